What follows belongs to an exercise in optimizing a design on an open flow for small area and a short achievable clock period; a production flow would make more cautious choices.
Where RTL was checked, it was by simulation tests only, not by an equivalence proof against the original.
The runs stand in the order in which they began. Some may have run side by side, so a run need not build on the results above it, and the first need not be the original design.
Not every run is shown, and edits may drop behaviour that the tests do not exercise.
The RTL of runs 4, 14, 16 and 17 was laid out without a check of its function.

$ cat design.v
`timescale 1 ns / 1 ns
module div_signed(clock, clken, numer, denom, quotient, remain);
   parameter stages = 32;  
   localparam width = stages;
   parameter z_width = 2*width;  
   parameter width_n = width;  
   parameter width_d = width;  
   input clock;                
   input clken;                
   input [width_n -1:0] numer;  
   input [width_d -1:0] denom;  
   output [width_n -1:0] quotient;  
   output [width_d -1:0] remain;  
   reg [width_n-1:0] 	 quotient;
   reg [width_d-1:0] 	 remain;
   function [z_width:0] gen_s;
      input [z_width:0]  si;
      input [z_width:0]  di;
      begin
	 if(si[z_width])
	   gen_s = {si[z_width-1:0], 1'b0} + di;
	 else
	   gen_s = {si[z_width-1:0], 1'b0} - di;
      end
   endfunction
   function [width-1:0] gen_q;
      input [width-1:0] qi;
      input [z_width:0]   si;
      begin
	 gen_q = {qi[width-2:0], ~si[z_width]};
      end
   endfunction
   function [width-1:0] assign_s;
      input [z_width:0] si;
      input [z_width:0] di;
      reg [z_width:0] 	tmp;
      begin
	 if(si[z_width])
	   tmp = si + di;
	 else
	   tmp = si;
	 assign_s = tmp[z_width-1:z_width-width];
      end
   endfunction
   reg [width-1:0] q_pipe  [width-1:0];
   reg [z_width:0]   s_pipe  [width:0];
   reg [z_width:0]   d_pipe  [width:0];
   reg [width-1:0]     spipe1;
   reg [width-1:0] 	 spipe2;
   reg [width-1:0] 	 inumer;
   reg [width-1:0] 	 idenom;
   integer 	     n0, n1, n2;
   always @(numer)
     if (numer[width_n-1])
       inumer = ~numer + 1'b1;
     else
       inumer = numer;
   always @(denom)
     if (denom[width_d-1])
       idenom = ~denom + 1'b1;
     else
       idenom = denom;
   always @(idenom)
     begin
	d_pipe[0] 	<= {1'b0, idenom, {(z_width-width){1'b0}} };
     end
   always @(posedge clock)
     if(clken)
       for(n0=1; n0 <= width; n0=n0+1)
	 d_pipe[n0] <= d_pipe[n0-1];
   always @(inumer)
     begin
	s_pipe[0] <= {{(width){1'b0}}, inumer};
     end
   always @(posedge clock)
     if(clken)
       for(n1=1; n1 <= width; n1=n1+1)
	 s_pipe[n1] <= gen_s(s_pipe[n1-1], d_pipe[n1-1]);
   always @(posedge clock)
     q_pipe[0] <= 0;
   always @(posedge clock)
     if(clken)
       for(n2=1; n2 < width; n2=n2+1)
	 q_pipe[n2] <= gen_q(q_pipe[n2-1], s_pipe[n2]);
   integer n,m;
   always @(posedge clock)
     if(clken)
       begin
	  spipe1[0] <= numer[width-1];
	  for(n=1; n < width; n=n+1)
	    spipe1[n] <= spipe1[n-1];
	  spipe2[0] <= numer[width-1] ^ denom[width-1];
	  for(m=1; m < width; m=m+1)
	    spipe2[m] <= spipe2[m-1];
       end
   always @(posedge clock)
     if(clken)  
       remain <= spipe1[width-1] ? ~assign_s(s_pipe[width], d_pipe[width]) + 1'b1 : assign_s(s_pipe[width], d_pipe[width]);
   always @(posedge clock)
     if(clken)  
       quotient <= spipe2[width-1] ? ~gen_q(q_pipe[width-1], s_pipe[width]) + 1'b1 : gen_q(q_pipe[width-1], s_pipe[width]);
endmodule
$ cat constraint.sdc
create_clock -name core_clock -period 5.5 [get_ports {clock}]
set_input_delay 1.1000 -clock core_clock [delete_from_list [all_inputs] [get_ports {clock}]]
set_output_delay 1.1000 -clock core_clock [all_outputs]
set_load 0.01 [all_outputs]
$ cat run.sh
#!/bin/bash
# synth_recipe.tcl (not shown) runs the flow's synth.tcl, then flattens the netlist and writes it again
# the make line also repeats each setting of config.mk as NAME=value (left out here)
make -C /OpenROAD-flow-scripts/flow DESIGN_CONFIG=/design/flow/config.mk WORK_HOME=/design/flow/orfs CLKGATE_MAP_FILE= SYNTH_SCRIPT=/design/flow/synth_recipe.tcl finish
$ cat config.mk
export PLATFORM = sky130hd
export DESIGN_NAME = div_signed
export DESIGN_NICKNAME = div_signed
export VERILOG_FILES = /design/flow/design.v
export SDC_FILE = /design/flow/constraint.sdc
export NUM_CORES = 4
export LEC_CHECK = 0
export CAP_MARGIN = 20
export CORE_MARGIN = 2
export CORE_UTILIZATION = 40
export SLEW_MARGIN = 20
==> summary.txt, run 1 <==
Run status
  • Outcome: no timing/DRC/antenna violations

Synthesis
  • Yosys warning count: 4
  • Post-Synthesis Cells: 13,369
  • Post-synth EDFFs: 3,200
  • Ranking of synthesized cells by instance count: edfxtp_1 (3,200), a21oi_1 (1,303), nor2_1 (1,080)
  • Post-Synthesis Cell Area: 0.166 mm²
  • Synth Register Bits: 3,200
  • Most common cell in the netlist: edfxtp_1
  • Ranking of synthesized cells by area: edfxtp_1 (58%), ha_1 (8.0%), xnor2_1 (5.5%), xor2_1 (5.2%), a21oi_1 (3.9%)
  • Area fraction of the dominant cell type after synthesis: 57.9%
  • Syn Nets: 14,527
  • Synth area leader: edfxtp_1
  • Post-synthesis sequential area ratio: 57.9%
  • Synth unique cells: 89
  • Synthesized area per cell: 12.4 µm²
  • Synth async-reset ratio: 0%
  • Post-synth top flop: edfxtp_1

Worst setup path
  • CP arrival: 5960 ps
  • Crit-path max FO: 4
  • Crit-path slowest cell: or4_4
  • Crit path cell chain: clkdlybuf4s50_1, or4_4, or3_4, or4_4, or3_4, or4_4, or4_4, nand4bb_4, ha_4, inv_1, ha_2, nand4_1, nor2_2, nand4b_1, nor2_4, nand2_2, or3_1
  • Crit path launch type: input pin
  • CP Class: input pin to register
  • Crit. End Element: register
  • CP required: 6170 ps
  • Most common cell on crit path: or4_4
  • Crit-path max cell delay: 490 ps

Drt
  • DR iter-0 viols: 6,460
  • Via count: 103,141
  • Drt wl/cell: 17.1 µm
  • Vias/cell: 5.17
  • Drt total wl: 341,000 µm
  • Drt drc: 0
  • First drt pass iteration count: 6
  • ANT nets after route: 0

CTS
  • Clk buf depth: 4
  • Root Buffer: clkbuf_16
  • Worst-skew pair later-pin latency: 930 ps
  • TritonCTS Buffers: 358
  • H-tree levels: 5
  • CTS sink count: 3,200
  • TritonCTS clock tree: done
  • Clock transition at path regs: 60 ps

Timing
  • Unrepaired setup endpoints after global routing: false
  • Max_slew headroom: 17.6%
  • Layout Skew: 70.0 ps
  • Hold Vio Cnt, Final: 0
  • Achievable Freq: 189 MHz
  • Slew Limit Fails: 0
  • Final cycle utilization of the critical path: 96.2%
  • Actual slew at the worst max-slew pin: 1200 ps
  • Final min period: 5290 ps
  • Final hold slack: 351 ps
  • Final setup fails: 0

Global routing
  • Global-route wire length before repair: 544,000 µm
  • Largest net degree at the start of global routing: 173
  • Global route overflow: 0
  • Vias in the first global route: 102,584
  • GRT Overall Usage: 15.9%
  • Antenna violations before repair: 14

Placed design
  • RePlAce Congestion: 0.837
  • Cell Area, Placed: 0.178 mm²
  • DP Wirelength: 255,000 µm
  • # port buffers: 129

Cells and area
  • Nets: 15,342
  • Area growth from synthesis to layout: 14.1%
  • Fill cells: 37,194
  • Share of cells above drive strength 1: 7.98%
  • Final instance area: 0.190 mm²

Die
  • Boundary pin count: 130
  • Width of the die: 648 µm
  • Total die area: 0.420 mm²
  • Die Y: 648 µm
  • # rows: 236
  • Initial Util: 40.2%
  • Area of the core: 0.413 mm²

Flow run
  • Total of max-cap violations: 0

Worst hold path
  • Hold Crit Class: register to register
final cells by class:
| cell class | instances | area [µm²] | area share (%) |
|---|---|---|---|
| multi-input combinational | 9495 | 67600 | 35.7 |
| inverter | 505 | 1900 | 1.00 |
| tap | 5474 | 6850 | 3.61 |
| clock buffer | 437 | 9400 | 4.96 |
| sequential | 3200 | 96100 | 50.7 |
| timing repair buffer | 624 | 5400 | 2.85 |
| clock inverter | 220 | 2270 | 1.20 |
| antenna | 5 | 12.5 | 0.00660 |
critical path, delay by kind of cell:
kind / cells / cell delay (ps)
buffers and inverters: 2 / 480
and+or+nand+nor: 13 / 3980
adders and majority gates: 2 / 390
through the flow:
stage,cells,setup TNS [ps],setup slack (ps),util (%)
global placement,19295,-49200,-1870,43.0
global route,19958,0,10.3,45.8
detailed placement,19295,-45360,-1740,43.0
floorplan,13369,-181,-78.1,-
CTS,19954,0,8.05,45.8
finish,19960,0,209,45.8
per-layer routing:
layer	vias up	GRT usage (%)	share of wire, %
li1	51597	-	-
met4	0	5.30	3.4
met2	1679	28.2	49
met5	-	0	0
met1	49257	20.0	44
met3	608	2.03	3.9
cell usage in the layout, fill, tap and decap left out, types with 78 or more instances in the layout:
cell type	netlist	routed
nor4_1	144	142
nand4_1	78	78
and2_1	87	87
edfxtp_1	3200	3200
nor2_1	1080	1074
o21ai_0	476	476
inv_1	504	504
and3_1	88	88
xor2_1	987	987
xnor2_1	1052	1051
nor3_1	345	342
nand2b_1	165	165
ha_1	1060	1058
clkinv_1	1	84
or3_1	83	83
a21o_1	486	486
nand2_1	517	515
nand3_1	171	170
clkbuf_16	0	365
o21a_1	139	139
a31oi_1	166	166
o21bai_1	168	168
buf_4	0	465
clkdlybuf4s50_1	0	124
nor2b_1	115	115
a21oi_1	1303	1303
final timing paths:
kind                   from              to  slack, ps  cells after the start
min reg2reg  s_pipe[15][19]  s_pipe[16][20]        350                      0
max reg2reg  d_pipe[29][38]  s_pipe[30][64]        360                     18
min          s_pipe[15][19]  s_pipe[16][20]        350                      0
max               numer[11]   s_pipe[1][64]        210                     17
repair_timing:
item / 4_1_cts / 5_1_grt
resized for setup: 17 / 7
setup endpoints to repair: 27 / 18
pin swaps: 7 / 6
buffers inserted: 3 / 1
hold buffers: 0 / 0
state kept, by name, indices dropped and copies added (netlist names):
signal	flops
remain	32
spipe2	32
s_pipe	1552
quotient	32
q_pipe	496
d_pipe	1024
spipe1	32
cells by family (layout without fill, tap and decap cells):
| group | Yosys count | after routing | share of synthesized area, % |
|---|---|---|---|
| fa+ha+maj | 1092 | 1092 | 8.37 |
| xor+xnor | 2039 | 2039 | 10.8 |
| mux | 55 | 55 | 0.358 |
| other cells | 0 | 5 | 0 |
| flops | 3200 | 3200 | 57.9 |
| buf+inv | 674 | 1786 | 1.53 |
| compound gates | 3194 | 3194 | 11.9 |
| simple gates | 3115 | 3115 | 9.20 |
Power of run 1 is not shown: the default activity estimate is doubtful for this run.
==> run 2: changes to the inputs <==
==> design.v (replaced) <==
`timescale 1 ns / 1 ns
module div_signed(clock, clken, numer, denom, quotient, remain);
   input clock;
   input clken;
   input [31:0] numer;
   input [31:0] denom;
   output [31:0] quotient;
   output [31:0] remain;
   reg [31:0] quotient;
   reg [31:0] remain;
   reg [31:0] n0;
   reg [31:0] d0;
   always @(posedge clock)
     if (clken) begin
        n0 <= numer;
        d0 <= denom;
     end
   wire [31:0] an = n0[31] ? (~n0 + 32'd1) : n0;
   wire [31:0] ad = d0[31] ? (~d0 + 32'd1) : d0;
   wire        g1 = ~|ad[31:1] & (an[31] | ~ad[0]);
   reg [31:0]  d1;
   reg [0:0]   r1;
   reg [31:0]  nq1;    
   reg         sn1;    
   reg         sq1;    
   always @(posedge clock)
     if (clken) begin
        d1  <= ad;
        r1  <= g1 ? (an[31] ^ ad[0]) : an[31];
        nq1 <= {an[30:0], g1};
        sn1 <= n0[31];
        sq1 <= n0[31] ^ d0[31];
     end
   genvar j;
   generate
      for (j = 2; j <= 31; j = j + 1) begin : st
         wire [31:0]  dp;
         wire [j-2:0] rp;
         wire [31:0]  nqp;
         wire         snp, sqp;
         if (j == 2) begin : from1
            assign dp = d1;
            assign rp = r1;
            assign nqp = nq1;
            assign snp = sn1;
            assign sqp = sq1;
         end else begin : fromj
            assign dp = st[j-1].d;
            assign rp = st[j-1].r;
            assign nqp = st[j-1].nq;
            assign snp = st[j-1].sn;
            assign sqp = st[j-1].sq;
         end
         wire [j-1:0] rr = {rp, nqp[31]};
         wire [j:0]   df = {1'b0, rr} - {1'b0, dp[j-1:0]};
         wire         g  = ~|dp[31:j] & ~df[j];
         reg [31:0]  d;
         reg [j-1:0] r;
         reg [31:0]  nq;
         reg         sn, sq;
         always @(posedge clock)
           if (clken) begin
              d  <= dp;
              r  <= g ? df[j-1:0] : rr;
              nq <= {nqp[30:0], g};
              sn <= snp;
              sq <= sqp;
           end
      end
   endgenerate
   wire [31:0] dl  = st[31].d;
   wire [31:0] rl  = {st[31].r, st[31].nq[31]};
   wire [30:0] ql  = st[31].nq[30:0];
   wire [32:0] dfl = {1'b0, rl} - {1'b0, dl};
   wire        gl  = ~dfl[32];
   wire [31:0] ndf = dl - rl;           
   wire [31:0] nrl = ~rl + 32'd1;       
   wire [30:0] nql = ~ql + 31'd1;       
   always @(posedge clock)
     if (clken) begin
        remain <= st[31].sn ? (gl ? ndf : nrl) : (gl ? dfl[31:0] : rl);
        quotient <= st[31].sq ? (gl ? {~ql, 1'b1} : {nql, 1'b0}) : {ql, gl};
     end
endmodule
==> summary.txt, run 2 <==
Run status
  • Outcome: no timing/DRC/antenna violations

Worst setup path
  • Crit path launch type: register
  • Crit-path slowest cell: or4_1
  • Crit. End Element: register
  • Crit-path max FO: 4 (unchanged)
  • CP endpoint: r1
  • CP arrival: 5250 ps (-710 ps)
  • Worst Reg-to-Reg Cells: 14 (-4)
  • Crit-path max cell delay: 530 ps (+40 ps)
  • CP required: 6180 ps (about the same)
  • Reg2Reg Launch Point: n0[6]
  • R2R setup slack: 920 ps (+560 ps)
  • Worst setup startpoint: n0[6]
  • Crit path cell chain: nor4_1, nand4_1, or3_1, or2_2, nor2_1, nand3_1, nand4bb_1, ha_1, or4_1, nor3_1, and3_1, nand4_1, nor4_2, mux2i_1
  • FF-to-FF End: r1
  • Most common cell on crit path: nand4_1
  • CP Class: register to register

Die
  • Boundary pin count: 130 (unchanged)
  • Width of the die: 542 µm (-16%)
  • Total die area: 0.294 mm² (-30%)
  • Area of the core: 0.288 mm² (-30%)
  • # rows: 197 (-17%)
  • Die Y: 542 µm (-16%)
  • Initial Util: 40.2% (+0.049 points)

Placed design
  • Pre-CTS WS: 872 ps (+2610 ps)
  • # port buffers: 129 (unchanged)
  • DP Wirelength: 142,000 µm (-44%)
  • RePlAce Congestion: 0.890 (+6.3%)

CTS
  • H-tree levels: 5 (unchanged)
  • Post-cts resize count: 0 (-17)
  • Worst-skew pair later-pin latency: 820 ps (-110 ps)
  • Postcts setup bufs: 0 (-3)
  • TritonCTS Buffers: 285 (-20%)
  • TritonCTS clock tree: done
  • Clock transition at path regs: 60 ps (about the same)
  • CTS sink count: 2,670 (-17%)
  • Root Buffer: clkbuf_16
  • Clk buf depth: 4 (unchanged)
  • Cts hold-fix bufs: 0 (unchanged)

Synthesis
  • Synthesized area per cell: 14.5 µm² (+16%)
  • Adder-cell share of the synthesized area: 6.62% (-1.8 points)
  • Post-Synth Simple-Gate Area: 6.56% (-2.6 points)
  • Most common cell in the netlist: edfxtp_1
  • Synth area leader: edfxtp_1
  • Post-synth top flop: edfxtp_1
  • Area fraction of the dominant cell type after synthesis: 69.2% (+11 points)
  • Post-synthesis sequential area ratio: 69.2% (+11 points)
  • Ranking of synthesized cells by area: edfxtp_1 (69%), ha_1 (6.1%), xnor2_1 (2.7%), inv_1 (2.3%), mux2_2 (2.3%)
  • Post-Synthesis Cell Area: 0.116 mm² (-30%)
  • Synth async-reset ratio: 0% (unchanged)
  • Post-synth EDFFs: 2,670 (-17%)
  • Synth Register Bits: 2,670 (-17%)
  • Post-synthesis compound-gate area fraction: 8.55% (-3.4 points)
  • Syn Nets: 8,674 (-40%)
  • Mux contribution to synthesized area: 2.65% (+2.3 points)
  • Largest family of logic cells by synthesized area: compound AO/OA/AOI/OAI gates
  • Synth Area in XOR/XNOR: 3.72% (-7.0 points)
  • Post-Synthesis Cells: 8,014 (-40%)
  • Yosys warning count: 1 (-3)
  • Synth unique cells: 83 (-6.7%)
  • Ranking of synthesized cells by instance count: edfxtp_1 (2,670), inv_1 (712), ha_1 (562)

Timing
  • Layout Skew: 41.0 ps (-29.0 ps)
  • Actual slew at the worst max-slew pin: 994 ps (-211 ps)
  • Final setup fails: 0 (unchanged)
  • Final min period: 4580 ps (-714 ps)
  • Final hold slack: 377 ps (+26.0 ps)
  • Final worst-path setup slack: 923 ps (+714 ps)
  • Slew Limit Fails: 0 (unchanged)
  • Final cycle utilization of the critical path: 83.2% (-13 points)
  • Unrepaired setup endpoints after global routing: false
  • Hold Vio Cnt, Final: 0 (unchanged)
  • Max_slew headroom: 33.8% (+16 points)
  • Setup TNS Final: 0 ps (unchanged)
  • Achievable Freq: 218 MHz (+16%)

Drt
  • DR iter-0 viols: 3,055 (-53%)
  • Drt drc: 0 (unchanged)
  • ANT nets after route: 0 (unchanged)
  • Drt wl/cell: 16.1 µm (-5.5%)
  • Drt total wl: 200,000 µm (-41%)
  • First drt pass iteration count: 5 (-1)
  • Vias/cell: 5.04 (-2.5%)
  • Via count: 62,431 (-39%)

Cells and area
  • Regs by FF count: st.d: 960 flops, st.nq: 960 flops, st.r: 495 flops
  • Nets: 9,059 (-41%)
  • Most frequent cells in the layout: edfxtp_1 (2,670), inv_1 (712), ha_1 (562), nand2_1 (499), o21ai_0 (469)
  • Most common cell after layout, fill and taps aside: edfxtp_1
  • Antenna fix cells: 0 (-5)
  • Area growth from synthesis to layout: 13.3%
  • Share of cells above drive strength 1: 8.75% (+0.77 points)
  • Fill cells: 24,781 (-33%)

Global routing
  • Global route overflow: 0 (unchanged)
  • Vias in the first global route: 65,761 (-36%)
  • Largest net degree at the start of global routing: 165 (-4.6%)
  • Global-route wire length before repair: 326,000 µm (-40%)
  • GRT Overall Usage: 13.5% (-2.4 points)
  • Antenna violations before repair: 0 (-14)

Worst hold path
  • Hold Crit Class: register to register

Flow run
  • Total of max-cap violations: 0 (unchanged)
## run 2: changes by cell type after synthesis, sizes merged, moves of 85 or more
cell    before   now
a21o       486   171
a21oi     1303   363
a31oi      166    45
edfxtp    3200  2670
ha        1060   562
inv        504   713
mux2        35   233
nand2b     165    80
nor2      1080   347
nor3       345   111
o21bai     168    36
xnor2     1052   356
xor2       987   136
## run 2: routing by layer
| metal | GRT usage (%) | wire length, µm | part of all wire [%] | up-vias |
|---|---|---|---|---|
| met5 | 0 | 0 | 0 | - |
| met1 | 13.4 | 72100 | 36 | 30216 |
| met2 | 27.2 | 114000 | 57 | 952 |
| met4 | 5.87 | 7980 | 4.0 | 0 |
| met3 | 1.84 | 5690 | 2.8 | 459 |
| li1 | - | - | - | 30804 |
## run 2: area by class of cell
cell class | instances | area, µm² | area share [%]
flip-flops and latches | 2670 | 80200 | 61.0
multi-input cells | 4505 | 32600 | 24.8
clock buffers | 351 | 7510 | 5.72
well taps | 3781 | 4730 | 3.60
inverters | 713 | 2680 | 2.04
repair buffers | 224 | 2370 | 1.81
clock inverters | 143 | 1270 | 0.966
## run 2: worst min-delay path by stage
stage	start	depth (start not counted)	slack, ps	to
5_1_grt	st[4].nq[5]	0	390	st[5].nq[6]
3_5_place_dp	st[9].nq[19]	0	400	st[10].nq[20]
2_1_floorplan	st[9].nq[9]	0	400	st[10].nq[10]
6_report	st[9].nq[8]	0	380	st[10].nq[9]
4_1_cts	st[8].nq[17]	0	390	st[9].nq[18]
3_3_place_gp	st[9].nq[12]	0	400	st[10].nq[13]
## run 2: worst max-delay path: cells and delay by family (launching register included)
family / cells / cell delay (ps)
muxes: 1 / 250
and+or+nand+nor: 12 / 3490
adders and majority gates: 1 / 280
DFF: 1 / 440
## run 2: cell families after synthesis
group           after synthesis
flops                      2670
simple gates               1576
compound gates             1567
buf+inv                     839
fa+ha+maj                   594
xor+xnor                    492
mux                         276
## run 2: per-stage QoR
| step | utilization [%] | instance area (µm²) | instances |
|---|---|---|---|
| after floorplan | - | 116000 | 8014 |
| after global placement | 42.5 | 123000 | 11893 |
| after detailed placement | 42.5 | 123000 | 11893 |
| after CTS | 45.6 | 131000 | 12387 |
| after global routing | 45.6 | 131000 | 12387 |
| final | 45.6 | 131000 | 12387 |
Power of run 2 is not shown: the default activity estimate is doubtful for this run.
==> run 3: changes to the inputs <==
--- a/config.mk
+++ b/config.mk
@@ -8,4 +8,5 @@
 export CAP_MARGIN = 20
 export CORE_MARGIN = 2
 export CORE_UTILIZATION = 40
+export SETUP_SLACK_MARGIN = 3.0
 export SLEW_MARGIN = 20
==> summary.txt, run 3 <==
Synthesis
  • Synth async-reset ratio: 0% (unchanged)
  • Ranking of synthesized cells by area: edfxtp_1 (69%), ha_1 (6.1%), xnor2_1 (2.7%), inv_1 (2.3%), mux2_2 (2.3%)
  • Area fraction of the dominant cell type after synthesis: 69.2% (unchanged)
  • Post-synthesis sequential area ratio: 69.2% (unchanged)
  • Synth area leader: edfxtp_1
  • Post-Synthesis Cell Area: 0.116 mm² (unchanged)
  • Yosys warning count: 1 (unchanged)
  • Post-synth EDFFs: 2,670 (unchanged)
  • Most common cell in the netlist: edfxtp_1
  • Post-Synthesis Cells: 8,014 (unchanged)
  • Ranking of synthesized cells by instance count: edfxtp_1 (2,670), inv_1 (712), ha_1 (562)
  • Synth Register Bits: 2,670 (unchanged)
  • Syn Nets: 8,674 (unchanged)
  • Synthesized area per cell: 14.5 µm² (unchanged)
  • Post-synth top flop: edfxtp_1
  • Synth unique cells: 83 (unchanged)

Die
  • Total die area: 0.294 mm² (unchanged)
  • Die Y: 542 µm (unchanged)
  • # rows: 197 (unchanged)
  • Width of the die: 542 µm (unchanged)
  • Initial Util: 40.2% (unchanged)
  • Boundary pin count: 130 (unchanged)
  • Area of the core: 0.288 mm² (unchanged)

Cells and area
  • Fill cells: 23,758 (-4.1%)
  • Area growth from synthesis to layout: 25.2%
  • Most common cell after layout, fill and taps aside: edfxtp_1
  • Nets: 9,652 (+6.5%)
  • Share of cells above drive strength 1: 25.8% (+17 points)
  • Regs by FF count: st.d: 960 flops, st.nq: 960 flops, st.r: 495 flops
  • Most frequent cells in the layout: edfxtp_1 (2,670), inv_1 (673), ha_1 (480), buf_4 (404), xnor2_1 (353)

Global routing
  • Antenna violations before repair: 1 (+1)
  • Gr busiest metal: met2
  • Vias in the first global route: 69,286 (+5.4%)
  • Largest net degree at the start of global routing: 145 (-12%)
  • M3 GR Usage: 1.94% (+0.10 points)
  • Met1 usage in global routing: 18.0% (+4.5 points)
  • GRT Overall Usage: 16.5% (+3.0 points)
  • Global route overflow: 0 (unchanged)
  • Met2 GRT Util: 31.9% (+4.7 points)
  • Global-route wire length before repair: 382,000 µm (+17%)

CTS
  • Clock transition at path regs: 60 ps (about the same)
  • Cts hold-fix bufs: 0 (unchanged)
  • H-tree levels: 5 (unchanged)
  • Root Buffer: clkbuf_16
  • Worst-skew pair later-pin latency: 900 ps (+80 ps)
  • TritonCTS Buffers: 291 (+2.1%)
  • Clk buf depth: 4 (unchanged)
  • TritonCTS clock tree: done
  • CTS sink count: 2,670 (unchanged)

Worst setup path
  • R2R setup slack: 1800 ps (+880 ps)
  • CP required: 6120 ps (-60 ps)
  • Crit. End Element: register
  • Crit path launch type: register
  • Crit-path max FO: 3 (-1)
  • Worst setup startpoint: n0[5]
  • CP Class: register to register
  • CP arrival: 4320 ps (-930 ps)
  • Reg2Reg Launch Point: n0[5]

Timing
  • Actual slew at the worst max-slew pin: 1040 ps (+43.4 ps)
  • Hold Vio Cnt, Final: 0 (unchanged)
  • Slew Limit Fails: 0 (unchanged)
  • Max_slew headroom: 30.1% (-3.6 points)
  • Final min period: 3700 ps (-878 ps)
  • Setup TNS Final: 0 ps (unchanged)
  • Unrepaired setup endpoints after global routing: true
  • Final setup fails: 0 (unchanged)
  • Layout Skew: 67.0 ps (+26.0 ps)
  • Final cycle utilization of the critical path: 67.2% (-16 points)
  • Achievable Freq: 270 MHz (+24%)

Drt
  • ANT nets after route: 0 (unchanged)
  • Vias/cell: 5.15 (+2.3%)
  • Drt drc: 0 (unchanged)
  • Drt total wl: 253,000 µm (+26%)
  • DR iter-0 viols: 4,175 (+37%)
  • First drt pass iteration count: 5 (unchanged)
  • Via count: 67,039 (+7.4%)
  • Drt wl/cell: 19.4 µm (+20%)

Placed design
  • DP Wirelength: 157,000 µm (+11%)
  • # port buffers: 129 (unchanged)
  • RePlAce Congestion: 0.864 (-3.0%)

Run status
  • Outcome: no timing/DRC/antenna violations

Worst hold path
  • Hold Startpoint: st[26].nq[2]
  • Hold Crit Class: register to register

Flow run
  • Total of max-cap violations: 0 (unchanged)
[run 3: cell counts after synthesis]
No cell type changed its count.
[run 3: cells by family (layout without fill, tap and decap cells)]
kind of cell	after synthesis	in the layout	share of synthesized area [%]
xor gates and xnor gates	492	492	3.72
and+or+nand+nor	1576	1580	6.56
adders and majority gates	594	594	6.62
buffers and inverters	839	2023	2.73
DFF	2670	2670	69.2
AOI/OAI and AO/OA	1567	1587	8.55
other	0	3	0
muxes	276	276	2.65
[run 3: what timing repair did]
item | 4_1_cts | 5_1_grt
hold endpoints to repair | 0 | 0
setup buffers | 376 | 145
cloned | 63 | 13
setup endpoints to repair | 650 | 658
gates resized for setup | 1175 | 571
pin swaps | 374 | 276
[run 3: metrics by stage]
| stage | setup WS (ps) | utilization, % | instances | instance area, µm² | hold slack (ps) |
|---|---|---|---|---|---|
| after global routing | 1620 | 50.4 | 13003 | 145000 | 382 |
| after floorplan | 1870 | - | 8014 | 118000 | 400 |
| after detailed placement | 1360 | 43.0 | 11883 | 124000 | 405 |
| final | 1800 | 50.4 | 13006 | 145000 | 363 |
| after CTS | 1790 | 49.1 | 12845 | 141000 | 374 |
| after global placement | 1310 | 43.0 | 11883 | 124000 | 400 |
[run 3: final cells by class]
class / count / area [µm²] / area share, %
multi-input cells: 4529 / 39700 / 27.4
repair inverters: 3 / 52.6 / 0.0362
clock buffers: 359 / 7730 / 5.33
well taps: 3781 / 4730 / 3.26
flip-flops and latches: 2670 / 80200 / 55.3
clock inverters: 164 / 1680 / 1.15
inverters: 713 / 2720 / 1.87
diodes: 3 / 7.51 / 0.00517
repair buffers: 784 / 8270 / 5.70
[run 3: per-layer routing]
metal | part of all wire, % | vias to the layer above
met4 | 4.2 | 0
li1 | - | 32109
met3 | 3.3 | 577
met5 | 0 | -
met2 | 55 | 1275
met1 | 37 | 33078
[run 3: worst paths after layout]
kind                            depth (start not counted)            to
worst max register to register                         14            r1
worst min-delay path                                    0  st[27].nq[3]
worst min register to register                          0  st[27].nq[3]
worst max-delay path                                   14            r1
[run 3: critical path, cell delays in order, from the launching register on]
cell	delay [ps]
edfxtp_1	430
nor4_4	320
nand4_1	170
or3_4	410
or2_4	250
nor2_4	100
nand3_2	110
nand4bb_4	280
ha_4	200
or4_4	410
nor3_2	120
and3_1	180
nand4_1	140
nor4_4	230
mux2i_1	110
Power of run 3 is not shown: the default activity estimate is doubtful for this run.
==> run 4: changes to the inputs <==
--- a/design.v
+++ b/design.v
@@ -17,7 +17,10 @@
      end
    wire [31:0] an = n0[31] ? (~n0 + 32'd1) : n0;
    wire [31:0] ad = d0[31] ? (~d0 + 32'd1) : d0;
-   wire        g1 = ~|ad[31:1] & (an[31] | ~ad[0]);
+   wire        nmin = n0 == 32'h80000000;
+   wire        dz   = d0 == 32'd0;
+   wire        d1s  = (d0 == 32'd1) | (d0 == 32'hffffffff);
+   wire        g1   = dz | (d1s & nmin);
    reg [31:0]  d1;
    reg [0:0]   r1;
    reg [31:0]  nq1;    
@@ -26,7 +29,7 @@
    always @(posedge clock)
      if (clken) begin
         d1  <= ad;
-        r1  <= g1 ? (an[31] ^ ad[0]) : an[31];
+        r1  <= nmin & ~d1s;
         nq1 <= {an[30:0], g1};
         sn1 <= n0[31];
         sq1 <= n0[31] ^ d0[31];
==> summary.txt, run 4 <==
Placed design
  • DP Wirelength: 150,000 µm (-4.4%)
  • Pre-CTS WS: 784 ps (-575 ps)
  • RePlAce Congestion: 0.876 (+1.5%)
  • # port buffers: 129 (unchanged)
  • Cell Area, Placed: 0.124 mm² (-0.40%)

Drt
  • Via count: 65,588 (-2.2%)
  • DR iter-0 viols: 3,431 (-18%)
  • ANT nets after route: 0 (unchanged)
  • Drt drc: 0 (unchanged)
  • First drt pass iteration count: 5 (unchanged)
  • Drt total wl: 245,000 µm (-3.2%)
  • Drt wl/cell: 18.9 µm (-2.8%)
  • Vias/cell: 5.06 (-1.8%)

Worst setup path
  • FF-to-FF End: quotient[31]
  • CP required: 6020 ps (-100 ps)
  • CP endpoint: quotient[31]
  • CP Class: register to register
  • Worst setup startpoint: st[31].nq[11]
  • Crit path launch type: register
  • Reg2Reg Launch Point: st[31].nq[11]
  • Crit. End Element: register
  • Worst Reg-to-Reg Cells: 10 (-4)
  • CP arrival: 4540 ps (+220 ps)
  • R2R setup slack: 1480 ps (-320 ps)
  • Crit-path max FO: 3 (unchanged)

Synthesis
  • Area fraction of the dominant cell type after synthesis: 69.5% (+0.37 points)
  • Synth area leader: edfxtp_1
  • Yosys warning count: 1 (unchanged)
  • Synth Area in XOR/XNOR: 4.00% (+0.28 points)
  • Post-Synthesis Cell Area: 0.115 mm² (-0.53%)
  • Post-Synth Simple-Gate Area: 6.25% (-0.32 points)
  • Post-synthesis compound-gate area fraction: 8.40% (-0.15 points)
  • Most common cell in the netlist: edfxtp_1
  • Ranking of synthesized cells by area: edfxtp_1 (70%), ha_1 (6.1%), xnor2_1 (2.8%), inv_1 (2.3%), o21ai_0 (2.2%)
  • Largest family of logic cells by synthesized area: compound AO/OA/AOI/OAI gates
  • Synth async-reset ratio: 0% (unchanged)
  • Mux contribution to synthesized area: 2.38% (-0.26 points)
  • Post-Synthesis Cells: 7,908 (-1.3%)
  • Post-synth top flop: edfxtp_1
  • Synth Register Bits: 2,670 (unchanged)
  • Synth unique cells: 79 (-4.8%)
  • Adder-cell share of the synthesized area: 6.67% (+0.046 points)
  • Post-synth EDFFs: 2,670 (unchanged)
  • Syn Nets: 8,569 (-1.2%)
  • Post-synthesis sequential area ratio: 69.5% (+0.37 points)
  • Ranking of synthesized cells by instance count: edfxtp_1 (2,670), inv_1 (717), ha_1 (563)
  • Synthesized area per cell: 14.6 µm² (+0.80%)

Die
  • Initial Util: 40.1% (-0.11 points)
  • Total die area: 0.293 mm² (-0.53%)
  • Boundary pin count: 130 (unchanged)
  • # rows: 197 (unchanged)
  • Die Y: 541 µm (-0.26%)
  • Width of the die: 541 µm (-0.26%)
  • Area of the core: 0.287 mm² (-0.26%)

Timing
  • Slew Limit Fails: 0 (unchanged)
  • Hold Vio Cnt, Final: 0 (unchanged)
  • Final cycle utilization of the critical path: 73.1% (+5.8 points)
  • Final worst-path setup slack: 1480 ps (-321 ps)
  • Unrepaired setup endpoints after global routing: true
  • Achievable Freq: 249 MHz (-8.0%)
  • Actual slew at the worst max-slew pin: 1050 ps (+15.3 ps)
  • Setup TNS Final: 0 ps (unchanged)
  • Final min period: 4020 ps (+321 ps)
  • Max_slew headroom: 28.0% (-2.1 points)
  • Layout Skew: 67.6 ps (+0.617 ps)
  • Final hold slack: 402 ps (+38.6 ps)
  • Final setup fails: 0 (unchanged)

Global routing
  • Antenna violations before repair: 8 (+7)
  • Global route overflow: 0 (unchanged)
  • GRT Overall Usage: 16.2% (-0.28 points)
  • Global-route wire length before repair: 373,000 µm (-2.2%)
  • Largest net degree at the start of global routing: 165 (+14%)
  • Vias in the first global route: 69,046 (-0.35%)

CTS
  • TritonCTS Buffers: 297 (+2.1%)
  • Root Buffer: clkbuf_16
  • TritonCTS clock tree: done
  • H-tree levels: 5 (unchanged)
  • Clock transition at path regs: 60 ps (about the same)
  • Clk buf depth: 4 (unchanged)
  • Worst-skew pair later-pin latency: 840 ps (-60 ps)
  • CTS sink count: 2,670 (unchanged)

Cells and area
  • Most common cell after layout, fill and taps aside: edfxtp_1
  • Fill cells: 23,607 (-0.64%)
  • Most frequent cells in the layout: edfxtp_1 (2,670), inv_1 (671), ha_1 (481), buf_4 (443), xnor2_1 (349)
  • Share of cells above drive strength 1: 26.0% (+0.14 points)
  • Multi-input gate area: 0.0390 mm² (-1.8%)
  • Regs by FF count: st.d: 960 flops, st.nq: 960 flops, st.r: 495 flops
  • Final instance area: 0.145 mm² (-0.36%)
  • FF+latch area: 0.0802 mm² (unchanged)
  • Area growth from synthesis to layout: 25.4%
  • Nets: 9,606 (-0.48%)

Run status
  • Outcome: no timing/DRC/antenna violations

Flow run
  • Total of max-cap violations: 0 (unchanged)

Worst hold path
  • Hold Startpoint: st[15].nq[15]
  • Hold Crit Class: register to register
run 4: cell types whose count changed after synthesis, sizes merged, moves of 22 or more:
cell | previous run | this run
a21o | 171 | 231
mux2 | 233 | 211
nand3 | 106 | 69
nor2 | 347 | 301
nor3 | 111 | 88
o21a | 96 | 59
o21ai | 472 | 499
xor2 | 136 | 160
run 4: routing by layer:
metal  GRT usage (%)  routed length (µm)  vias to the layer above
met5               0                   0                        -
met4            10.8               17400                        0
met3            2.02                6350                      642
met2            32.4              139000                     1107
met1            15.1               81700                    32134
li1                -                   -                    31705
run 4: worst min path at each step:
| stage | endpoint | slack (ps) | cells past startpoint |
|---|---|---|---|
| after CTS | st[16].nq[16] | 390 | 0 |
| after floorplan | st[10].nq[10] | 400 | 0 |
| final | st[16].nq[16] | 400 | 0 |
| after detailed placement | st[10].nq[11] | 400 | 0 |
| after global placement | st[24].nq[14] | 400 | 0 |
| after global routing | st[16].nq[16] | 400 | 0 |
run 4: cell type report:
type | count | share of cell area (%)
Timing Repair Buffer | 839 | 6.19
Inverter | 717 | 1.88
Antenna cell | 12 | 0.0208
Tap cell | 3781 | 3.27
Multi-Input combinational cell | 4420 | 27.0
Clock buffer | 369 | 5.39
Clock inverter | 144 | 0.820
Sequential cell | 2670 | 55.5
run 4: timing repair:
item / in CTS / in global routing
hold buffers: 0 / 0
setup endpoints to repair: 674 / 633
gates cloned: 74 / 3
endpoints found under the hold margin: 0 / 0
pin swaps: 374 / 326
resized for setup: 1166 / 524
setup buffers: 430 / 155
run 4: critical path: stages (launching register included):
cell	delay (ps)
edfxtp_1	390
or4_4	560
or4_4	470
or3_4	360
or4_4	440
or4_4	440
or2_1	240
or3_4	340
or2_4	260
o31ai_4	180
xnor2_1	90
run 4: logic make-up (layout without fill, tap and decap cells):
family | after synthesis | after routing
fa+ha+maj | 595 | 595
flops | 2670 | 2670
buf+inv | 848 | 2069
other cells | 0 | 12
xor+xnor | 526 | 526
simple gates | 1475 | 1498
mux | 247 | 247
compound gates | 1547 | 1554
run 4: stage by stage:
step	std cells	utilization, %
after global routing	12951	50.3
after global placement	11764	43.0
after CTS	12781	49.0
after floorplan	7908	-
final	12952	50.3
after detailed placement	11764	43.0
Power of run 4 is not shown: the default activity estimate is doubtful for this run.
==> run 5: changes to the inputs <==
--- a/design.v
+++ b/design.v
@@ -8,6 +8,22 @@
    output [31:0] remain;
    reg [31:0] quotient;
    reg [31:0] remain;
+   function [32:0] ks_carry;
+      input [31:0] gi;
+      input [31:0] pi;
+      reg [32:0] g, p;
+      integer i, k;
+      begin
+         g = {gi, 1'b1};
+         p = {pi, 1'b1};
+         for (k = 1; k < 33; k = k * 2)
+           for (i = 32; i >= k; i = i - 1) begin
+              g[i] = g[i] | (p[i] & g[i-k]);
+              p[i] = p[i] & p[i-k];
+           end
+         ks_carry = g;
+      end
+   endfunction
    reg [31:0] n0;
    reg [31:0] d0;
    always @(posedge clock)
@@ -55,8 +71,12 @@
             assign sqp = st[j-1].sq;
          end
          wire [j-1:0] rr = {rp, nqp[31]};
-         wire [j:0]   df = {1'b0, rr} - {1'b0, dp[j-1:0]};
-         wire         g  = ~|dp[31:j] & ~df[j];
+         wire [j:0]   df;
+         wire [j:0]   cy;
+         assign df[j-1:0] = ~(rr ^ dp[j-1:0] ^ cy[j-1:0]);
+         assign df[j] = ~cy[j];
+         assign cy = ks_carry(rr & ~dp[j-1:0], rr | ~dp[j-1:0]);
+         wire         g  = ~|dp[31:j] & cy[j];
          reg [31:0]  d;
          reg [j-1:0] r;
          reg [31:0]  nq;
==> summary.txt, run 5 <==
Timing
  • Slew Limit Fails: 0 (unchanged)
  • Hold Vio Cnt, Final: 0 (unchanged)
  • Layout Skew: 96.3 ps (+28.7 ps)
  • Achievable Freq: 269 MHz (+8.3%)
  • Unrepaired setup endpoints after global routing: true
  • Max_slew headroom: 26.5% (-1.6 points)
  • Final min period: 3710 ps (-306 ps)
  • Final cycle utilization of the critical path: 67.5% (-5.6 points)
  • Actual slew at the worst max-slew pin: 1100 ps (+50.5 ps)
  • Final setup fails: 0 (unchanged)
  • Setup TNS Final: 0 ps (unchanged)

Worst setup path
  • CP Class: register to register
  • Worst Reg-to-Reg Cells: 15 (+5)
  • Crit. End Element: register
  • Crit-path max FO: 6 (+3)
  • FF-to-FF End: quotient[18]
  • CP arrival: 4330 ps (-210 ps)
  • CP required: 6110 ps (+90 ps)
  • Reg2Reg Launch Point: st[31].nq[31]
  • R2R setup slack: 1790 ps (+310 ps)
  • Crit path launch type: register

Flow run
  • Total of max-cap violations: 0 (unchanged)

Worst hold path
  • Hold Path Sink: st[26].nq[19]
  • Hold Crit Class: register to register
  • Hold Path Depth: 0 (unchanged)
  • Hold Startpoint: st[25].nq[18]

Synthesis
  • Post-synth EDFFs: 2,670 (unchanged)
  • Yosys warning count: 1 (unchanged)
  • Synth unique cells: 94 (+19%)
  • Synth async-reset ratio: 0% (unchanged)
  • Area fraction of the dominant cell type after synthesis: 64.4% (-5.1 points)
  • Most common cell in the netlist: edfxtp_1
  • Post-synthesis sequential area ratio: 64.4% (-5.1 points)
  • Synth area leader: edfxtp_1
  • Synth Area in XOR/XNOR: 4.12% (+0.12 points)
  • Ranking of synthesized cells by instance count: edfxtp_1 (2,670), inv_1 (1,421), ha_1 (1,060)
  • Post-Synthesis Cell Area: 0.124 mm² (+8.0%)
  • Synth Register Bits: 2,670 (unchanged)
  • Post-synth top flop: edfxtp_1
  • Ranking of synthesized cells by area: edfxtp_1 (64%), ha_1 (11%), inv_1 (4.3%), mux2i_1 (2.2%), xor2_1 (2.1%)
  • Post-Synth Simple-Gate Area: 6.00% (-0.25 points)
  • Synthesized area per cell: 13.6 µm² (-7.0%)
  • Post-Synthesis Cells: 9,177 (+16%)
  • Adder-cell share of the synthesized area: 10.7% (+4.0 points)
  • Post-synthesis compound-gate area fraction: 7.67% (-0.73 points)
  • Largest family of logic cells by synthesized area: adder cells
  • Syn Nets: 10,305 (+20%)
  • Mux contribution to synthesized area: 2.45% (+0.061 points)

Die
  • Boundary pin count: 130 (unchanged)
  • # rows: 204 (+3.6%)
  • Die Y: 562 µm (+3.9%)
  • Initial Util: 40.2% (+0.13 points)
  • Width of the die: 562 µm (+3.9%)
  • Area of the core: 0.309 mm² (+7.6%)
  • Total die area: 0.316 mm² (+7.9%)

Drt
  • Drt drc: 0 (unchanged)
  • First drt pass iteration count: 5 (unchanged)
  • Drt wl/cell: 18.7 µm (-0.87%)
  • Via count: 72,948 (+11%)
  • Drt total wl: 273,000 µm (+12%)
  • DR iter-0 viols: 4,054 (+18%)
  • ANT nets after route: 0 (unchanged)
  • Vias/cell: 5.00 (-1.2%)

CTS
  • TritonCTS Buffers: 297 (unchanged)
  • H-tree levels: 5 (unchanged)
  • Clock transition at path regs: 60 ps (about the same)
  • TritonCTS clock tree: done
  • CTS sink count: 2,670 (unchanged)
  • Cts hold-fix bufs: 0 (unchanged)
  • Worst-skew pair later-pin latency: 920 ps (+80 ps)
  • Clk buf depth: 4 (unchanged)
  • Root Buffer: clkbuf_16

Cells and area
  • Fill cells: 25,757 (+9.1%)
  • Most frequent cells in the layout: edfxtp_1 (2,670), inv_1 (1,358), ha_1 (918), nor2_1 (456), buf_4 (430)
  • Nets: 11,355 (+18%)
  • Area growth from synthesis to layout: 25.1%
  • Regs by FF count: st.d: 960 flops, st.nq: 960 flops, st.r: 495 flops
  • Multi-input gate area: 0.0459 mm² (+18%)
  • Final instance area: 0.156 mm² (+7.7%)
  • Most common cell after layout, fill and taps aside: edfxtp_1
  • FF+latch area: 0.0802 mm² (unchanged)
  • Share of cells above drive strength 1: 22.5% (-3.5 points)
  • Antenna fix cells: 0 (-12)

Global routing
  • GRT Overall Usage: 16.7% (+0.51 points)
  • Global route overflow: 0 (unchanged)
  • Antenna violations before repair: 9 (+1)
  • Largest net degree at the start of global routing: 175 (+6.1%)
  • Global-route wire length before repair: 417,000 µm (+12%)
  • Vias in the first global route: 75,924 (+10%)

Placed design
  • Cell Area, Placed: 0.132 mm² (+7.2%)
  • DP Wirelength: 174,000 µm (+16%)
  • RePlAce Congestion: 0.866 (-1.2%)
  • # port buffers: 129 (unchanged)

Run status
  • Outcome: no timing/DRC/antenna violations
[run 5: cell types whose count changed in the layout (fill, tap and decap cells not counted), sizes merged, moves of 92 or more]
cell | previous run | this run
o21bai | 47 | 139
nor2 | 301 | 490
xor2 | 160 | 299
a21o | 234 | 68
mux2i | 35 | 276
nand2 | 487 | 332
o21ai | 500 | 385
ha | 563 | 1060
mux2 | 211 | 25
inv | 730 | 1436
[run 5: cell families (layout without fill, tap and decap cells)]
kind of cell | after synthesis | count (layout)
and+or+nand+nor | 1534 | 1540
DFF | 2670 | 2670
xor gates and xnor gates | 585 | 585
muxes | 301 | 301
buffers and inverters | 1541 | 2814
adders and majority gates | 1062 | 1062
AOI/OAI and AO/OA | 1484 | 1488
[run 5: timing repair]
action                                   CTS  global route
cloned                                    66             6
buffers inserted                         401           187
resized for setup                       1451           480
endpoints found under the setup margin   650           656
pin swaps                                374           269
[run 5: metrics by stage]
| step | hold slack (ps) | util [%] | setup WS, ps | instances |
|---|---|---|---|---|
| 2_1_floorplan | 400 | - | 2110 | 9177 |
| 3_3_place_gp | 400 | 42.8 | 1020 | 13387 |
| 3_5_place_dp | 405 | 42.8 | 1040 | 13388 |
| 4_1_cts | 370 | 49.1 | 1810 | 14387 |
| 5_1_grt | 378 | 50.3 | 1680 | 14580 |
| 6_report | 386 | 50.3 | 1790 | 14580 |
[run 5: area by class of cell]
class | count | share of cell area (%)
clock inverters | 172 | 1.17
inverters | 1425 | 3.48
clock buffers | 360 | 4.97
well taps | 4120 | 3.31
repair inverters | 1 | 0.0104
repair buffers | 856 | 6.06
multi-input cells | 4976 | 29.5
flip-flops and latches | 2670 | 51.5
[run 5: critical path: stages, from the launching register on]
cell and delay (ps):
edfxtp_1 410, inv_2 100, ha_4 130, fa_2 200
nor2b_2 50, o31a_1 260, o41a_1 450, o211ai_1 180
buf_4 190, a311oi_4 120, a41oi_2 230, a21o_4 230
inv_12 70, or3b_4 490, o31ai_4 240, xnor2_1 90
[run 5: metal layers]
layer | global-route usage [%] | part of all wire, % | wire length [µm] | up-vias
met5 | 0 | 0 | 0 | -
li1 | - | - | - | 35005
met3 | 1.91 | 3.1 | 8580 | 626
met4 | 6.83 | 4.0 | 10800 | 0
met1 | 18.7 | 39 | 105000 | 36029
met2 | 32.0 | 54 | 148000 | 1288
[run 5: worst max path at each step]
| stage | start | to | slack (ps) | depth (start not counted) |
|---|---|---|---|---|
| after CTS | st[30].r[3] | st[31].r[9] | 1810 | 14 |
| after detailed placement | st[31].r[1] | quotient[18] | 1040 | 12 |
| after global placement | st[31].r[1] | quotient[18] | 1020 | 12 |
| final | st[31].nq[31] | quotient[18] | 1790 | 15 |
| after global routing | st[30].r[3] | st[31].r[8] | 1680 | 16 |
| after floorplan | st[31].r[14] | quotient[14] | 2110 | 14 |
Power of run 5 is not shown: the default activity estimate is doubtful for this run.
==> run 6: changes to the inputs <==
--- a/config.mk
+++ b/config.mk
@@ -7,6 +7,6 @@
 export LEC_CHECK = 0
 export CAP_MARGIN = 20
 export CORE_MARGIN = 2
-export CORE_UTILIZATION = 40
+export CORE_UTILIZATION = 60
 export SETUP_SLACK_MARGIN = 3.0
 export SLEW_MARGIN = 20
==> summary.txt, run 6 <==
Run status
  • Outcome: no timing/DRC/antenna violations

CTS
  • Root Buffer: clkbuf_16
  • H-tree levels: 5 (unchanged)
  • TritonCTS clock tree: done
  • TritonCTS Buffers: 297 (unchanged)
  • Clk buf depth: 4 (unchanged)
  • Worst-skew pair later-pin latency: 970 ps (+50 ps)
  • CTS sink count: 2,670 (unchanged)
  • Clock transition at path regs: 50 ps (about the same)

Worst setup path
  • FF-to-FF End: st[31].r[4]
  • Crit-path max FO: 2 (-4)
  • CP Class: register to register
  • CP required: 6230 ps (+120 ps)
  • R2R setup slack: 1550 ps (-230 ps)
  • Most common cell on crit path: buf_4
  • Crit-path slowest cell: edfxtp_1
  • Crit. End Element: register
  • Crit-path max cell delay: 420 ps (-70 ps)
  • Worst Reg-to-Reg Cells: 28 (+13)
  • Crit path launch type: register
  • Reg2Reg Launch Point: st[30].r[3]
  • CP arrival: 4680 ps (+350 ps)

Drt
  • ANT nets after route: 0 (unchanged)
  • Drt total wl: 295,000 µm (+7.9%)
  • Via count: 75,319 (+3.3%)
  • Drt drc: 0 (unchanged)
  • Drt wl/cell: 22.3 µm (+19%)
  • Vias/cell: 5.71 (+14%)
  • First drt pass iteration count: 6 (+1)
  • DR iter-0 viols: 5,645 (+39%)

Timing
  • Final min period: 3950 ps (+234 ps)
  • Max_slew headroom: 23.9% (-2.6 points)
  • Final setup fails: 0 (unchanged)
  • Final cycle utilization of the critical path: 71.8% (+4.2 points)
  • Achievable Freq: 253 MHz (-5.9%)
  • Actual slew at the worst max-slew pin: 1130 ps (+29.8 ps)
  • Slew Limit Fails: 0 (unchanged)
  • Unrepaired setup endpoints after global routing: true
  • Final worst-path setup slack: 1550 ps (-234 ps)
  • Layout Skew: 86.5 ps (-9.79 ps)
  • Setup TNS Final: 0 ps (unchanged)
  • Hold Vio Cnt, Final: 0 (unchanged)

Cells and area
  • Area growth from synthesis to layout: 23.9%
  • FF+latch area: 0.0802 mm² (unchanged)
  • Fill cells: 12,535 (-51%)
  • Most common cell after layout, fill and taps aside: edfxtp_1
  • Regs by FF count: st.d: 960 flops, st.nq: 960 flops, st.r: 495 flops
  • Multi-input gate area: 0.0460 mm² (+0.18%)
  • Share of cells above drive strength 1: 22.7% (+0.23 points)
  • Final instance area: 0.154 mm² (-0.96%)
  • Most frequent cells in the layout: edfxtp_1 (2,670), inv_1 (1,362), ha_1 (932), nor2_1 (456), buf_4 (444)
  • Nets: 11,405 (+0.44%)
  • Final core occ: 74.6% (+24 points)

Synthesis
  • Post-Synthesis Cells: 9,177 (unchanged)
  • Synth unique cells: 94 (unchanged)
  • Most common cell in the netlist: edfxtp_1
  • Synth area leader: edfxtp_1
  • Ranking of synthesized cells by area: edfxtp_1 (64%), ha_1 (11%), inv_1 (4.3%), mux2i_1 (2.2%), xor2_1 (2.1%)
  • Ranking of synthesized cells by instance count: edfxtp_1 (2,670), inv_1 (1,421), ha_1 (1,060)
  • Synth Register Bits: 2,670 (unchanged)
  • Post-synthesis sequential area ratio: 64.4% (unchanged)
  • Synthesized area per cell: 13.6 µm² (unchanged)
  • Post-synth top flop: edfxtp_1
  • Post-synth EDFFs: 2,670 (unchanged)
  • Yosys warning count: 1 (unchanged)
  • Synth async-reset ratio: 0% (unchanged)
  • Post-Synthesis Cell Area: 0.124 mm² (unchanged)
  • Syn Nets: 10,305 (unchanged)
  • Area fraction of the dominant cell type after synthesis: 64.4% (unchanged)

Placed design
  • Cell Area, Placed: 0.131 mm² (-1.2%)
  • # port buffers: 129 (unchanged)
  • Pre-CTS WS: 971 ps (-71.5 ps)
  • DP Wirelength: 184,000 µm (+5.4%)
  • RePlAce Congestion: 0.890 (+2.9%)

Die
  • # rows: 167 (-18%)
  • Width of the die: 459 µm (-18%)
  • Initial Util: 60.2% (+20 points)
  • Total die area: 0.211 mm² (-33%)
  • Die Y: 459 µm (-18%)
  • Area of the core: 0.207 mm² (-33%)
  • Boundary pin count: 130 (unchanged)

Global routing
  • Largest net degree at the start of global routing: 133 (-24%)
  • Met2 GRT Util: 48.7% (+17 points)
  • Vias in the first global route: 75,932 (+0.011%)
  • Antenna violations before repair: 13 (+4)
  • M3 GR Usage: 3.72% (+1.8 points)
  • Gr busiest metal: met2
  • Met1 usage in global routing: 32.7% (+14 points)
  • GRT Overall Usage: 27.0% (+10 points)
  • Global-route wire length before repair: 436,000 µm (+4.7%)
  • Global route overflow: 0 (unchanged)

Worst hold path
  • Hold Path Depth: 0 (unchanged)
  • Hold Startpoint: st[12].nq[4]
  • Hold Crit Class: register to register
  • Hold Path Sink: st[13].nq[5]

Flow run
  • Total of max-cap violations: 0 (unchanged)
## run 6: cell counts after synthesis
Identical to the previous run, type by type.
## run 6: kinds of logic (layout without fill, tap and decap cells)
kind of cell	after synthesis	count (layout)	share of synthesized area, %
simple gates	1534	1538	6.00
flops	2670	2670	64.4
compound gates	1484	1489	7.67
fa+ha+maj	1062	1062	10.7
other cells	0	5	0
mux	301	301	2.45
xor+xnor	585	585	4.12
buf+inv	1541	2836	4.68
## run 6: cell type report
type	count	share of cell area [%]
diodes	5	0.00811
clock buffers	361	5.04
clock inverters	142	0.868
inverters	1425	3.52
multi-input cells	4975	29.8
flip-flops and latches	2670	52.0
well taps	2704	2.19
repair buffers	907	6.51
repair inverters	1	0.00730
## run 6: per-stage QoR
stage               hold slack (ps)  std cells
floorplan                       400       9177
global placement                400      11979
CTS                             372      12946
global route                    380      13187
finish                          378      13190
detailed placement              405      11979
## run 6: worst max-delay path by stage
stage | to | depth (start not counted) | slack [ps] | startpoint
4_1_cts | st[31].r[9] | 14 | 1630 | st[30].r[3]
2_1_floorplan | quotient[14] | 14 | 2110 | st[31].r[14]
3_3_place_gp | quotient[18] | 12 | 1020 | st[31].r[1]
6_report | st[31].r[4] | 28 | 1550 | st[30].r[3]
3_5_place_dp | quotient[18] | 14 | 970 | st[31].nq[31]
5_1_grt | st[31].r[4] | 28 | 1510 | st[30].r[3]
## run 6: metal layers
layer	up-vias	part of all wire, %
li1	35162	-
met1	37527	39
met2	1913	52
met3	717	4.6
met4	0	4.8
met5	-	0
## run 6: what timing repair did
item,in CTS,in global routing
hold buffers,0,0
buffers inserted,406,228
endpoints found under the hold margin,0,0
gates cloned,58,11
endpoints found under the setup margin,657,660
pin swaps,361,323
gates resized for setup,1385,592
## run 6: worst max-delay path: cells and delay by family (launching register included)
kind                   cells  cell delay (ps)
buffers and inverters     27             3240
DFF                        1              420
muxes                      1              160
Power of run 6 is not shown: the default activity estimate is doubtful for this run.
==> run 7: changes to the inputs <==
==> flow/run.sh (new file) <==
#!/bin/bash
# Own layout flow: the standard flow (standard.sh), with one change in
# synthesis: the combinational logic is mapped by ABC with a delay-driven
# script (flow/abc_map.script) instead of ORFS's default speed script, and no
# half/full adder cells are extracted before ABC, so that ABC sees the whole
# adder logic.  Registers are mapped exactly as in the standard synthesis.
set -euo pipefail
here=$(pwd)
flowdir=$(cd "$(dirname "${BASH_SOURCE[0]}")" && pwd)

# a copy of ORFS's scripts with the ABC script replaced
rm -rf "$here/scripts"
cp -r "$FLOW_HOME/scripts" "$here/scripts"
cp "$flowdir/abc_map.script" "$here/scripts/abc_speed.script"

# standard.sh with the changed scripts folder and no adder-cell map
sed -e "s|^make -C \(.*\) DESIGN_CONFIG=|make -C \1 SCRIPTS_DIR=$here/scripts ADDER_MAP_FILE= DESIGN_CONFIG=|" \
    "$here/standard.sh" > "$here/own_standard.sh"
grep -q "SCRIPTS_DIR=$here/scripts" "$here/own_standard.sh"

bash "$here/own_standard.sh" > "$here/make.log" 2>&1
==> flow/abc_map.script (new file) <==
strash
dch
map -D 1500
buffer -c
topo
stime -c
upsize -c
dnsize -c
==> standard.sh (new file) <==
#!/bin/bash
# synth_recipe.tcl (not shown) runs the flow's synth.tcl, then flattens the netlist and writes it again
# the make line also repeats each setting of config.mk as NAME=value (left out here)
make -C /OpenROAD-flow-scripts/flow DESIGN_CONFIG=/design/flow/config.mk WORK_HOME=/design/flow/orfs CLKGATE_MAP_FILE= SYNTH_SCRIPT=/design/flow/synth_recipe.tcl "${@:-finish}"
--- a/config.mk
+++ b/config.mk
@@ -7,6 +7,6 @@
 export LEC_CHECK = 0
 export CAP_MARGIN = 20
 export CORE_MARGIN = 2
-export CORE_UTILIZATION = 60
+export CORE_UTILIZATION = 40
 export SETUP_SLACK_MARGIN = 3.0
 export SLEW_MARGIN = 20
removed: run.sh
==> summary.txt, run 7 <==
Run status
  • Outcome: no timing/DRC/antenna violations

CTS
  • TritonCTS clock tree: done
  • Worst-skew pair later-pin latency: 910 ps (-60 ps)
  • Root Buffer: clkbuf_16
  • CTS sink count: 2,670 (unchanged)
  • H-tree levels: 5 (unchanged)
  • Clock transition at path regs: 60 ps (about the same)
  • TritonCTS Buffers: 294 (-1.0%)
  • Clk buf depth: 4 (unchanged)
  • Cts hold-fix bufs: 0 (unchanged)

Placed design
  • # port buffers: 129 (unchanged)
  • DP Wirelength: 202,000 µm (+10%)
  • RePlAce Congestion: 0.916 (+2.9%)

Worst setup path
  • CP required: 6110 ps (-120 ps)
  • Worst setup startpoint: st[17].r[0]
  • CP arrival: 3500 ps (-1180 ps)
  • Crit-path max FO: 8 (+6)
  • Crit path launch type: register
  • R2R setup slack: 2610 ps (+1060 ps)
  • Reg2Reg Launch Point: st[17].r[0]
  • Worst Reg-to-Reg Cells: 16 (-43%)
  • Crit. End Element: register
  • FF-to-FF End: st[18].r[14]
  • CP Class: register to register

Timing
  • Final cycle utilization of the critical path: 52.5% (-19 points)
  • Unrepaired setup endpoints after global routing: true
  • Actual slew at the worst max-slew pin: 1230 ps (+96.1 ps)
  • Max_slew headroom: 18.0% (-5.9 points)
  • Achievable Freq: 346 MHz (+37%)
  • Layout Skew: 63.7 ps (-22.8 ps)
  • Hold Vio Cnt, Final: 0 (unchanged)
  • Setup TNS Final: 0 ps (unchanged)
  • Slew Limit Fails: 0 (unchanged)
  • Final min period: 2890 ps (-1060 ps)
  • Final setup fails: 0 (unchanged)

Synthesis
  • Post-synth EDFFs: 2,670 (unchanged)
  • Synth Register Bits: 2,670 (unchanged)
  • Post-synth top flop: edfxtp_1
  • Ranking of synthesized cells by instance count: edfxtp_1 (2,670), nor2_1 (1,598), nand2_1 (1,549)
  • Area fraction of the dominant cell type after synthesis: 68.4% (+4.0 points)
  • Yosys warning count: 1 (unchanged)
  • Synth async-reset ratio: 0% (unchanged)
  • Most common cell in the netlist: edfxtp_1
  • Ranking of synthesized cells by area: edfxtp_1 (68%), nor2_1 (5.1%), nand2_1 (5.0%), inv_1 (4.6%), o21ai_0 (3.0%)
  • Synth unique cells: 95 (+1.1%)
  • Syn Nets: 10,415 (+1.1%)
  • Synthesized area per cell: 11.3 µm² (-17%)
  • Post-Synthesis Cell Area: 0.117 mm² (-5.9%)
  • Post-synthesis sequential area ratio: 68.4% (+4.0 points)
  • Synth area leader: edfxtp_1
  • Post-Synthesis Cells: 10,349 (+13%)

Die
  • Initial Util: 40.2% (-20 points)
  • Area of the core: 0.291 mm² (+41%)
  • # rows: 198 (+19%)
  • Total die area: 0.297 mm² (+41%)
  • Boundary pin count: 130 (unchanged)
  • Die Y: 545 µm (+19%)
  • Width of the die: 545 µm (+19%)

Worst hold path
  • Hold Startpoint: st[19].nq[10]
  • Hold Path Sink: st[20].nq[11]
  • Hold Crit Class: register to register
  • Hold Path Depth: 0 (unchanged)

Global routing
  • Antenna violations before repair: 13 (unchanged)
  • Largest net degree at the start of global routing: 184 (+38%)
  • Global-route wire length before repair: 470,000 µm (+7.7%)
  • GRT Overall Usage: 20.3% (-6.7 points)
  • Vias in the first global route: 79,883 (+5.2%)
  • Global route overflow: 0 (unchanged)

Drt
  • First drt pass iteration count: 6 (unchanged)
  • Drt wl/cell: 20.3 µm (-9.2%)
  • Drt drc: 0 (unchanged)
  • Vias/cell: 5.09 (-11%)
  • Via count: 80,087 (+6.3%)
  • Drt total wl: 319,000 µm (+8.3%)
  • ANT nets after route: 0 (unchanged)
  • DR iter-0 viols: 5,574 (-1.3%)

Cells and area
  • Share of cells above drive strength 1: 25.9% (+3.2 points)
  • Most common cell after layout, fill and taps aside: edfxtp_1
  • Area growth from synthesis to layout: 28.7%
  • Most frequent cells in the layout: edfxtp_1 (2,670), nor2_1 (1,376), inv_1 (1,348), nand2_1 (1,111), buf_4 (587)
  • Nets: 11,669 (+2.3%)
  • Regs by FF count: st.d: 960 flops, st.nq: 960 flops, st.r: 495 flops

Flow run
  • Total of max-cap violations: 0 (unchanged)
==> run 7: cell types whose count changed after synthesis, sizes merged, moves of 84 or more <==
cell	delta
nand2	+1238
nor2	+1147
ha	-1060
o21ai	+533
mux2i	-273
xor2	+99
nand3	+87
xnor2	-84
==> run 7: area by class of cell <==
class / instances / area [µm²]
fillers: 24562 / 140000
inverters: 1462 / 5560
multi-input cells: 6163 / 40100
clock buffers: 362 / 7720
well taps: 3900 / 4880
repair buffers: 1012 / 10600
clock inverters: 165 / 1710
flip-flops and latches: 2670 / 80200
diodes: 4 / 10.0
==> run 7: cell families after synthesis <==
group,after synthesis,synth area share [%]
AOI/OAI and AO/OA,1786,8.74
xor gates and xnor gates,600,4.49
buffers and inverters,1576,5.22
DFF,2670,68.4
muxes,3,0.0256
and+or+nand+nor,3714,13.1
==> run 7: worst max path at each step <==
stage	endpoint	slack, ps
4_1_cts	st[29].r[10]	2580
3_3_place_gp	st[25].r[8]	1720
6_report	st[18].r[14]	2610
3_5_place_dp	st[25].r[8]	1740
5_1_grt	remain[31]	2470
2_1_floorplan	remain[31]	3100
==> run 7: per-stage QoR <==
stage | cell area, µm² | hold slack (ps) | cells | setup WS [ps] | util, %
5_1_grt | 151000 | 408 | 15738 | 2470 | 51.8
3_3_place_gp | 124000 | 401 | 14343 | 1720 | 42.4
3_5_place_dp | 124000 | 405 | 14343 | 1740 | 42.4
6_report | 151000 | 390 | 15738 | 2610 | 51.8
4_1_cts | 144000 | 391 | 15437 | 2580 | 49.4
2_1_floorplan | 117000 | 400 | 10349 | 3100 | -
==> run 7: worst max-delay path, cell delays in order, from the launching register on <==
cell and delay [ps]:
edfxtp_1 390, inv_2 90, or2_1 130, nand2_2 80, nand3_2 100, nand3_4 90
a211oi_4 300, o22ai_4 130, nand2_2 110, o21ai_4 80, nand4_1 90, nand4_1 260
nor3b_4 270, buf_12 160, buf_16 170, nand2_4 60, o21ai_2 60
==> run 7: per-layer routing <==
metal  up-vias  GRT usage (%)  wire length, µm
li1      38276              -                -
met1     39128           23.3           123000
met2      1988           38.0           169000
met3       695           2.62            13400
met4         0           8.02            14200
met5         -              0                0
==> run 7: repair_timing <==
item	4_1_cts	5_1_grt
gates resized for setup	1872	1194
pin swaps	301	438
endpoints found under the hold margin	0	0
cloned	97	20
setup buffers	470	277
endpoints found under the setup margin	660	639
Power of run 7 is not shown: the default activity estimate is doubtful for this run.
==> run 8: changes to the inputs <==
--- a/config.mk
+++ b/config.mk
@@ -8,5 +8,6 @@
 export CAP_MARGIN = 20
 export CORE_MARGIN = 2
 export CORE_UTILIZATION = 40
+export CTS_BUF_LIST = sky130_fd_sc_hd__clkbuf_8
 export SETUP_SLACK_MARGIN = 3.0
 export SLEW_MARGIN = 20
==> summary.txt, run 8 <==
Run status
  • Outcome: no timing/DRC/antenna violations

Worst setup path
  • Crit-path slowest cell: edfxtp_1
  • CP required: 6310 ps (+200 ps)
  • Most common cell on crit path: a31oi_4
  • Crit-path max cell delay: 490 ps (+100 ps)
  • Crit. End Element: register
  • Crit path launch type: register
  • Crit-path max FO: 6 (-2)
  • Crit path cell chain: nand2_2, a31oi_4, o311ai_4, a31oi_4, o21ai_2, and3_4, nor2_4, nor4_2, o21bai_4, buf_6, buf_12, buf_16, a21oi_4
  • CP Class: register to register
  • CP arrival: 3770 ps (+270 ps)

Timing
  • Final cycle utilization of the critical path: 53.8% (+1.2 points)
  • Hold Vio Cnt, Final: 0 (unchanged)
  • Layout Skew: 128 ps (+63.9 ps)
  • Actual slew at the worst max-slew pin: 1120 ps (-110 ps)
  • Final setup fails: 0 (unchanged)
  • Slew Limit Fails: 0 (unchanged)
  • Final min period: 2960 ps (+66.4 ps)
  • Achievable Freq: 338 MHz (-2.2%)
  • Final hold slack: 365 ps (-25.4 ps)
  • Setup TNS Final: 0 ps (unchanged)
  • Max_slew headroom: 25.4% (+7.4 points)
  • Unrepaired setup endpoints after global routing: true

Cells and area
  • Share of cells above drive strength 1: 25.9% (about the same)
  • Most common cell after layout, fill and taps aside: edfxtp_1
  • Regs by FF count: st.d: 960 flops, st.nq: 960 flops, st.r: 495 flops
  • Most frequent cells in the layout: edfxtp_1 (2,670), inv_1 (1,505), nor2_1 (1,385), nand2_1 (1,139), buf_4 (579)
  • Area growth from synthesis to layout: 26.9%
  • Nets: 11,793 (+1.1%)

Global routing
  • GRT Overall Usage: 20.2% (-0.10 points)
  • Global-route wire length before repair: 469,000 µm (-0.21%)
  • Vias in the first global route: 81,036 (+1.4%)
  • Global route overflow: 0 (unchanged)
  • Largest net degree at the start of global routing: 184 (unchanged)
  • Antenna violations before repair: 14 (+1)

CTS
  • Root Buffer: clkbuf_8
  • Cts hold-fix bufs: 0 (unchanged)
  • Worst-skew pair later-pin latency: 1120 ps (+210 ps)
  • CTS sink count: 2,670 (unchanged)
  • TritonCTS clock tree: done
  • Clk buf depth: 4 (unchanged)
  • Clock transition at path regs: 60 ps (about the same)
  • H-tree levels: 5 (unchanged)
  • TritonCTS Buffers: 436 (+48%)

Die
  • Total die area: 0.297 mm² (unchanged)
  • Area of the core: 0.291 mm² (unchanged)
  • Die Y: 545 µm (unchanged)
  • Boundary pin count: 130 (unchanged)
  • # rows: 198 (unchanged)
  • Width of the die: 545 µm (unchanged)
  • Initial Util: 40.2% (unchanged)

Placed design
  • RePlAce Congestion: 0.916 (unchanged)
  • # port buffers: 129 (unchanged)
  • DP Wirelength: 202,000 µm (unchanged)

Synthesis
  • Post-Synthesis Cell Area: 0.117 mm² (unchanged)
  • Post-synthesis sequential area ratio: 68.4% (unchanged)
  • Post-Synth Simple-Gate Area: 13.1% (unchanged)
  • Yosys warning count: 1 (unchanged)
  • Synth area leader: edfxtp_1
  • Most common cell in the netlist: edfxtp_1
  • Synth unique cells: 95 (unchanged)
  • Synth Register Bits: 2,670 (unchanged)
  • Synthesized area per cell: 11.3 µm² (unchanged)
  • Post-Synthesis Cells: 10,349 (unchanged)
  • Mux contribution to synthesized area: 0.0256% (unchanged)
  • Post-synthesis compound-gate area fraction: 8.74% (unchanged)
  • Adder-cell share of the synthesized area: 0% (unchanged)
  • Largest family of logic cells by synthesized area: simple AND/OR/NAND/NOR gates
  • Synth Area in XOR/XNOR: 4.49% (unchanged)
  • Synth async-reset ratio: 0% (unchanged)
  • Ranking of synthesized cells by area: edfxtp_1 (68%), nor2_1 (5.1%), nand2_1 (5.0%), inv_1 (4.6%), o21ai_0 (3.0%)
  • Ranking of synthesized cells by instance count: edfxtp_1 (2,670), nor2_1 (1,598), nand2_1 (1,549)
  • Syn Nets: 10,415 (unchanged)
  • Area fraction of the dominant cell type after synthesis: 68.4% (unchanged)
  • Post-synth EDFFs: 2,670 (unchanged)
  • Post-synth top flop: edfxtp_1

Drt
  • Drt wl/cell: 19.7 µm (-2.7%)
  • Vias/cell: 5.03 (-1.1%)
  • Wire length on met3: 13,900 µm (+3.7%)
  • Drt total wl: 315,000 µm (-1.2%)
  • Drt drc: 0 (unchanged)
  • Met1 wire length: 121,000 µm (-1.2%)
  • First drt pass iteration count: 5 (-1)
  • DR iter-0 viols: 5,556 (-0.32%)
  • Top Layer Used: met4
  • Via count: 80,431 (+0.43%)
  • ANT nets after route: 0 (unchanged)
  • Met2 WL post-DR: 166,000 µm (-1.4%)

Flow run
  • Total of max-cap violations: 0 (unchanged)

Worst hold path
  • Hold Crit Class: register to register
run 8: cell types whose count changed in the layout (fill, tap and decap cells not counted), moves of 38 or more:
cell / change
clkbuf_16: -307
clkbuf_1: -63
clkbuf_8: +441
nand2_4: -38
clkinv_1: +57
inv_1: +157
run 8: final timing paths:
path	slack, ps	end	cells after the start	from
worst max-delay path	2540	st[27].r[23]	13	st[26].d[2]
worst min-delay path	360	st[2].d[0]	0	d1[0]
worst max register to register	2540	st[27].r[23]	13	st[26].d[2]
worst min register to register	360	st[2].d[0]	0	d1[0]
run 8: cell families (layout without fill, tap and decap cells):
kind of cell | count (synthesis) | in the layout
buffers and inverters | 1576 | 3252
other | 0 | 4
xor gates and xnor gates | 600 | 600
and+or+nand+nor | 3714 | 3765
muxes | 3 | 3
AOI/OAI and AO/OA | 1786 | 1793
DFF | 2670 | 2670
run 8: final cells by class:
cell class                      count  area, µm²
Clock buffer                      441       6070
Timing Repair Buffer              996      10400
Sequential cell                  2670      80200
Inverter                         1462       5540
Multi-Input combinational cell   6161      39700
Fill cell                       24955     142000
Antenna cell                        4       10.0
Tap cell                         3900       4880
Clock inverter                    353       1980
run 8: per-layer routing:
layer | GRT usage, % | up-vias
met1 | 23.0 | 39069
met3 | 2.95 | 730
li1 | - | 38553
met2 | 37.6 | 2079
met5 | 0 | -
met4 | 8.56 | 0
run 8: timing repair:
item	CTS	global route
setup buffers	455	273
gates resized for setup	1844	1091
setup endpoints to repair	659	642
gates cloned	104	12
pin swaps	306	423
run 8: critical path: cells and delay by family, from the launching register on:
family / cells / cell delay (ps)
buffers and inverters: 3 / 430
AND/OR/NAND/NOR: 4 / 550
AO/OA/AOI/OAI: 6 / 1180
flip-flops: 1 / 490
run 8: per-stage QoR:
step	instances	area, µm²	utilization (%)	setup WS, ps
floorplan	10349	117000	-	3100
global placement	14343	124000	42.4	1720
detailed placement	14343	124000	42.4	1740
CTS	15696	142000	48.9	2550
global route	15987	149000	51.1	2440
finish	15987	149000	51.1	2540
Power of run 8 is not shown: the default activity estimate is doubtful for this run.
==> run 9: changes to the inputs <==
--- a/config.mk
+++ b/config.mk
@@ -8,6 +8,5 @@
 export CAP_MARGIN = 20
 export CORE_MARGIN = 2
 export CORE_UTILIZATION = 40
-export CTS_BUF_LIST = sky130_fd_sc_hd__clkbuf_8
-export SETUP_SLACK_MARGIN = 3.0
+export SETUP_SLACK_MARGIN = 2.6
 export SLEW_MARGIN = 20
==> summary.txt, run 9 <==
Synthesis
  • Ranking of synthesized cells by area: edfxtp_1 (68%), nor2_1 (5.1%), nand2_1 (5.0%), inv_1 (4.6%), o21ai_0 (3.0%)
  • Most common cell in the netlist: edfxtp_1
  • Post-synthesis sequential area ratio: 68.4% (unchanged)
  • Post-Synthesis Cell Area: 0.117 mm² (unchanged)
  • Ranking of synthesized cells by instance count: edfxtp_1 (2,670), nor2_1 (1,598), nand2_1 (1,549)
  • Syn Nets: 10,415 (unchanged)
  • Post-synth top flop: edfxtp_1
  • Post-synth EDFFs: 2,670 (unchanged)
  • Post-Synthesis Cells: 10,349 (unchanged)
  • Area fraction of the dominant cell type after synthesis: 68.4% (unchanged)
  • Yosys warning count: 1 (unchanged)
  • Synthesized area per cell: 11.3 µm² (unchanged)
  • Synth area leader: edfxtp_1
  • Synth Register Bits: 2,670 (unchanged)
  • Synth async-reset ratio: 0% (unchanged)
  • Synth unique cells: 95 (unchanged)

Worst setup path
  • CP required: 6100 ps (-210 ps)
  • Crit. End Element: register
  • CP arrival: 3480 ps (-290 ps)
  • CP Class: register to register
  • Crit path max-delay family: compound AO/OA/AOI/OAI gates
  • Crit-path slowest cell: edfxtp_1
  • Crit path buffers/inverters: 1 (-2)
  • Crit path launch type: register
  • Crit path cell chain: inv_1, nor2_1, nor2_2, nand2_1, o21ai_0, o21bai_1, nor2_2, o21ai_1, xnor2_1, nand2_1, o211ai_1, o21ai_1
  • Crit-path max FO: 5 (-1)
  • R2R setup slack: 2610 ps (+70 ps)
  • Crit-path max cell delay: 460 ps (-30 ps)

Die
  • Area of the core: 0.291 mm² (unchanged)
  • Width of the die: 545 µm (unchanged)
  • Initial Util: 40.2% (unchanged)
  • Die Y: 545 µm (unchanged)
  • Total die area: 0.297 mm² (unchanged)
  • # rows: 198 (unchanged)
  • Boundary pin count: 130 (unchanged)

Global routing
  • Antenna violations before repair: 13 (-1)
  • Global route overflow: 0 (unchanged)
  • Vias in the first global route: 75,608 (-6.7%)
  • Global-route wire length before repair: 434,000 µm (-7.3%)
  • Largest net degree at the start of global routing: 184 (unchanged)
  • GRT Overall Usage: 18.7% (-1.6 points)

Timing
  • Achievable Freq: 346 MHz (+2.4%)
  • Max_slew headroom: 5.98% (-19 points)
  • Final cycle utilization of the critical path: 52.5% (-1.3 points)
  • Final min period: 2890 ps (-68.8 ps)
  • Final setup fails: 0 (unchanged)
  • Slew Limit Fails: 0 (unchanged)
  • Hold Vio Cnt, Final: 0 (unchanged)
  • Setup TNS Final: 0 ps (unchanged)
  • Layout Skew: 62.9 ps (-64.7 ps)
  • Unrepaired setup endpoints after global routing: true
  • Actual slew at the worst max-slew pin: 1410 ps (+286 ps)

CTS
  • Clk buf depth: 4 (unchanged)
  • Worst-skew pair later-pin latency: 910 ps (-210 ps)
  • TritonCTS Buffers: 294 (-33%)
  • H-tree levels: 5 (unchanged)
  • TritonCTS clock tree: done
  • Root Buffer: clkbuf_16
  • CTS sink count: 2,670 (unchanged)
  • Clock transition at path regs: 60 ps (about the same)

Flow run
  • Total of max-cap violations: 0 (unchanged)

Cells and area
  • Final core occ: 47.5% (-3.6 points)
  • Most common cell after layout, fill and taps aside: edfxtp_1
  • Regs by FF count: st.d: 960 flops, st.nq: 960 flops, st.r: 495 flops
  • Most frequent cells in the layout: edfxtp_1 (2,670), nor2_1 (1,510), nand2_1 (1,486), inv_1 (1,417), o21ai_0 (606)
  • Area growth from synthesis to layout: 18.0%
  • Share of cells above drive strength 1: 12.0% (-14 points)
  • Nets: 11,080 (-6.0%)

Drt
  • DR iter-0 viols: 5,617 (+1.1%)
  • ANT nets after route: 0 (unchanged)
  • Drt drc: 0 (unchanged)
  • Drt wl/cell: 19.3 µm (-2.4%)
  • Via count: 75,773 (-5.8%)
  • Vias/cell: 5.00 (-0.58%)
  • First drt pass iteration count: 8 (+3)
  • Drt total wl: 292,000 µm (-7.5%)

Placed design
  • # port buffers: 129 (unchanged)
  • RePlAce Congestion: 0.916 (unchanged)
  • DP Wirelength: 202,000 µm (unchanged)

Worst hold path
  • Hold Crit Class: register to register

Run status
  • Outcome: no timing/DRC/antenna violations
-- run 9: cell counts after synthesis --
Identical to the previous run, type by type.
-- run 9: cell families after synthesis --
kind of cell / count (synthesis) / share of synthesized area [%]
xor gates and xnor gates: 600 / 4.49
DFF: 2670 / 68.4
buffers and inverters: 1576 / 5.22
muxes: 3 / 0.0256
and+or+nand+nor: 3714 / 13.1
AOI/OAI and AO/OA: 1786 / 8.74
-- run 9: stage by stage --
stage,hold WS (ps),worst slack (ps),area (µm²),std cells
final,393,2610,138000,15149
after global routing,408,2490,138000,15149
after CTS,391,2500,136000,15006
after detailed placement,405,1740,124000,14343
after global placement,401,1720,124000,14343
after floorplan,400,3100,117000,10349
-- run 9: worst paths after layout --
path	start	to	cells past startpoint
worst max register to register	st[31].r[13]	remain[23]	12
worst min register to register	st[19].nq[10]	st[20].nq[11]	0
worst min-delay path	st[19].nq[10]	st[20].nq[11]	0
worst max-delay path	st[31].r[13]	remain[23]	12
-- run 9: repair_timing --
item,CTS,global route
gates cloned,25,24
buffers inserted,111,115
pin swaps,80,126
hold buffers,0,0
setup endpoints to repair,587,499
resized for setup,445,331
-- run 9: area by class of cell --
cell class	count	area, µm²
Clock inverter	165	1710
Sequential cell	2670	80200
Tap cell	3900	4880
Clock buffer	362	7720
Timing Repair Buffer	454	4500
Multi-Input combinational cell	6132	33700
Inverter	1462	5500
Antenna cell	4	10.0
Fill cell	25866	153000
-- run 9: routing by layer --
| metal | part of all wire, % | GRT usage [%] | routed length [µm] |
|---|---|---|---|
| met3 | 4.0 | 2.39 | 11700 |
| met2 | 53 | 34.7 | 153000 |
| met5 | 0 | 0 | 0 |
| met4 | 3.7 | 6.73 | 10700 |
| met1 | 40 | 21.8 | 116000 |
Power of run 9 is not shown: the default activity estimate is doubtful for this run.
==> run 10: changes to the inputs <==
--- a/config.mk
+++ b/config.mk
@@ -8,5 +8,6 @@
 export CAP_MARGIN = 20
 export CORE_MARGIN = 2
 export CORE_UTILIZATION = 40
+export CTS_BUF_LIST = sky130_fd_sc_hd__clkbuf_8
 export SETUP_SLACK_MARGIN = 2.6
 export SLEW_MARGIN = 20
==> summary.txt, run 10 <==
Run status
  • Outcome: no timing/DRC/antenna violations

Worst setup path
  • CP arrival: 3700 ps (+220 ps)
  • Crit path cell chain: nand2_2, a31oi_4, o311ai_4, a31oi_4, o21ai_2, and3_4, nor2_4, nor4_2, o21bai_4, buf_12, clkbuf_16, a21oi_4
  • R2R setup slack: 2610 ps (about the same)
  • Worst Reg-to-Reg Cells: 12 (unchanged)
  • FF-to-FF End: st[27].r[23]
  • CP required: 6300 ps (+200 ps)
  • Most common cell on crit path: a31oi_4
  • Crit-path max FO: 7 (+2)
  • CP endpoint: st[27].r[23]
  • Crit. End Element: register
  • Worst setup startpoint: st[26].d[2]
  • Reg2Reg Launch Point: st[26].d[2]
  • CP Class: register to register
  • Crit path launch type: register
  • Crit-path max cell delay: 480 ps (+20 ps)
  • Crit-path slowest cell: edfxtp_1

Die
  • Initial Util: 40.2% (unchanged)
  • # rows: 198 (unchanged)
  • Die Y: 545 µm (unchanged)
  • Width of the die: 545 µm (unchanged)
  • Total die area: 0.297 mm² (unchanged)
  • Boundary pin count: 130 (unchanged)
  • Area of the core: 0.291 mm² (unchanged)

Drt
  • Met2 WL post-DR: 155,000 µm (+1.1%)
  • First drt pass iteration count: 6 (-2)
  • ANT nets after route: 0 (unchanged)
  • Wire length on met3: 12,700 µm (+7.9%)
  • Vias/cell: 4.98 (-0.44%)
  • Met1 wire length: 117,000 µm (+0.61%)
  • Drt drc: 0 (unchanged)
  • DR iter-0 viols: 5,573 (-0.78%)
  • Drt total wl: 295,000 µm (+1.2%)
  • Top Layer Used: met4
  • Via count: 76,895 (+1.5%)
  • Drt wl/cell: 19.1 µm (-0.75%)

Cells and area
  • Area growth from synthesis to layout: 17.4%
  • Share of cells above drive strength 1: 14.1% (+2.1 points)
  • Fill cells: 26,157 (+1.1%)
  • Most frequent cells in the layout: edfxtp_1 (2,670), inv_1 (1,555), nor2_1 (1,505), nand2_1 (1,454), o21ai_0 (606)
  • Most common cell after layout, fill and taps aside: edfxtp_1
  • Nets: 11,248 (+1.5%)
  • Regs by FF count: st.d: 960 flops, st.nq: 960 flops, st.r: 495 flops

CTS
  • Cts hold-fix bufs: 0 (unchanged)
  • TritonCTS clock tree: done
  • Worst-skew pair later-pin latency: 1110 ps (+200 ps)
  • TritonCTS Buffers: 436 (+48%)
  • Clk buf depth: 4 (unchanged)
  • Root Buffer: clkbuf_8
  • H-tree levels: 5 (unchanged)
  • Clock transition at path regs: 60 ps (about the same)
  • CTS sink count: 2,670 (unchanged)

Global routing
  • Largest net degree at the start of global routing: 184 (unchanged)
  • GRT Overall Usage: 18.8% (+0.13 points)
  • Vias in the first global route: 76,955 (+1.8%)
  • Global-route wire length before repair: 438,000 µm (+0.79%)
  • Antenna violations before repair: 14 (+1)
  • Global route overflow: 0 (unchanged)

Synthesis
  • Area fraction of the dominant cell type after synthesis: 68.4% (unchanged)
  • Most common cell in the netlist: edfxtp_1
  • Post-synth top flop: edfxtp_1
  • Post-Synthesis Cell Area: 0.117 mm² (unchanged)
  • Post-synthesis sequential area ratio: 68.4% (unchanged)
  • Yosys warning count: 1 (unchanged)
  • Syn Nets: 10,415 (unchanged)
  • Synth Register Bits: 2,670 (unchanged)
  • Ranking of synthesized cells by instance count: edfxtp_1 (2,670), nor2_1 (1,598), nand2_1 (1,549)
  • Ranking of synthesized cells by area: edfxtp_1 (68%), nor2_1 (5.1%), nand2_1 (5.0%), inv_1 (4.6%), o21ai_0 (3.0%)
  • Post-synth EDFFs: 2,670 (unchanged)
  • Synth async-reset ratio: 0% (unchanged)
  • Post-Synthesis Cells: 10,349 (unchanged)
  • Synth unique cells: 95 (unchanged)
  • Synth area leader: edfxtp_1
  • Synthesized area per cell: 11.3 µm² (unchanged)

Timing
  • Final min period: 2890 ps (+4.66 ps)
  • Layout Skew: 121 ps (+58.5 ps)
  • Achievable Freq: 346 MHz (-0.16%)
  • Unrepaired setup endpoints after global routing: true
  • Actual slew at the worst max-slew pin: 1130 ps (-275 ps)
  • Slew Limit Fails: 0 (unchanged)
  • Setup TNS Final: 0 ps (unchanged)
  • Final cycle utilization of the critical path: 52.6% (+0.085 points)
  • Max_slew headroom: 24.7% (+19 points)
  • Final setup fails: 0 (unchanged)
  • Hold Vio Cnt, Final: 0 (unchanged)

Flow run
  • Total of max-cap violations: 0 (unchanged)

Worst hold path
  • Hold Crit Class: register to register

Placed design
  • DP Wirelength: 202,000 µm (unchanged)
  • # port buffers: 129 (unchanged)
  • RePlAce Congestion: 0.916 (unchanged)
==> run 10: cell families after synthesis <==
family | count (synthesis) | synth area share, %
and+or+nand+nor | 3714 | 13.1
DFF | 2670 | 68.4
AOI/OAI and AO/OA | 1786 | 8.74
buffers and inverters | 1576 | 5.22
xor gates and xnor gates | 600 | 4.49
muxes | 3 | 0.0256
==> run 10: worst max-delay path, delay by kind of cell, from the launching register on <==
family	cells	cell delay, ps
DFF	1	480
AOI/OAI and AO/OA	6	1130
and+or+nand+nor	4	550
buffers and inverters	2	410
==> run 10: repair_timing <==
| item | CTS | global route |
|---|---|---|
| pin swaps | 74 | 141 |
| resized for setup | 633 | 450 |
| setup endpoints to repair | 597 | 511 |
| gates cloned | 34 | 28 |
| buffers inserted | 111 | 128 |
==> run 10: worst min-delay path by stage <==
stage	start	to	cells after the start
5_1_grt	d1[0]	st[2].d[0]	0
2_1_floorplan	st[9].nq[9]	st[10].nq[10]	0
3_3_place_gp	st[9].nq[2]	st[10].nq[3]	0
3_5_place_dp	st[10].nq[25]	st[11].nq[26]	0
4_1_cts	d1[0]	st[2].d[0]	0
6_report	d1[0]	st[2].d[0]	0
==> run 10: layout make-up <==
cell class / instances / area, µm² / area share, %
flip-flops and latches: 2670 / 80200 / 58.3
multi-input cells: 6137 / 34200 / 24.9
inverters: 1462 / 5500 / 4.00
well taps: 3900 / 4880 / 3.55
repair buffers: 475 / 4720 / 3.43
diodes: 4 / 10.0 / 0.00728
clock buffers: 441 / 6070 / 4.41
clock inverters: 353 / 1980 / 1.44
==> run 10: through the flow <==
step	util (%)	std cells	setup WS [ps]	hold WS (ps)	instance area, µm²
5_1_grt	47.2	15442	2410	381	138000
6_report	47.2	15442	2610	367	138000
3_3_place_gp	42.4	14343	1720	401	124000
4_1_cts	46.2	15282	2430	361	134000
2_1_floorplan	-	10349	3100	400	117000
3_5_place_dp	42.4	14343	1740	405	124000
==> run 10: routing by layer <==
layer,up-vias,track usage [%]
met4,0,6.79
met3,574,2.63
li1,37348,-
met5,-,0
met1,37133,21.8
met2,1840,35.0
Power of run 10 is not shown: the default activity estimate is doubtful for this run.
==> run 11: changes to the inputs <==
--- a/design.v
+++ b/design.v
@@ -17,10 +17,11 @@
          g = {gi, 1'b1};
          p = {pi, 1'b1};
          for (k = 1; k < 33; k = k * 2)
-           for (i = 32; i >= k; i = i - 1) begin
-              g[i] = g[i] | (p[i] & g[i-k]);
-              p[i] = p[i] & p[i-k];
-           end
+           for (i = 32; i >= 0; i = i - 1)
+             if ((i / k) % 2 == 1) begin
+                g[i] = g[i] | (p[i] & g[(i / k) * k - 1]);
+                p[i] = p[i] & p[(i / k) * k - 1];
+             end
          ks_carry = g;
       end
    endfunction
==> flow/abc_map.script (replaced) <==
strash
dch
map -D 1200
buffer -c
topo
stime -c
upsize -c
dnsize -c
--- a/config.mk
+++ b/config.mk
@@ -9,5 +9,6 @@
 export CORE_MARGIN = 2
 export CORE_UTILIZATION = 40
 export CTS_BUF_LIST = sky130_fd_sc_hd__clkbuf_8
+export CTS_CLUSTER_SIZE = 30
 export SETUP_SLACK_MARGIN = 2.6
 export SLEW_MARGIN = 20
==> summary.txt, run 11 <==
Cells and area
  • Most common cell after layout, fill and taps aside: edfxtp_1
  • Share of cells above drive strength 1: 10.5% (-3.6 points)
  • Regs by FF count: st.d: 960 flops, st.nq: 960 flops, st.r: 495 flops
  • Area growth from synthesis to layout: 14.2%
  • Nets: 10,518 (-6.5%)
  • Most frequent cells in the layout: edfxtp_1 (2,670), nand2_1 (1,799), inv_1 (1,352), nor2_1 (976), o21ai_0 (785)

Run status
  • Outcome: no timing/DRC/antenna violations

CTS
  • Clock transition at path regs: 60 ps (about the same)
  • TritonCTS Buffers: 435 (-0.23%)
  • TritonCTS clock tree: done
  • Worst-skew pair later-pin latency: 1060 ps (-50 ps)
  • Clk buf depth: 4 (unchanged)
  • H-tree levels: 5 (unchanged)
  • CTS sink count: 2,670 (unchanged)
  • Root Buffer: clkbuf_8

Drt
  • ANT nets after route: 0 (unchanged)
  • Drt wl/cell: 16.8 µm (-12%)
  • DR iter-0 viols: 4,738 (-15%)
  • Drt drc: 0 (unchanged)
  • Via count: 72,560 (-5.6%)
  • Drt total wl: 244,000 µm (-17%)
  • Vias/cell: 4.98 (about the same)
  • First drt pass iteration count: 7 (+1)

Synthesis
  • Post-synth top flop: edfxtp_1
  • Post-synth EDFFs: 2,670 (unchanged)
  • Synth Register Bits: 2,670 (unchanged)
  • Yosys warning count: 1 (unchanged)
  • Area fraction of the dominant cell type after synthesis: 70.0% (+1.6 points)
  • Synth unique cells: 82 (-14%)
  • Synth area leader: edfxtp_1
  • Synth async-reset ratio: 0% (unchanged)
  • Post-Synthesis Cells: 9,826 (-5.1%)
  • Post-Synthesis Cell Area: 0.114 mm² (-2.3%)
  • Post-synthesis sequential area ratio: 70.0% (+1.6 points)
  • Synthesized area per cell: 11.7 µm² (+3.0%)
  • Ranking of synthesized cells by instance count: edfxtp_1 (2,670), nand2_1 (1,815), inv_1 (1,215)
  • Most common cell in the netlist: edfxtp_1
  • Ranking of synthesized cells by area: edfxtp_1 (70%), nand2_1 (6.0%), inv_1 (4.0%), o21ai_0 (3.6%), nor2_1 (3.4%)
  • Syn Nets: 9,892 (-5.0%)

Die
  • # rows: 196 (-1.0%)
  • Width of the die: 539 µm (-1.1%)
  • Area of the core: 0.285 mm² (-2.1%)
  • Die Y: 539 µm (-1.1%)
  • Total die area: 0.291 mm² (-2.2%)
  • Boundary pin count: 130 (unchanged)
  • Initial Util: 40.2% (-0.060 points)

Worst setup path
  • Crit-path max FO: 1 (-6)
  • Crit. End Element: output port
  • Crit path cell chain: buf_2
  • Crit path buffers/inverters: 1 (-1)
  • CP arrival: 1790 ps (-1910 ps)
  • Crit-path slowest cell: edfxtp_1
  • CP required: 4400 ps (-1900 ps)
  • Crit path max-delay family: flip-flops
  • Crit path launch type: register
  • CP Class: register to output port
  • Crit-path max cell delay: 520 ps (+40 ps)

Global routing
  • Vias in the first global route: 72,691 (-5.5%)
  • Antenna violations before repair: 3 (-11)
  • GRT Overall Usage: 16.4% (-2.4 points)
  • Global-route wire length before repair: 383,000 µm (-13%)
  • Largest net degree at the start of global routing: 174 (-5.4%)
  • Global route overflow: 0 (unchanged)

Timing
  • Slew Limit Fails: 0 (unchanged)
  • Final setup fails: 0 (unchanged)
  • Achievable Freq: 346 MHz (about the same)
  • Layout Skew: 82.5 ps (-38.9 ps)
  • Hold Vio Cnt, Final: 0 (unchanged)
  • Unrepaired setup endpoints after global routing: true
  • Final cycle utilization of the critical path: 52.6% (about the same)
  • Final min period: 2890 ps (-1.05 ps)
  • Max_slew headroom: 28.3% (+3.7 points)
  • Actual slew at the worst max-slew pin: 1070 ps (-65.1 ps)
  • Setup TNS Final: 0 ps (unchanged)

Placed design
  • DP Wirelength: 170,000 µm (-16%)
  • RePlAce Congestion: 0.891 (-2.7%)
  • # port buffers: 129 (unchanged)

Flow run
  • Total of max-cap violations: 0 (unchanged)

Worst hold path
  • Hold Crit Class: register to register
[run 11: changes by cell type in the layout (fill, tap and decap cells not counted), sizes merged, moves of 25 or more]
cell,change
a21boi,+37
a21oi,-68
and3,+25
buf,-151
inv,-220
nand2,+234
nand3,+128
nand3b,+34
nor2,-589
o211ai,+49
o21a,+39
or2,+29
xor2,-186
[run 11: area by class of cell]
| class | count | area, µm² |
|---|---|---|
| Antenna cell | 3 | 7.51 |
| Clock buffer | 436 | 6000 |
| Clock inverter | 345 | 1980 |
| Fill cell | 25551 | 154000 |
| Inverter | 1235 | 4640 |
| Multi-Input combinational cell | 5806 | 30400 |
| Sequential cell | 2670 | 80200 |
| Tap cell | 3762 | 4710 |
| Timing Repair Buffer | 304 | 2820 |
[run 11: cell families after synthesis]
kind of cell / share of synthesized area (%)
xor gates and xnor gates: 3.14
buffers and inverters: 4.60
and+or+nand+nor: 13.0
DFF: 70.0
AOI/OAI and AO/OA: 9.19
[run 11: final timing paths]
kind | start | to | slack (ps) | depth (start not counted)
max | remain[17] | remain[17] | 2610 | 1
min | st[27].nq[0] | st[28].nq[1] | 380 | 0
max reg2reg | st[31].r[3] | remain[28] | 2660 | 11
min reg2reg | st[27].nq[0] | st[28].nq[1] | 380 | 0
[run 11: metrics by stage]
step / instances / cell area (µm²) / util (%) / setup WS (ps) / hold slack [ps]
2_1_floorplan: 9826 / 114000 / - / 3270 / 400
3_3_place_gp: 13668 / 121000 / 42.4 / 1980 / 400
3_5_place_dp: 13668 / 121000 / 42.4 / 1940 / 405
4_1_cts: 14492 / 129000 / 45.4 / 2510 / 378
5_1_grt: 14559 / 131000 / 45.9 / 2520 / 398
6_report: 14561 / 131000 / 45.9 / 2610 / 384
[run 11: metal layers]
metal	share of wire, %	vias up	global-route usage (%)
met5	0	-	0
met4	4.6	0	7.83
met3	3.9	622	2.33
met2	52	1626	30.5
met1	39	34624	18.2
li1	-	35688	-
[run 11: repair_timing]
item                                    in CTS  in global routing
resized for setup                          414                183
hold buffers                                 0                  0
buffers inserted                            34                 63
pin swaps                                   22                 34
endpoints found under the setup margin     425                419
cloned                                       9                  3
Power of run 11 is not shown: the default activity estimate is doubtful for this run.
==> run 12: changes to the inputs <==
==> flow/abc_map.script (replaced) <==
strash
dch
map -D 1500
buffer -c
topo
stime -c
upsize -c
dnsize -c
==> summary.txt, run 12 <==
CTS
  • Clk buf depth: 4 (unchanged)
  • Clock transition at path regs: 60 ps (about the same)
  • CTS sink count: 2,670 (unchanged)
  • TritonCTS Buffers: 433 (-0.46%)
  • Cts hold-fix bufs: 0 (unchanged)
  • H-tree levels: 5 (unchanged)
  • Worst-skew pair later-pin latency: 980 ps (-80 ps)
  • TritonCTS clock tree: done
  • Root Buffer: clkbuf_8

Global routing
  • Largest net degree at the start of global routing: 169 (-2.9%)
  • Global route overflow: 0 (unchanged)
  • GRT Overall Usage: 15.3% (-1.0 points)
  • Antenna violations before repair: 7 (+4)
  • Vias in the first global route: 68,357 (-6.0%)
  • Global-route wire length before repair: 352,000 µm (-7.9%)

Cells and area
  • Most frequent cells in the layout: edfxtp_1 (2,670), nand2_1 (1,571), inv_1 (1,330), nor2_1 (1,151), o21ai_0 (669)
  • Nets: 10,165 (-3.4%)
  • Most common cell after layout, fill and taps aside: edfxtp_1
  • Regs by FF count: st.d: 960 flops, st.nq: 960 flops, st.r: 495 flops
  • Fill cells: 24,622 (-3.6%)
  • Area growth from synthesis to layout: 16.2%
  • Share of cells above drive strength 1: 12.3% (+1.7 points)

Die
  • Initial Util: 40.2% (about the same)
  • Width of the die: 534 µm (-0.94%)
  • Boundary pin count: 130 (unchanged)
  • Area of the core: 0.279 mm² (-2.0%)
  • Die Y: 534 µm (-0.94%)
  • Total die area: 0.285 mm² (-1.9%)
  • # rows: 194 (-1.0%)

Timing
  • Max_slew headroom: 11.6% (-17 points)
  • Final cycle utilization of the critical path: 52.3% (-0.29 points)
  • Setup TNS Final: 0 ps (unchanged)
  • Slew Limit Fails: 0 (unchanged)
  • Final setup fails: 0 (unchanged)
  • Actual slew at the worst max-slew pin: 1320 ps (+250 ps)
  • Hold Vio Cnt, Final: 0 (unchanged)
  • Unrepaired setup endpoints after global routing: true
  • Final min period: 2880 ps (-15.9 ps)
  • Layout Skew: 83.5 ps (+0.998 ps)
  • Achievable Freq: 348 MHz (+0.55%)

Worst setup path
  • Crit-path max FO: 18 (+17)
  • Crit-path max cell delay: 390 ps (-130 ps)
  • Crit path buffers/inverters: 4 (+3)
  • CP Class: register to register
  • Crit path launch type: register
  • CP required: 6240 ps (+1840 ps)
  • CP arrival: 3620 ps (+1830 ps)
  • Crit-path slowest cell: edfxtp_1
  • Crit path max-delay family: compound AO/OA/AOI/OAI gates
  • Crit path cell chain: inv_1, nand2_1, o21ai_2, a21boi_2, a311oi_4, o21ai_4, a2111oi_4, buf_4, nor3_4, buf_4, o21ai_4, buf_12, o21ai_0
  • Crit. End Element: register

Synthesis
  • Area fraction of the dominant cell type after synthesis: 71.4% (+1.3 points)
  • Largest family of logic cells by synthesized area: simple AND/OR/NAND/NOR gates
  • Mux contribution to synthesized area: 0.0368% (+0.037 points)
  • Post-Synth Simple-Gate Area: 12.0% (-1.1 points)
  • Post-synthesis sequential area ratio: 71.4% (+1.3 points)
  • Post-Synthesis Cells: 9,369 (-4.7%)
  • Ranking of synthesized cells by instance count: edfxtp_1 (2,670), nand2_1 (1,615), nor2_1 (1,227)
  • Post-synth EDFFs: 2,670 (unchanged)
  • Synth unique cells: 77 (-6.1%)
  • Ranking of synthesized cells by area: edfxtp_1 (71%), nand2_1 (5.4%), nor2_1 (4.1%), inv_1 (4.1%), o21ai_0 (3.2%)
  • Adder-cell share of the synthesized area: 0% (unchanged)
  • Synth async-reset ratio: 0% (unchanged)
  • Most common cell in the netlist: edfxtp_1
  • Post-Synthesis Cell Area: 0.112 mm² (-1.9%)
  • Synthesized area per cell: 12.0 µm² (+2.9%)
  • Synth Register Bits: 2,670 (unchanged)
  • Synth area leader: edfxtp_1
  • Post-synthesis compound-gate area fraction: 7.17% (-2.0 points)
  • Post-synth top flop: edfxtp_1
  • Yosys warning count: 1 (unchanged)
  • Syn Nets: 9,435 (-4.6%)
  • Synth Area in XOR/XNOR: 4.71% (+1.6 points)

Placed design
  • RePlAce Congestion: 0.861 (-3.4%)
  • # port buffers: 129 (unchanged)
  • DP Wirelength: 149,000 µm (-12%)

Drt
  • Drt wl/cell: 16.2 µm (-3.1%)
  • Via count: 68,784 (-5.2%)
  • Drt total wl: 230,000 µm (-5.8%)
  • Vias/cell: 4.86 (-2.5%)
  • First drt pass iteration count: 7 (unchanged)
  • Drt drc: 0 (unchanged)
  • ANT nets after route: 0 (unchanged)
  • DR iter-0 viols: 4,103 (-13%)

Flow run
  • Total of max-cap violations: 0 (unchanged)

Worst hold path
  • Hold Crit Class: register to register

Run status
  • Outcome: no timing/DRC/antenna violations
[run 12: path summary, 6_finish.rpt]
kind              depth (start not counted)           from  slack, ps            to
setup / recovery                         13  st[18].nq[31]       2620   st[19].r[5]
hold / removal                            0   st[18].nq[7]        390  st[19].nq[8]
hold reg to reg                           0   st[18].nq[7]        390  st[19].nq[8]
setup reg to reg                         13  st[18].nq[31]       2620   st[19].r[5]
[run 12: area by class of cell]
class | count | area (µm²) | area share (%)
sequential | 2670 | 80200 | 61.4
multi-input combinational | 5371 | 28900 | 22.2
clock buffer | 435 | 5990 | 4.59
tap | 3724 | 4660 | 3.57
inverter | 1234 | 4650 | 3.56
timing repair buffer | 389 | 4220 | 3.23
clock inverter | 331 | 1880 | 1.44
antenna | 2 | 5.00 | 0.00384
[run 12: per-stage QoR]
step	util (%)	setup WS [ps]	hold WS [ps]	cell area, µm²	std cells
floorplan	-	3110	400	112000	9369
global placement	42.4	1770	400	118000	13175
detailed placement	42.4	1720	405	118000	13176
CTS	45.8	2560	366	128000	14022
global route	46.7	2500	389	130000	14156
finish	46.7	2620	386	130000	14156
[run 12: logic make-up (layout without fill, tap and decap cells)]
group,count (synthesis),in the layout
buf+inv,1351,2389
simple gates,3305,3324
flops,2670,2670
other cells,0,2
xor+xnor,604,604
mux,4,4
compound gates,1435,1439
[run 12: repair_timing]
| item | in CTS | in global routing |
|---|---|---|
| setup endpoints to repair | 534 | 464 |
| gates cloned | 25 | 18 |
| resized for setup | 282 | 321 |
| pin swaps | 37 | 89 |
| setup buffers | 55 | 114 |
[run 12: per-layer routing]
layer  GRT usage (%)  share of wire [%]  vias up
met5               0                  0        -
met4            6.46                3.8        0
met3            2.24                3.8      569
met2            28.6                 53     1522
met1            17.3                 40    32933
li1                -                  -    33760
[run 12: worst register-to-register path, delay by kind of cell (launching register included)]
family,cells,cell delay (ps)
AOI/OAI and AO/OA,7,1470
buffers and inverters,4,600
DFF,1,390
and+or+nand+nor,2,160
Power of run 12 is not shown: the default activity estimate is doubtful for this run.
==> run 13: changes to the inputs <==
--- a/config.mk
+++ b/config.mk
@@ -10,5 +10,5 @@
 export CORE_UTILIZATION = 40
 export CTS_BUF_LIST = sky130_fd_sc_hd__clkbuf_8
 export CTS_CLUSTER_SIZE = 30
-export SETUP_SLACK_MARGIN = 2.6
+export SETUP_SLACK_MARGIN = 2.85
 export SLEW_MARGIN = 20
==> summary.txt, run 13 <==
Synthesis
  • Ranking of synthesized cells by area: edfxtp_1 (71%), nand2_1 (5.4%), nor2_1 (4.1%), inv_1 (4.1%), o21ai_0 (3.2%)
  • Synthesized area per cell: 12.0 µm² (unchanged)
  • Synth Register Bits: 2,670 (unchanged)
  • Post-synth EDFFs: 2,670 (unchanged)
  • Post-synth top flop: edfxtp_1
  • Yosys warning count: 1 (unchanged)
  • Syn Nets: 9,435 (unchanged)
  • Most common cell in the netlist: edfxtp_1
  • Area fraction of the dominant cell type after synthesis: 71.4% (unchanged)
  • Synth unique cells: 77 (unchanged)
  • Post-Synthesis Cell Area: 0.112 mm² (unchanged)
  • Synth async-reset ratio: 0% (unchanged)
  • Synth area leader: edfxtp_1
  • Ranking of synthesized cells by instance count: edfxtp_1 (2,670), nand2_1 (1,615), nor2_1 (1,227)
  • Post-Synthesis Cells: 9,369 (unchanged)
  • Post-synthesis sequential area ratio: 71.4% (unchanged)

Timing
  • Setup TNS Final: 0 ps (unchanged)
  • Final min period: 2790 ps (-83.9 ps)
  • Max_slew headroom: 25.8% (+14 points)
  • Hold Vio Cnt, Final: 0 (unchanged)
  • Achievable Freq: 358 MHz (+3.0%)
  • Unrepaired setup endpoints after global routing: true
  • Layout Skew: 84.4 ps (+0.901 ps)
  • Final cycle utilization of the critical path: 50.8% (-1.5 points)
  • Actual slew at the worst max-slew pin: 1110 ps (-203 ps)
  • Final setup fails: 0 (unchanged)
  • Slew Limit Fails: 0 (unchanged)

CTS
  • CTS sink count: 2,670 (unchanged)
  • Worst-skew pair later-pin latency: 980 ps (about the same)
  • H-tree levels: 5 (unchanged)
  • Clock transition at path regs: 60 ps (about the same)
  • Cts hold-fix bufs: 0 (unchanged)
  • Root Buffer: clkbuf_8
  • TritonCTS clock tree: done
  • TritonCTS Buffers: 433 (unchanged)
  • Clk buf depth: 4 (unchanged)

Worst setup path
  • R2R setup slack: 2710 ps (+80 ps)
  • Worst Reg-to-Reg Cells: 20 (+7)
  • FF-to-FF End: st[30].r[10]
  • CP Class: register to register
  • CP arrival: 3490 ps (-130 ps)
  • Reg2Reg Launch Point: st[29].nq[31]
  • CP required: 6200 ps (-40 ps)
  • Crit path launch type: register
  • Crit-path max FO: 3 (-15)
  • Crit. End Element: register

Drt
  • Drt drc: 0 (unchanged)
  • First drt pass iteration count: 6 (-1)
  • Via count: 71,951 (+4.6%)
  • Vias/cell: 4.92 (+1.3%)
  • DR iter-0 viols: 4,425 (+7.8%)
  • ANT nets after route: 0 (unchanged)
  • Drt wl/cell: 17.2 µm (+6.0%)
  • Drt total wl: 252,000 µm (+9.5%)

Die
  • Width of the die: 534 µm (unchanged)
  • Initial Util: 40.2% (unchanged)
  • Boundary pin count: 130 (unchanged)
  • # rows: 194 (unchanged)
  • Total die area: 0.285 mm² (unchanged)
  • Area of the core: 0.279 mm² (unchanged)
  • Die Y: 534 µm (unchanged)

Worst hold path
  • Hold Path Sink: st[19].nq[8]
  • Hold Path Depth: 0 (unchanged)
  • Hold Crit Class: register to register
  • Hold Startpoint: st[18].nq[7]

Global routing
  • Largest net degree at the start of global routing: 169 (unchanged)
  • GRT Overall Usage: 16.3% (+0.95 points)
  • Vias in the first global route: 71,090 (+4.0%)
  • Global route overflow: 0 (unchanged)
  • Antenna violations before repair: 9 (+2)
  • Global-route wire length before repair: 372,000 µm (+5.5%)

Cells and area
  • Nets: 10,629 (+4.6%)
  • Area growth from synthesis to layout: 23.5%
  • Most common cell after layout, fill and taps aside: edfxtp_1
  • Regs by FF count: st.d: 960 flops, st.nq: 960 flops, st.r: 495 flops
  • Share of cells above drive strength 1: 23.5% (+11 points)
  • Fill cells: 23,904 (-2.9%)
  • Most frequent cells in the layout: edfxtp_1 (2,670), nand2_1 (1,355), inv_1 (1,256), nor2_1 (1,047), buf_4 (503)

Placed design
  • RePlAce Congestion: 0.861 (unchanged)
  • # port buffers: 129 (unchanged)
  • DP Wirelength: 149,000 µm (unchanged)

Flow run
  • Total of max-cap violations: 0 (unchanged)

Run status
  • Outcome: no timing/DRC/antenna violations
## run 13: routing by layer
metal	track usage, %	vias up	share of wire (%)
met1	18.0	34844	38
li1	-	34771	-
met4	7.29	0	4.3
met2	30.7	1692	54
met5	0	-	0
met3	2.41	644	4.0
## run 13: layout make-up
class / instances / area [µm²] / share of cell area [%]
Sequential cell: 2670 / 80200 / 57.8
Multi-Input combinational cell: 5394 / 32800 / 23.7
Timing Repair Buffer: 830 / 8560 / 6.17
Clock buffer: 435 / 5990 / 4.31
Inverter: 1234 / 4680 / 3.37
Tap cell: 3724 / 4660 / 3.36
Clock inverter: 331 / 1880 / 1.36
Antenna cell: 3 / 7.51 / 0.00541
## run 13: logic make-up after synthesis
logic type | after synthesis | synth area share (%)
buffers and inverters | 1351 | 4.73
AOI/OAI and AO/OA | 1435 | 7.17
and+or+nand+nor | 3305 | 12.0
DFF | 2670 | 71.4
muxes | 4 | 0.0368
xor gates and xnor gates | 604 | 4.71
## run 13: worst max path at each step
stage / cells after the start / slack [ps] / from / to
2_1_floorplan: 11 / 3110 / st[18].nq[31] / st[19].r[10]
3_3_place_gp: 7 / 1770 / st[24].d[26] / st[25].r[22]
3_5_place_dp: 12 / 1720 / st[31].nq[31] / quotient[29]
4_1_cts: 1 / 2670 / remain[31] / remain[31]
5_1_grt: 20 / 2570 / st[29].nq[31] / st[30].r[10]
6_report: 20 / 2710 / st[29].nq[31] / st[30].r[10]
## run 13: metrics by stage
stage          util [%]  setup slack, ps  instances  area [µm²]  hold WS, ps
2_1_floorplan         -             3110       9369      112000          400
3_5_place_dp       42.4             1720      13176      118000          405
4_1_cts            47.4             2670      14288      132000          366
6_report           49.7             2710      14621      139000          379
3_3_place_gp       42.4             1770      13175      118000          400
5_1_grt            49.7             2570      14620      139000          388
## run 13: critical path, cell delays in order (launching register included)
cell,delay (ps)
edfxtp_1,500
inv_1,110
nand2_2,80
o21ai_2,180
nand2_1,90
nand2_2,100
nor2_4,50
nor2_4,160
inv_2,80
buf_6,110
buf_4,120
buf_4,120
buf_6,110
buf_6,100
buf_6,100
nand2_2,50
nand2_2,70
nor2_2,110
nor2_2,70
xnor2_1,140
o21ai_1,70
## run 13: timing repair
| action | CTS | global route |
|---|---|---|
| endpoints found under the setup margin | 613 | 573 |
| gates cloned | 59 | 42 |
| resized for setup | 1094 | 1080 |
| pin swaps | 196 | 393 |
| endpoints found under the hold margin | 0 | 0 |
| setup buffers | 287 | 288 |
Power of run 13 is not shown: the default activity estimate is doubtful for this run.
==> run 14: changes to the inputs <==
--- a/design.v
+++ b/design.v
@@ -82,10 +82,14 @@
          reg [j-1:0] r;
          reg [31:0]  nq;
          reg         sn, sq;
+         wire [j-1:0] rn = ({j{clken & g}} & df[j-1:0]) |
+                           ({j{clken & ~g}} & rr) |
+                           ({j{~clken}} & r);
+         always @(posedge clock)
+           r <= rn;
          always @(posedge clock)
            if (clken) begin
               d  <= dp;
-              r  <= g ? df[j-1:0] : rr;
               nq <= {nqp[30:0], g};
               sn <= snp;
               sq <= sqp;
--- a/config.mk
+++ b/config.mk
@@ -10,5 +10,5 @@
 export CORE_UTILIZATION = 40
 export CTS_BUF_LIST = sky130_fd_sc_hd__clkbuf_8
 export CTS_CLUSTER_SIZE = 30
-export SETUP_SLACK_MARGIN = 2.85
+export SETUP_SLACK_MARGIN = 2.6
 export SLEW_MARGIN = 20
==> summary.txt, run 14 <==
CTS
  • Clk buf depth: 4 (unchanged)
  • Clock transition at path regs: 60 ps (about the same)
  • Worst-skew pair later-pin latency: 1000 ps (+20 ps)
  • TritonCTS clock tree: done
  • H-tree levels: 5 (unchanged)
  • Cts hold-fix bufs: 0 (unchanged)
  • Root Buffer: clkbuf_8
  • TritonCTS Buffers: 433 (unchanged)
  • CTS sink count: 2,670 (unchanged)

Timing
  • Final cycle utilization of the critical path: 52.8% (+2.0 points)
  • Final min period: 2900 ps (+111 ps)
  • Max_slew headroom: 38.0% (+12 points)
  • Layout Skew: 71.5 ps (-12.9 ps)
  • Achievable Freq: 344 MHz (-3.8%)
  • Hold Vio Cnt, Final: 0 (unchanged)
  • Final setup fails: 0 (unchanged)
  • Final worst-path setup slack: 2600 ps (-111 ps)
  • Slew Limit Fails: 0 (unchanged)
  • Unrepaired setup endpoints after global routing: true
  • Setup TNS Final: 0 ps (unchanged)
  • Actual slew at the worst max-slew pin: 921 ps (-192 ps)

Die
  • Area of the core: 0.276 mm² (-1.3%)
  • # rows: 193 (-0.52%)
  • Total die area: 0.281 mm² (-1.6%)
  • Die Y: 530 µm (-0.78%)
  • Boundary pin count: 130 (unchanged)
  • Initial Util: 40.1% (-0.12 points)
  • Width of the die: 530 µm (-0.78%)

Cells and area
  • FF+latch area: 0.0753 mm² (-6.1%)
  • Share of cells above drive strength 1: 11.3% (-12 points)
  • Fill cells: 25,059 (+4.8%)
  • Area growth from synthesis to layout: 15.3%
  • Most frequent cells in the layout: edfxtp_1 (2,175), nand2_1 (1,550), inv_1 (1,444), nor2_1 (1,125), o21ai_0 (486)
  • Nets: 10,449 (-1.7%)
  • Most common cell after layout, fill and taps aside: edfxtp_1
  • Multi-input gate area: 0.0312 mm² (-4.9%)
  • Regs by FF count: st.d: 960 flops, st.nq: 960 flops, st.r: 495 flops
  • Final instance area: 0.128 mm² (-8.1%)

Synthesis
  • Post-synthesis sequential area ratio: 68.0% (-3.3 points)
  • Post-synth EDFFs: 2,175 (-19%)
  • Post-synth top flop: edfxtp_1
  • Area fraction of the dominant cell type after synthesis: 59.1% (-12 points)
  • Syn Nets: 9,869 (+4.6%)
  • Synthesized area per cell: 11.3 µm² (-5.9%)
  • Synth Register Bits: 2,670 (unchanged)
  • Synth area leader: edfxtp_1
  • Ranking of synthesized cells by area: edfxtp_1 (59%), dfxtp_1 (9.0%), nand2_1 (5.4%), inv_1 (4.5%), nor2_1 (4.1%)
  • Most common cell in the netlist: edfxtp_1
  • Post-Synthesis Cell Area: 0.111 mm² (-1.6%)
  • Synth async-reset ratio: 0% (unchanged)
  • Ranking of synthesized cells by instance count: edfxtp_1 (2,175), nand2_1 (1,602), inv_1 (1,312)
  • Synth unique cells: 73 (-5.2%)
  • Yosys warning count: 1 (unchanged)
  • Post-Synthesis Cells: 9,803 (+4.6%)

Drt
  • Vias/cell: 4.98 (+1.2%)
  • DR iter-0 viols: 5,130 (+16%)
  • Drt drc: 0 (unchanged)
  • Drt wl/cell: 17.7 µm (+2.9%)
  • ANT nets after route: 0 (unchanged)
  • Drt total wl: 256,000 µm (+1.7%)
  • Via count: 71,996 (+0.063%)
  • First drt pass iteration count: 8 (+2)

Run status
  • Outcome: no timing/DRC/antenna violations

Worst setup path
  • Crit. End Element: register
  • Crit path launch type: register
  • CP required: 6180 ps (-20 ps)
  • CP Class: register to register
  • Crit-path max FO: 6 (+3)
  • CP arrival: 3580 ps (+90 ps)

Flow run
  • Total of max-cap violations: 0 (unchanged)

Placed design
  • DP Wirelength: 177,000 µm (+19%)
  • RePlAce Congestion: 0.898 (+4.2%)
  • # port buffers: 129 (unchanged)
  • Cell Area, Placed: 0.117 mm² (-1.6%)
  • Pre-CTS WS: 1760 ps (+39.3 ps)

Global routing
  • Vias in the first global route: 70,219 (-1.2%)
  • Global-route wire length before repair: 391,000 µm (+5.2%)
  • GRT Overall Usage: 17.6% (+1.3 points)
  • Global route overflow: 0 (unchanged)
  • Antenna violations before repair: 5 (-4)
  • Largest net degree at the start of global routing: 152 (-10%)

Worst hold path
  • Hold Crit Class: register to register
run 14: cell families (layout without fill, tap and decap cells):
group           count (synthesis)  after routing  synth area share [%]
mux                             3              3                0.0272
other cells                     0              5                     0
simple gates                 3405           3414                  12.7
buf+inv                      1503           2432                  5.22
flops                        2670           2670                  68.0
xor+xnor                      547            547                  4.33
compound gates               1675           1675                  9.67
run 14: what timing repair did:
item / CTS / global route
hold endpoints to repair: 0 / 0
setup buffers: 36 / 64
resized for setup: 243 / 300
pin swaps: 28 / 68
gates cloned: 5 / 8
setup endpoints to repair: 531 / 478
run 14: layout make-up:
cell class	instances	share of cell area, %
flip-flops and latches	2670	59.0
multi-input cells	5639	24.5
clock buffers	466	5.03
inverters	1348	3.99
well taps	3705	3.64
repair buffers	291	2.33
clock inverters	327	1.50
diodes	5	0.00981
run 14: per-stage QoR:
| stage | hold WS (ps) | instances | utilization (%) |
|---|---|---|---|
| 2_1_floorplan | 400 | 9803 | - |
| 3_3_place_gp | 400 | 13539 | 42.3 |
| 3_5_place_dp | 405 | 13540 | 42.3 |
| 4_1_cts | 378 | 14374 | 45.6 |
| 5_1_grt | 390 | 14448 | 46.2 |
| 6_report | 391 | 14451 | 46.2 |
run 14: metal layers:
layer | vias up | track usage [%] | part of all wire, %
met2 | 1755 | 30.1 | 49
met4 | 0 | 7.51 | 4.4
met1 | 34452 | 22.3 | 43
li1 | 35251 | - | -
met5 | - | 0 | 0
met3 | 538 | 2.39 | 4.0
run 14: path summary, 6_finish.rpt:
check / from / to / slack (ps) / cells past startpoint
hold reg to reg: st[29].nq[10] / st[30].nq[11] / 390 / 0
hold / removal: st[29].nq[10] / st[30].nq[11] / 390 / 0
setup reg to reg: st[31].nq[31] / remain[28] / 2600 / 13
setup / recovery: st[31].nq[31] / remain[28] / 2600 / 13
run 14: worst max-delay path, stage by stage (launching register included):
cell,delay (ps)
edfxtp_1,360
inv_2,60
buf_4,130
or2_1,310
a21oi_2,240
o21ai_1,190
nand2_1,110
nand2_1,160
nand3_1,200
nor2_1,70
nor3_2,270
nand3_1,180
a32oi_1,230
o22ai_1,90
Power of run 14 is not shown: the default activity estimate is doubtful for this run.
==> run 15: changes to the inputs <==
--- a/design.v
+++ b/design.v
@@ -82,14 +82,10 @@
          reg [j-1:0] r;
          reg [31:0]  nq;
          reg         sn, sq;
-         wire [j-1:0] rn = ({j{clken & g}} & df[j-1:0]) |
-                           ({j{clken & ~g}} & rr) |
-                           ({j{~clken}} & r);
-         always @(posedge clock)
-           r <= rn;
          always @(posedge clock)
            if (clken) begin
               d  <= dp;
+              r  <= g ? df[j-1:0] : rr;
               nq <= {nqp[30:0], g};
               sn <= snp;
               sq <= sqp;
--- a/config.mk
+++ b/config.mk
@@ -10,5 +10,5 @@
 export CORE_UTILIZATION = 40
 export CTS_BUF_LIST = sky130_fd_sc_hd__clkbuf_8
 export CTS_CLUSTER_SIZE = 30
-export SETUP_SLACK_MARGIN = 2.6
+export SETUP_SLACK_MARGIN = 2.3
 export SLEW_MARGIN = 20
==> summary.txt, run 15 <==
Worst setup path
  • Crit. End Element: register
  • CP Class: register to register
  • CP required: 6180 ps (about the same)
  • Crit path launch type: register
  • FF-to-FF End: quotient[30]
  • R2R setup slack: 2400 ps (-200 ps)
  • CP arrival: 3790 ps (+210 ps)
  • Crit-path max FO: 20 (+14)
  • Worst Reg-to-Reg Cells: 13 (unchanged)
  • Reg2Reg Launch Point: st[31].r[10]

Worst hold path
  • Hold Path Sink: st[19].nq[8]
  • Hold Startpoint: st[18].nq[7]
  • Hold Path Depth: 0 (unchanged)
  • Hold Crit Class: register to register

Timing
  • Slew Limit Fails: 11 (+11)
  • Max_slew headroom: -10.5% (-49 points)
  • Final setup fails: 0 (unchanged)
  • Final hold slack: 382 ps (-9.22 ps)
  • Final min period: 3100 ps (+201 ps)
  • Achievable Freq: 322 MHz (-6.5%)
  • Layout Skew: 90.4 ps (+18.9 ps)
  • Unrepaired setup endpoints after global routing: true
  • Actual slew at the worst max-slew pin: 1640 ps (+723 ps)
  • Final cycle utilization of the critical path: 56.4% (+3.6 points)
  • Hold Vio Cnt, Final: 0 (unchanged)
  • Setup TNS Final: 0 ps (unchanged)

Run status
  • Outcome: complete, but fails checks
  • Failed Checks: capacitance limit, slew limit

CTS
  • Clock transition at path regs: 60 ps (about the same)
  • CTS sink count: 2,670 (unchanged)
  • TritonCTS Buffers: 433 (unchanged)
  • Root Buffer: clkbuf_8
  • H-tree levels: 5 (unchanged)
  • Clk buf depth: 4 (unchanged)
  • TritonCTS clock tree: done
  • Cts hold-fix bufs: 0 (unchanged)
  • Worst-skew pair later-pin latency: 980 ps (-20 ps)

Synthesis
  • Most common cell in the netlist: edfxtp_1
  • Synthesized area per cell: 12.0 µm² (+6.3%)
  • Yosys warning count: 1 (unchanged)
  • Synth area leader: edfxtp_1
  • Ranking of synthesized cells by area: edfxtp_1 (71%), nand2_1 (5.4%), nor2_1 (4.1%), inv_1 (4.1%), o21ai_0 (3.2%)
  • Ranking of synthesized cells by instance count: edfxtp_1 (2,670), nand2_1 (1,615), nor2_1 (1,227)
  • Post-synth top flop: edfxtp_1
  • Synth unique cells: 77 (+5.5%)
  • Post-Synthesis Cell Area: 0.112 mm² (+1.6%)
  • Synth async-reset ratio: 0% (unchanged)
  • Area fraction of the dominant cell type after synthesis: 71.4% (+12 points)
  • Post-Synthesis Cells: 9,369 (-4.4%)
  • Post-synth EDFFs: 2,670 (+23%)
  • Syn Nets: 9,435 (-4.4%)
  • Post-synthesis sequential area ratio: 71.4% (+3.3 points)
  • Synth Register Bits: 2,670 (unchanged)

Die
  • Total die area: 0.285 mm² (+1.6%)
  • # rows: 194 (+0.52%)
  • Die Y: 534 µm (+0.79%)
  • Area of the core: 0.279 mm² (+1.3%)
  • Width of the die: 534 µm (+0.79%)
  • Initial Util: 40.2% (+0.12 points)
  • Boundary pin count: 130 (unchanged)

Placed design
  • DP Wirelength: 149,000 µm (-16%)
  • # port buffers: 129 (unchanged)
  • RePlAce Congestion: 0.861 (-4.1%)
  • Cell Area, Placed: 0.118 mm² (+1.7%)

Cells and area
  • Most frequent cells in the layout: edfxtp_1 (2,670), nand2_1 (1,608), inv_1 (1,348), nor2_1 (1,211), o21ai_0 (706)
  • Area growth from synthesis to layout: 13.4%
  • Most common cell after layout, fill and taps aside: edfxtp_1
  • Final instance area: 0.127 mm² (-0.12%)
  • Fill cells: 24,803 (-1.0%)
  • Nets: 10,003 (-4.3%)
  • Share of cells above drive strength 1: 8.59% (-2.7 points)
  • Regs by FF count: st.d: 960 flops, st.nq: 960 flops, st.r: 495 flops
  • Final core occ: 45.6% (-0.65 points)

Drt
  • ANT nets after route: 0 (unchanged)
  • First drt pass iteration count: 8 (unchanged)
  • Vias/cell: 4.82 (-3.3%)
  • DR iter-0 viols: 4,070 (-21%)
  • Wire length on met3: 8030 µm (-21%)
  • Via count: 67,412 (-6.4%)
  • Met1 wire length: 89,100 µm (-19%)
  • Drt drc: 0 (unchanged)
  • Met2 WL post-DR: 114,000 µm (-8.1%)
  • Drt wl/cell: 15.7 µm (-12%)
  • Top Layer Used: met4
  • Drt total wl: 219,000 µm (-14%)

Global routing
  • GRT Overall Usage: 14.6% (-3.0 points)
  • Largest net degree at the start of global routing: 169 (+11%)
  • Antenna violations before repair: 7 (+2)
  • Global-route wire length before repair: 339,000 µm (-13%)
  • Vias in the first global route: 67,020 (-4.6%)
  • Global route overflow: 0 (unchanged)

Flow run
  • Total of max-cap violations: 2 (+2)
-- run 15: cell count changes in the layout (fill, tap and decap cells not counted), sizes merged, moves of 121 or more --
| cell | before | now |
|---|---|---|
| a22oi | 234 | 7 |
| o221ai | 261 | 5 |
| inv | 1500 | 1379 |
| edfxtp | 2175 | 2670 |
| dfxtp | 495 | 0 |
| o21ai | 589 | 819 |
-- run 15: through the flow --
| stage | setup WS, ps | std cells |
|---|---|---|
| global route | 2230 | 13994 |
| CTS | 2280 | 13948 |
| finish | 2400 | 13994 |
| global placement | 1770 | 13175 |
| detailed placement | 1720 | 13176 |
| floorplan | 3110 | 9369 |
-- run 15: worst max-delay path by stage --
stage / start / to / slack (ps) / depth (start not counted)
final: st[31].r[10] / quotient[30] / 2400 / 13
after global routing: st[26].d[3] / st[27].r[0] / 2230 / 13
after floorplan: st[18].nq[31] / st[19].r[10] / 3110 / 11
after global placement: st[24].d[26] / st[25].r[22] / 1770 / 7
after detailed placement: st[31].nq[31] / quotient[29] / 1720 / 12
after CTS: st[31].r[10] / quotient[30] / 2280 / 13
-- run 15: timing repair --
action                                  in CTS  in global routing
pin swaps                                    2                 19
buffers inserted                             5                 30
resized for setup                           29                101
cloned                                       1                 14
endpoints found under the setup margin     270                338
-- run 15: logic make-up after synthesis --
family	after synthesis	synth area share, %
compound gates	1435	7.17
xor+xnor	604	4.71
buf+inv	1351	4.73
flops	2670	71.4
mux	4	0.0368
simple gates	3305	12.0
-- run 15: cell type report --
cell class | count | area [µm²] | share of cell area, %
flip-flops and latches | 2670 | 80200 | 62.9
multi-input cells | 5362 | 27500 | 21.6
well taps | 3724 | 4660 | 3.66
clock buffers | 435 | 5990 | 4.70
diodes | 2 | 5.00 | 0.00393
inverters | 1234 | 4640 | 3.64
repair buffers | 236 | 2540 | 2.00
clock inverters | 331 | 1880 | 1.48
-- run 15: routing by layer --
metal  up-vias  GRT usage [%]
li1      33414              -
met1     32096           16.9
met5         -              0
met3       502           2.22
met2      1400           26.9
met4         0           6.03
-- run 15: worst max-delay path: stages, from the launching register on --
cell	delay (ps)
edfxtp_1	430
nor2_2	210
inv_1	80
a21oi_1	220
a21boi_1	310
nor2_1	70
nor2_1	180
o21ai_4	140
nand2_2	210
nand2_8	180
buf_4	250
o21ai_1	240
o21ai_0	160
xor2_1	180
Power of run 15 is not shown: the default activity estimate is doubtful for this run.
==> run 16: changes to the inputs <==
--- a/design.v
+++ b/design.v
@@ -82,10 +82,14 @@
          reg [j-1:0] r;
          reg [31:0]  nq;
          reg         sn, sq;
+         wire [j-1:0] rn = ({j{clken & g}} & df[j-1:0]) |
+                           ({j{clken & ~g}} & rr) |
+                           ({j{~clken}} & r);
+         always @(posedge clock)
+           r <= rn;
          always @(posedge clock)
            if (clken) begin
               d  <= dp;
-              r  <= g ? df[j-1:0] : rr;
               nq <= {nqp[30:0], g};
               sn <= snp;
               sq <= sqp;
==> config.mk (replaced) <==
export PLATFORM = sky130hd
export DESIGN_NAME = div_signed
export DESIGN_NICKNAME = div_signed
export VERILOG_FILES = /design/flow/design.v
export SDC_FILE = /design/flow/constraint.sdc
export NUM_CORES = 4
export LEC_CHECK = 0
export CAP_MARGIN = 10
export CORE_MARGIN = 2
export CORE_UTILIZATION = 40
export CTS_BUF_LIST = sky130_fd_sc_hd__clkbuf_8
export CTS_CLUSTER_SIZE = 30
export SETUP_SLACK_MARGIN = 2.6
export SLEW_MARGIN = 10
==> summary.txt, run 16 <==
Cells and area
  • Regs by FF count: st.d: 960 flops, st.nq: 960 flops, st.r: 495 flops
  • Most frequent cells in the layout: edfxtp_1 (2,175), nand2_1 (1,554), inv_1 (1,468), nor2_1 (1,122), o21ai_0 (484)
  • Most common cell after layout, fill and taps aside: edfxtp_1
  • Share of cells above drive strength 1: 11.2% (+2.6 points)
  • Area growth from synthesis to layout: 15.3%
  • Final instance area: 0.128 mm² (+0.11%)
  • Finished Layout Cells: 14,448 (+3.2%)
  • Nets: 10,457 (+4.5%)

Drt
  • DR iter-0 viols: 5,280 (+30%)
  • Drt wl/cell: 17.7 µm (+13%)
  • Via count: 72,034 (+6.9%)
  • First drt pass iteration count: 6 (-2)
  • Drt total wl: 256,000 µm (+17%)
  • ANT nets after route: 0 (unchanged)
  • Drt drc: 0 (unchanged)
  • Vias/cell: 4.99 (+3.5%)

Placed design
  • Placed Instances: 13,539 (+2.8%)
  • # port buffers: 129 (unchanged)
  • DP Wirelength: 177,000 µm (+19%)
  • Cell Area, Placed: 0.117 mm² (-1.6%)
  • RePlAce Congestion: 0.898 (+4.2%)

Worst setup path
  • Crit path max-delay family: simple AND/OR/NAND/NOR gates
  • FF-to-FF End: remain[28]
  • CP arrival: 3550 ps (-240 ps)
  • Crit-path max cell delay: 420 ps (about the same)
  • CP endpoint: remain[28]
  • Reg2Reg Launch Point: st[31].r[10]
  • Crit. End Element: register
  • CP required: 6180 ps (about the same)
  • Crit-path max FO: 5 (-75%)
  • Crit path buffers/inverters: 1 (-1)
  • Crit-path slowest cell: dfxtp_1
  • R2R setup slack: 2630 ps (+230 ps)
  • Crit path launch type: register
  • Worst Reg-to-Reg Cells: 13 (unchanged)
  • Crit. path cell count: 13 (unchanged)
  • CP Class: register to register
  • Crit path cell chain: inv_2, nor2_4, nor2_4, a21oi_1, o21ai_0, a21oi_1, nand2_1, nand3_1, nor2_1, nor3_2, nand3_1, a32oi_1, o22ai_1
  • Worst setup startpoint: st[31].r[10]

CTS
  • TritonCTS clock tree: done
  • Clk buf depth: 4 (unchanged)
  • TritonCTS Buffers: 432 (-0.23%)
  • Root Buffer: clkbuf_8
  • Cts hold-fix bufs: 0 (unchanged)
  • H-tree levels: 5 (unchanged)
  • Worst-skew pair later-pin latency: 1030 ps (+50 ps)
  • Clock transition at path regs: 60 ps (about the same)
  • CTS sink count: 2,670 (unchanged)

Timing
  • Setup TNS Final: 0 ps (unchanged)
  • Unrepaired setup endpoints after global routing: true
  • Final setup fails: 0 (unchanged)
  • Hold Vio Cnt, Final: 0 (unchanged)
  • Final cycle utilization of the critical path: 52.2% (-4.3 points)
  • Final min period: 2870 ps (-235 ps)
  • Layout Skew: 110 ps (+19.4 ps)
  • Actual slew at the worst max-slew pin: 1050 ps (-597 ps)
  • Achievable Freq: 349 MHz (+8.2%)
  • Slew Limit Fails: 0 (-11)
  • Max_slew headroom: 29.5% (+40 points)

Synthesis
  • Synth async-reset ratio: 0% (unchanged)
  • Synthesized area per cell: 11.3 µm² (-5.9%)
  • Most common cell in the netlist: edfxtp_1
  • Ranking of synthesized cells by instance count: edfxtp_1 (2,175), nand2_1 (1,602), inv_1 (1,312)
  • Post-synth EDFFs: 2,175 (-19%)
  • Syn Nets: 9,869 (+4.6%)
  • Post-synthesis sequential area ratio: 68.0% (-3.3 points)
  • Post-Synthesis Cell Area: 0.111 mm² (-1.6%)
  • Post-Synthesis Cells: 9,803 (+4.6%)
  • Area fraction of the dominant cell type after synthesis: 59.1% (-12 points)
  • Synth Register Bits: 2,670 (unchanged)
  • Synth area leader: edfxtp_1
  • Ranking of synthesized cells by area: edfxtp_1 (59%), dfxtp_1 (9.0%), nand2_1 (5.4%), inv_1 (4.5%), nor2_1 (4.1%)
  • Synth unique cells: 73 (-5.2%)
  • Yosys warning count: 1 (unchanged)
  • Post-synth top flop: edfxtp_1

Flow run
  • Total of max-cap violations: 0 (-2)

Die
  • Initial Util: 40.1% (-0.12 points)
  • Die Y: 530 µm (-0.78%)
  • Area of the core: 0.276 mm² (-1.3%)
  • Width of the die: 530 µm (-0.78%)
  • Total die area: 0.281 mm² (-1.6%)
  • Boundary pin count: 130 (unchanged)
  • # rows: 193 (-0.52%)

Global routing
  • GRT Overall Usage: 17.7% (+3.0 points)
  • Global route overflow: 0 (unchanged)
  • Global-route wire length before repair: 392,000 µm (+16%)
  • Vias in the first global route: 70,408 (+5.1%)
  • Antenna violations before repair: 4 (-3)
  • Largest net degree at the start of global routing: 152 (-10%)

Worst hold path
  • Hold Crit Class: register to register

Run status
  • Outcome: no timing/DRC/antenna violations
==> run 16: changes by cell type after synthesis, moves of 23 or more <==
| cell | delta |
|---|---|
| dfxtp_1 | +495 |
| xnor2_1 | -38 |
| edfxtp_1 | -495 |
| inv_1 | +91 |
| o21ai_0 | -201 |
| o221ai_1 | +256 |
| a31oi_1 | -23 |
| clkbuf_1 | +62 |
| a22oi_1 | +227 |
| or2_2 | +31 |
| nand3_1 | +83 |
==> run 16: cell families after synthesis <==
family,Yosys count,synth area share (%)
buf+inv,1503,5.22
compound gates,1675,9.67
simple gates,3405,12.7
xor+xnor,547,4.33
mux,3,0.0272
flops,2670,68.0
==> run 16: how the worst min path moves through the flow <==
stage,start,endpoint,slack (ps),cells after the start
2_1_floorplan,st[9].nq[9],st[10].nq[10],400,0
5_1_grt,st[16].nq[14],st[17].nq[15],370,0
3_5_place_dp,st[9].nq[5],st[10].nq[6],400,0
4_1_cts,st[11].nq[2],st[12].nq[3],360,0
3_3_place_gp,st[15].nq[29],st[16].nq[30],400,0
6_report,st[11].nq[2],st[12].nq[3],370,0
==> run 16: what timing repair did <==
action,in CTS,in global routing
pin swaps,37,80
buffers inserted,42,69
resized for setup,271,285
setup endpoints to repair,544,479
gates cloned,6,6
==> run 16: stage by stage <==
stage / setup WS (ps) / util [%] / hold slack, ps
finish: 2630 / 46.2 / 369
global route: 2490 / 46.2 / 367
CTS: 2570 / 45.6 / 357
detailed placement: 1760 / 42.3 / 405
global placement: 1740 / 42.3 / 400
floorplan: 2890 / - / 400
==> run 16: area by class of cell <==
class,instances,area [µm²]
clock inverters,323,1950
multi-input cells,5639,31200
clock buffers,460,6330
well taps,3705,4640
repair buffers,300,3010
diodes,3,7.51
flip-flops and latches,2670,75300
inverters,1348,5100
fillers,25060,148000
==> run 16: worst reg2reg max path: cells and delay by family (launching register included) <==
kind	cells	cell delay (ps)
compound gates	5	920
flops	1	420
buf+inv	1	80
simple gates	7	1140
==> run 16: routing by layer <==
layer	routed length (µm)	part of all wire (%)	vias up	global-route usage, %
met3	10500	4.1	534	2.33
met2	124000	49	1781	30.0
met1	110000	43	34506	22.4
met5	0	0	-	0
met4	11200	4.4	0	8.06
li1	-	-	35213	-
Power of run 16 is not shown: the default activity estimate is doubtful for this run.
==> run 17: changes to the inputs <==
--- a/config.mk
+++ b/config.mk
@@ -5,10 +5,11 @@
 export SDC_FILE = /design/flow/constraint.sdc
 export NUM_CORES = 4
 export LEC_CHECK = 0
-export CAP_MARGIN = 10
+export CAP_MARGIN = 20
 export CORE_MARGIN = 2
 export CORE_UTILIZATION = 40
 export CTS_BUF_LIST = sky130_fd_sc_hd__clkbuf_8
 export CTS_CLUSTER_SIZE = 30
+export PLACE_DENSITY = 0.75
 export SETUP_SLACK_MARGIN = 2.6
-export SLEW_MARGIN = 10
+export SLEW_MARGIN = 20
==> summary.txt, run 17 <==
Global routing
  • Antenna violations before repair: 2 (-2)
  • Vias in the first global route: 67,650 (-3.9%)
  • Largest net degree at the start of global routing: 176 (+16%)
  • Global route overflow: 0 (unchanged)
  • Global-route wire length before repair: 324,000 µm (-18%)
  • GRT Overall Usage: 13.9% (-3.7 points)

Synthesis
  • Synth async-reset ratio: 0% (unchanged)
  • Post-synth top flop: edfxtp_1
  • Most common cell in the netlist: edfxtp_1
  • Area fraction of the dominant cell type after synthesis: 59.1% (unchanged)
  • Post-synthesis sequential area ratio: 68.0% (unchanged)
  • Synthesized area per cell: 11.3 µm² (unchanged)
  • Post-synth EDFFs: 2,175 (unchanged)
  • Synth Register Bits: 2,670 (unchanged)
  • Yosys warning count: 1 (unchanged)
  • Synth area leader: edfxtp_1
  • Post-Synthesis Cells: 9,803 (unchanged)
  • Ranking of synthesized cells by instance count: edfxtp_1 (2,175), nand2_1 (1,602), inv_1 (1,312)
  • Post-Synthesis Cell Area: 0.111 mm² (unchanged)
  • Syn Nets: 9,869 (unchanged)
  • Ranking of synthesized cells by area: edfxtp_1 (59%), dfxtp_1 (9.0%), nand2_1 (5.4%), inv_1 (4.5%), nor2_1 (4.1%)
  • Synth unique cells: 73 (unchanged)

CTS
  • Cts hold-fix bufs: 0 (unchanged)
  • H-tree levels: 5 (unchanged)
  • Worst-skew pair later-pin latency: 940 ps (-90 ps)
  • CTS sink count: 2,670 (unchanged)
  • TritonCTS clock tree: done
  • Root Buffer: clkbuf_8
  • TritonCTS Buffers: 393 (-9.0%)
  • Clock transition at path regs: 60 ps (about the same)
  • Clk buf depth: 4 (unchanged)

Timing
  • Final worst-path setup slack: 2630 ps (+2.92 ps)
  • Actual slew at the worst max-slew pin: 1300 ps (+248 ps)
  • Layout Skew: 59.0 ps (-50.8 ps)
  • Setup TNS Final: 0 ps (unchanged)
  • Final cycle utilization of the critical path: 52.1% (-0.053 points)
  • Slew Limit Fails: 0 (unchanged)
  • Achievable Freq: 349 MHz (+0.10%)
  • Max_slew headroom: 13.6% (-16 points)
  • Final setup fails: 0 (unchanged)
  • Final min period: 2870 ps (-2.92 ps)
  • Unrepaired setup endpoints after global routing: true
  • Hold Vio Cnt, Final: 0 (unchanged)

Worst setup path
  • Worst setup startpoint: st[31].sq
  • Crit path cell chain: inv_1, o21ai_1, nor2_1, xnor2_1
  • Crit path launch type: register
  • Crit. End Element: register
  • Crit-path slowest cell: edfxtp_1
  • CP Class: register to register
  • CP arrival: 3530 ps (-20 ps)
  • Crit-path max cell delay: 1210 ps (+790 ps)
  • CP required: 6160 ps (-20 ps)
  • Reg2Reg Launch Point: st[31].sq
  • Crit-path max FO: 19 (+14)

Placed design
  • # port buffers: 129 (unchanged)
  • DP Wirelength: 139,000 µm (-22%)
  • Placed Instances: 13,541 (+0.015%)
  • RePlAce Congestion: 0.922 (+2.7%)
  • Pre-CTS WS: 1970 ps (+210 ps)

Flow run
  • Total of max-cap violations: 0 (unchanged)

Die
  • Boundary pin count: 130 (unchanged)
  • Area of the core: 0.276 mm² (unchanged)
  • Total die area: 0.281 mm² (unchanged)
  • Die Y: 530 µm (unchanged)
  • Initial Util: 40.1% (unchanged)
  • Width of the die: 530 µm (unchanged)
  • # rows: 193 (unchanged)

Worst hold path
  • Hold Crit Class: register to register
  • Hold Startpoint: st[26].nq[7]

Cells and area
  • Most frequent cells in the layout: edfxtp_1 (2,175), nand2_1 (1,567), inv_1 (1,455), nor2_1 (1,152), o21ai_0 (497)
  • Area growth from synthesis to layout: 13.8%
  • Regs by FF count: st.d: 960 flops, st.nq: 960 flops, st.r: 495 flops
  • Nets: 10,392 (-0.62%)
  • Finished Layout Cells: 14,351 (-0.67%)
  • Most common cell after layout, fill and taps aside: edfxtp_1
  • Final core occ: 45.6% (-0.62 points)
  • Share of cells above drive strength 1: 9.91% (-1.3 points)

Drt
  • First drt pass iteration count: 6 (unchanged)
  • Drt wl/cell: 14.2 µm (-20%)
  • ANT nets after route: 0 (unchanged)
  • Drt drc: 0 (unchanged)
  • Via count: 68,994 (-4.2%)
  • Vias/cell: 4.81 (-3.6%)
  • Drt total wl: 204,000 µm (-20%)
  • DR iter-0 viols: 4,168 (-21%)

Run status
  • Outcome: no timing/DRC/antenna violations
-- run 17: cell counts after synthesis --
Identical to the previous run, type by type.
-- run 17: critical path: cells and delay by family, from the launching register on --
family / cells / cell delay, ps
xor+xnor: 1 / 120
flops: 1 / 1210
compound gates: 1 / 400
buf+inv: 1 / 760
simple gates: 1 / 80
-- run 17: cells by family after synthesis --
| family | Yosys count | share of synthesized area, % |
|---|---|---|
| xor+xnor | 547 | 4.33 |
| mux | 3 | 0.0272 |
| flops | 2670 | 68.0 |
| compound gates | 1675 | 9.67 |
| simple gates | 3405 | 12.7 |
| buf+inv | 1503 | 5.22 |
-- run 17: layout make-up --
type,instances,area (µm²)
fill,24442,150000
sequential,2670,75200
multi-input combinational,5635,30800
clock buffer,425,5850
inverter,1348,5090
tap,3705,4640
timing repair buffer,278,2780
clock inverter,289,1410
antenna,1,2.50
-- run 17: final timing paths --
| kind | end | slack (ps) | cells after the start |
|---|---|---|---|
| max | quotient[28] | 2630 | 4 |
| min | st[27].nq[8] | 390 | 0 |
| max reg2reg | quotient[28] | 2630 | 4 |
| min reg2reg | st[27].nq[8] | 390 | 0 |
-- run 17: timing repair --
item / 4_1_cts / 5_1_grt
pin swaps: 20 / 60
gates resized for setup: 170 / 252
setup endpoints to repair: 480 / 484
buffers inserted: 27 / 59
gates cloned: 4 / 5
-- run 17: metal layers --
metal	global-route usage, %	vias to the layer above	wire length (µm)
li1	-	35065	-
met1	15.3	32143	81700
met2	26.0	1302	106000
met3	2.07	484	7200
met4	6.89	0	8930
met5	0	-	0
-- run 17: per-stage QoR --
step	hold slack (ps)	instance area [µm²]
final	389	126000
after global routing	397	126000
after CTS	392	124000
after detailed placement	405	116000
after global placement	400	116000
after floorplan	400	111000
Power of run 17 is not shown: the default activity estimate is doubtful for this run.
==> run 18: changes to the inputs <==
--- a/design.v
+++ b/design.v
@@ -99,11 +99,15 @@
    wire [31:0] dl  = st[31].d;
    wire [31:0] rl  = {st[31].r, st[31].nq[31]};
    wire [30:0] ql  = st[31].nq[30:0];
-   wire [32:0] dfl = {1'b0, rl} - {1'b0, dl};
-   wire        gl  = ~dfl[32];
-   wire [31:0] ndf = dl - rl;           
-   wire [31:0] nrl = ~rl + 32'd1;       
-   wire [30:0] nql = ~ql + 31'd1;       
+   wire [32:0] cdf = ks_carry(rl & ~dl, rl | ~dl);    
+   wire [32:0] cnd = ks_carry(dl & ~rl, dl | ~rl);    
+   wire [32:0] cnr = ks_carry(32'd0, ~rl);            
+   wire [32:0] cnq = ks_carry(32'd0, {1'b0, ~ql});    
+   wire [32:0] dfl = {~cdf[32], ~(rl ^ dl) ^ cdf[31:0]};
+   wire        gl  = cdf[32];
+   wire [31:0] ndf = ~(dl ^ rl) ^ cnd[31:0];          
+   wire [31:0] nrl = ~rl ^ cnr[31:0];                 
+   wire [30:0] nql = ~ql ^ cnq[30:0];                 
    always @(posedge clock)
      if (clken) begin
         remain <= st[31].sn ? (gl ? ndf : nrl) : (gl ? dfl[31:0] : rl);
--- a/config.mk
+++ b/config.mk
@@ -10,6 +10,5 @@
 export CORE_UTILIZATION = 40
 export CTS_BUF_LIST = sky130_fd_sc_hd__clkbuf_8
 export CTS_CLUSTER_SIZE = 30
-export PLACE_DENSITY = 0.75
 export SETUP_SLACK_MARGIN = 2.6
 export SLEW_MARGIN = 20
==> summary.txt, run 18 <==
Synthesis
  • Post-Synthesis Cells: 9,751 (-0.53%)
  • Syn Nets: 9,817 (-0.53%)
  • Mux contribution to synthesized area: 0% (-0.027 points)
  • Synth Register Bits: 2,670 (unchanged)
  • Post-synthesis sequential area ratio: 67.9% (-0.12 points)
  • Synth Area in XOR/XNOR: 4.30% (-0.031 points)
  • Post-synth EDFFs: 2,175 (unchanged)
  • Largest family of logic cells by synthesized area: simple AND/OR/NAND/NOR gates
  • Area fraction of the dominant cell type after synthesis: 59.0% (-0.10 points)
  • Synthesized area per cell: 11.4 µm² (+0.71%)
  • Post-synthesis compound-gate area fraction: 9.41% (-0.26 points)
  • Synth area leader: edfxtp_1
  • Synth async-reset ratio: 0% (unchanged)
  • Adder-cell share of the synthesized area: 0% (unchanged)
  • Yosys warning count: 1 (unchanged)
  • Post-Synthesis Cell Area: 0.111 mm² (+0.18%)
  • Ranking of synthesized cells by area: edfxtp_1 (59%), dfxtp_1 (8.9%), nand2_1 (5.2%), inv_1 (4.4%), nor2_1 (4.2%)
  • Synth unique cells: 85 (+16%)
  • Post-Synth Simple-Gate Area: 13.0% (+0.31 points)
  • Ranking of synthesized cells by instance count: edfxtp_1 (2,175), nand2_1 (1,543), inv_1 (1,308)
  • Most common cell in the netlist: edfxtp_1
  • Post-synth top flop: edfxtp_1

Global routing
  • Vias in the first global route: 69,622 (+2.9%)
  • Global route overflow: 0 (unchanged)
  • Antenna violations before repair: 4 (+2)
  • Global-route wire length before repair: 342,000 µm (+5.7%)
  • GRT Overall Usage: 14.7% (+0.78 points)
  • Largest net degree at the start of global routing: 194 (+10%)

Drt
  • Drt drc: 0 (unchanged)
  • Via count: 69,983 (+1.4%)
  • Drt wl/cell: 15.1 µm (+6.1%)
  • ANT nets after route: 0 (unchanged)
  • DR iter-0 viols: 3,994 (-4.2%)
  • First drt pass iteration count: 6 (unchanged)
  • Vias/cell: 4.88 (+1.5%)
  • Drt total wl: 217,000 µm (+6.1%)

Die
  • # rows: 193 (unchanged)
  • Initial Util: 40.1% (about the same)
  • Total die area: 0.281 mm² (+0.17%)
  • Die Y: 530 µm (about the same)
  • Width of the die: 530 µm (about the same)
  • Area of the core: 0.276 mm² (about the same)
  • Boundary pin count: 130 (unchanged)

Cells and area
  • Final instance area: 0.126 mm² (+0.44%)
  • Share of cells above drive strength 1: 9.72% (-0.19 points)
  • Regs by FF count: st.d: 960 flops, st.nq: 960 flops, st.r: 495 flops
  • Fill cells: 24,897 (+1.9%)
  • Area growth from synthesis to layout: 14.1%
  • Most frequent cells in the layout: edfxtp_1 (2,175), nand2_1 (1,524), inv_1 (1,455), nor2_1 (1,198), dfxtp_1 (492)
  • Most common cell after layout, fill and taps aside: edfxtp_1
  • Nets: 10,346 (-0.44%)

CTS
  • Root Buffer: clkbuf_8
  • TritonCTS Buffers: 430 (+9.4%)
  • Clock transition at path regs: 60 ps (about the same)
  • CTS sink count: 2,670 (unchanged)
  • Worst-skew pair later-pin latency: 1050 ps (+110 ps)
  • Clk buf depth: 4 (unchanged)
  • TritonCTS clock tree: done
  • H-tree levels: 5 (unchanged)

Timing
  • Slew Limit Fails: 0 (unchanged)
  • Setup TNS Final: 0 ps (unchanged)
  • Layout Skew: 103 ps (+44.3 ps)
  • Unrepaired setup endpoints after global routing: true
  • Final setup fails: 0 (unchanged)
  • Hold Vio Cnt, Final: 0 (unchanged)
  • Actual slew at the worst max-slew pin: 1120 ps (-176 ps)
  • Final min period: 2870 ps (+5.21 ps)
  • Achievable Freq: 348 MHz (-0.18%)
  • Final cycle utilization of the critical path: 52.2% (+0.095 points)
  • Max_slew headroom: 25.4% (+12 points)

Worst hold path
  • Hold Startpoint: st[3].nq[28]
  • Hold Path Depth: 0 (unchanged)
  • Hold Crit Class: register to register

Worst setup path
  • Reg2Reg Launch Point: st[27].d[1]
  • Crit-path max FO: 12 (-7)
  • Crit-path max cell delay: 460 ps (-750 ps)
  • CP required: 6270 ps (+110 ps)
  • CP Class: register to register
  • Crit path buffers/inverters: 5 (+4)
  • Crit. End Element: register
  • Crit path max-delay family: simple AND/OR/NAND/NOR gates
  • Worst setup startpoint: st[27].d[1]
  • Crit path cell chain: nor2_2, o21ai_1, nand2_1, nand2_1, nor4_2, nor2_2, inv_2, a21oi_4, buf_12, nor3_4, o21ai_4, nand2_4, buf_12, clkinvlp_4, buf_4, a22oi_1, o21ai_0
  • CP arrival: 3640 ps (+110 ps)
  • Crit. path cell count: 17 (+13)
  • Crit-path slowest cell: edfxtp_1
  • Crit path launch type: register
  • Worst Reg-to-Reg Cells: 17 (+13)

Flow run
  • Total of max-cap violations: 0 (unchanged)

Run status
  • Outcome: no timing/DRC/antenna violations

Placed design
  • RePlAce Congestion: 0.902 (-2.1%)
  • # port buffers: 129 (unchanged)
  • Cell Area, Placed: 0.116 mm² (about the same)
  • DP Wirelength: 142,000 µm (+2.4%)
==> run 18: cell count changes after synthesis, sizes merged, moves of 29 or more <==
cell    delta
a21oi     -67
a22oi     -49
buf       +29
nand2     -56
nand3     +79
o21ai     -84
o221ai    -32
o311ai    +66
==> run 18: worst reg2reg max path: stages, from the launching register on <==
cell and delay [ps]:
edfxtp_1 460, nor2_2 170, o21ai_1 100, nand2_1 70, nand2_1 110, nor4_2 220
nor2_2 120, inv_2 120, a21oi_4 70, buf_12 140, nor3_4 170, o21ai_4 140
nand2_4 170, buf_12 150, clkinvlp_4 100, buf_4 160, a22oi_1 150, o21ai_0 100
==> run 18: final timing paths <==
kind,endpoint,slack (ps)
setup / recovery,st[28].r[2],2630
hold / removal,st[4].nq[29],360
setup reg to reg,st[28].r[2],2630
hold reg to reg,st[4].nq[29],360
==> run 18: logic make-up (layout without fill, tap and decap cells) <==
family                 after synthesis  in the layout
AO/OA/AOI/OAI                     1570           1570
buffers and inverters             1516           2395
XOR/XNOR                           544            544
flip-flops                        2670           2670
other                                0              1
AND/OR/NAND/NOR                   3451           3461
==> run 18: repair_timing <==
item                                    in CTS  in global routing
buffers inserted                            25                 56
resized for setup                          162                164
endpoints found under the setup margin     417                419
pin swaps                                   13                 39
hold endpoints to repair                     0                  0
gates cloned                                 5                 13
hold buffers                                 0                  0
==> run 18: metrics by stage <==
step / utilization [%] / setup slack [ps] / hold WS [ps] / cells
global placement: 42.2 / 1940 / 400 / 13454
finish: 45.8 / 2630 / 357 / 14346
detailed placement: 42.2 / 1870 / 405 / 13454
floorplan: - / 2660 / 400 / 9751
CTS: 45.3 / 2590 / 346 / 14276
global route: 45.8 / 2490 / 364 / 14346
==> run 18: metal layers <==
metal | vias up | routed length (µm) | GRT usage [%]
met2 | 1440 | 113000 | 27.3
met4 | 0 | 9140 | 6.65
met3 | 592 | 7830 | 2.30
met1 | 32909 | 86900 | 16.5
met5 | - | 0 | 0
li1 | 35042 | - | -
==> run 18: area by class of cell <==
cell class / instances / area (µm²) / area share (%)
well taps: 3705 / 4640 / 3.67
clock buffers: 462 / 6360 / 5.03
inverters: 1334 / 5050 / 4.00
flip-flops and latches: 2670 / 75200 / 59.5
repair buffers: 267 / 2830 / 2.24
repair inverters: 2 / 16.3 / 0.0129
diodes: 1 / 2.50 / 0.00198
multi-input cells: 5575 / 30600 / 24.2
clock inverters: 330 / 1610 / 1.27
Power of run 18 is not shown: the default activity estimate is doubtful for this run.
==> run 19: changes to the inputs <==
--- a/config.mk
+++ b/config.mk
@@ -10,5 +10,6 @@
 export CORE_UTILIZATION = 40
 export CTS_BUF_LIST = sky130_fd_sc_hd__clkbuf_8
 export CTS_CLUSTER_SIZE = 30
+export PLACE_DENSITY = 0.88
 export SETUP_SLACK_MARGIN = 2.6
 export SLEW_MARGIN = 20
==> summary.txt, run 19 <==
Run status
  • Outcome: no timing/DRC/antenna violations

Worst setup path
  • CP arrival: 3550 ps (-90 ps)
  • Crit path buffers/inverters: 3 (-2)
  • Crit-path slowest cell: edfxtp_1
  • Crit. End Element: register
  • CP required: 6170 ps (-100 ps)
  • CP Class: register to register
  • Crit path launch type: register
  • Crit-path max FO: 25 (+13)
  • Crit path cell chain: inv_2, nand2_1, nand2_1, nand3_1, o21a_2, a31o_1, a21o_4, nand3_1, nand2_1, nand2_2, nand2_4, buf_4, clkbuf_16, o21ai_1, o22ai_1
  • Crit-path max cell delay: 430 ps (-30 ps)
  • Most common cell on crit path: nand2_1
  • Crit path max-delay family: compound AO/OA/AOI/OAI gates

Synthesis
  • Area fraction of the dominant cell type after synthesis: 59.0% (unchanged)
  • Ranking of synthesized cells by area: edfxtp_1 (59%), dfxtp_1 (8.9%), nand2_1 (5.2%), inv_1 (4.4%), nor2_1 (4.2%)
  • Post-synthesis sequential area ratio: 67.9% (unchanged)
  • Synth Area in XOR/XNOR: 4.30% (unchanged)
  • Post-synth EDFFs: 2,175 (unchanged)
  • Post-Synth Simple-Gate Area: 13.0% (unchanged)
  • Syn Nets: 9,817 (unchanged)
  • Post-synth top flop: edfxtp_1
  • Synth area leader: edfxtp_1
  • Most common cell in the netlist: edfxtp_1
  • Post-Synthesis Cell Area: 0.111 mm² (unchanged)
  • Synth unique cells: 85 (unchanged)
  • Largest family of logic cells by synthesized area: simple AND/OR/NAND/NOR gates
  • Synth Register Bits: 2,670 (unchanged)
  • Mux contribution to synthesized area: 0% (unchanged)
  • Post-synthesis compound-gate area fraction: 9.41% (unchanged)
  • Synth async-reset ratio: 0% (unchanged)
  • Synthesized area per cell: 11.4 µm² (unchanged)
  • Yosys warning count: 1 (unchanged)
  • Ranking of synthesized cells by instance count: edfxtp_1 (2,175), nand2_1 (1,543), inv_1 (1,308)
  • Post-Synthesis Cells: 9,751 (unchanged)
  • Adder-cell share of the synthesized area: 0% (unchanged)

Timing
  • Final setup fails: 0 (unchanged)
  • Slew Limit Fails: 0 (unchanged)
  • Max_slew headroom: 30.4% (+5.0 points)
  • Final hold slack: 396 ps (+39.1 ps)
  • Actual slew at the worst max-slew pin: 1040 ps (-74.9 ps)
  • Setup TNS Final: 0 ps (unchanged)
  • Final cycle utilization of the critical path: 52.4% (+0.23 points)
  • Final min period: 2880 ps (+12.4 ps)
  • Unrepaired setup endpoints after global routing: true
  • Hold Vio Cnt, Final: 0 (unchanged)
  • Achievable Freq: 347 MHz (-0.43%)
  • Layout Skew: 78.3 ps (-25.0 ps)

Drt
  • First drt pass iteration count: 10 (+4)
  • Via count: 70,633 (+0.93%)
  • Drt drc: 0 (unchanged)
  • DR iter-0 viols: 5,505 (+38%)
  • Vias/cell: 4.98 (+2.1%)
  • Drt wl/cell: 14.2 µm (-6.0%)
  • ANT nets after route: 0 (unchanged)
  • Drt total wl: 201,000 µm (-7.1%)

Die
  • # rows: 193 (unchanged)
  • Total die area: 0.281 mm² (unchanged)
  • Area of the core: 0.276 mm² (unchanged)
  • Initial Util: 40.1% (unchanged)
  • Boundary pin count: 130 (unchanged)
  • Width of the die: 530 µm (unchanged)
  • Die Y: 530 µm (unchanged)

CTS
  • TritonCTS Buffers: 366 (-15%)
  • Clock transition at path regs: 60 ps (about the same)
  • Clk buf depth: 4 (unchanged)
  • CTS sink count: 2,670 (unchanged)
  • TritonCTS clock tree: done
  • Worst-skew pair later-pin latency: 970 ps (-80 ps)
  • H-tree levels: 5 (unchanged)
  • Root Buffer: clkbuf_8

Global routing
  • Global-route wire length before repair: 317,000 µm (-7.3%)
  • Global route overflow: 0 (unchanged)
  • Vias in the first global route: 68,649 (-1.4%)
  • Largest net degree at the start of global routing: 206 (+6.2%)
  • Antenna violations before repair: 1 (-3)
  • GRT Overall Usage: 13.3% (-1.4 points)

Cells and area
  • Most common cell after layout, fill and taps aside: edfxtp_1
  • Nets: 10,251 (-0.92%)
  • Most frequent cells in the layout: edfxtp_1 (2,175), nand2_1 (1,527), inv_1 (1,423), nor2_1 (1,203), dfxtp_1 (494)
  • Area growth from synthesis to layout: 12.3%
  • Share of cells above drive strength 1: 8.54% (-1.2 points)
  • Final instance area: 0.124 mm² (-1.6%)
  • Regs by FF count: st.d: 960 flops, st.nq: 960 flops, st.r: 495 flops

Placed design
  • RePlAce Congestion: 0.888 (-1.6%)
  • # port buffers: 129 (unchanged)
  • Cell Area, Placed: 0.116 mm² (about the same)
  • DP Wirelength: 128,000 µm (-10%)

Flow run
  • Total of max-cap violations: 0 (unchanged)

Worst hold path
  • Hold Crit Class: register to register
## run 19: cell types whose count changed in the layout (fill, tap and decap cells not counted), sizes merged
cell and delta:
clkbuf -62, clkinv -39, dlymetal6s2s +1, buf -31
bufinv -3, clkinvlp -1, diode +1, dlygate4sd2 +2
inv -30
## run 19: kinds of logic after synthesis
kind of cell              after synthesis
AOI/OAI and AO/OA                    1570
xor gates and xnor gates              544
buffers and inverters                1516
DFF                                  2670
and+or+nand+nor                      3451
## run 19: layer usage
layer  wire, µm  GRT usage (%)
met3       9020           2.11
met4       8040           6.28
met2     105000           24.6
met1      79300           14.9
met5        253              0
## run 19: worst paths after layout
kind / startpoint / cells past startpoint / to / slack (ps)
worst min-delay path: st[19].nq[7] / 0 / st[20].nq[8] / 400
worst max-delay path: st[31].nq[31] / 15 / quotient[1] / 2620
worst max register to register: st[31].nq[31] / 15 / quotient[1] / 2620
worst min register to register: st[19].nq[7] / 0 / st[20].nq[8] / 400
## run 19: stage by stage
step	std cells	setup slack, ps	utilization (%)
floorplan	9751	2660	-
global placement	13455	1940	42.1
detailed placement	13455	1910	42.1
CTS	14121	2570	44.6
global route	14184	2510	45.1
finish	14184	2620	45.1
## run 19: cell type report
type	count	area, µm²
multi-input cells	5575	30300
diodes	2	5.00
repair inverters	1	7.51
well taps	3705	4640
fillers	23023	152000
repair buffers	237	2370
inverters	1334	5050
clock buffers	402	5530
clock inverters	258	1230
flip-flops and latches	2670	75200
## run 19: timing repair
item	CTS	global route
hold endpoints to repair	0	0
hold buffers	0	0
endpoints found under the setup margin	311	389
cloned	1	15
pin swaps	3	32
setup buffers	5	45
gates resized for setup	105	146
Power of run 19 is not shown: the default activity estimate is doubtful for this run.
==> run 20: changes to the inputs <==
==> flow/abc_map.script (replaced) <==
strash
dch
map -D 2000
buffer -c
topo
stime -c
upsize -c
dnsize -c
--- a/config.mk
+++ b/config.mk
@@ -10,6 +10,6 @@
 export CORE_UTILIZATION = 40
 export CTS_BUF_LIST = sky130_fd_sc_hd__clkbuf_8
 export CTS_CLUSTER_SIZE = 30
-export PLACE_DENSITY = 0.88
+export PLACE_DENSITY = 0.75
 export SETUP_SLACK_MARGIN = 2.6
 export SLEW_MARGIN = 20
==> summary.txt, run 20 <==
Run status
  • Outcome: no timing/DRC/antenna violations

Timing
  • Achievable Freq: 327 MHz (-5.7%)
  • Slew Limit Fails: 0 (unchanged)
  • Layout Skew: 83.2 ps (+4.87 ps)
  • Final cycle utilization of the critical path: 55.6% (+3.2 points)
  • Final setup fails: 0 (unchanged)
  • Unrepaired setup endpoints after global routing: true
  • Final min period: 3060 ps (+174 ps)
  • Setup TNS Final: 0 ps (unchanged)
  • Max_slew headroom: 19.6% (-11 points)
  • Hold Vio Cnt, Final: 0 (unchanged)
  • Actual slew at the worst max-slew pin: 1210 ps (+162 ps)

Cells and area
  • Regs by FF count: st.d: 960 flops, st.nq: 960 flops, st.r: 495 flops
  • Multi-input gate area: 0.0308 mm² (+1.7%)
  • Share of cells above drive strength 1: 11.9% (+3.4 points)
  • Most common cell after layout, fill and taps aside: edfxtp_1
  • FF+latch area: 0.0752 mm² (about the same)
  • Area growth from synthesis to layout: 15.5%
  • Most frequent cells in the layout: edfxtp_1 (2,175), inv_1 (1,641), nor2_1 (1,554), nand2_1 (1,055), dfxtp_1 (488)
  • Nets: 10,517 (+2.6%)
  • Fill cells: 24,114 (+4.7%)

Drt
  • Via count: 69,463 (-1.7%)
  • Drt wl/cell: 14.3 µm (+0.57%)
  • DR iter-0 viols: 4,476 (-19%)
  • First drt pass iteration count: 6 (-4)
  • Drt drc: 0 (unchanged)
  • Drt total wl: 207,000 µm (+2.7%)
  • ANT nets after route: 0 (unchanged)
  • Vias/cell: 4.80 (-3.7%)

Die
  • Initial Util: 40.2% (about the same)
  • # rows: 193 (unchanged)
  • Width of the die: 530 µm (about the same)
  • Area of the core: 0.276 mm² (unchanged)
  • Total die area: 0.281 mm² (about the same)
  • Die Y: 530 µm (about the same)
  • Boundary pin count: 130 (unchanged)

Worst setup path
  • Crit. End Element: register
  • Crit path cell chain: nor2_4, nand2_2, nor2_4, nand2_2, buf_6, buf_4, buf_4, buf_4, buf_4, buf_4, buf_4, buf_4, buf_6, buf_4, buf_4, buf_4, buf_4, buf_4, buf_4, nand2_4, xnor2_2
  • Reg2Reg Launch Point: n0[1]
  • Crit path max-delay family: buffers and inverters
  • CP arrival: 3780 ps (+230 ps)
  • CP required: 6220 ps (+50 ps)
  • Crit-path slowest cell: edfxtp_1
  • CP Class: register to register
  • Crit path buffers/inverters: 15 (+12)
  • Worst Reg-to-Reg Cells: 21 (+6)
  • FF-to-FF End: nq1[7]
  • Crit path launch type: register
  • Most common cell on crit path: buf_4
  • R2R setup slack: 2440 ps (-170 ps)
  • Crit-path max FO: 2 (-92%)
  • Crit-path max cell delay: 450 ps (+20 ps)

Synthesis
  • Syn Nets: 9,858 (+0.42%)
  • Synth async-reset ratio: 0% (unchanged)
  • Post-synthesis sequential area ratio: 67.8% (about the same)
  • Most common cell in the netlist: edfxtp_1
  • Synth unique cells: 82 (-3.5%)
  • Area fraction of the dominant cell type after synthesis: 58.9% (about the same)
  • Post-synth top flop: edfxtp_1
  • Post-Synthesis Cells: 9,792 (+0.42%)
  • Ranking of synthesized cells by instance count: edfxtp_1 (2,175), nor2_1 (1,629), inv_1 (1,524)
  • Synth area leader: edfxtp_1
  • Synth Register Bits: 2,670 (unchanged)
  • Post-Synthesis Cell Area: 0.111 mm² (about the same)
  • Post-synth EDFFs: 2,175 (unchanged)
  • Synthesized area per cell: 11.3 µm² (-0.32%)
  • Yosys warning count: 1 (unchanged)
  • Ranking of synthesized cells by area: edfxtp_1 (59%), dfxtp_1 (8.9%), nor2_1 (5.5%), inv_1 (5.2%), nand2_1 (3.7%)

Placed design
  • RePlAce Congestion: 0.861 (-3.1%)
  • # port buffers: 129 (unchanged)
  • DP Wirelength: 133,000 µm (+4.2%)

Worst hold path
  • Hold Startpoint: st[3].nq[28]
  • Hold Crit Class: register to register
  • Hold Path Sink: st[4].nq[29]
  • Hold Path Depth: 0 (unchanged)

CTS
  • CTS sink count: 2,670 (unchanged)
  • TritonCTS Buffers: 406 (+11%)
  • Clock transition at path regs: 60 ps (about the same)
  • Root Buffer: clkbuf_8
  • TritonCTS clock tree: done
  • Clk buf depth: 4 (unchanged)
  • Worst-skew pair later-pin latency: 1060 ps (+90 ps)
  • H-tree levels: 5 (unchanged)

Global routing
  • Antenna violations before repair: 2 (+1)
  • Global-route wire length before repair: 324,000 µm (+2.1%)
  • Vias in the first global route: 67,182 (-2.1%)
  • GRT Overall Usage: 13.9% (+0.57 points)
  • Largest net degree at the start of global routing: 200 (-2.9%)
  • Global route overflow: 0 (unchanged)

Flow run
  • Total of max-cap violations: 0 (unchanged)
-- run 20: changes by cell type after synthesis, sizes merged, moves of 42 or more --
cell	before	now
a22oi	185	243
a21oi	277	333
nand3	259	105
nor2	1276	1682
o311ai	69	2
or2	73	31
nand2	1555	1105
inv	1333	1568
-- run 20: worst max-delay path by stage --
stage	from	to	slack, ps	depth (start not counted)
3_3_place_gp	st[31].r[22]	quotient[30]	1840	16
2_1_floorplan	clken	st[21].r[15]	2700	6
5_1_grt	n0[1]	nq1[7]	2350	21
6_report	n0[1]	nq1[7]	2440	21
3_5_place_dp	st[31].r[17]	quotient[11]	1740	15
4_1_cts	n0[1]	nq1[7]	2450	21
-- run 20: through the flow --
step	setup slack (ps)	area [µm²]	hold slack, ps	instances	util [%]
floorplan	2700	111000	400	9792	-
global placement	1840	117000	400	13514	42.2
detailed placement	1740	117000	405	13514	42.2
CTS	2450	125000	367	14345	45.4
global route	2350	128000	385	14484	46.4
finish	2440	128000	357	14484	46.4
-- run 20: cells by family (layout without fill, tap and decap cells) --
kind of cell    after synthesis  after routing  synth area share, %
simple gates               3249           3268                 12.4
flops                      2670           2670                 67.8
buf+inv                    1726           2693                 6.01
compound gates             1602           1602                 9.48
xor+xnor                    544            544                 4.30
mux                           1              1              0.00903
other cells                   0              1                    0
-- run 20: area by class of cell --
class	count	area share, %
Clock buffer	447	4.80
Tap cell	3705	3.62
Multi-Input combinational cell	5415	24.1
Antenna cell	1	0.00195
Timing Repair inverter	1	0.00879
Inverter	1572	4.68
Clock inverter	288	1.18
Timing Repair Buffer	385	2.92
Sequential cell	2670	58.7
-- run 20: what timing repair did --
item	in CTS	in global routing
setup buffers	85	120
hold endpoints to repair	0	0
hold buffers	0	0
gates cloned	11	18
setup endpoints to repair	542	516
resized for setup	204	338
pin swaps	44	119
-- run 20: worst reg2reg max path, delay by kind of cell (launching register included) --
family	cells	cell delay, ps
buf+inv	15	1820
xor+xnor	1	60
simple gates	5	470
flops	1	450
-- run 20: routing by layer --
| metal | wire, µm | global-route usage [%] | part of all wire (%) |
|---|---|---|---|
| met2 | 107000 | 25.7 | 52 |
| met1 | 83400 | 15.7 | 40 |
| met4 | 8150 | 5.95 | 3.9 |
| met3 | 7430 | 2.14 | 3.6 |
| met5 | 255 | 0 | 0.12 |
Power of run 20 is not shown: the default activity estimate is doubtful for this run.
==> run 21: changes to the inputs <==
==> flow/abc_map.script (replaced) <==
strash
dch
map -D 1500
buffer -c
topo
stime -c
upsize -c
dnsize -c
==> summary.txt, run 21 <==
Die
  • # rows: 193 (unchanged)
  • Die Y: 530 µm (about the same)
  • Total die area: 0.281 mm² (about the same)
  • Width of the die: 530 µm (about the same)
  • Area of the core: 0.276 mm² (unchanged)
  • Initial Util: 40.1% (about the same)
  • Boundary pin count: 130 (unchanged)

Synthesis
  • Synthesized area per cell: 11.4 µm² (+0.32%)
  • Ranking of synthesized cells by instance count: edfxtp_1 (2,175), nand2_1 (1,543), inv_1 (1,308)
  • Ranking of synthesized cells by area: edfxtp_1 (59%), dfxtp_1 (8.9%), nand2_1 (5.2%), inv_1 (4.4%), nor2_1 (4.2%)
  • Synth Register Bits: 2,670 (unchanged)
  • Post-synth top flop: edfxtp_1
  • Post-synth EDFFs: 2,175 (unchanged)
  • Synth unique cells: 85 (+3.7%)
  • Yosys warning count: 1 (unchanged)
  • Synth async-reset ratio: 0% (unchanged)
  • Most common cell in the netlist: edfxtp_1
  • Area fraction of the dominant cell type after synthesis: 59.0% (about the same)
  • Synth area leader: edfxtp_1
  • Syn Nets: 9,817 (-0.42%)
  • Post-synthesis sequential area ratio: 67.9% (about the same)
  • Post-Synthesis Cell Area: 0.111 mm² (about the same)
  • Post-Synthesis Cells: 9,751 (-0.42%)

Worst hold path
  • Hold Startpoint: st[12].nq[6]
  • Hold Crit Class: register to register
  • Hold Path Depth: 0 (unchanged)
  • Hold Path Sink: st[13].nq[7]

Worst setup path
  • Worst Reg-to-Reg Cells: 12 (-43%)
  • Crit-path max FO: 12 (+10)
  • Reg2Reg Launch Point: st[24].d[1]
  • R2R setup slack: 2660 ps (+220 ps)
  • Crit-path slowest cell: nor2_2
  • Crit path max-delay family: simple AND/OR/NAND/NOR gates
  • Crit path cell chain: nor2_1, o21ai_2, nand2_1, nand2_1, nor4_1, or2_2, a21oi_4, nor3_2, o21ai_2, nor2_2, a22oi_1, o21ai_0
  • CP required: 6350 ps (+130 ps)
  • Crit. End Element: register
  • FF-to-FF End: st[25].r[23]
  • Crit path launch type: register
  • Crit path buffers/inverters: 0 (-15)
  • CP Class: register to register
  • CP arrival: 3690 ps (-90 ps)
  • Crit-path max cell delay: 590 ps (+140 ps)

Timing
  • Setup TNS Final: 0 ps (unchanged)
  • Hold Vio Cnt, Final: 0 (unchanged)
  • Actual slew at the worst max-slew pin: 1240 ps (+31.4 ps)
  • Slew Limit Fails: 0 (unchanged)
  • Achievable Freq: 353 MHz (+7.8%)
  • Max_slew headroom: 17.5% (-2.1 points)
  • Final min period: 2840 ps (-222 ps)
  • Final cycle utilization of the critical path: 51.6% (-4.0 points)
  • Layout Skew: 60.6 ps (-22.5 ps)
  • Unrepaired setup endpoints after global routing: true
  • Final setup fails: 0 (unchanged)

Drt
  • First drt pass iteration count: 5 (-1)
  • Via count: 68,113 (-1.9%)
  • DR iter-0 viols: 4,156 (-7.1%)
  • Drt drc: 0 (unchanged)
  • Drt wl/cell: 13.4 µm (-6.2%)
  • Drt total wl: 191,000 µm (-7.7%)
  • Vias/cell: 4.78 (-0.26%)
  • ANT nets after route: 0 (unchanged)

CTS
  • Worst-skew pair later-pin latency: 950 ps (-110 ps)
  • Clock transition at path regs: 60 ps (about the same)
  • TritonCTS Buffers: 387 (-4.7%)
  • TritonCTS clock tree: done
  • CTS sink count: 2,670 (unchanged)
  • H-tree levels: 5 (unchanged)
  • Root Buffer: clkbuf_8
  • Clk buf depth: 4 (unchanged)

Cells and area
  • Most frequent cells in the layout: edfxtp_1 (2,175), nand2_1 (1,527), inv_1 (1,424), nor2_1 (1,202), dfxtp_1 (490)
  • Fill cells: 24,087 (-0.11%)
  • Area growth from synthesis to layout: 13.2%
  • Nets: 10,274 (-2.3%)
  • Share of cells above drive strength 1: 9.07% (-2.8 points)
  • Final core occ: 45.4% (-0.99 points)
  • Regs by FF count: st.d: 960 flops, st.nq: 960 flops, st.r: 495 flops
  • Most common cell after layout, fill and taps aside: edfxtp_1

Global routing
  • Global-route wire length before repair: 304,000 µm (-6.1%)
  • Global route overflow: 0 (unchanged)
  • GRT Overall Usage: 12.8% (-1.1 points)
  • Vias in the first global route: 64,880 (-3.4%)
  • Largest net degree at the start of global routing: 203 (+1.5%)
  • Antenna violations before repair: 1 (-1)

Run status
  • Outcome: no timing/DRC/antenna violations

Placed design
  • DP Wirelength: 122,000 µm (-8.6%)
  • # port buffers: 129 (unchanged)
  • RePlAce Congestion: 0.866 (+0.62%)

Flow run
  • Total of max-cap violations: 0 (unchanged)
## run 21: cell types whose count changed after synthesis, sizes merged, moves of 25 or more
| cell | previous run | this run |
|---|---|---|
| xnor2 | 186 | 211 |
| nand2 | 1105 | 1555 |
| or2 | 31 | 73 |
| nor2 | 1682 | 1276 |
| nor3 | 110 | 84 |
| xor2 | 358 | 333 |
| a22oi | 243 | 185 |
| inv | 1568 | 1333 |
| o21ai | 531 | 505 |
| nand3 | 105 | 259 |
| a21oi | 333 | 277 |
| o311ai | 2 | 69 |
## run 21: routing by layer
metal,vias up,share of wire (%),global-route usage (%)
met2,1252,52,23.5
met5,-,0,0
li1,34891,-,-
met3,425,3.8,2.07
met4,0,3.1,4.62
met1,31545,41,14.9
## run 21: what timing repair did
item / in CTS / in global routing
cloned: 7 / 20
hold endpoints to repair: 0 / 0
resized for setup: 118 / 151
endpoints found under the setup margin: 389 / 435
setup buffers: 17 / 26
hold buffers: 0 / 0
pin swaps: 10 / 26
## run 21: layout make-up
type	count	area (µm²)	share of cell area, %
inverters	1334	5070	4.04
flip-flops and latches	2670	75200	60.0
clock inverters	276	1530	1.22
well taps	3705	4640	3.70
repair inverters	4	35.0	0.0279
clock buffers	438	6030	4.81
repair buffers	234	2490	1.99
multi-input cells	5577	30400	24.2
diodes	2	5.00	0.00399
## run 21: worst max path at each step
stage	startpoint	to	slack, ps	cells past startpoint
2_1_floorplan	clken	st[27].r[12]	2660	8
4_1_cts	st[26].nq[31]	st[27].r[24]	2590	13
3_5_place_dp	clken	st[11].r[10]	1870	4
6_report	st[24].d[1]	st[25].r[23]	2660	12
3_3_place_gp	clken	st[12].d[11]	1910	3
5_1_grt	st[25].nq[31]	st[26].r[4]	2540	15
## run 21: per-stage QoR
step | setup slack, ps | hold slack [ps] | std cells | cell area (µm²)
finish | 2660 | 385 | 14240 | 125000
detailed placement | 1870 | 405 | 13453 | 116000
global placement | 1910 | 400 | 13453 | 116000
global route | 2540 | 381 | 14240 | 125000
CTS | 2590 | 378 | 14191 | 124000
floorplan | 2660 | 400 | 9751 | 111000
## run 21: kinds of logic after synthesis
| group | after synthesis | share of synthesized area [%] |
|---|---|---|
| compound gates | 1570 | 9.41 |
| flops | 2670 | 67.9 |
| buf+inv | 1516 | 5.35 |
| simple gates | 3451 | 13.0 |
| xor+xnor | 544 | 4.30 |
Power of run 21 is not shown: the default activity estimate is doubtful for this run.
==> run 22: changes to the inputs <==
--- a/config.mk
+++ b/config.mk
@@ -11,5 +11,5 @@
 export CTS_BUF_LIST = sky130_fd_sc_hd__clkbuf_8
 export CTS_CLUSTER_SIZE = 30
 export PLACE_DENSITY = 0.75
-export SETUP_SLACK_MARGIN = 2.6
+export SETUP_SLACK_MARGIN = 2.5
 export SLEW_MARGIN = 20
==> summary.txt, run 22 <==
Run status
  • Outcome: no timing/DRC/antenna violations

Worst setup path
  • CP Class: register to output port
  • FF-to-FF End: remain[10]
  • Crit-path slowest cell: clkdlybuf4s50_1
  • Reg2Reg Launch Point: st[31].nq[31]
  • Crit-path max FO: 1 (-11)
  • R2R setup slack: 2610 ps (-50 ps)
  • Crit path launch type: register
  • Crit path cell chain: clkdlybuf4s50_1
  • CP arrival: 1800 ps (-1890 ps)
  • Crit path buffers/inverters: 1 (+1)
  • Crit path max-delay family: buffers and inverters
  • Crit-path max cell delay: 540 ps (-50 ps)
  • Crit. End Element: output port
  • Worst Reg-to-Reg Cells: 14 (+2)
  • CP required: 4400 ps (-1950 ps)

Cells and area
  • Fill cells: 24,170 (+0.34%)
  • Regs by FF count: st.d: 960 flops, st.nq: 960 flops, st.r: 495 flops
  • Area growth from synthesis to layout: 12.6%
  • Nets: 10,245 (-0.28%)
  • Most frequent cells in the layout: edfxtp_1 (2,175), nand2_1 (1,533), inv_1 (1,425), nor2_1 (1,209), dfxtp_1 (495)
  • Most common cell after layout, fill and taps aside: edfxtp_1
  • Share of cells above drive strength 1: 8.40% (-0.67 points)

CTS
  • Clock transition at path regs: 70 ps (about the same)
  • Root Buffer: clkbuf_8
  • CTS sink count: 2,670 (unchanged)
  • Clk buf depth: 4 (unchanged)
  • H-tree levels: 5 (unchanged)
  • TritonCTS Buffers: 387 (unchanged)
  • Worst-skew pair later-pin latency: 940 ps (about the same)
  • TritonCTS clock tree: done

Synthesis
  • Post-Synthesis Cells: 9,751 (unchanged)
  • Synthesized area per cell: 11.4 µm² (unchanged)
  • Syn Nets: 9,817 (unchanged)
  • Post-Synthesis Cell Area: 0.111 mm² (unchanged)
  • Ranking of synthesized cells by area: edfxtp_1 (59%), dfxtp_1 (8.9%), nand2_1 (5.2%), inv_1 (4.4%), nor2_1 (4.2%)
  • Area fraction of the dominant cell type after synthesis: 59.0% (unchanged)
  • Most common cell in the netlist: edfxtp_1
  • Post-synthesis sequential area ratio: 67.9% (unchanged)
  • Ranking of synthesized cells by instance count: edfxtp_1 (2,175), nand2_1 (1,543), inv_1 (1,308)
  • Synth Register Bits: 2,670 (unchanged)
  • Post-synth top flop: edfxtp_1
  • Synth unique cells: 85 (unchanged)
  • Post-synth EDFFs: 2,175 (unchanged)
  • Synth area leader: edfxtp_1
  • Yosys warning count: 1 (unchanged)
  • Synth async-reset ratio: 0% (unchanged)

Timing
  • Layout Skew: 60.6 ps (-0.00960 ps)
  • Setup TNS Final: 0 ps (unchanged)
  • Final cycle utilization of the critical path: 52.8% (+1.2 points)
  • Slew Limit Fails: 0 (unchanged)
  • Achievable Freq: 344 MHz (-2.3%)
  • Actual slew at the worst max-slew pin: 1160 ps (-81.1 ps)
  • Final setup fails: 0 (unchanged)
  • Final min period: 2900 ps (+67.7 ps)
  • Unrepaired setup endpoints after global routing: true
  • Hold Vio Cnt, Final: 0 (unchanged)
  • Max_slew headroom: 22.9% (+5.4 points)

Die
  • Initial Util: 40.1% (unchanged)
  • # rows: 193 (unchanged)
  • Area of the core: 0.276 mm² (unchanged)
  • Boundary pin count: 130 (unchanged)
  • Die Y: 530 µm (unchanged)
  • Width of the die: 530 µm (unchanged)
  • Total die area: 0.281 mm² (unchanged)

Global routing
  • Vias in the first global route: 64,442 (-0.68%)
  • Largest net degree at the start of global routing: 203 (unchanged)
  • Gr busiest metal: met2
  • GRT Overall Usage: 12.6% (-0.18 points)
  • Antenna violations before repair: 1 (unchanged)
  • Global route overflow: 0 (unchanged)
  • Global-route wire length before repair: 301,000 µm (-1.1%)
  • Met1 usage in global routing: 14.8% (-0.084 points)
  • M3 GR Usage: 2.07% (-0.0046 points)
  • Met2 GRT Util: 23.0% (-0.41 points)

Placed design
  • DP Wirelength: 122,000 µm (unchanged)
  • # port buffers: 129 (unchanged)
  • RePlAce Congestion: 0.866 (unchanged)

Drt
  • DR iter-0 viols: 3,986 (-4.1%)
  • ANT nets after route: 0 (unchanged)
  • Vias/cell: 4.77 (-0.29%)
  • Drt total wl: 187,000 µm (-2.2%)
  • First drt pass iteration count: 6 (+1)
  • Drt wl/cell: 13.1 µm (-2.0%)
  • Drt drc: 0 (unchanged)
  • Via count: 67,778 (-0.49%)

Flow run
  • Total of max-cap violations: 0 (unchanged)

Worst hold path
  • Hold Crit Class: register to register
  • Hold Startpoint: st[12].nq[6]
  • Hold Path Depth: 0 (unchanged)
  • Hold Path Sink: st[13].nq[7]
## run 22: kinds of logic (layout without fill, tap and decap cells)
family,after synthesis,after routing,synth area share (%)
AOI/OAI and AO/OA,1570,1570,9.41
xor gates and xnor gates,544,544,4.30
buffers and inverters,1516,2263,5.35
DFF,2670,2670,67.9
other,0,2,0
and+or+nand+nor,3451,3457,13.0
## run 22: worst max-delay path by stage
stage,from,to,cells after the start
after floorplan,clken,st[27].r[12],8
after global placement,clken,st[12].d[11],3
after detailed placement,clken,st[11].r[10],4
after CTS,st[26].nq[31],st[27].r[24],13
after global routing,st[26].d[7],st[27].r[15],14
final,quotient[2],quotient[2],1
## run 22: final cells by class
class | count | area [µm²] | area share (%)
multi-input cells | 5571 | 30000 | 24.1
well taps | 3705 | 4640 | 3.72
repair buffers | 215 | 2230 | 1.79
clock buffers | 438 | 6030 | 4.83
inverters | 1334 | 5070 | 4.06
flip-flops and latches | 2670 | 75200 | 60.3
diodes | 2 | 5.00 | 0.00401
clock inverters | 276 | 1530 | 1.22
## run 22: stage by stage
| stage | util [%] | hold WS [ps] | setup slack [ps] | instance area [µm²] | cells |
|---|---|---|---|---|---|
| global placement | 42.1 | 400 | 1910 | 116000 | 13453 |
| floorplan | - | 400 | 2660 | 111000 | 9751 |
| finish | 45.2 | 385 | 2600 | 125000 | 14211 |
| global route | 45.2 | 381 | 2430 | 125000 | 14211 |
| CTS | 44.9 | 378 | 2490 | 124000 | 14175 |
| detailed placement | 42.1 | 405 | 1870 | 116000 | 13453 |
## run 22: timing repair
action,CTS,global route
endpoints found under the setup margin,245,335
pin swaps,3,19
hold buffers,0,0
gates resized for setup,49,91
cloned,0,12
setup buffers,8,21
## run 22: per-layer routing
layer / share of wire (%) / vias up
met3: 3.7 / 397
li1: - / 34816
met1: 42 / 31373
met4: 2.8 / 0
met2: 52 / 1192
met5: 0 / -
Power of run 22 is not shown: the default activity estimate is doubtful for this run.
==> run 23: changes to the inputs <==
--- a/config.mk
+++ b/config.mk
@@ -7,9 +7,9 @@
 export LEC_CHECK = 0
 export CAP_MARGIN = 20
 export CORE_MARGIN = 2
-export CORE_UTILIZATION = 40
+export CORE_UTILIZATION = 50
 export CTS_BUF_LIST = sky130_fd_sc_hd__clkbuf_8
 export CTS_CLUSTER_SIZE = 30
 export PLACE_DENSITY = 0.75
-export SETUP_SLACK_MARGIN = 2.5
+export SETUP_SLACK_MARGIN = 2.6
 export SLEW_MARGIN = 20
==> summary.txt, run 23 <==
Timing
  • Actual slew at the worst max-slew pin: 1180 ps (+24.4 ps)
  • Setup TNS Final: 0 ps (unchanged)
  • Layout Skew: 86.2 ps (+25.6 ps)
  • Final hold slack: 363 ps (-21.8 ps)
  • Final cycle utilization of the critical path: 53.4% (+0.58 points)
  • Hold Vio Cnt, Final: 0 (unchanged)
  • Final worst-path setup slack: 2560 ps (-32.0 ps)
  • Final min period: 2940 ps (+32.0 ps)
  • Max_slew headroom: 21.3% (-1.6 points)
  • Achievable Freq: 341 MHz (-1.1%)
  • Final setup fails: 0 (unchanged)
  • Slew Limit Fails: 0 (unchanged)
  • Unrepaired setup endpoints after global routing: true

Synthesis
  • Most common cell in the netlist: edfxtp_1
  • Post-synthesis sequential area ratio: 67.9% (unchanged)
  • Synth unique cells: 85 (unchanged)
  • Synthesized area per cell: 11.4 µm² (unchanged)
  • Synth Register Bits: 2,670 (unchanged)
  • Post-Synthesis Cell Area: 0.111 mm² (unchanged)
  • Syn Nets: 9,817 (unchanged)
  • Post-synth EDFFs: 2,175 (unchanged)
  • Ranking of synthesized cells by instance count: edfxtp_1 (2,175), nand2_1 (1,543), inv_1 (1,308)
  • Post-Synthesis Cells: 9,751 (unchanged)
  • Ranking of synthesized cells by area: edfxtp_1 (59%), dfxtp_1 (8.9%), nand2_1 (5.2%), inv_1 (4.4%), nor2_1 (4.2%)
  • Synth area leader: edfxtp_1
  • Area fraction of the dominant cell type after synthesis: 59.0% (unchanged)
  • Yosys warning count: 1 (unchanged)
  • Post-synth top flop: edfxtp_1
  • Synth async-reset ratio: 0% (unchanged)

Global routing
  • Global route overflow: 0 (unchanged)
  • GRT Overall Usage: 17.9% (+5.3 points)
  • Largest net degree at the start of global routing: 219 (+7.9%)
  • Antenna violations before repair: 2 (+1)
  • Vias in the first global route: 70,049 (+8.7%)
  • Global-route wire length before repair: 334,000 µm (+11%)

Worst setup path
  • Crit-path max FO: 12 (+11)
  • CP required: 6420 ps (+2020 ps)
  • CP Class: register to register
  • Crit. End Element: register
  • Crit path launch type: register
  • CP arrival: 3860 ps (+2060 ps)

Cells and area
  • Nets: 10,355 (+1.1%)
  • Share of cells above drive strength 1: 9.87% (+1.5 points)
  • Most frequent cells in the layout: edfxtp_1 (2,175), nand2_1 (1,519), inv_1 (1,445), nor2_1 (1,195), dfxtp_1 (491)
  • Final instance area: 0.125 mm² (+0.52%)
  • Multi-input gate area: 0.0305 mm² (+1.7%)
  • Area growth from synthesis to layout: 13.2%
  • Regs by FF count: st.d: 960 flops, st.nq: 960 flops, st.r: 495 flops
  • Most common cell after layout, fill and taps aside: edfxtp_1
  • FF+latch area: 0.0752 mm² (about the same)
  • Fill cells: 17,506 (-28%)

CTS
  • CTS sink count: 2,670 (unchanged)
  • Clock transition at path regs: 60 ps (about the same)
  • Root Buffer: clkbuf_8
  • TritonCTS clock tree: done
  • TritonCTS Buffers: 425 (+9.8%)
  • Clk buf depth: 4 (unchanged)
  • Worst-skew pair later-pin latency: 1100 ps (+160 ps)
  • H-tree levels: 5 (unchanged)
  • Cts hold-fix bufs: 0 (unchanged)

Die
  • Total die area: 0.225 mm² (-20%)
  • Area of the core: 0.220 mm² (-20%)
  • Initial Util: 50.4% (+10 points)
  • # rows: 172 (-11%)
  • Boundary pin count: 130 (unchanged)
  • Width of the die: 475 µm (-10%)
  • Die Y: 475 µm (-10%)

Drt
  • ANT nets after route: 0 (unchanged)
  • Vias/cell: 5.22 (+9.4%)
  • Via count: 70,897 (+4.6%)
  • Drt total wl: 211,000 µm (+13%)
  • First drt pass iteration count: 6 (unchanged)
  • DR iter-0 viols: 4,691 (+18%)
  • Drt drc: 0 (unchanged)
  • Drt wl/cell: 15.5 µm (+18%)

Placed design
  • Cell Area, Placed: 0.115 mm² (-0.78%)
  • Pre-CTS WS: 1870 ps (-2.05 ps)
  • # port buffers: 129 (unchanged)
  • RePlAce Congestion: 0.882 (+1.8%)
  • DP Wirelength: 137,000 µm (+12%)

Worst hold path
  • Hold Crit Class: register to register

Run status
  • Outcome: no timing/DRC/antenna violations

Flow run
  • Total of max-cap violations: 0 (unchanged)
[run 23: worst paths after layout]
| path | slack [ps] | depth (start not counted) | endpoint | start |
|---|---|---|---|---|
| max | 2560 | 13 | st[24].r[23] | st[23].d[16] |
| min | 360 | 0 | st[8].sn | st[7].sn |
| max reg2reg | 2560 | 13 | st[24].r[23] | st[23].d[16] |
| min reg2reg | 360 | 0 | st[8].sn | st[7].sn |
[run 23: routing by layer]
layer,wire (µm),track usage [%],up-vias
li1,-,-,35041
met1,83000,20.1,33504
met2,110000,32.8,1771
met3,9140,3.00,581
met4,8300,8.29,0
met5,0,0,-
[run 23: stage by stage]
stage	std cells	utilization [%]
2_1_floorplan	9751	-
3_3_place_gp	12704	52.5
3_5_place_dp	12705	52.5
4_1_cts	13498	56.4
5_1_grt	13582	57.0
6_report	13584	57.0
[run 23: cells by family (layout without fill, tap and decap cells)]
kind of cell / Yosys count / count (layout) / share of synthesized area (%)
other: 0 / 5 / 0
and+or+nand+nor: 3451 / 3460 / 13.0
DFF: 2670 / 2670 / 67.9
AOI/OAI and AO/OA: 1570 / 1571 / 9.41
xor gates and xnor gates: 544 / 544 / 4.30
buffers and inverters: 1516 / 2376 / 5.35
[run 23: critical path: stages, from the launching register on]
cell and delay [ps]:
edfxtp_1 400, or2_1 280, a21oi_2 200, nand2_2 100, a31oi_4 180, inv_1 110
o31ai_2 260, nand2_1 100, nand2_1 120, o21ai_4 70, buf_4 170, nor2_2 550
nand2_1 150, o221ai_1 110
[run 23: area by class of cell]
type	instances	share of cell area, %
Antenna cell	5	0.00998
Clock buffer	462	5.07
Clock inverter	297	1.24
Inverter	1334	4.05
Multi-Input combinational cell	5575	24.4
Sequential cell	2670	60.0
Tap cell	2958	2.95
Timing Repair Buffer	281	2.32
Timing Repair inverter	2	0.0130
[run 23: timing repair]
item                       CTS  global route
buffers inserted            29            70
pin swaps                   11            46
hold endpoints to repair     0             0
setup endpoints to repair  422           449
cloned                       5            11
gates resized for setup    180           165
Power of run 23 is not shown: the default activity estimate is doubtful for this run.

[static timing again, ports no longer ideal]
No port has a modelled driver above. Below, the same layouts with a new extraction and two added sets of constraints.
Step 1 assumes that a clkbuf_16 drives the clock port and a buf_2 every other input.
Step 2 times the ports against the registers' clock, not the clock port: input delays grow and output delays shrink by t, the midpoint of the rising clock arrivals with the driver on.
Three values: ideal ports, drivers, drivers and shift; two values: the first two.
run | shift t [ns] | setup slack, ns | worst setup path at the end | slew at the worst register clock pin (ns) | pins driven straight from the clock port
run 1 | 1.017 | 0.209 / 0.256 / -0.761 | input to register | 0.06 / 0.06 | 1
run 2 | 0.901 | 0.923 / 0.923 / 0.923 | register to register | 0.06 / 0.06 | 1
run 3 | 0.967 | 1.801 / 1.801 / 1.801 | register to register | 0.06 / 0.06 | 1
run 4 | 0.926 | 1.481 / 1.481 / 1.481 | register to register | 0.06 / 0.06 | 1
run 5 | 0.961 | 1.787 / 1.787 / 1.787 | register to register | 0.06 / 0.06 | 1
run 6 | 1.003 | 1.554 / 1.554 / 1.554 | register to register | 0.07 / 0.07 | 1
run 7 | 0.972 | 2.610 / 2.610 / 2.201 | input to register | 0.07 / 0.07 | 1
run 8 | 1.151 | 2.543 / 2.543 / 2.201 | input to register | 0.07 / 0.07 | 1
run 9 | 0.974 | 2.612 / 2.578 / 2.218 | input to register | 0.07 / 0.07 | 1
run 10 | 1.142 | 2.607 / 2.607 / 2.206 | input to register | 0.07 / 0.07 | 1
run 11 | 1.136 | 2.609 / 2.515 / 2.297 | input to register | 0.07 / 0.07 | 1
run 12 | 1.059 | 2.624 / 2.624 / 2.364 | input to register | 0.07 / 0.07 | 1
run 13 | 1.065 | 2.708 / 2.683 / 2.354 | input to register | 0.07 / 0.07 | 1
run 14 | 1.064 | 2.597 / 2.597 / 1.967 | input to register | 0.08 / 0.08 | 1
run 15 | 1.049 | 2.396 / 2.342 / 2.376 | input to register | 0.07 / 0.07 | 1
run 16 | 1.066 | 2.631 / 2.592 / 1.937 | input to register | 0.07 / 0.07 | 1
run 17 | 1.012 | 2.634 / 2.634 / 1.942 | input to register | 0.07 / 0.07 | 1
run 18 | 1.066 | 2.629 / 2.629 / 1.957 | input to register | 0.08 / 0.08 | 1
run 19 | 1.012 | 2.616 / 2.616 / 1.849 | input to register | 0.08 / 0.08 | 1
run 20 | 1.067 | 2.443 / 2.443 / 1.918 | input to register | 0.07 / 0.07 | 1
run 21 | 1.022 | 2.664 / 2.659 / 1.740 | input to register | 0.07 / 0.07 | 1
run 22 | 1.022 | 2.596 / 2.509 / 1.717 | input to register | 0.07 / 0.07 | 1
run 23 | 1.121 | 2.564 / 2.564 / 1.707 | input to register | 0.07 / 0.07 | 1
Met with ideal ports but missed after step 2: setup timing in run 1. The setup slack of run 1, which loses most, moves by +0.047 ns with the drivers and by -0.970 ns with both steps.
